This is an optimization exercise on Yosys and OpenROAD, whose aim is a short achievable clock period and few clock cycles, not a production implementation. RTL that was checked went through simulation tests only; none was proved equivalent to the original. Order is by start time. A run may have started before the one above it ended, and the first run may already hold edits. Not every run is shown, and edits may drop behaviour that the tests do not exercise. No functional check of the RTL was part of run 2.

[flow/design.v]
module MUX(
    input[31:0]a,
    input[31:0]b,
    input switch,
    output reg[31:0]out
);
always@(*) begin
    if(switch)
        out<=b;
    else 
        out<=a;
end
endmodule
module MUX_3src_5bit(
    input[4:0]a,
    input[4:0]b,
    input[4:0]c,
    input b_enable,
    input c_enable,
    output reg[4:0]out
);
always@(*) begin
    if(b_enable)
        out<=b;
    else if(c_enable)
        out<=c;
    else out<=a;
end
endmodule
module MUX3#(parameter WIDTH = 5)
(
    input[WIDTH-1:0]a,
    input[WIDTH-1:0]b,
    input[WIDTH-1:0]c,
    input[1:0]switch,
    output reg[WIDTH-1:0]out
);
always@(*)begin
    case(switch)
    2'b00:out<=a;
    2'b01:out<=b;
    2'b10:out<=c;
    default:out<=a;
    endcase
end
endmodule
module MUX4#(parameter WIDTH = 32)
(
    input[WIDTH-1:0]a,
    input[WIDTH-1:0]b,
    input[WIDTH-1:0]c,
    input[WIDTH-1:0]d,
    input[1:0]switch,
    output reg[WIDTH-1:0]out
);
always@(*)begin
    case(switch)
    2'b00:out=a;
    2'b01:out=b;
    2'b10:out=c;
    default:out=d;
    endcase
end
endmodule
module s_ext(
    input [15:0] in,
    output [31:0] out
);
wire signed [31:0]S={{16{in[15]}},in};
assign out=S;
endmodule
module z_ext(
    input [15:0] in,
    output [31:0] out
);
wire [31:0]Z={16'b0,in};
assign out=Z;
endmodule
module PC(
    input clk,
    input rst,
    input [31:0]input_data,
    output reg[31:0]output_data
);
always@(posedge clk or posedge rst)begin
    if(rst) output_data<=32'h00003000;
    else begin
        output_data<=input_data;
    end
end
endmodule
module regfile(
    input clk,
    input rst,
    input we,    
    input [4:0] raddr1,  
    input [4:0] raddr2,  
    input [4:0] waddr,   
    input [31:0] wdata,  
    output [31:0] rdata1,    
    output [31:0] rdata2     
);
reg [31:0] my_cell [31:0];       
integer i;
always@(posedge clk or posedge rst) begin
    if(rst) begin
        for(i=0;i<32;i=i+1)
        begin
             my_cell[i]<=32'b0;
        end
    end else begin
        if(we&&waddr!=5'b0) my_cell[waddr]<=wdata;
    end
    my_cell[0]<=0; 
end
assign rdata1=my_cell[raddr1];
assign rdata2=my_cell[raddr2];
endmodule
module ALU(
    input [31:0] a,
    input [31:0] b,
    input [4:0] aluc,
    output [31:0] r,
    input [4:0] shamt,   
    output zero,
    output carry,
    output overflow
);
reg[32:0] result;
parameter Addu = 5'b00000;
parameter And = 5'b00011;
parameter Or = 5'b00101;
parameter Xor= 5'b00110;
parameter Nor=5'b00100;
parameter Sll= 5'b00111;
parameter Slt= 5'b00010;
parameter Sltu= 5'b01001;
parameter Srl=5'b01000;
parameter Subu=5'b00001;
parameter Lui=5'b10000;
parameter Sra=5'b01101;
parameter Srav=5'b01110;
parameter Srlv=5'b01111;
parameter Sllv=5'b01100;
parameter Jr=5'b01011;
parameter Jalr=5'b01010;
wire signed [31:0] signed_a=a,signed_b=b;
always@(*) begin
    case(aluc)
        Addu:begin  result=a+b;end
        And:begin  result=a&b;end
        Or:begin  result=a|b;end
        Nor:begin result=~(a|b);end
        Sll:begin  result=b<<shamt;end
        Srl:begin result=b>>shamt;end
        Slt:begin result=signed_a<signed_b?1:0;end
        Sltu:begin result=a<b?1:0;end
        Xor:begin result=a^b;end
        Sra:begin result=signed_b>>>shamt;end
        Srav:begin result=signed_b>>>a;end
        Srlv:begin result=b>>a;end
        Sllv:begin result=b<<a;end
        Subu:begin result=a-b;end
        Lui:begin result = {b[15:0], 16'b0};end
        Jr,Jalr:begin result=a+32'h00003000;end
        default: result=a+b;
    endcase
end
assign r=result[31:0];
assign carry=result[32];
assign zero=(result==32'b0)?1:0;
assign overflow=result[32];
endmodule
module npc(
    input [31:0] cur_pc,     
    input [31:0] rdata1,rdata2, 
    input [31:0] br_offset_words,  
    input [25:0] instruction, 
    input jmp,jr,jalr,jal,
    input Branch,nBranch,BGEZ,BGTZ,BLEZ,BLTZ,
    input [31:0] jf_data,
    input pc_stall_en, 
    output reg[31:0] jr_pc_addr,
    output FlushCondition
);
wire br_ctr;
reg[31:0] br_out;
wire[31:0] br_offset;
wire[31:0] bj_mux_result;
wire[31:0] jmp_pc_addr;
wire bgez,blez,bgtz,bltz;
reg Br_Condition;
wire signed [31:0] signed_a=rdata1,signed_b=rdata2;
wire[3:0]bgbl={BGEZ,BGTZ,BLEZ,BLTZ};
always@(*)begin
    case(bgbl)
    4'd8:Br_Condition=signed_a>=0?1:0;
    4'd4:Br_Condition=signed_a>0?1:0;
    4'd2:Br_Condition=signed_a<=0?1:0;
    4'd1:Br_Condition=signed_a<0?1:0;
    default:Br_Condition=1'b0;
    endcase
end
assign bgez=(BGEZ==1)?Br_Condition:1'b0;
assign bgtz=(BGTZ==1)?Br_Condition:1'b0;
assign blez=(BLEZ==1)?Br_Condition:1'b0;
assign bltz=(BLTZ==1)?Br_Condition:1'b0;
wire zero;
assign zero=(rdata1==rdata2);
assign br_offset=br_offset_words<<2;
assign br_ctr=(((Branch&zero&!nBranch&&!BGEZ&&!BGTZ&&!BLEZ&&!BLTZ)||(nBranch&&!zero)||bgez||bgtz||blez||bltz)&&(!pc_stall_en))?1'b1:1'b0;
always@(*) begin
    if(br_ctr) br_out<=cur_pc+br_offset;
    else br_out<=32'hffff_ffff;
end
assign jmp_pc_addr=(jmp==1)?({cur_pc[31:28],instruction[25:0],2'b00}+32'h00003000):32'b0;
MUX bj_mux(br_out,jmp_pc_addr,jmp,bj_mux_result);
always@(*) begin
    if(jr==1||jalr==1) jr_pc_addr<=jf_data+32'h00003000;
    else jr_pc_addr<=bj_mux_result;
end
assign FlushCondition=(br_ctr||jmp||jalr||jal||jr)&&(!pc_stall_en);
endmodule
module ALUctl(
    input [5:0] func,  
    input R_Type,
    output reg[4:0] aluc,     
    output sftmd,    
    output jr_out,
    output jalr_out
);
wire jr,jalr;
always@(*)begin
    case(func)    
        6'b100001:aluc<=5'b00000; 
        6'b100011:aluc<=5'b00001; 
        6'b101010:aluc<=5'b00010; 
        6'b100100:aluc<=5'b00011; 
        6'b100111:aluc<=5'b00100; 
        6'b100101:aluc<=5'b00101; 
        6'b100110:aluc<=5'b00110; 
        6'b000000:aluc<=5'b00111; 
        6'b000010:aluc<=5'b01000; 
        6'b101011:aluc<=5'b01001; 
        6'b001001:aluc<=5'b01010; 
        6'b001000:aluc<=5'b01011; 
        6'b000100:aluc<=5'b01100; 
        6'b000011:aluc<=5'b01101; 
        6'b000111:aluc<=5'b01110; 
        6'b000110:aluc<=5'b01111; 
        default:aluc<=5'b00000;
    endcase
end
assign sftmd=(!func[5]&&!func[4]&&!func[3]&&!func[2]&&!func[0])
||(!func[5]&&!func[4]&&!func[3]&&!func[2]&&func[1]&&func[0]);    
assign jr=(!func[5]&&!func[4]&&func[3]&&!func[2]&&!func[1]&&!func[0]);
assign jr_out=(R_Type==1)?jr:1'b0;
assign jalr=(!func[5]&&!func[4]&&func[3]&&!func[2]&&!func[1]&&func[0]);
assign jalr_out=(R_Type==1)?jalr:1'b0;
endmodule
module control(
    input [31:26]op,     
    input [20:16]br_div,
    output R_format,     
    output RegDST,   
    output ALUSrc,   
    output MemtoReg, 
    output RegWrite, 
    output MemWrite, 
    output Branch,   
    output nBranch,  
    output BGEZ,BGTZ,BLEZ,BLTZ,
    output lb,lbu,sb,
    output jal,
    output Jmp,      
    output ExtOp,    
    output reg[4:0] ALUop
);
assign Branch=(!op[31]&&!op[30]&&!op[29]&&op[28])||(!op[31]&&!op[30]&&!op[29]&&!op[28]&&!op[27]&&op[26]);
assign nBranch=(!op[31]&&!op[30]&&!op[29]&&op[28]&&!op[27]&&op[26]);
assign lb=(op[31]&&!op[30]&&!op[29]&&!op[28]&&!op[27]&&!op[26]);
assign lbu=(op[31]&&!op[30]&&!op[29]&&op[28]&&!op[27]&&!op[26]);
assign sb=(op[31]&&!op[30]&&op[29]&&!op[28]&&!op[27]&&!op[26]);
assign Jmp=!op[31]&&!op[30]&&!op[29]&&!op[28]&&op[27];
assign R_format=(op==6'b000000)?1'b1:1'b0;
assign RegDST=R_format;
assign ALUSrc=(!op[31]&&!op[30]&&op[29]&&!op[28]&&!op[27]&&op[26])||(op[31]&&!op[30]&&!op[28]&&op[27]&&op[26])
||(!op[31]&&!op[30]&&op[29]&&op[28]&&op[27]&&op[26])||(!op[31]&&!op[30]&&op[29]&&!op[28]&&op[27])
||(op[31]&&!op[30]&&!op[29]&&!op[27]&&!op[26])||(op[31]&&!op[30]&&op[29]&&!op[28]&&!op[27]&&!op[26])
||(!op[31]&&!op[30]&&op[29]&&op[28]&&!op[27])||(!op[31]&&!op[30]&&op[29]&&op[28]&&op[27]&&!op[26]);
assign MemWrite=(op[31]&&!op[30]&&op[29]&&!op[28]&&op[27]&&op[26])
||(op[31]&&!op[30]&&op[29]&&!op[28]&&!op[27]&&!op[26]);
assign MemtoReg= (op[31]&&!op[30]&&!op[29]&&!op[28]&&op[27]&&op[26])
||(op[31]&&!op[30]&&!op[29]&&!op[27]&&!op[26]);
assign RegWrite=(!op[31]&&!op[30]&&!op[29]&&!op[28]&&!op[27]&&!op[26])
||(!op[31]&&!op[30]&&op[29]&&!op[28]&&!op[27]&&op[26])||(op[31]&&!op[30]&&!op[29]&&!op[28]&&op[27]&&op[26])
||(!op[31]&&!op[30]&&op[29]&&op[28]&&op[27]&&op[26])||(!op[31]&&!op[30]&&op[29]&&!op[28]&&op[27])
||(op[31]&&!op[30]&&!op[29]&&!op[27]&&!op[26])||(!op[31]&&!op[30]&&op[29]&&op[28]&&!op[27])
||(!op[31]&&!op[30]&&op[29]&&op[28]&&op[27]&&!op[26])||(!op[31]&&!op[30]&&!op[29]&&!op[28]&&op[27]&&op[26]);
assign ExtOp=(!op[31]&&!op[30]&&op[29]&&!op[28]&&!op[27]&&op[26])
||(!op[31]&&!op[30]&&op[29]&&!op[28]&&op[27])||(op[31]&&!op[30]&&!op[29]&&!op[28]&&!op[27]&&!op[26])
||(op[31]&&!op[30]&&!op[29]&&!op[28]&&op[27]&&op[26])||(op[31]&&!op[30]&&!op[29]&&op[28]&&!op[27]&&!op[26])
||(op[31]&&!op[30]&&op[29]&&!op[28]&&!op[27]&&!op[26])||(op[31]&&!op[30]&&op[29]&&!op[28]&&op[27]&&op[26]);
assign jal=(!op[31]&&!op[30]&&!op[29]&&!op[28]&&op[27]&&op[26]);
always@(*)begin
    case(op)    
        6'b001001:ALUop<=5'b00000; 
        6'b000100:ALUop<=5'b00001; 
        6'b000101:ALUop<=5'b00001; 
        6'b100011:ALUop<=5'b00000; 
        6'b101011:ALUop<=5'b00000; 
        6'b001111:ALUop<=5'b10000; 
        6'b001010:ALUop<=5'b00010; 
        6'b001011:ALUop<=5'b01001; 
        6'b001100:ALUop<=5'b00011; 
        6'b001101:ALUop<=5'b00101; 
        6'b001110:ALUop<=5'b00110; 
        6'b101000:ALUop<=5'b00000; 
        6'b100000:ALUop<=5'b00000; 
        6'b100100:ALUop<=5'b00000; 
        6'b000011:ALUop<=5'b01010; 
        default:ALUop<=5'b00000;
    endcase
end
assign BGEZ=(!op[31]&&!op[30]&&!op[29]&&!op[28]&&!op[27]&&op[26]
&&!br_div[20]&&!br_div[19]&&!br_div[18]&&!br_div[17]&&br_div[16]);
assign BLTZ=(!op[31]&&!op[30]&&!op[29]&&!op[28]&&!op[27]&&op[26]
&&!br_div[20]&&!br_div[19]&&!br_div[18]&&!br_div[17]&&!br_div[16]);
assign BGTZ=!op[31]&&!op[30]&&!op[29]&&op[28]&&op[27]&&op[26];
assign BLEZ=!op[31]&&!op[30]&&!op[29]&&op[28]&&op[27]&&!op[26];
endmodule
module ForwardingUnit(
    input[4:0]IFID_Rs,
    input[4:0]IFID_Rt,
    input[4:0]IDEX_Rw,
    input[4:0]EXMEM_Rw,
    input[4:0]MEMWR_Rw,
    input IDEX_RegWr,
    input EXMEM_RegWr,
    input MEMWR_RegWr,
    output reg[1:0]ForwardS,
    output reg[1:0]ForwardT
);
wire exS,exT,memS,memT,wrS,wrT;
assign exS=IDEX_RegWr&&(IDEX_Rw!=5'b0)&&(IDEX_Rw==IFID_Rs);
assign exT=IDEX_RegWr&&(IDEX_Rw!=5'b0)&&(IDEX_Rw==IFID_Rt);
assign memS=EXMEM_RegWr&&(EXMEM_Rw!=5'b0)&&(EXMEM_Rw==IFID_Rs);
assign memT=EXMEM_RegWr&&(EXMEM_Rw!=5'b0)&&(EXMEM_Rw==IFID_Rt);
assign wrS=MEMWR_RegWr&&(MEMWR_Rw!=5'b0)&&(MEMWR_Rw==IFID_Rs);
assign wrT=MEMWR_RegWr&&(MEMWR_Rw!=5'b0)&&(MEMWR_Rw==IFID_Rt);
always@(*)begin
    if(exS) ForwardS=2'b01;
    else if(memS) ForwardS=2'b10;
    else if(wrS) ForwardS=2'b11;
    else ForwardS=2'b00;
    if(exT) ForwardT=2'b01;
    else if(memT) ForwardT=2'b10;
    else if(wrT) ForwardT=2'b11;
    else ForwardT=2'b00;
end
endmodule
module HazardDetectionUnit(
    input[4:0]IFID_Rs,
    input[4:0]IFID_Rt,
    input[4:0]IDEX_Rt,
    input IDEX_MemtoReg,
    output pc_stall_en,
    output IFID_Wr,
    output IDEX_Clear
);
wire condition;
assign condition=(IDEX_MemtoReg && (IFID_Rs==IDEX_Rt ||IFID_Rt==IDEX_Rt));
assign pc_stall_en=(condition)?1'b1:1'b0;
assign IFID_Wr=(condition)?1'b0:1'b1;
assign IDEX_Clear=(condition)?1'b1:1'b0;
endmodule
module IDEX_SigMux(
    input IDEX_Clear,
    input [31:0] ID_pc,
    input [31:0] ID_pc_plus4,
    input [31:0] ID_npc,
    input [31:0] ID_inst,
    input [31:0] ID_immExt,
    input [31:0] ID_busA,
    input [31:0] ID_busB,
    input ID_RegDST,
    input ID_ALUSrc,
    input ID_MemtoReg,
    input ID_RegWrite,
    input ID_Memwrite,
    input ID_Branch,ID_nBranch,ID_BGEZ,ID_BGTZ,ID_BLEZ,ID_BLTZ,
    input ID_lb,ID_lbu,ID_sb,
    input ID_jal,ID_jmp,ID_jr,ID_jalr,
    input [4:0] ID_ALUctr,
    input [4:0] ID_shamt,
    output reg[31:0] real_ID_pc,
    output reg[31:0] real_ID_pc_plus4,
    output reg[31:0] real_ID_npc,
    output reg[31:0] real_ID_inst,
    output reg[31:0] real_ID_immExt,
    output reg[31:0] real_ID_busA,
    output reg[31:0] real_ID_busB,
    output reg[4:0] real_ID_ALUctr,
    output reg[4:0] real_ID_shamt,
    output reg real_ID_RegDST,
    output reg real_ID_ALUSrc,
    output reg real_ID_MemtoReg,
    output reg real_ID_RegWrite,
    output reg real_ID_Memwrite,
    output reg real_ID_Branch,real_ID_nBranch,real_ID_BGEZ,real_ID_BGTZ,real_ID_BLEZ,real_ID_BLTZ,
    output reg real_ID_lb,real_ID_lbu,real_ID_sb,
    output reg real_ID_jal,real_ID_jmp,real_ID_jr,real_ID_jalr
);
always@(*)begin
    if(IDEX_Clear)begin
        real_ID_pc<=0;
        real_ID_pc_plus4<=0;
        real_ID_npc<=0;
        real_ID_inst<=0;
        real_ID_immExt<=0;
        real_ID_busA<=0;
        real_ID_busB<=0;
        real_ID_RegDST<=0;
        real_ID_ALUSrc<=0;
        real_ID_MemtoReg<=0;
        real_ID_RegWrite<=0;
        real_ID_Memwrite<=0;
        real_ID_Branch<=ID_Branch;real_ID_nBranch<=0;
        real_ID_BGEZ<=0;real_ID_BGTZ<=0;real_ID_BLEZ<=0;real_ID_BLTZ<=0;
        real_ID_lb<=0;real_ID_lbu<=0;real_ID_sb<=0;
        real_ID_jal<=0;real_ID_jmp<=0;real_ID_jr<=0;real_ID_jalr<=0;
        real_ID_ALUctr<=0;
        real_ID_shamt<=0;
    end
    else begin
        real_ID_pc<=ID_pc;
        real_ID_pc_plus4<=ID_pc_plus4;
        real_ID_npc<=ID_npc;
        real_ID_inst<=ID_inst;
        real_ID_immExt<=ID_immExt;
        real_ID_busA<=ID_busA;
        real_ID_busB<=ID_busB;
        real_ID_RegDST<=ID_RegDST;
        real_ID_ALUSrc<=ID_ALUSrc;
        real_ID_MemtoReg<=ID_MemtoReg;
        real_ID_RegWrite<=ID_RegWrite;
        real_ID_Memwrite<=ID_Memwrite;
        real_ID_Branch<=ID_Branch;real_ID_nBranch<=ID_nBranch;
        real_ID_BGEZ<=ID_BGEZ;real_ID_BGTZ<=ID_BGTZ;real_ID_BLEZ<=ID_BLEZ;real_ID_BLTZ<=ID_BLTZ;
        real_ID_lb<=ID_lb;real_ID_lbu<=ID_lbu;real_ID_sb<=ID_sb;
        real_ID_jal<=ID_jal;real_ID_jmp<=ID_jmp;real_ID_jr<=ID_jr;real_ID_jalr<=ID_jalr;
        real_ID_ALUctr<=ID_ALUctr;
        real_ID_shamt<=ID_shamt;
    end
end
endmodule
module IF_ID(
    input clk,
    input rst,
    input [31:0] pc,
    input [31:0] pc_plus4,
    input [31:0] inst,
    input IFID_Wr,
    input Flush,
    output reg[31:0] ID_pc,
    output reg[31:0] ID_pc_plus4,
    output reg[31:0] ID_inst
);
always@(posedge clk or posedge rst)begin
    if(rst)begin
        ID_inst<=0;
        ID_pc<=0;
        ID_pc_plus4<=0;
    end else begin
    if(IFID_Wr&&!Flush)begin     
        ID_inst<=inst;
        ID_pc<=pc;
        ID_pc_plus4<=pc_plus4;
    end
    if(Flush)begin
        ID_inst<=0;
        ID_pc<=0;
        ID_pc_plus4<=0;
    end
    end
end
endmodule
module ID_EX(
    input clk,
    input rst,
    input [31:0] ID_pc,
    input [31:0] ID_pc_plus4,
    input [31:0] ID_inst,
    input [31:0] ID_immExt,
    input [31:0] ID_busA,
    input [31:0] ID_busB,
    input ID_RegDST,
    input ID_ALUSrc,
    input ID_MemtoReg,
    input ID_RegWrite,
    input ID_Memwrite,
    input ID_Branch,ID_nBranch,ID_BGEZ,ID_BGTZ,ID_BLEZ,ID_BLTZ,
    input ID_lb,ID_lbu,ID_sb,
    input ID_jal,ID_jmp,ID_jr,ID_jalr,
    input [4:0] ID_ALUctr,
    input [4:0] ID_shamt,
    output reg[31:0] EX_pc,
    output reg[31:0] EX_pc_plus4,
    output reg[31:0] EX_inst,
    output reg[31:0] EX_immExt,
    output reg[31:0] EX_busA,
    output reg[31:0] EX_busB,
    output reg[4:0] EX_ALUctr,
    output reg[4:0] EX_shamt,
    output reg EX_RegDST,
    output reg EX_ALUSrc,
    output reg EX_MemtoReg,
    output reg EX_RegWrite,
    output reg EX_Memwrite,
    output reg EX_Branch,EX_nBranch,EX_BGEZ,EX_BGTZ,EX_BLEZ,EX_BLTZ,
    output reg EX_lb,EX_lbu,EX_sb,
    output reg EX_jal,EX_jmp,EX_jr,EX_jalr
);
always@(posedge clk or posedge rst)begin
    if(rst)begin
    EX_RegDST<=0;
    EX_ALUSrc<=0;
    EX_MemtoReg<=0;
    EX_RegWrite<=0;
    EX_Memwrite<=0;
    EX_Branch<=0;EX_nBranch<=0;
    EX_BGEZ<=0;EX_BGTZ<=0;EX_BLEZ<=0;EX_BLTZ<=0;
    EX_lb<=0;EX_lbu<=0;EX_sb<=0;EX_jr<=0;EX_jalr<=0;
    EX_jal<=0;EX_jmp<=0;
    EX_immExt<=32'b0;
    EX_inst<=32'b0;
    EX_pc<=32'b0;
    EX_pc_plus4<=32'b0;
    EX_ALUctr<=5'b0;
    EX_busA<=32'b0;
    EX_busB<=32'b0;
    EX_shamt<=5'b0;
    end else begin
    EX_pc<=ID_pc;
    EX_pc_plus4<=ID_pc_plus4;
    EX_inst<=ID_inst;
    EX_immExt<=ID_immExt;
    EX_busA<=ID_busA;
    EX_busB<=ID_busB;
    EX_RegDST<=ID_RegDST;
    EX_ALUSrc<=ID_ALUSrc;
    EX_MemtoReg<=ID_MemtoReg;
    EX_RegWrite<=ID_RegWrite;
    EX_Memwrite<=ID_Memwrite;
    EX_Branch<=ID_Branch;EX_nBranch<=ID_nBranch;
    EX_BGEZ<=ID_BGEZ;EX_BGTZ<=ID_BGTZ;EX_BLEZ<=ID_BLEZ;EX_BLTZ<=ID_BLTZ;
    EX_lb<=ID_lb;EX_lbu<=ID_lbu;EX_sb<=ID_sb;
    EX_jal<=ID_jal;EX_jmp<=ID_jmp;EX_jr<=ID_jr;EX_jalr<=ID_jalr;
    EX_ALUctr<=ID_ALUctr;
    EX_shamt<=ID_shamt;
    end
end
endmodule
module EX_MEM(
    input clk,
    input rst,
    input [31:0] EX_pc,
    input [31:0] EX_pc_plus4,
    input [31:0] EX_inst,
    input [31:0] EX_busB,
    input [4:0] EX_Rw,
    input [31:0] EX_ALUresult,
    input EX_MemtoReg,EX_MemWrite,
    input EX_RegWrite,
    input EX_Branch,EX_nBranch,EX_BGEZ,EX_BGTZ,EX_BLEZ,EX_BLTZ,
    input EX_lb,EX_lbu,EX_sb,
    input EX_jal,EX_jalr,EX_jmp,
    output reg[31:0] MEM_pc,
    output reg[31:0] MEM_pc_plus4,
    output reg[31:0] MEM_inst,
    output reg[31:0] MEM_busB,
    output reg[4:0] MEM_Rw,
    output reg[31:0] MEM_ALUresult,
    output reg MEM_MemtoReg,MEM_MemWrite,
    output reg MEM_RegWrite,
    output reg MEM_Branch,MEM_nBranch,MEM_BGEZ,MEM_BGTZ,MEM_BLEZ,MEM_BLTZ,
    output reg MEM_lb,MEM_lbu,MEM_sb,
    output reg MEM_jal,MEM_jalr,MEM_jmp
);
always@(posedge clk or posedge rst)begin
    if(rst)begin
    MEM_MemtoReg<=0;
    MEM_RegWrite<=0;
    MEM_Branch<=0;MEM_nBranch<=0;
    MEM_BGEZ<=0;MEM_BGTZ<=0;MEM_BLEZ<=0;MEM_BLTZ<=0;
    MEM_lb<=0;MEM_lbu<=0;MEM_sb<=0;
    MEM_jal<=0;MEM_jmp<=0;
    MEM_inst<=32'b0;
    MEM_pc<=32'b0;
    MEM_pc_plus4<=32'b0;
    MEM_busB<=32'b0;
    MEM_ALUresult<=32'b0;
    MEM_Rw<=5'b0;
    MEM_MemWrite<=0;
    MEM_jalr<=0;
    end else begin
    MEM_pc<=EX_pc;
    MEM_pc_plus4<=EX_pc_plus4;
    MEM_inst<=EX_inst;
    MEM_busB<=EX_busB;
    MEM_Rw<=EX_Rw;
    MEM_ALUresult<=EX_ALUresult;
    MEM_MemtoReg<=EX_MemtoReg;
    MEM_MemWrite<=EX_MemWrite;
    MEM_RegWrite<=EX_RegWrite;
    MEM_Branch<=EX_Branch;MEM_nBranch<=EX_nBranch;
    MEM_BGEZ<=EX_BGEZ;MEM_BGTZ<=EX_BGTZ;MEM_BLEZ<=EX_BLEZ;MEM_BLTZ<=EX_BLTZ;
    MEM_lb<=EX_lb;MEM_lbu<=EX_lbu;MEM_sb<=EX_sb;
    MEM_jal<=EX_jal;MEM_jmp<=EX_jmp;
    MEM_jalr<=EX_jalr;
    end
end
endmodule
module MEM_WR(
    input clk,
    input rst,
    input [31:0] MEM_pc,
    input [31:0] MEM_pc_plus4,
    input [31:0] MEM_inst,
    input [31:0] MEM_dout,
    input [31:0] MEM_ALUresult,
    input [4:0] MEM_Rw,
    input MEM_RegWrite,
    input MEM_MemtoReg,
    input MEM_jal,MEM_jalr,
    output reg[31:0] WR_pc,
    output reg[31:0] WR_pc_plus4,
    output reg[31:0] WR_dout,
    output reg[31:0] WR_ALUresult,
    output reg[4:0] WR_Rw,
    output reg WR_RegWrite,
    output reg WR_MemtoReg,
    output reg WR_jal,
    output reg WR_jalr
);
always@(posedge clk or posedge rst)begin
    if(rst)begin
    WR_pc<=32'b0;
    WR_pc_plus4<=32'b0;
    WR_dout<=32'b0;
    WR_ALUresult<=32'b0;
    WR_Rw<=5'b0;
    WR_RegWrite<=0;
    WR_MemtoReg<=0;
    WR_jal<=0;
    WR_jalr<=0;
    end else begin
    WR_pc<=MEM_pc;
    WR_pc_plus4<=MEM_pc_plus4;
    WR_dout<=MEM_dout;
    WR_ALUresult<=MEM_ALUresult;
    WR_Rw<=MEM_Rw;
    WR_RegWrite<=MEM_RegWrite;
    WR_MemtoReg<=MEM_MemtoReg;
    WR_jal<=MEM_jal;
    WR_jalr<=MEM_jalr;
    end
end
endmodule
module IF(
    input[31:0] npc,
    input clk,rst,
    input pc_stall_en,   
    input Flush,
    input[31:0] imem_rdata,  
    output[31:0] inst,
    output[31:0] IF_pc,
    output[31:0] IF_pc_plus4
);
wire[31:0]next_pc;
wire[31:0]next_pc2;
wire[31:0]instruction;
PC pc(
    .clk(clk),.rst(rst),
    .input_data(next_pc2),
    .output_data(IF_pc)
);
assign next_pc2=(pc_stall_en)?IF_pc:next_pc;
assign next_pc=(npc!=32'hffff_ffff)?npc:IF_pc_plus4;
assign IF_pc_plus4=IF_pc+4;
assign instruction=imem_rdata;
assign inst=(Flush)?32'b0:instruction;
endmodule
module ID(
    input clk,rst,
    input [31:0] inst,
    input [4:0] wreg,
    input [4:0] Rs,
    input [4:0] Rt,
    input [31:0] pc,
    input [31:0] pc_plus4,
    input [31:0] wdata,
    input RegWrite,
    input IDEX_Clear,
    input pc_stall_en,
    input [1:0] ForwardS,
    input [1:0] ForwardT,
    input [31:0] C_ex,
    input [31:0] C_mem,
    input [31:0] C_wr,
    output [31:0] real_ID_npc,
    output [31:0] real_ID_inst,
    output [31:0] real_ID_pc,
    output [31:0] real_ID_pc_plus4,
    output [31:0] real_ID_busA,
    output [31:0] real_ID_busB,
    output [31:0] real_ID_immExt,
    output real_ID_RegDST,
    output real_ID_ALUSrc,
    output real_ID_MemtoReg,
    output real_ID_RegWrite,
    output real_ID_MemWrite,
    output real_ID_Branch,real_ID_nBranch,real_ID_BGEZ,real_ID_BGTZ,real_ID_BLEZ,real_ID_BLTZ,
    output real_ID_lb,real_ID_lbu,real_ID_sb,
    output real_ID_jal,real_ID_jmp,real_ID_jr,real_ID_jalr,
    output [4:0] real_ID_ALUctr,
    output [4:0] real_ID_shamt,
    output ID_Flush
);
wire Sftmd;
wire ID_ExtOp;
wire R_format;
wire [4:0] aluc;
wire [4:0] ALUop;
wire [31:0]extend;wire[31:0]zextend;
wire [31:0]ID_npc;
wire [31:0]ID_busA;wire[31:0]ID_busB;wire[31:0]ID_immExt;
wire [4:0]ID_ALUctr;wire[4:0]ID_shamt;
wire ID_ALUSrc,ID_MemtoReg,ID_RegWrite,
ID_MemWrite,ID_Branch,ID_nBranch,ID_BGEZ,ID_BGTZ,ID_BLEZ,ID_BLTZ,
ID_lb,ID_lbu,ID_sb,ID_jmp,ID_jal,ID_jr,ID_jalr;
wire[31:0]bf_rdata1;wire[31:0]bf_rdata2;
wire[31:0]read_Rs;wire[31:0]read_Rt;
regfile rf(
    .clk(clk),.rst(rst),
    .we(RegWrite),
    .raddr1(Rs),.raddr2(Rt),
    .waddr(wreg),
    .wdata(wdata),
    .rdata1(ID_busA),.rdata2(ID_busB)
);
s_ext sext(inst[15:0],extend);
z_ext zext(inst[15:0],zextend);
assign ID_immExt=(ID_ExtOp==1)?extend:zextend;
control ctl(
    .op(inst[31:26]),.br_div(inst[20:16]),
    .R_format(R_format),
    .RegDST(ID_RegDST),.ALUSrc(ID_ALUSrc),.MemtoReg(ID_MemtoReg),
    .RegWrite(ID_RegWrite),.MemWrite(ID_MemWrite),.Branch(ID_Branch),
    .nBranch(ID_nBranch),.BGEZ(ID_BGEZ),.BGTZ(ID_BGTZ),.BLEZ(ID_BLEZ),
    .BLTZ(ID_BLTZ),.lb(ID_lb),.lbu(ID_lbu),.sb(ID_sb),.jal(ID_jal),
    .Jmp(ID_jmp),.ExtOp(ID_ExtOp),.ALUop(ALUop)
);
ALUctl alu_ctl(
    .func(inst[5:0]),
    .R_Type(R_format),
    .aluc(aluc),
    .sftmd(Sftmd),
    .jr_out(ID_jr),.jalr_out(ID_jalr)
);
assign ID_ALUctr=(R_format==1)?aluc:ALUop;
assign ID_shamt=(Sftmd==1)?inst[10:6]:5'b00000;
wire[31:0] real_bf_rdata1,real_bf_rdata2;
wire[31:0] sign_ext_offset;wire[31:0] jf_data;
npc npc(pc,read_Rs,read_Rt,sign_ext_offset,inst[25:0],ID_jmp,ID_jr,ID_jalr,ID_jal,
ID_Branch,ID_nBranch,ID_BGEZ,ID_BGTZ,ID_BLEZ,ID_BLTZ,real_bf_rdata1,pc_stall_en,
ID_npc,ID_Flush);
assign sign_ext_offset=(ID_Branch==1)?extend:32'b0;
MUX4#(32) fwd_rs(ID_busA,C_ex,C_mem,C_wr,ForwardS,read_Rs);
MUX4#(32) fwd_rt(ID_busB,C_ex,C_mem,C_wr,ForwardT,read_Rt);
assign real_bf_rdata1=read_Rs;
IDEX_SigMux IDEX_SigMux(
    .IDEX_Clear(IDEX_Clear),.ID_pc(pc),.ID_pc_plus4(pc_plus4),.ID_npc(ID_npc),.ID_inst(inst),.ID_immExt(ID_immExt),
    .ID_busA(read_Rs),.ID_busB(read_Rt),.ID_RegDST(ID_RegDST),.ID_ALUSrc(ID_ALUSrc),
    .ID_MemtoReg(ID_MemtoReg),.ID_RegWrite(ID_RegWrite),.ID_Memwrite(ID_MemWrite),
    .ID_Branch(ID_Branch),.ID_nBranch(ID_nBranch),.ID_BGEZ(ID_BGEZ),.ID_BGTZ(ID_BGTZ),.ID_BLEZ(ID_BLEZ),.ID_BLTZ(ID_BLTZ),
    .ID_lb(ID_lb),.ID_lbu(ID_lbu),.ID_sb(ID_sb),.ID_jal(ID_jal),.ID_jmp(ID_jmp),.ID_jr(ID_jr),.ID_jalr(ID_jalr),
    .ID_ALUctr(ID_ALUctr),.ID_shamt(ID_shamt),
    .real_ID_pc(real_ID_pc),.real_ID_pc_plus4(real_ID_pc_plus4),.real_ID_npc(real_ID_npc),.real_ID_inst(real_ID_inst),.real_ID_immExt(real_ID_immExt),
    .real_ID_busA(real_ID_busA),.real_ID_busB(real_ID_busB),
    .real_ID_ALUctr(real_ID_ALUctr),.real_ID_shamt(real_ID_shamt),.real_ID_RegDST(real_ID_RegDST),.real_ID_ALUSrc(real_ID_ALUSrc),
    .real_ID_MemtoReg(real_ID_MemtoReg),.real_ID_RegWrite(real_ID_RegWrite),.real_ID_Memwrite(real_ID_MemWrite),
    .real_ID_Branch(real_ID_Branch),.real_ID_nBranch(real_ID_nBranch),.real_ID_BGEZ(real_ID_BGEZ),.real_ID_BGTZ(real_ID_BGTZ),.real_ID_BLEZ(real_ID_BLEZ),.real_ID_BLTZ(real_ID_BLTZ),
    .real_ID_lb(real_ID_lb),.real_ID_lbu(real_ID_lbu),.real_ID_sb(real_ID_sb),.real_ID_jal(real_ID_jal),.real_ID_jmp(real_ID_jmp),.real_ID_jr(real_ID_jr),.real_ID_jalr(real_ID_jalr)
);
endmodule
module EX(
    input[31:0] pc,
    input[31:0] pc_plus4,
    input[31:0] inst,
    input[31:0] immExt,
    input[31:0] busA,
    input[31:0] busB,
    input[4:0] ALUctr,
    input[4:0] shamt,
    input RegDST,
    input ALUSrc,
    input MemtoReg,
    input RegWrite,
    input MemWrite,
    input Branch,nBranch,BGEZ,BGTZ,BLEZ,BLTZ,
    input lb,lbu,sb,
    input jal,jmp,jr,jalr,
    output [31:0] EX_pc,
    output [31:0] EX_pc_plus4,
    output [31:0] EX_inst,
    output EX_MemtoReg,
    output EX_RegWrite,
    output EX_Memwrite,
    output EX_lb,EX_lbu,EX_sb,
    output EX_jal,EX_jalr,
    output [31:0] EX_ALUresult,
    output EX_zero,
    output [4:0] EX_Rw
);
wire carry,overflow;
wire[31:0]ALUbusB;
wire[31:0]real_busA,real_busB;
assign real_busA=busA;
assign real_busB=ALUbusB;
ALU alu(real_busA,real_busB,ALUctr,EX_ALUresult,shamt,EX_zero,carry,overflow);
MUX alusrc_mux(busB,immExt,ALUSrc,ALUbusB);
wire [4:0]reg31=5'b11111;
MUX_3src_5bit wreg_mux(inst[20:16],inst[15:11],reg31[4:0],RegDST,jal,EX_Rw);
assign EX_pc=pc;
assign EX_pc_plus4=pc_plus4;
assign EX_inst=inst;
assign EX_MemtoReg=MemtoReg;
assign EX_RegWrite=RegWrite;
assign EX_Memwrite=MemWrite;
assign EX_lb=lb;
assign EX_lbu=lbu;
assign EX_sb=sb;
assign EX_jal=jal;
assign EX_jalr=jalr;
endmodule
module MEM(
    input clk,
    input [31:0]inst,
    input MemWrite,
    input [11:0]dm_addr,
    input [31:0]busB,
    input sb,lb,lbu,
    input jal,jalr,
    input [31:0]dmem_rdata,   
    output reg[31:0]dm_rdata,
    output dmem_we,
    output reg[3:0]dmem_wstrb,
    output [31:0]dmem_wdata,
    output mem_jal,mem_jalr
);
assign dmem_we=MemWrite;
assign dmem_wdata=sb?{4{busB[7:0]}}:busB;
always@(*)begin
    if(sb) begin
        case(dm_addr[1:0])
        2'b00:dmem_wstrb=4'b0001;
        2'b01:dmem_wstrb=4'b0010;
        2'b10:dmem_wstrb=4'b0100;
        default:dmem_wstrb=4'b1000;
        endcase
    end
    else dmem_wstrb=4'b1111;
end
wire[31:0] r;
assign r=dmem_rdata;
reg[7:0] byte_sel;
always@(*) begin
    case(dm_addr[1:0])
    2'b00:byte_sel=r[7:0];
    2'b01:byte_sel=r[15:8];
    2'b10:byte_sel=r[23:16];
    default:byte_sel=r[31:24];
    endcase
    if(lb) dm_rdata={{24{byte_sel[7]}},byte_sel};
    else if(lbu) dm_rdata={24'b0,byte_sel};
    else dm_rdata=r;
end
assign mem_jal=jal;
assign mem_jalr=jalr;
endmodule
module WR(
    input [31:0]dm_rdata,
    input [31:0]ALUresult,
    input MemtoReg,
    input jal,jalr,
    input [31:0]pc_plus4,
    output [31:0]WR_busW
);
wire[31:0]wdata;
MUX regsrc_mux(ALUresult,dm_rdata,MemtoReg,wdata);
MUX jalr_mux(wdata,pc_plus4,(jalr||jal),WR_busW); 
endmodule
module mips(
    input clk,
    input rst,
    output [9:0] imem_addr,
    input [31:0] imem_rdata,
    output [9:0] dmem_addr,
    input [31:0] dmem_rdata,
    output dmem_we,
    output [3:0] dmem_wstrb,
    output [31:0] dmem_wdata
);
wire[31:0] pc;
wire[31:0] pc_plus4;
wire[31:0]instruction;
wire[31:0] id_pc;
wire[31:0] id_pc_plus4;
wire[31:0] id_inst;
wire[31:0] id_busA;
wire[31:0] id_busB;
wire[31:0] id_immExt;
wire id_RegWr;
wire id_RegDst;
wire id_ALUsrc;
wire id_Branch,id_nBranch,id_BGEZ,id_BGTZ,id_BLTZ,id_BLEZ;
wire id_jmp,id_jal,id_jr,id_jalr;
wire id_lb,id_lbu,id_sb;
wire id_MemWr;
wire id_MemtoReg;
wire[31:0] ID_inst;
wire[31:0] ID_pc;
wire[31:0] ID_pc_plus4;
wire[4:0] id_ALUctr;
wire[4:0] id_shamt;
wire[31:0] ex_inst;
wire[31:0] ex_pc;
wire[31:0] ex_pc_plus4;
wire[31:0] ex_immEXt;
wire[31:0] ex_busA;
wire[31:0] ex_busB;
wire ex_RegWr;
wire ex_RegDst;
wire ex_ALUsrc;
wire ex_Branch,ex_nBranch,ex_BGEZ,ex_BGTZ,ex_BLEZ,ex_BLTZ;
wire ex_Jmp,ex_jal,ex_jr,ex_jalr,ex_lb,ex_lbu,ex_sb;
wire ex_MemWr;
wire ex_MemtoReg;
wire[4:0] ex_ALUctr;
wire[4:0] ex_shamt;
wire[31:0] EX_inst;
wire[31:0] EX_pc;
wire[31:0] EX_pc_plus4;
wire[31:0] EX_alu_result;
wire[4:0] EX_Rw;
wire EX_RegWr;
wire EX_lb,EX_lbu,EX_sb;
wire EX_jal,EX_jalr;
wire EX_MemWr;
wire EX_MemtoReg;
wire EX_zero;
wire[31:0]mem_pc;
wire[31:0]mem_pc_plus4;
wire[31:0]mem_inst;
wire[31:0]mem_busB;
wire[4:0]mem_Rw;
wire[31:0]mem_alu_result;
wire mem_MemtoReg,mem_MemWr;
wire mem_RegWr;
wire mem_Branch,mem_nBranch,mem_BGEZ,mem_BGTZ,mem_BLEZ,mem_BLTZ;
wire mem_lb,mem_lbu,mem_sb;
wire mem_jal,mem_jalr,mem_jmp;
wire[31:0]WR_pc;wire[31:0]WR_pc_plus4;
wire[31:0]WR_rdata;wire[31:0]WR_alu_result;
wire[4:0]WR_Rw;
wire WR_RegWr,WR_MemtoReg;
wire WR_jal,WR_jalr;
wire[31:0]WR_busW;
wire[31:0]MEM_rdata;
wire[31:0]ID_npc;
wire MEM_jal,MEM_jalr;
wire[1:0]ForwardS,ForwardT;
wire pc_stall_en,IFID_Wr,IDEX_Clear;
wire FlushCondition;
ForwardingUnit ForwardingUnit(
    .IFID_Rs(id_inst[25:21]),.IFID_Rt(id_inst[20:16]),
    .IDEX_Rw(EX_Rw),.EXMEM_Rw(mem_Rw),.MEMWR_Rw(WR_Rw),
    .IDEX_RegWr(ex_RegWr),.EXMEM_RegWr(mem_RegWr),.MEMWR_RegWr(WR_RegWr),
    .ForwardS(ForwardS),.ForwardT(ForwardT)
);
HazardDetectionUnit HazardDetectionUnit(
    .IFID_Rs(id_inst[25:21]),.IFID_Rt(id_inst[20:16]),.IDEX_Rt(ex_inst[20:16]),.IDEX_MemtoReg(ex_MemtoReg),
    .pc_stall_en(pc_stall_en),.IFID_Wr(IFID_Wr),.IDEX_Clear(IDEX_Clear)
);
IF IF_(
    .npc(ID_npc),.clk(clk),.rst(rst),.pc_stall_en(pc_stall_en),.Flush(FlushCondition),.imem_rdata(imem_rdata),
    .inst(instruction),.IF_pc_plus4(pc_plus4),.IF_pc(pc)
);
IF_ID reg_IFID(
    .clk(clk),.rst(rst),.pc(pc),.pc_plus4(pc_plus4),.inst(instruction),.IFID_Wr(IFID_Wr),.Flush(FlushCondition),
    .ID_pc(id_pc),.ID_pc_plus4(id_pc_plus4),.ID_inst(id_inst)
);
wire[31:0]id_Cex,id_Cmem;
assign id_Cex=(ex_jal||ex_jalr)?ex_pc_plus4:EX_alu_result;
assign id_Cmem=(mem_MemtoReg)?MEM_rdata:(mem_jal||mem_jalr)?mem_pc_plus4:mem_alu_result;
ID ID_(
    .clk(clk),.rst(rst),.inst(id_inst),.wreg(WR_Rw),.Rs(id_inst[25:21]),.Rt(id_inst[20:16]),
    .pc(id_pc),.pc_plus4(id_pc_plus4),.wdata(WR_busW),.RegWrite(WR_RegWr),.IDEX_Clear(IDEX_Clear),.pc_stall_en(pc_stall_en),
    .ForwardS(ForwardS),.ForwardT(ForwardT),.C_ex(id_Cex),.C_mem(id_Cmem),.C_wr(WR_busW),
    .real_ID_inst(ID_inst),.real_ID_npc(ID_npc),.real_ID_pc(ID_pc),.real_ID_pc_plus4(ID_pc_plus4),
    .real_ID_busA(id_busA),.real_ID_busB(id_busB),.real_ID_immExt(id_immExt),.real_ID_RegDST(id_RegDst),
    .real_ID_ALUSrc(id_ALUsrc),.real_ID_MemtoReg(id_MemtoReg),.real_ID_RegWrite(id_RegWr),
    .real_ID_MemWrite(id_MemWr),.real_ID_Branch(id_Branch),.real_ID_nBranch(id_nBranch),
    .real_ID_BGEZ(id_BGEZ),.real_ID_BGTZ(id_BGTZ),.real_ID_BLEZ(id_BLEZ),.real_ID_BLTZ(id_BLTZ),
    .real_ID_lb(id_lb),.real_ID_lbu(id_lbu),.real_ID_sb(id_sb),.real_ID_jal(id_jal),.real_ID_jmp(id_jmp),
    .real_ID_jr(id_jr),.real_ID_jalr(id_jalr),.real_ID_ALUctr(id_ALUctr),.real_ID_shamt(id_shamt),.ID_Flush(FlushCondition)
);
ID_EX reg_IDEX(
    .clk(clk),.rst(rst),.ID_pc(ID_pc),.ID_pc_plus4(ID_pc_plus4),.ID_inst(ID_inst),.ID_immExt(id_immExt),
    .ID_busA(id_busA),.ID_busB(id_busB),.ID_RegDST(id_RegDst),.ID_ALUSrc(id_ALUsrc),
    .ID_MemtoReg(id_MemtoReg),.ID_RegWrite(id_RegWr),.ID_Memwrite(id_MemWr),
    .ID_Branch(id_Branch),.ID_nBranch(id_nBranch),.ID_BGEZ(id_BGEZ),.ID_BGTZ(id_BGTZ),.ID_BLEZ(id_BLEZ),.ID_BLTZ(id_BLTZ),
    .ID_lb(id_lb),.ID_lbu(id_lbu),.ID_sb(id_sb),.ID_jal(id_jal),.ID_jmp(id_jmp),.ID_jr(id_jr),.ID_jalr(id_jalr),
    .ID_ALUctr(id_ALUctr),.ID_shamt(id_shamt),
    .EX_pc(ex_pc),.EX_pc_plus4(ex_pc_plus4),.EX_inst(ex_inst),.EX_immExt(ex_immEXt),
    .EX_busA(ex_busA),.EX_busB(ex_busB),
    .EX_ALUctr(ex_ALUctr),.EX_shamt(ex_shamt),.EX_RegDST(ex_RegDst),.EX_ALUSrc(ex_ALUsrc),
    .EX_MemtoReg(ex_MemtoReg),.EX_RegWrite(ex_RegWr),.EX_Memwrite(ex_MemWr),
    .EX_Branch(ex_Branch),.EX_nBranch(ex_nBranch),.EX_BGEZ(ex_BGEZ),.EX_BGTZ(ex_BGTZ),.EX_BLEZ(ex_BLEZ),.EX_BLTZ(ex_BLTZ),
    .EX_lb(ex_lb),.EX_lbu(ex_lbu),.EX_sb(ex_sb),.EX_jal(ex_jal),.EX_jmp(ex_Jmp),.EX_jr(ex_jr),.EX_jalr(ex_jalr)
);
EX EX_(
    .pc(ex_pc),.pc_plus4(ex_pc_plus4),.inst(ex_inst),.immExt(ex_immEXt),
    .busA(ex_busA),.busB(ex_busB),.ALUctr(ex_ALUctr),.shamt(ex_shamt),
    .RegDST(ex_RegDst),.ALUSrc(ex_ALUsrc),.MemtoReg(ex_MemtoReg),.RegWrite(ex_RegWr),.MemWrite(ex_MemWr),
    .Branch(ex_Branch),.nBranch(ex_nBranch),.BGEZ(ex_BGEZ),.BGTZ(ex_BGTZ),.BLEZ(ex_BLEZ),.BLTZ(ex_BLTZ),
    .lb(ex_lb),.lbu(ex_lbu),.sb(ex_sb),.jal(ex_jal),.jmp(ex_Jmp),.jr(ex_jr),.jalr(ex_jalr),
    .EX_pc(EX_pc),.EX_pc_plus4(EX_pc_plus4),.EX_inst(EX_inst),
    .EX_MemtoReg(EX_MemtoReg),.EX_RegWrite(EX_RegWr),.EX_Memwrite(EX_MemWr),.EX_lb(EX_lb),.EX_lbu(EX_lbu),.EX_sb(EX_sb),
    .EX_jal(EX_jal),.EX_jalr(EX_jalr),.EX_ALUresult(EX_alu_result),.EX_zero(EX_zero),.EX_Rw(EX_Rw)
);
EX_MEM reg_EXMEM(
    .clk(clk),.rst(rst),.EX_pc(EX_pc),.EX_pc_plus4(EX_pc_plus4),.EX_inst(EX_inst),
    .EX_busB(ex_busB),.EX_Rw(EX_Rw),
    .EX_ALUresult(EX_alu_result),.EX_MemtoReg(EX_MemtoReg),.EX_MemWrite(EX_MemWr),.EX_RegWrite(EX_RegWr),
    .EX_Branch(ex_Branch),.EX_nBranch(ex_nBranch),.EX_BGEZ(ex_BGEZ),.EX_BGTZ(ex_BGTZ),.EX_BLEZ(ex_BLEZ),.EX_BLTZ(ex_BLTZ),
    .EX_lb(ex_lb),.EX_lbu(ex_lbu),.EX_sb(ex_sb),.EX_jal(ex_jal),.EX_jalr(EX_jalr),.EX_jmp(ex_Jmp),
    .MEM_pc(mem_pc),.MEM_pc_plus4(mem_pc_plus4),.MEM_inst(mem_inst),
    .MEM_busB(mem_busB),.MEM_Rw(mem_Rw),.MEM_ALUresult(mem_alu_result),
    .MEM_MemtoReg(mem_MemtoReg),.MEM_MemWrite(mem_MemWr),.MEM_RegWrite(mem_RegWr),
    .MEM_Branch(mem_Branch),.MEM_nBranch(mem_nBranch),.MEM_BGEZ(mem_BGEZ),.MEM_BGTZ(mem_BGTZ),.MEM_BLEZ(mem_BLEZ),.MEM_BLTZ(mem_BLTZ),
    .MEM_lb(mem_lb),.MEM_lbu(mem_lbu),.MEM_sb(mem_sb),.MEM_jal(mem_jal),.MEM_jalr(mem_jalr),.MEM_jmp(mem_jmp)
);
MEM MEM_(
    .clk(clk),
    .inst(mem_inst),
    .MemWrite(mem_MemWr),
    .dm_addr(mem_alu_result[11:0]),
    .busB(mem_busB),
    .sb(mem_sb),.lb(mem_lb),.lbu(mem_lbu),
    .jal(mem_jal),.jalr(mem_jalr),
    .dmem_rdata(dmem_rdata),
    .dm_rdata(MEM_rdata),.dmem_we(dmem_we),.dmem_wstrb(dmem_wstrb),.dmem_wdata(dmem_wdata),
    .mem_jal(MEM_jal),.mem_jalr(MEM_jalr)
);
MEM_WR reg_MEMWR(
    .clk(clk),.rst(rst),
    .MEM_pc(mem_pc),
    .MEM_pc_plus4(mem_pc_plus4),
    .MEM_inst(mem_inst),
    .MEM_dout(MEM_rdata),
    .MEM_ALUresult(mem_alu_result),
    .MEM_Rw(mem_Rw),
    .MEM_RegWrite(mem_RegWr),
    .MEM_MemtoReg(mem_MemtoReg),
    .MEM_jal(MEM_jal),.MEM_jalr(MEM_jalr),
    .WR_pc(WR_pc),
    .WR_pc_plus4(WR_pc_plus4),
    .WR_dout(WR_rdata),
    .WR_ALUresult(WR_alu_result),
    .WR_Rw(WR_Rw),
    .WR_RegWrite(WR_RegWr),
    .WR_MemtoReg(WR_MemtoReg),
    .WR_jal(WR_jal),.WR_jalr(WR_jalr)
);
WR WR_(
    .dm_rdata(WR_rdata),
    .ALUresult(WR_alu_result),
    .MemtoReg(WR_MemtoReg),
    .jal(WR_jal),.jalr(WR_jalr),
    .pc_plus4(WR_pc_plus4),
    .WR_busW(WR_busW)
);
assign imem_addr=pc[11:2];
assign dmem_addr=mem_alu_result[11:2];
endmodule
[flow/run.sh]
#!/bin/bash
# synth_recipe.tcl (not shown) runs the flow's synth.tcl, then flattens the netlist and writes it again
# the make line also repeats each setting of config.mk as NAME=value (left out here)
make -C /OpenROAD-flow-scripts/flow DESIGN_CONFIG=/design/flow/config.mk WORK_HOME=/design/flow/orfs CLKGATE_MAP_FILE= SYNTH_SCRIPT=/design/flow/synth_recipe.tcl finish
[flow/config.mk]
export PLATFORM = sky130hd
export DESIGN_NAME = mips
export DESIGN_NICKNAME = mips
export VERILOG_FILES = /design/flow/design.v
export SDC_FILE = /design/flow/constraint.sdc
export NUM_CORES = 4
export LEC_CHECK = 0
export CAP_MARGIN = 35
export CORE_MARGIN = 2
export CORE_UTILIZATION = 30
export PLACE_DENSITY = 0.5
export SLEW_MARGIN = 30
[flow/constraint.sdc]
create_clock -name core_clock -period 11.5 [get_ports {clk}]
set_input_delay 2.3000 -clock core_clock [delete_from_list [all_inputs] [get_ports {clk}]]
set_output_delay 2.3000 -clock core_clock [all_outputs]
set_load 0.01 [all_outputs]
==> flow_metrics.env, run 1 <==
export IMPL_status="timing/DRC/antenna clean"
export IMPL_fmax_ghz=0.0990
export IMPL_tns_ns=0
export IMPL_synth_top_area_cell="dfrtp_1"
export IMPL_dp_hpwl_um=382000
export IMPL_cp_top_family="simple AND/OR/NAND/NOR gates"
export IMPL_synth_seq_cells=1470
export IMPL_die_width_um=537
export IMPL_num_nets_final=10184
export IMPL_drtAntennaViolNets=0
export IMPL_wirelength_um=551000
export IMPL_gp_congestion=1.04
export IMPL_setup_viol=0
export IMPL_worst_ep_arrival_time_ns=10.80
export IMPL_cpMaxStageDelayCell="a222oi_1"
export IMPL_vias=90627
export IMPL_grt_max_degree=147
export IMPL_synthTopCellsByArea="dfrtp_1, o21ai_0, a22oi_1"
export IMPL_die_area_mm2=0.289
export IMPL_worst_pin_slew_ns=1.19
export IMPL_syn_area_mm2=0.0853
export IMPL_synth_top_flop_cell="dfrtp_1"
export IMPL_clockBufferDepth=4
export IMPL_min_period_ns=10.10
export IMPL_cap_violations=0
export IMPL_syn_avg_cell_area_um2=8.50
export IMPL_yosysMostFrequentCell="nand2_1"
export IMPL_crit_path_end_kind="flop"
export IMPL_rows=195
export IMPL_holdCritPathClass="flop to flop"
export IMPL_multiInputGateArea_mm2=0.0456
export IMPL_area_growth_pct=16.3
export IMPL_async_reset_ff_share_pct=100
export IMPL_synth_distinct_cells=109
export IMPL_cts_resized=0
export IMPL_crit_path_start_kind="flop"
export IMPL_cts_max_level=4
export IMPL_synth_cells=10035
export IMPL_route_detailed_drc=0
export IMPL_hold_violations=0
export IMPL_post_cts_buffers=0
export IMPL_crit_fanout=22
export IMPL_seq_area_mm2=0.0368
export IMPL_cts_made_buffers=168
export IMPL_wl_per_cell_um=39.8
export IMPL_reg2reg_from="reg_IDEX.EX_ALUSrc"
export IMPL_synth_nets=10242
export IMPL_slew_viol_final=0
export IMPL_port_buffers=122
export IMPL_critPathKind="flop to flop"
export IMPL_rsz0062_at_grt="no"
export IMPL_via_per_inst=6.53
export IMPL_synth_edff_count=0
export IMPL_cts_clk_slew_worst_paths_ns=0.07
export IMPL_ys_warn_count=18
export IMPL_critPathBufInv=6
export IMPL_boundaryPins=123
export IMPL_synth_commonest_cells="nand2_1, dfrtp_1, o21ai_0, a22oi_1, clkbuf_1"
export IMPL_grt_pass1_vias=85051
export IMPL_drtIter0Drc=14640
export IMPL_start_util_pct=30.2
export IMPL_clk_latency_ns=0.88
export IMPL_die_y_um=537
export IMPL_drive_gt1_share_pct=10.8
export IMPL_fin_skew_ns=0.0805
export IMPL_grtUsageTotal_pct=37.0
export IMPL_first_pass_iters=9
export IMPL_synth_top_area_share_pct=43.1
export IMPL_slew_headroom_pct=18.9
export IMPL_antenna_found_initial=58
export IMPL_startpoint="reg_IDEX.EX_ALUSrc"
export IMPL_postCtsHoldBufs=0
export IMPL_crit_path_max_incr_delay_ns=0.82
export IMPL_cts_tree="yes"
export IMPL_grt_pass1_wl_um=743000
export IMPL_cts_sinks=1470
export IMPL_ys_seq_area_share_pct=43.1
export IMPL_worstHoldStart="reg_EXMEM.MEM_ALUresult[25]"
export IMPL_grt_ovfl_total=0
export IMPL_coreArea_mm2=0.283
export IMPL_cts_root_buf="clkbuf_16"
export IMPL_nFillCells=29100
export IMPL_fin_crit_sh_pct=87.8
export IMPL_crit_required_ns=12.20
-- layer usage --
layer,GRT usage (%),routed length (um),up-vias
li1,-,-,36769
met1,48.5,216000,45200
met2,53.2,227000,6852
met3,10.2,63500,1782
met4,24.6,44300,24
met5,0,317,-
-- metrics by stage --
| stage | utilization, % | std cells | hold slack (ns) | setup WS (ns) | cell area [um^2] |
|---|---|---|---|---|---|
| 2_1_floorplan | - | 10035 | 0.331 | -11.15 | 85300 |
| 3_3_place_gp | 32.8 | 13490 | 0.339 | 1.77 | 92600 |
| 3_5_place_dp | 33.0 | 13528 | 0.342 | 1.99 | 93300 |
| 4_1_cts | 35.0 | 13818 | 0.339 | 1.89 | 98700 |
| 5_1_grt | 35.1 | 13842 | 0.357 | 1.44 | 99100 |
| 6_report | 35.1 | 13870 | 0.341 | 1.40 | 99200 |
-- registers in the layout, summed over array words and instances, names as in the netlist, 30 cells and up --
| signal | count |
|---|---|
| reg_MEMWR.WR_ALUresult | 32 |
| reg_EXMEM.MEM_pc_plus4 | 32 |
| reg_MEMWR.WR_dout | 32 |
| reg_IDEX.EX_busA | 32 |
| IF_.pc.output_data | 32 |
| reg_EXMEM.MEM_busB | 32 |
| reg_IFID.ID_pc | 30 |
| reg_IFID.ID_pc_plus4 | 32 |
| reg_EXMEM.MEM_ALUresult | 32 |
| reg_IFID.ID_inst | 32 |
| ID_.rf.my_cell | 992 |
| reg_IDEX.EX_pc_plus4 | 32 |
| reg_IDEX.EX_busB | 32 |
| reg_MEMWR.WR_pc_plus4 | 32 |
-- placed cells by master (no fill, tap or decap), types with 138 or more instances in the layout --
cell       Yosys  routed
ha_1         138     138
o21ai_0     1400    1365
nor3_1       171     170
nand2_1     1635    1617
clkbuf_16      0     173
a21oi_1      374     361
buf_4         34     465
inv_1        181     180
dfrtp_1     1468    1464
nor2_1       494     428
a22oi_1      833     833
nand3_1      310     304
-- final cells by class --
cell class / instances / share of cell area [%]
Tap cell: 3743 / 4.72
Multi-Input combinational cell: 7490 / 45.9
Inverter: 190 / 0.723
Timing Repair Buffer: 657 / 5.98
Clock inverter: 49 / 0.531
Antenna cell: 30 / 0.0757
Clock buffer: 241 / 4.96
Sequential cell: 1470 / 37.1
-- logic make-up after synthesis --
logic type               after synthesis  share of synthesized area (%)
flip-flops                          1470                           43.1
AO/OA/AOI/OAI                       3680                           28.0
adder cells (fa/ha/maj)              141                           2.09
buffers and inverters               1075                           4.97
multiplexers                         166                           2.08
XOR/XNOR                             188                           1.93
AND/OR/NAND/NOR                     3315                           17.8
-- final timing paths --
kind / end / slack, ns / cells after the start
max in group asynchronous: reg_IFID.ID_pc_plus4[11] / 7.29 / 5
min in group asynchronous: ID_.rf.my_cell[29][31] / 1.95 / 2
worst max-delay path: IF_.pc.output_data[25] / 1.40 / 26
worst min register to register: reg_MEMWR.WR_ALUresult[25] / 0.34 / 0
worst min-delay path: reg_MEMWR.WR_ALUresult[25] / 0.34 / 0
worst max register to register: IF_.pc.output_data[25] / 1.40 / 26
Testbench counts, summed over its fixed seeds: cycles 22,543.
Power of run 1 is not shown: the default activity estimate is doubtful for this run.
==> inputs of run 2 (changes only) <==
==> flow/design.v (replaced) <==
module mips(
    input clk,
    input rst,
    output [9:0] imem_addr,
    input [31:0] imem_rdata,
    output [9:0] dmem_addr,
    input [31:0] dmem_rdata,
    output dmem_we,
    output [3:0] dmem_wstrb,
    output [31:0] dmem_wdata
);
reg [31:0] pc_f;
reg [31:0] ir, pc_d, pc4_d;
reg        v_d;
reg [31:0] a_q, b_q, sd_q, alt_q;
reg [2:0]  fa_q, fb_q, fs_q;         
reg        e_we;                     
reg [4:0]  e_rd;
reg        e_load, e_lb, e_lbu, e_store, e_sb;
reg        e_add, e_sub, e_slt, e_sltu, e_logic, e_sll, e_srl, e_sra;
reg [3:0]  e_tt;                     
reg [5:0]  e_br;                     
reg        e_pred;                   
reg        e_jr;                     
reg [31:0] m_res;
reg        m_we;
reg [4:0]  m_rd;
reg        m_load, m_lb, m_lbu;
reg        m_dwe;
reg [3:0]  m_strb;
reg [31:0] m_wdata;
reg [31:0] w_val;
reg        w_we;
reg [4:0]  w_rd;
reg [31:0] rf [1:31];
wire [5:0] op = ir[31:26];
wire [4:0] rs = ir[25:21];
wire [4:0] rt = ir[20:16];
wire [4:0] rd = ir[15:11];
wire [4:0] sh = ir[10:6];
wire [5:0] fn = ir[5:0];
wire r_type  = (op == 6'h00);
wire d_jr    = r_type & (fn == 6'h08);
wire d_jalr  = r_type & (fn == 6'h09);
wire d_addu  = r_type & (fn == 6'h21);
wire d_subu  = r_type & (fn == 6'h23);
wire d_sltr  = r_type & (fn == 6'h2A);
wire d_sltur = r_type & (fn == 6'h2B);
wire d_and   = r_type & (fn == 6'h24);
wire d_or    = r_type & (fn == 6'h25);
wire d_xor   = r_type & (fn == 6'h26);
wire d_nor   = r_type & (fn == 6'h27);
wire d_sll   = r_type & (fn == 6'h00);
wire d_srl   = r_type & (fn == 6'h02);
wire d_sra   = r_type & (fn == 6'h03);
wire d_sllv  = r_type & (fn == 6'h04);
wire d_srlv  = r_type & (fn == 6'h06);
wire d_srav  = r_type & (fn == 6'h07);
wire d_shimm = d_sll | d_srl | d_sra;
wire d_addiu = (op == 6'h09);
wire d_slti  = (op == 6'h0A);
wire d_sltiu = (op == 6'h0B);
wire d_andi  = (op == 6'h0C);
wire d_ori   = (op == 6'h0D);
wire d_xori  = (op == 6'h0E);
wire d_lui   = (op == 6'h0F);
wire d_lw    = (op == 6'h23);
wire d_lb    = (op == 6'h20);
wire d_lbu   = (op == 6'h24);
wire d_sw    = (op == 6'h2B);
wire d_sb    = (op == 6'h28);
wire d_beq   = (op == 6'h04);
wire d_bne   = (op == 6'h05);
wire d_rimm  = (op == 6'h01);
wire d_bltz  = d_rimm & ~rt[0];
wire d_bgez  = d_rimm &  rt[0];
wire d_blez  = (op == 6'h06);
wire d_bgtz  = (op == 6'h07);
wire d_j     = (op == 6'h02);
wire d_jal   = (op == 6'h03);
wire d_load   = d_lw | d_lb | d_lbu;
wire d_store  = d_sw | d_sb;
wire d_branch = d_beq | d_bne | d_rimm | d_blez | d_bgtz;
wire d_ialu   = d_addiu | d_slti | d_sltiu | d_andi | d_ori | d_xori | d_lui;
wire [4:0] d_dst = d_jal ? 5'd31 :
                   (r_type & ~d_jr) ? rd :
                   (d_ialu | d_load) ? rt : 5'd0;
wire d_wr = (d_dst != 5'd0);
wire use_rs = ~(d_j | d_jal | d_lui | d_shimm);
wire use_rt = r_type | d_beq | d_bne | d_store;
wire [31:0] rf_rs = (rs == 5'd0) ? 32'd0 : rf[rs];
wire [31:0] rf_rt = (rt == 5'd0) ? 32'd0 : rf[rt];
wire [31:0] rs_val = (w_we && w_rd == rs) ? w_val : rf_rs;
wire [31:0] rt_val = (w_we && w_rd == rt) ? w_val : rf_rt;
wire stall = v_d & e_load & e_we &
             ((use_rs & (e_rd == rs)) | (use_rt & (e_rd == rt)));
wire rs_ex  = use_rs & e_we & (e_rd == rs);
wire rs_mem = use_rs & m_we & (m_rd == rs);
wire rt_ex  = use_rt & e_we & (e_rd == rt);
wire rt_mem = use_rt & m_we & (m_rd == rt);
wire b_imm = d_ialu | d_load | d_store | d_jal | d_jalr;
wire [2:0] fa = rs_ex ? 3'b010 : rs_mem ? 3'b100 : 3'b001;
wire [2:0] ft = rt_ex ? 3'b010 : rt_mem ? 3'b100 : 3'b001;
wire [2:0] fb = b_imm ? 3'b001 : ft;
wire [31:0] simm = {{16{ir[15]}}, ir[15:0]};
wire [31:0] zimm = {16'd0, ir[15:0]};
wire [31:0] a_in = d_shimm ? {27'd0, sh} : rs_val;
wire [31:0] b_in = (d_jal | d_jalr) ? pc4_d :
                   d_lui ? {ir[15:0], 16'd0} :
                   (d_andi | d_ori | d_xori) ? zimm :
                   (d_addiu | d_slti | d_sltiu | d_load | d_store) ? simm :
                   rt_val;
wire [3:0] d_tt = (d_and | d_andi) ? 4'b1000 :
                  (d_or  | d_ori)  ? 4'b1110 :
                  (d_xor | d_xori) ? 4'b0110 :
                  d_nor            ? 4'b0001 :
                                     4'b1010;    
wire d_logic = d_and | d_andi | d_or | d_ori | d_xor | d_xori | d_nor |
               d_lui | d_jal | d_jalr;
wire        pred_t  = d_branch & ir[15];           
wire [31:0] br_tgt  = pc_d + {simm[29:0], 2'b00};
wire [31:0] j_tgt   = {pc_d[31:28], ir[25:0], 2'b00} + 32'h0000_3000;
wire        id_redir = v_d & ~stall & (d_j | d_jal | pred_t);
wire [31:0] id_tgt  = (d_j | d_jal) ? j_tgt : br_tgt;
wire [31:0] m_fwd = m_res;
wire [31:0] opa = ({32{fa_q[0]}} & a_q)  | ({32{fa_q[1]}} & m_fwd) | ({32{fa_q[2]}} & w_val);
wire [31:0] opb = ({32{fb_q[0]}} & b_q)  | ({32{fb_q[1]}} & m_fwd) | ({32{fb_q[2]}} & w_val);
wire [31:0] ops = ({32{fs_q[0]}} & sd_q) | ({32{fs_q[1]}} & m_fwd) | ({32{fs_q[2]}} & w_val);
wire [31:0] sum  = opa + opb;
wire [31:0] diff = opa - opb;
wire lt_s = $signed(opa) < $signed(opb);
wire lt_u = opa < opb;
wire [31:0] lres = ({32{e_tt[0]}} & ~opa & ~opb) | ({32{e_tt[1]}} & ~opa & opb) |
                   ({32{e_tt[2]}} &  opa & ~opb) | ({32{e_tt[3]}} &  opa & opb);
wire        big  = |opa[31:5];
wire [4:0]  amt  = opa[4:0];
wire [31:0] sll_r = big ? 32'd0 : (opb << amt);
wire signed [32:0] sr_in = {e_sra & opb[31], opb};
wire signed [32:0] sr_sh = sr_in >>> amt;
wire [31:0] srl_r = big ? {32{e_sra & opb[31]}} : sr_sh[31:0];
wire [31:0] ex_res = ({32{e_add}} & sum) | ({32{e_sub}} & diff) |
                     {31'd0, (e_slt & lt_s) | (e_sltu & lt_u)} |
                     ({32{e_logic}} & lres) | ({32{e_sll}} & sll_r) |
                     ({32{e_srl | e_sra}} & srl_r);
wire a_eq   = (opa == opb);
wire a_neg  = opa[31];
wire a_zero = (opa == 32'd0);
wire taken  = (e_br[5] & a_eq) | (e_br[4] & ~a_eq) | (e_br[3] & a_neg) |
              (e_br[2] & ~a_neg) | (e_br[1] & (a_neg | a_zero)) |
              (e_br[0] & ~a_neg & ~a_zero);
wire mispred  = (|e_br) & (taken ^ e_pred);
wire ex_redir = mispred | e_jr;
wire [31:0] jr_tgt = opa + 32'h0000_3000;
wire [31:0] ex_tgt = e_jr ? jr_tgt : alt_q;
wire [1:0] ea = sum[1:0];
wire [3:0] st_strb = e_sb ? (4'b0001 << ea) : 4'b1111;
wire [31:0] st_data = e_sb ? {4{ops[7:0]}} : ops;
reg [7:0] ld_byte;
always @(*) begin
    case (m_res[1:0])
    2'b00: ld_byte = dmem_rdata[7:0];
    2'b01: ld_byte = dmem_rdata[15:8];
    2'b10: ld_byte = dmem_rdata[23:16];
    default: ld_byte = dmem_rdata[31:24];
    endcase
end
wire [31:0] ld_val = m_lb  ? {{24{ld_byte[7]}}, ld_byte} :
                     m_lbu ? {24'd0, ld_byte} : dmem_rdata;
wire [31:0] mem_val = m_load ? ld_val : m_res;
assign imem_addr  = pc_f[11:2];
assign dmem_addr  = m_res[11:2];
assign dmem_we    = m_dwe;
assign dmem_wstrb = m_strb;
assign dmem_wdata = m_wdata;
wire [31:0] pc4_f = pc_f + 32'd4;
always @(posedge clk or posedge rst) begin
    if (rst) begin
        pc_f <= 32'h0000_3000;
        v_d  <= 1'b0;
    end else begin
        if (ex_redir)      pc_f <= ex_tgt;
        else if (stall)    pc_f <= pc_f;
        else if (id_redir) pc_f <= id_tgt;
        else               pc_f <= pc4_f;
        if (ex_redir | id_redir) v_d <= 1'b0;
        else if (!stall)         v_d <= 1'b1;
    end
end
always @(posedge clk) begin
    if (ex_redir | ~stall) begin
        ir    <= imem_rdata;
        pc_d  <= pc_f;
        pc4_d <= pc4_f;
    end
end
always @(posedge clk) begin
    a_q   <= a_in;
    b_q   <= b_in;
    sd_q  <= rt_val;
    fa_q  <= fa;
    fb_q  <= fb;
    fs_q  <= ft;
    e_rd  <= d_dst;
    e_lb  <= d_lb;
    e_lbu <= d_lbu;
    e_sb  <= d_sb;
    e_tt  <= d_tt;
    e_add <= d_addu | d_addiu | d_load | d_store;
    e_sub <= d_subu;
    e_slt <= d_sltr | d_slti;
    e_sltu <= d_sltur | d_sltiu;
    e_logic <= d_logic;
    e_sll <= d_sll | d_sllv;
    e_srl <= d_srl | d_srlv;
    e_sra <= d_sra | d_srav;
    e_pred <= pred_t;
    alt_q <= pred_t ? pc4_d : br_tgt;
end
wire id_go = v_d & ~stall & ~ex_redir;
always @(posedge clk or posedge rst) begin
    if (rst) begin
        e_we <= 1'b0; e_load <= 1'b0; e_store <= 1'b0; e_br <= 6'd0; e_jr <= 1'b0;
    end else begin
        e_we    <= id_go & d_wr;
        e_load  <= id_go & d_load;
        e_store <= id_go & d_store;
        e_br    <= {6{id_go}} & {d_beq, d_bne, d_bltz, d_bgez, d_blez, d_bgtz};
        e_jr    <= id_go & (d_jr | d_jalr);
    end
end
always @(posedge clk) begin
    m_res   <= ex_res;
    m_rd    <= e_rd;
    m_lb    <= e_lb;
    m_lbu   <= e_lbu;
    m_strb  <= st_strb;
    m_wdata <= st_data;
end
always @(posedge clk or posedge rst) begin
    if (rst) begin
        m_we <= 1'b0; m_load <= 1'b0; m_dwe <= 1'b0;
    end else begin
        m_we   <= e_we;
        m_load <= e_load;
        m_dwe  <= e_store;
    end
end
always @(posedge clk) begin
    w_val <= mem_val;
    w_rd  <= m_rd;
end
always @(posedge clk or posedge rst) begin
    if (rst) w_we <= 1'b0;
    else     w_we <= m_we;
end
integer i;
always @(posedge clk or posedge rst) begin
    if (rst) begin
        for (i = 1; i < 32; i = i + 1) rf[i] <= 32'd0;
    end else begin
        for (i = 1; i < 32; i = i + 1)
            if (w_we && w_rd == i) rf[i] <= w_val;
    end
end
endmodule
==> run 2 against run 1 <==
Compared with the run above: utilization is 0.14 points lower; non-clock buffer count is 183 lower; sequential cell count is 67 lower; area after synthesis is 12% lower; final cell count is 23% lower; global-route usage is 6.5 points lower; routed wire length is 26% lower; register-to-register slack better by 3.6 ns; critical path depth is 11 lower; clock skew is 0.031 ns lower.
==> flow_metrics.env, run 2 <==
export IMPL_synth_top_flop_cell="dfrtp_1"
export IMPL_syn_avg_cell_area_um2=10.3
export IMPL_antenna_found_initial=23
export IMPL_first_pass_iters=11
export IMPL_hold_ws_ns=0.326
export IMPL_cts_made_buffers=152
export IMPL_cts_max_level=4
export IMPL_cts_resized=0
export IMPL_min_period_ns=6.47
export IMPL_slew_headroom_pct=21.9
export IMPL_postCtsHoldBufs=0
export IMPL_layout_commonest_cell="mux2_2"
export IMPL_holdCritPathClass="flop to flop"
export IMPL_cp_cell_sequence="buf_4, a222oi_1, clkdlybuf4s15_2, inv_1, ha_1, nor4_1, nand4_1, o31ai_1, nand4b_1, mux2i_1, mux2i_4, buf_4, nor2_4, nand2_4, buf_4"
export IMPL_dp_hpwl_um=260000
export IMPL_cts_clk_slew_worst_paths_ns=0.06
export IMPL_coreArea_mm2=0.251
export IMPL_gp_congestion=0.967
export IMPL_synthTopCellsByArea="dfrtp_1, mux2_2, dfxtp_1"
export IMPL_crit_required_ns=11.93
export IMPL_r2r_cells=15
export IMPL_num_nets_final=7373
export IMPL_post_cts_buffers=0
export IMPL_route_detailed_drc=0
export IMPL_reg2reg_setup_slack_ns=5.03
export IMPL_area_growth_pct=16.2
export IMPL_clk_latency_ns=0.84
export IMPL_largest_reg_flops=992
export IMPL_drtAntennaViolNets=0
export IMPL_place_inst=10389
export IMPL_async_reset_ff_share_pct=74.1
export IMPL_via_per_inst=6.54
export IMPL_reg2reg_from="fa_q[2]"
export IMPL_cts_sinks=1403
export IMPL_wirelength_um=406000
export IMPL_synth_top_area_share_pct=34.4
export IMPL_die_width_um=506
export IMPL_die_y_um=506
export IMPL_worstHoldStart="e_lbu"
export IMPL_synth_commonest_cells="mux2_2, dfrtp_1, nand2_1, clkbuf_1, a22oi_1"
export IMPL_place_area_mm2=0.0820
export IMPL_fmax_ghz=0.155
export IMPL_crit_path_end_kind="flop"
export IMPL_grt_pass1_wl_um=555000
export IMPL_critPathKind="flop to flop"
export IMPL_worst_pin_slew_ns=1.17
export IMPL_synth_top_area_cell="dfrtp_1"
export IMPL_grt_pass1_vias=66760
export IMPL_clockBufferDepth=3
export IMPL_syn_area_mm2=0.0755
export IMPL_fin_cells=10691
export IMPL_synth_distinct_cells=89
export IMPL_cpMaxStageDelayCell="buf_4"
export IMPL_setup_viol=0
export IMPL_largest_register="rf"
export IMPL_yosysMostFrequentCell="mux2_2"
export IMPL_grtUsageTotal_pct=30.6
export IMPL_ys_seq_area_share_pct=45.4
export IMPL_cts_tree="yes"
export IMPL_cp_top_family="buffers and inverters"
export IMPL_vias=69952
export IMPL_port_buffers=122
export IMPL_worst_ep_arrival_time_ns=6.90
export IMPL_min_to="m_lbu"
export IMPL_grt_ovfl_total=0
export IMPL_synth_cells=7304
export IMPL_critPathBufInv=5
export IMPL_r2r_end="pc4_d[4]"
export IMPL_crit_path_start_kind="flop"
export IMPL_rows=184
export IMPL_cts_root_buf="clkbuf_16"
export IMPL_drive_gt1_share_pct=24.8
export IMPL_wl_per_cell_um=38.0
export IMPL_ys_warn_count=34
export IMPL_hold_depth=0
export IMPL_die_area_mm2=0.256
export IMPL_fin_crit_sh_pct=56.3
export IMPL_crit_fanout=63
export IMPL_synth_nets=7470
export IMPL_boundaryPins=123
export IMPL_start_util_pct=30.1
export IMPL_drtIter0Drc=12404
export IMPL_crit_path_max_incr_delay_ns=0.73
export IMPL_final_area_mm2=0.0877
export IMPL_synth_edff_count=94
export IMPL_cap_violations=0
export IMPL_layout_common_cells="mux2_2, dfrtp_1, nand2_1"
export IMPL_hold_violations=0
export IMPL_synth_seq_cells=1403
export IMPL_status="timing/DRC/antenna clean"
export IMPL_slew_viol_final=0
export IMPL_fin_skew_ns=0.0497
export IMPL_rsz0062_at_grt="no"
export IMPL_grt_max_degree=183
export IMPL_crit_top_cell="buf_4"
run 2: cell types whose count changed after synthesis, moves of 136 or more:
| cell | change |
|---|---|
| nand3_1 | -207 |
| a221oi_1 | +149 |
| mux2_2 | +1021 |
| dfrtp_1 | -431 |
| o21ai_0 | -1176 |
| dfxtp_1 | +270 |
| nor2_1 | -136 |
| nand2_1 | -1057 |
| a22oi_1 | -349 |
run 2: area by class of cell:
| type | count | area (um^2) |
|---|---|---|
| repair buffers | 474 | 4600 |
| flip-flops and latches | 1403 | 34200 |
| clock buffers | 212 | 4520 |
| diodes | 10 | 25.0 |
| clock inverters | 68 | 920 |
| fillers | 25186 | 163000 |
| multi-input cells | 5016 | 38600 |
| inverters | 160 | 604 |
| well taps | 3348 | 4190 |
run 2: cells by family after synthesis:
logic type | share of synthesized area, %
AO/OA/AOI/OAI | 20.2
XOR/XNOR | 1.47
adder cells (fa/ha/maj) | 1.69
buffers and inverters | 4.56
flip-flops | 45.4
multiplexers | 17.6
AND/OR/NAND/NOR | 9.11
run 2: worst max-delay path by stage:
stage	from	to	depth (start not counted)
after floorplan	rst	e_br[0]	1
after global placement	fa_q[2]	ir[9]	14
after detailed placement	fa_q[2]	ir[5]	15
after CTS	fa_q[2]	pc_d[4]	15
after global routing	w_val[23]	pc4_d[4]	15
final	fa_q[2]	pc4_d[4]	15
run 2: stage by stage:
stage	util, %	setup WS [ns]	TNS (ns)
3_3_place_gp	32.4	4.86	0
3_5_place_dp	32.7	5.09	0
6_report	35.0	5.03	0
4_1_cts	34.9	5.09	0
5_1_grt	35.0	4.56	0
2_1_floorplan	-	-5.12	-5313.66
run 2: per-layer routing:
metal | track usage, % | routed length [um]
met5 | 0.0938 | 409
met1 | 39.2 | 155000
met3 | 9.73 | 49900
met4 | 19.4 | 31500
met2 | 44.2 | 169000
Power of run 2 is not shown: the default activity estimate is doubtful for this run.
==> inputs of run 3 (changes only) <==
--- a/flow/design.v
+++ b/flow/design.v
@@ -128,7 +128,7 @@
 wire [31:0] ops = ({32{fs_q[0]}} & sd_q) | ({32{fs_q[1]}} & m_fwd) | ({32{fs_q[2]}} & w_val);
 wire [31:0] sum  = opa + opb;
 wire [31:0] diff = opa - opb;
-wire lt_s = $signed(opa) < $signed(opb);
+wire lt_s = (opa[31] ^ opb[31]) ? opa[31] : diff[31];
 wire lt_u = opa < opb;
 wire [31:0] lres = ({32{e_tt[0]}} & ~opa & ~opb) | ({32{e_tt[1]}} & ~opa & opb) |
                    ({32{e_tt[2]}} &  opa & ~opb) | ({32{e_tt[3]}} &  opa & opb);
@@ -187,7 +187,7 @@
     end
 end
 always @(posedge clk) begin
-    if (ex_redir | ~stall) begin
+    if (~stall) begin
         ir    <= imem_rdata;
         pc_d  <= pc_f;
         pc4_d <= pc4_f;
==> flow/flow/run.sh (new file) <==
#!/bin/bash
# Standard layout, with the timing repair steps asked to leave more setup slack than the
# clock needs (the constraint file is the standard flow's, unchanged).
set -euo pipefail
bash standard.sh SETUP_SLACK_MARGIN=8 TNS_END_PERCENT=100 finish > standard_flow.log 2>&1
==> flow/standard.sh (new file) <==
#!/bin/bash
# synth_recipe.tcl (not shown) runs the flow's synth.tcl, then flattens the netlist and writes it again
# the make line also repeats each setting of config.mk as NAME=value (left out here)
make -C /OpenROAD-flow-scripts/flow DESIGN_CONFIG=/design/flow/config.mk WORK_HOME=/design/flow/orfs CLKGATE_MAP_FILE= SYNTH_SCRIPT=/design/flow/synth_recipe.tcl "${@:-finish}"
--- a/flow/config.mk
+++ b/flow/config.mk
@@ -10,3 +10,4 @@
 export CORE_UTILIZATION = 30
 export PLACE_DENSITY = 0.5
 export SLEW_MARGIN = 30
+export TNS_END_PERCENT = 100
removed: flow/run.sh
==> run 3 against run 2 <==
Compared with the run above: critical path type unchanged; via count rose by 2.9%; still clean; clock-buffer cell count up 20; critical path depth rose by 1; worst setup slack improved by 1.6 ns.
==> flow_metrics.env, run 3 <==
export IMPL_port_buffers=122
export IMPL_grt_pass1_wl_um=568000
export IMPL_cts_tree="yes"
export IMPL_multiInputGateArea_mm2=0.0411
export IMPL_synth_top_area_share_pct=34.4
export IMPL_drive_gt1_share_pct=33.6
export IMPL_rsz0062_at_grt="yes"
export IMPL_grtUsageTotal_pct=31.4
export IMPL_setup_viol=0
export IMPL_fin_skew_ns=0.0479
export IMPL_synth_top_flop_cell="dfrtp_1"
export IMPL_synth_edff_count=94
export IMPL_fin_crit_sh_pct=42.0
export IMPL_hold_depth=0
export IMPL_area_growth_pct=24.3
export IMPL_boundaryPins=123
export IMPL_reg2reg_from="fa_q[0]"
export IMPL_gp_congestion=0.961
export IMPL_ys_warn_count=34
export IMPL_critPathKind="flop to flop"
export IMPL_slew_headroom_pct=25.2
export IMPL_synth_commonest_cells="mux2_2, dfrtp_1, clkbuf_1, nand2_1, a22oi_1"
export IMPL_synth_seq_cells=1403
export IMPL_cts_sinks=1403
export IMPL_crit_path_end_kind="flop"
export IMPL_coreArea_mm2=0.251
export IMPL_wl_per_cell_um=38.0
export IMPL_grt_ovfl_total=0
export IMPL_clk_latency_ns=0.84
export IMPL_layout_commonest_cell="mux2_2"
export IMPL_syn_avg_cell_area_um2=10.3
export IMPL_syn_area_mm2=0.0754
export IMPL_dp_hpwl_um=250000
export IMPL_r2r_end="e_br[1]"
export IMPL_r2r_cells=16
export IMPL_crit_path_start_kind="flop"
export IMPL_slew_viol_final=0
export IMPL_num_nets_final=7672
export IMPL_postCtsHoldBufs=0
export IMPL_grt_pass1_vias=68396
export IMPL_crit_fanout=16
export IMPL_cts_made_buffers=154
export IMPL_hold_violations=0
export IMPL_start_util_pct=30.1
export IMPL_die_width_um=505
export IMPL_fin_cells=10993
export IMPL_synth_distinct_cells=84
export IMPL_synth_top_area_cell="dfrtp_1"
export IMPL_status="timing/DRC/antenna clean"
export IMPL_seq_area_mm2=0.0344
export IMPL_vias=71986
export IMPL_drtIter0Drc=12701
export IMPL_crit_required_ns=12.24
export IMPL_largest_reg_flops=992
export IMPL_nFillCells=24633
export IMPL_cts_clk_slew_worst_paths_ns=0.06
export IMPL_async_reset_ff_share_pct=74.1
export IMPL_cap_violations=0
export IMPL_hold_ws_ns=0.340
export IMPL_worst_ep_arrival_time_ns=5.56
export IMPL_min_to="m_lbu"
export IMPL_antenna_found_initial=24
export IMPL_via_per_inst=6.55
export IMPL_tns_ns=0
export IMPL_place_inst=10355
export IMPL_die_y_um=505
export IMPL_largest_register="rf"
export IMPL_synth_nets=7459
export IMPL_rows=184
export IMPL_ys_seq_area_share_pct=45.4
export IMPL_reg2reg_setup_slack_ns=6.67
export IMPL_worst_pin_slew_ns=1.12
export IMPL_crit_top_cell="nor4_4"
export IMPL_grt_max_degree=143
export IMPL_layout_common_cells="mux2_2, dfrtp_1, a22oi_1"
export IMPL_first_pass_iters=10
export IMPL_min_period_ns=4.83
export IMPL_crit_path_max_incr_delay_ns=0.48
export IMPL_wirelength_um=418000
export IMPL_clockBufferDepth=3
export IMPL_synth_cells=7292
export IMPL_cts_root_buf="clkbuf_16"
export IMPL_drtAntennaViolNets=0
export IMPL_fmax_ghz=0.207
export IMPL_synthTopCellsByArea="dfrtp_1, mux2_2, dfxtp_1"
export IMPL_holdCritPathClass="flop to flop"
export IMPL_route_detailed_drc=0
export IMPL_worstHoldStart="e_lbu"
export IMPL_cp_cell_sequence="bufbuf_16, a222oi_1, buf_4, inv_1, ha_1, inv_1, nor4_4, nand3_2, nor4_4, mux2_4, nor4_4, mux2i_4, buf_12, or3_4, or4_4, nor2_1"
export IMPL_cts_max_level=4
export IMPL_cpMaxStageDelayCell="or4_4"
export IMPL_die_area_mm2=0.255
export IMPL_yosysMostFrequentCell="mux2_2"
==> run 3: layout make-up <==
| type | count | share of cell area [%] |
|---|---|---|
| Antenna cell | 19 | 0.0507 |
| Clock buffer | 232 | 4.88 |
| Clock inverter | 45 | 0.644 |
| Inverter | 153 | 0.683 |
| Multi-Input combinational cell | 5012 | 43.8 |
| Sequential cell | 1403 | 36.7 |
| Tap cell | 3348 | 4.47 |
| Timing Repair Buffer | 781 | 8.83 |
==> run 3: how the worst max path moves through the flow <==
stage	cells past startpoint	start	slack (ns)	endpoint
2_1_floorplan	1	rst	-5.12	e_br[0]
3_3_place_gp	19	w_val[2]	5.00	m_res[0]
3_5_place_dp	14	w_val[22]	5.09	e_store
4_1_cts	16	fa_q[0]	6.61	e_br[5]
5_1_grt	19	fa_q[2]	6.54	m_res[31]
6_report	16	fa_q[0]	6.67	e_br[1]
==> run 3: cells by family (layout without fill, tap and decap cells) <==
kind of cell               count (synthesis)  after routing  synth area share, %
AOI/OAI and AO/OA                       2076           2076                 19.9
and+or+nand+nor                         1480           1481                 9.03
DFF                                     1403           1403                 45.4
muxes                                   1222           1222                 18.0
buffers and inverters                    878           1211                 4.51
xor gates and xnor gates                 132            132                 1.53
adders and majority gates                101            101                 1.72
other                                      0             19                    0
==> run 3: critical path: cells and delay by family (launching register included) <==
family          cells  cell delay (ns)
simple gates        7             2.25
mux                 2             0.48
fa+ha+maj           1             0.35
flops               1             0.36
compound gates      1             0.42
buf+inv             5             0.88
==> run 3: what timing repair did <==
item	CTS	global route
setup buffers	221	84
endpoints found under the setup margin	677	506
gates cloned	27	4
gates resized for setup	884	263
pin swaps	158	99
==> run 3: per-stage QoR <==
stage | util, % | worst slack [ns] | area [um^2]
finish | 37.4 | 6.67 | 93800
global route | 37.4 | 6.54 | 93700
CTS | 36.6 | 6.61 | 91700
detailed placement | 32.5 | 5.09 | 81600
global placement | 32.4 | 5.00 | 81100
floorplan | - | -5.12 | 75600
==> run 3: layer usage <==
metal / share of wire [%] / vias to the layer above / global-route usage [%] / routed length [um]
met2: 41 / 5806 / 44.6 / 171000
met4: 7.7 / 14 / 19.0 / 32000
met1: 38 / 36538 / 39.9 / 159000
met3: 13 / 1582 / 12.1 / 55700
met5: 0.033 / - / 0.188 / 138
li1: - / 28046 / - / -
Testbench counts for the RTL of run 3, summed over its fixed seeds: cycles 24,865.
Power of run 3 is not shown: the default activity estimate is doubtful for this run.
==> inputs of run 4 (changes only) <==
--- a/flow/design.v
+++ b/flow/design.v
@@ -13,15 +13,14 @@
 reg [31:0] ir, pc_d, pc4_d;
 reg        v_d;
 reg [31:0] a_q, b_q, sd_q, alt_q;
-reg [2:0]  fa_q, fb_q, fs_q;         
 reg        e_we;                     
 reg [4:0]  e_rd;
 reg        e_load, e_lb, e_lbu, e_store, e_sb;
 reg        e_add, e_sub, e_slt, e_sltu, e_logic, e_sll, e_srl, e_sra;
 reg [3:0]  e_tt;                     
-reg [5:0]  e_br;                     
-reg        e_pred;                   
+reg [5:0]  e_mc;                     
 reg        e_jr;                     
+reg        e_kill;                   
 reg [31:0] m_res;
 reg        m_we;
 reg [4:0]  m_rd;
@@ -33,6 +32,18 @@
 reg        w_we;
 reg [4:0]  w_rd;
 reg [31:0] rf [1:31];
+reg [7:0] ld_byte;
+always @(*) begin
+    case (m_res[1:0])
+    2'b00: ld_byte = dmem_rdata[7:0];
+    2'b01: ld_byte = dmem_rdata[15:8];
+    2'b10: ld_byte = dmem_rdata[23:16];
+    default: ld_byte = dmem_rdata[31:24];
+    endcase
+end
+wire [31:0] ld_val = m_lb  ? {{24{ld_byte[7]}}, ld_byte} :
+                     m_lbu ? {24'd0, ld_byte} : dmem_rdata;
+wire [31:0] mem_val = m_load ? ld_val : m_res;
 wire [5:0] op = ir[31:26];
 wire [4:0] rs = ir[25:21];
 wire [4:0] rt = ir[20:16];
@@ -92,24 +103,23 @@
 wire [31:0] rf_rt = (rt == 5'd0) ? 32'd0 : rf[rt];
 wire [31:0] rs_val = (w_we && w_rd == rs) ? w_val : rf_rs;
 wire [31:0] rt_val = (w_we && w_rd == rt) ? w_val : rf_rt;
-wire stall = v_d & e_load & e_we &
+wire e_wv = e_we & ~e_kill;
+wire stall = v_d & e_load & e_wv &
              ((use_rs & (e_rd == rs)) | (use_rt & (e_rd == rt)));
-wire rs_ex  = use_rs & e_we & (e_rd == rs);
+wire rs_ex  = use_rs & e_wv & (e_rd == rs);
 wire rs_mem = use_rs & m_we & (m_rd == rs);
-wire rt_ex  = use_rt & e_we & (e_rd == rt);
+wire rt_ex  = use_rt & e_wv & (e_rd == rt);
 wire rt_mem = use_rt & m_we & (m_rd == rt);
 wire b_imm = d_ialu | d_load | d_store | d_jal | d_jalr;
-wire [2:0] fa = rs_ex ? 3'b010 : rs_mem ? 3'b100 : 3'b001;
-wire [2:0] ft = rt_ex ? 3'b010 : rt_mem ? 3'b100 : 3'b001;
-wire [2:0] fb = b_imm ? 3'b001 : ft;
 wire [31:0] simm = {{16{ir[15]}}, ir[15:0]};
 wire [31:0] zimm = {16'd0, ir[15:0]};
-wire [31:0] a_in = d_shimm ? {27'd0, sh} : rs_val;
-wire [31:0] b_in = (d_jal | d_jalr) ? pc4_d :
+wire [31:0] a_early = d_shimm ? {27'd0, sh} : rs_mem ? mem_val : rs_val;
+wire [31:0] rt_early = rt_mem ? mem_val : rt_val;
+wire [31:0] b_early = (d_jal | d_jalr) ? pc4_d :
                    d_lui ? {ir[15:0], 16'd0} :
                    (d_andi | d_ori | d_xori) ? zimm :
                    (d_addiu | d_slti | d_sltiu | d_load | d_store) ? simm :
-                   rt_val;
+                   rt_early;
 wire [3:0] d_tt = (d_and | d_andi) ? 4'b1000 :
                   (d_or  | d_ori)  ? 4'b1110 :
                   (d_xor | d_xori) ? 4'b0110 :
@@ -121,15 +131,55 @@
 wire [31:0] br_tgt  = pc_d + {simm[29:0], 2'b00};
 wire [31:0] j_tgt   = {pc_d[31:28], ir[25:0], 2'b00} + 32'h0000_3000;
 wire        id_redir = v_d & ~stall & (d_j | d_jal | pred_t);
+wire [5:0] d_mc = {(d_beq & ~pred_t) | (d_bne & pred_t),
+                   (d_bne & ~pred_t) | (d_beq & pred_t),
+                   (d_bltz & ~pred_t) | (d_bgez & pred_t),
+                   (d_bgez & ~pred_t) | (d_bltz & pred_t),
+                   (d_blez & ~pred_t) | (d_bgtz & pred_t),
+                   (d_bgtz & ~pred_t) | (d_blez & pred_t)};
 wire [31:0] id_tgt  = (d_j | d_jal) ? j_tgt : br_tgt;
-wire [31:0] m_fwd = m_res;
-wire [31:0] opa = ({32{fa_q[0]}} & a_q)  | ({32{fa_q[1]}} & m_fwd) | ({32{fa_q[2]}} & w_val);
-wire [31:0] opb = ({32{fb_q[0]}} & b_q)  | ({32{fb_q[1]}} & m_fwd) | ({32{fb_q[2]}} & w_val);
-wire [31:0] ops = ({32{fs_q[0]}} & sd_q) | ({32{fs_q[1]}} & m_fwd) | ({32{fs_q[2]}} & w_val);
-wire [31:0] sum  = opa + opb;
-wire [31:0] diff = opa - opb;
+function [32:0] ks_add;
+    input [31:0] a, b;
+    input cin;
+    reg [31:0] p, g, pp, gg, pn, gn;
+    integer i, d;
+    begin
+        p = a ^ b;
+        g = a & b;
+        gg = g;
+        gg[0] = g[0] | (p[0] & cin);
+        pp = p;
+        for (d = 1; d < 32; d = d * 2) begin
+            for (i = 0; i < 32; i = i + 1) begin
+                if (i >= d) begin
+                    gn[i] = gg[i] | (pp[i] & gg[i-d]);
+                    pn[i] = pp[i] & pp[i-d];
+                end else begin
+                    gn[i] = gg[i];
+                    pn[i] = pp[i];
+                end
+            end
+            gg = gn;
+            pp = pn;
+        end
+        ks_add = {gg[31], p ^ {gg[30:0], cin}};
+    end
+endfunction
+wire [31:0] opa = a_q;
+wire [31:0] opb = b_q;
+wire [31:0] ops = sd_q;
+wire [16:0] sl   = {1'b0, opa[15:0]} + {1'b0, opb[15:0]};
+wire [16:0] sh0  = {1'b0, opa[31:16]} + {1'b0, opb[31:16]};
+wire [16:0] sh1  = {1'b0, opa[31:16]} + {1'b0, opb[31:16]} + 17'd1;
+wire [32:0] sum_c = sl[16] ? {sh1, sl[15:0]} : {sh0, sl[15:0]};
+wire [16:0] dl   = {1'b0, opa[15:0]} + {1'b0, ~opb[15:0]} + 17'd1;
+wire [16:0] dh0  = {1'b0, opa[31:16]} + {1'b0, ~opb[31:16]};
+wire [16:0] dh1  = {1'b0, opa[31:16]} + {1'b0, ~opb[31:16]} + 17'd1;
+wire [32:0] diff_c = dl[16] ? {dh1, dl[15:0]} : {dh0, dl[15:0]};
+wire [31:0] sum  = sum_c[31:0];
+wire [31:0] diff = diff_c[31:0];
 wire lt_s = (opa[31] ^ opb[31]) ? opa[31] : diff[31];
-wire lt_u = opa < opb;
+wire lt_u = ~diff_c[32];
 wire [31:0] lres = ({32{e_tt[0]}} & ~opa & ~opb) | ({32{e_tt[1]}} & ~opa & opb) |
                    ({32{e_tt[2]}} &  opa & ~opb) | ({32{e_tt[3]}} &  opa & opb);
 wire        big  = |opa[31:5];
@@ -143,47 +193,31 @@
                      ({32{e_logic}} & lres) | ({32{e_sll}} & sll_r) |
                      ({32{e_srl | e_sra}} & srl_r);
 wire a_eq   = (opa == opb);
+wire a_zero = (opa == 32'd0);
 wire a_neg  = opa[31];
-wire a_zero = (opa == 32'd0);
-wire taken  = (e_br[5] & a_eq) | (e_br[4] & ~a_eq) | (e_br[3] & a_neg) |
-              (e_br[2] & ~a_neg) | (e_br[1] & (a_neg | a_zero)) |
-              (e_br[0] & ~a_neg & ~a_zero);
-wire mispred  = (|e_br) & (taken ^ e_pred);
-wire ex_redir = mispred | e_jr;
+wire a_le   = a_neg | a_zero;
+wire mispred = (e_mc[5] & a_eq) | (e_mc[4] & ~a_eq) | (e_mc[3] & a_neg) |
+               (e_mc[2] & ~a_neg) | (e_mc[1] & a_le) | (e_mc[0] & ~a_le);
+wire ex_redir = (mispred | e_jr) & ~e_kill;
 wire [31:0] jr_tgt = opa + 32'h0000_3000;
 wire [31:0] ex_tgt = e_jr ? jr_tgt : alt_q;
 wire [1:0] ea = sum[1:0];
 wire [3:0] st_strb = e_sb ? (4'b0001 << ea) : 4'b1111;
 wire [31:0] st_data = e_sb ? {4{ops[7:0]}} : ops;
-reg [7:0] ld_byte;
-always @(*) begin
-    case (m_res[1:0])
-    2'b00: ld_byte = dmem_rdata[7:0];
-    2'b01: ld_byte = dmem_rdata[15:8];
-    2'b10: ld_byte = dmem_rdata[23:16];
-    default: ld_byte = dmem_rdata[31:24];
-    endcase
-end
-wire [31:0] ld_val = m_lb  ? {{24{ld_byte[7]}}, ld_byte} :
-                     m_lbu ? {24'd0, ld_byte} : dmem_rdata;
-wire [31:0] mem_val = m_load ? ld_val : m_res;
 assign imem_addr  = pc_f[11:2];
 assign dmem_addr  = m_res[11:2];
 assign dmem_we    = m_dwe;
 assign dmem_wstrb = m_strb;
 assign dmem_wdata = m_wdata;
 wire [31:0] pc4_f = pc_f + 32'd4;
+wire [31:0] pc_seq = stall ? pc_f : id_redir ? id_tgt : pc4_f;
 always @(posedge clk or posedge rst) begin
     if (rst) begin
         pc_f <= 32'h0000_3000;
         v_d  <= 1'b0;
     end else begin
-        if (ex_redir)      pc_f <= ex_tgt;
-        else if (stall)    pc_f <= pc_f;
-        else if (id_redir) pc_f <= id_tgt;
-        else               pc_f <= pc4_f;
-        if (ex_redir | id_redir) v_d <= 1'b0;
-        else if (!stall)         v_d <= 1'b1;
+        pc_f <= ex_redir ? ex_tgt : pc_seq;
+        v_d  <= ex_redir ? 1'b0 : stall ? v_d : ~id_redir;
     end
 end
 always @(posedge clk) begin
@@ -194,12 +228,9 @@
     end
 end
 always @(posedge clk) begin
-    a_q   <= a_in;
-    b_q   <= b_in;
-    sd_q  <= rt_val;
-    fa_q  <= fa;
-    fb_q  <= fb;
-    fs_q  <= ft;
+    a_q   <= rs_ex ? ex_res : a_early;
+    b_q   <= (rt_ex & ~b_imm) ? ex_res : b_early;
+    sd_q  <= rt_ex ? ex_res : rt_early;
     e_rd  <= d_dst;
     e_lb  <= d_lb;
     e_lbu <= d_lbu;
@@ -213,19 +244,20 @@
     e_sll <= d_sll | d_sllv;
     e_srl <= d_srl | d_srlv;
     e_sra <= d_sra | d_srav;
-    e_pred <= pred_t;
     alt_q <= pred_t ? pc4_d : br_tgt;
 end
-wire id_go = v_d & ~stall & ~ex_redir;
-always @(posedge clk or posedge rst) begin
-    if (rst) begin
-        e_we <= 1'b0; e_load <= 1'b0; e_store <= 1'b0; e_br <= 6'd0; e_jr <= 1'b0;
+wire id_go = v_d & ~stall;
+always @(posedge clk or posedge rst) begin
+    if (rst) begin
+        e_we <= 1'b0; e_load <= 1'b0; e_store <= 1'b0; e_mc <= 6'd0; e_jr <= 1'b0;
+        e_kill <= 1'b0;
     end else begin
         e_we    <= id_go & d_wr;
         e_load  <= id_go & d_load;
         e_store <= id_go & d_store;
-        e_br    <= {6{id_go}} & {d_beq, d_bne, d_bltz, d_bgez, d_blez, d_bgtz};
+        e_mc    <= {6{id_go}} & d_mc;
         e_jr    <= id_go & (d_jr | d_jalr);
+        e_kill  <= ex_redir;
     end
 end
 always @(posedge clk) begin
@@ -240,9 +272,9 @@
     if (rst) begin
         m_we <= 1'b0; m_load <= 1'b0; m_dwe <= 1'b0;
     end else begin
-        m_we   <= e_we;
+        m_we   <= e_we & ~e_kill;
         m_load <= e_load;
-        m_dwe  <= e_store;
+        m_dwe  <= e_store & ~e_kill;
     end
 end
 always @(posedge clk) begin
==> run 4 against run 3 <==
Compared with the run above: still clean on timing, DRC and antenna; final cell count increased by 1.3%; clock-buffer cell count decreased by 19; fmax increased by 24%; largest cell class unchanged.
==> flow_metrics.env, run 4 <==
export IMPL_status="timing/DRC/antenna clean"
export IMPL_cp_top_family="compound AO/OA/AOI/OAI gates"
export IMPL_via_per_inst=6.55
export IMPL_critPathBufInv=6
export IMPL_drtIter0Drc=12127
export IMPL_die_area_mm2=0.260
export IMPL_cts_root_buf="clkbuf_16"
export IMPL_wl_per_cell_um=38.7
export IMPL_layout_commonest_cell="mux2_2"
export IMPL_hold_ws_ns=0.372
export IMPL_rsz0062_at_grt="yes"
export IMPL_synth_edff_count=94
export IMPL_die_width_um=510
export IMPL_gp_congestion=0.971
export IMPL_clk_latency_ns=0.84
export IMPL_synth_top_family_by_area="multiplexers"
export IMPL_cts_clk_slew_worst_paths_ns=0.06
export IMPL_coreArea_mm2=0.254
export IMPL_synth_xor_area_share_pct=1.90
export IMPL_worst_pin_slew_ns=1.05
export IMPL_grtUsageTotal_pct=31.5
export IMPL_area_growth_pct=24.8
export IMPL_syn_avg_cell_area_um2=10.4
export IMPL_ys_warn_count=34
export IMPL_synthTopCellsByArea="dfrtp_1, mux2_2, a22oi_1"
export IMPL_ys_seq_area_share_pct=44.3
export IMPL_synth_compound_area_share_pct=18.4
export IMPL_grt_pass1_vias=69057
export IMPL_rows=185
export IMPL_largest_register="rf"
export IMPL_boundaryPins=123
export IMPL_synth_cells=7354
export IMPL_critPathKind="flop to flop"
export IMPL_postCtsHoldBufs=0
export IMPL_syn_area_mm2=0.0768
export IMPL_cts_sinks=1394
export IMPL_antenna_found_initial=35
export IMPL_worst_ep_arrival_time_ns=4.60
export IMPL_setup_viol=0
export IMPL_cts_max_level=4
export IMPL_yosys_area_share_simple_pct=10.4
export IMPL_seq_area_mm2=0.0342
export IMPL_synthAdderAreaFrac_pct=1.73
export IMPL_cts_made_buffers=152
export IMPL_min_period_ns=3.89
export IMPL_start_util_pct=30.2
export IMPL_cp_cell_sequence="buf_6, inv_4, ha_4, fa_2, a211o_4, a2111oi_4, a311oi_4, a2111oi_4, buf_4, buf_6, o2111ai_4, or3_4, nor2_4, xnor2_2, a211oi_4, buf_4, inv_2"
export IMPL_fmax_ghz=0.257
export IMPL_die_y_um=510
export IMPL_grt_pass1_wl_um=576000
export IMPL_synth_commonest_cells="mux2_2, dfrtp_1, a22oi_1, clkbuf_1, nand2_1"
export IMPL_crit_path_start_kind="flop"
export IMPL_synth_top_area_cell="dfrtp_1"
export IMPL_nFillCells=24712
export IMPL_yosysMostFrequentCell="mux2_2"
export IMPL_grt_ovfl_total=0
export IMPL_route_detailed_drc=0
export IMPL_synth_top_flop_cell="dfrtp_1"
export IMPL_vias=72999
export IMPL_port_buffers=122
export IMPL_async_reset_ff_share_pct=74.6
export IMPL_dp_hpwl_um=266000
export IMPL_fin_crit_sh_pct=33.8
export IMPL_drtAntennaViolNets=0
export IMPL_crit_path_end_kind="flop"
export IMPL_synth_nets=7523
export IMPL_clockBufferDepth=3
export IMPL_holdCritPathClass="flop to flop"
export IMPL_slew_headroom_pct=29.7
export IMPL_hold_violations=0
export IMPL_multiInputGateArea_mm2=0.0430
export IMPL_synth_seq_cells=1394
export IMPL_crit_required_ns=12.21
export IMPL_crit_path_max_incr_delay_ns=0.40
export IMPL_slew_viol_final=0
export IMPL_cts_tree="yes"
export IMPL_cap_violations=0
export IMPL_synth_distinct_cells=104
export IMPL_synth_top_area_share_pct=33.8
export IMPL_largest_reg_flops=992
export IMPL_wirelength_um=431000
export IMPL_crit_fanout=5
export IMPL_num_nets_final=7815
export IMPL_cpMaxStageDelayCell="or3_4"
export IMPL_first_pass_iters=10
export IMPL_muxShareOfSynthArea_pct=18.9
export IMPL_fin_skew_ns=0.0480
export IMPL_grt_max_degree=112
export IMPL_layout_common_cells="mux2_2, dfrtp_1, a22oi_1"
export IMPL_drive_gt1_share_pct=35.6
-- run 4: cell types whose count changed after synthesis, sizes merged, moves of 92 or more --
cell	previous run	this run
a221oi	230	80
a22oi	484	762
mux2i	175	62
mux4	1	93
a21oi	434	279
a22o	207	54
-- run 4: final cells by class --
type | count | share of cell area [%]
multi-input cells | 5116 | 44.9
clock buffers | 213 | 4.59
flip-flops and latches | 1394 | 35.7
repair buffers | 831 | 8.95
inverters | 151 | 0.641
diodes | 12 | 0.0313
clock inverters | 56 | 0.831
well taps | 3366 | 4.39
-- run 4: worst paths after layout --
check                              from  cells past startpoint  slack (ns)          to
max in group asynchronous           rst                      5        8.35   rf[31][4]
worst min-delay path            m_rd[1]                      0        0.37     w_rd[1]
min in group asynchronous           rst                      3        1.94  rf[16][15]
worst max-delay path            b_q[16]                     17        7.61    m_res[0]
worst max register to register  b_q[16]                     17        7.61    m_res[0]
worst min register to register  m_rd[1]                      0        0.37     w_rd[1]
-- run 4: cell families after synthesis --
logic type | count (synthesis)
compound gates | 1984
simple gates | 1654
flops | 1394
mux | 1205
buf+inv | 848
xor+xnor | 166
fa+ha+maj | 103
-- run 4: metrics by stage --
| step | cell area (um^2) | worst slack, ns | util (%) | instances | setup TNS, ns |
|---|---|---|---|---|---|
| finish | 95900 | 7.61 | 37.7 | 11139 | 0 |
| detailed placement | 82900 | 6.28 | 32.6 | 10440 | 0 |
| floorplan | 77000 | -5.14 | - | 7354 | -5333.32 |
| global placement | 82500 | 6.46 | 32.4 | 10419 | 0 |
| CTS | 92100 | 7.61 | 36.2 | 10907 | 0 |
| global route | 95900 | 7.56 | 37.7 | 11133 | 0 |
-- run 4: metal layers --
metal	GRT usage [%]	up-vias	part of all wire (%)
met5	0	-	0.052
met4	23.7	26	9.7
met3	12.1	2091	13
met2	46.0	5992	41
met1	37.3	36459	36
li1	-	28431	-
-- run 4: timing repair --
action / CTS / global route
setup endpoints to repair: 1130 / 610
resized for setup: 851 / 383
buffers inserted: 182 / 198
cloned: 16 / 16
pin swaps: 121 / 177
Testbench counts for the RTL of run 4, summed over its fixed seeds: cycles 24,865.
Power of run 4 is not shown: the default activity estimate is doubtful for this run.
==> inputs of run 5 (changes only) <==
--- a/flow/design.v
+++ b/flow/design.v
@@ -12,6 +12,9 @@
 reg [31:0] pc_f;
 reg [31:0] ir, pc_d, pc4_d;
 reg        v_d;
+reg        u_rs, u_rt;               
+reg        fx_rs, fm_rs, fw_rs, fx_rt, fm_rt, fw_rt;
+reg [31:0] ras_tgt, ras_link;
 reg [31:0] a_q, b_q, sd_q, alt_q;
 reg        e_we;                     
 reg [4:0]  e_rd;
@@ -19,6 +22,8 @@
 reg        e_add, e_sub, e_slt, e_sltu, e_logic, e_sll, e_srl, e_sra;
 reg [3:0]  e_tt;                     
 reg [5:0]  e_mc;                     
+reg        e_addx;                   
+reg        e_jrp;                    
 reg        e_jr;                     
 reg        e_kill;                   
 reg [31:0] m_res;
@@ -97,25 +102,25 @@
                    (r_type & ~d_jr) ? rd :
                    (d_ialu | d_load) ? rt : 5'd0;
 wire d_wr = (d_dst != 5'd0);
-wire use_rs = ~(d_j | d_jal | d_lui | d_shimm);
-wire use_rt = r_type | d_beq | d_bne | d_store;
+wire use_rs = u_rs;
+wire use_rt = u_rt;
 wire [31:0] rf_rs = (rs == 5'd0) ? 32'd0 : rf[rs];
 wire [31:0] rf_rt = (rt == 5'd0) ? 32'd0 : rf[rt];
-wire [31:0] rs_val = (w_we && w_rd == rs) ? w_val : rf_rs;
-wire [31:0] rt_val = (w_we && w_rd == rt) ? w_val : rf_rt;
+wire [31:0] rs_val = fw_rs ? w_val : rf_rs;
+wire [31:0] rt_val = fw_rt ? w_val : rf_rt;
 wire e_wv = e_we & ~e_kill;
-wire stall = v_d & e_load & e_wv &
-             ((use_rs & (e_rd == rs)) | (use_rt & (e_rd == rt)));
-wire rs_ex  = use_rs & e_wv & (e_rd == rs);
-wire rs_mem = use_rs & m_we & (m_rd == rs);
-wire rt_ex  = use_rt & e_wv & (e_rd == rt);
-wire rt_mem = use_rt & m_we & (m_rd == rt);
-wire b_imm = d_ialu | d_load | d_store | d_jal | d_jalr;
+wire stall = v_d & e_load & ((use_rs & fx_rs) | (use_rt & fx_rt));
+wire rs_ex  = use_rs & fx_rs;
+wire rs_mem = use_rs & fm_rs;
+wire rt_ex  = use_rt & fx_rt;
+wire rt_mem = use_rt & fm_rt;
+wire b_imm = d_ialu | d_load | d_store | d_jal | d_jalr | d_jr;
 wire [31:0] simm = {{16{ir[15]}}, ir[15:0]};
 wire [31:0] zimm = {16'd0, ir[15:0]};
 wire [31:0] a_early = d_shimm ? {27'd0, sh} : rs_mem ? mem_val : rs_val;
 wire [31:0] rt_early = rt_mem ? mem_val : rt_val;
 wire [31:0] b_early = (d_jal | d_jalr) ? pc4_d :
+                   d_jr ? ras_link :
                    d_lui ? {ir[15:0], 16'd0} :
                    (d_andi | d_ori | d_xori) ? zimm :
                    (d_addiu | d_slti | d_sltiu | d_load | d_store) ? simm :
@@ -130,14 +135,18 @@
 wire        pred_t  = d_branch & ir[15];           
 wire [31:0] br_tgt  = pc_d + {simm[29:0], 2'b00};
 wire [31:0] j_tgt   = {pc_d[31:28], ir[25:0], 2'b00} + 32'h0000_3000;
-wire        id_redir = v_d & ~stall & (d_j | d_jal | pred_t);
+wire ex_zero = ((a_q ^ b_q) == {a_q[30:0] | b_q[30:0], 1'b0});
+wire fz = (d_beq | d_bne) & (rt == 5'd0) & rs_ex & e_addx;
+wire fz_taken = d_beq ? ex_zero : ~ex_zero;
+wire br_ids = d_branch & (fz ? fz_taken : pred_t);
+wire        id_redir = v_d & ~stall & (d_j | d_jal | d_jr | br_ids);
 wire [5:0] d_mc = {(d_beq & ~pred_t) | (d_bne & pred_t),
                    (d_bne & ~pred_t) | (d_beq & pred_t),
                    (d_bltz & ~pred_t) | (d_bgez & pred_t),
                    (d_bgez & ~pred_t) | (d_bltz & pred_t),
                    (d_blez & ~pred_t) | (d_bgtz & pred_t),
                    (d_bgtz & ~pred_t) | (d_blez & pred_t)};
-wire [31:0] id_tgt  = (d_j | d_jal) ? j_tgt : br_tgt;
+wire [31:0] id_tgt  = (d_j | d_jal) ? j_tgt : d_jr ? ras_tgt : br_tgt;
 function [32:0] ks_add;
     input [31:0] a, b;
     input cin;
@@ -198,9 +207,9 @@
 wire a_le   = a_neg | a_zero;
 wire mispred = (e_mc[5] & a_eq) | (e_mc[4] & ~a_eq) | (e_mc[3] & a_neg) |
                (e_mc[2] & ~a_neg) | (e_mc[1] & a_le) | (e_mc[0] & ~a_le);
-wire ex_redir = (mispred | e_jr) & ~e_kill;
+wire ex_redir = (mispred | e_jr | (e_jrp & ~a_eq)) & ~e_kill;
 wire [31:0] jr_tgt = opa + 32'h0000_3000;
-wire [31:0] ex_tgt = e_jr ? jr_tgt : alt_q;
+wire [31:0] ex_tgt = (e_jr | e_jrp) ? jr_tgt : alt_q;
 wire [1:0] ea = sum[1:0];
 wire [3:0] st_strb = e_sb ? (4'b0001 << ea) : 4'b1111;
 wire [31:0] st_data = e_sb ? {4{ops[7:0]}} : ops;
@@ -210,6 +219,13 @@
 assign dmem_wstrb = m_strb;
 assign dmem_wdata = m_wdata;
 wire [31:0] pc4_f = pc_f + 32'd4;
+wire [4:0] n_rs = imem_rdata[25:21];
+wire [4:0] n_rt = imem_rdata[20:16];
+wire [5:0] n_op = imem_rdata[31:26];
+wire [5:0] n_fn = imem_rdata[5:0];
+wire n_use_rs = ~((n_op == 6'h02) | (n_op == 6'h03) | (n_op == 6'h0F) |
+                  ((n_op == 6'h00) & ((n_fn == 6'h00) | (n_fn == 6'h02) | (n_fn == 6'h03))));
+wire n_use_rt = (n_op == 6'h00) | (n_op == 6'h04) | (n_op == 6'h05) | (n_op == 6'h2B) | (n_op == 6'h28);
 wire [31:0] pc_seq = stall ? pc_f : id_redir ? id_tgt : pc4_f;
 always @(posedge clk or posedge rst) begin
     if (rst) begin
@@ -223,11 +239,39 @@
 always @(posedge clk) begin
     if (~stall) begin
         ir    <= imem_rdata;
+        u_rs  <= n_use_rs;
+        u_rt  <= n_use_rt;
         pc_d  <= pc_f;
         pc4_d <= pc4_f;
     end
 end
 always @(posedge clk) begin
+    if (~stall) begin
+        fx_rs <= v_d & d_wr & (d_dst == n_rs);
+        fm_rs <= e_wv & (e_rd == n_rs);
+        fw_rs <= m_we & (m_rd == n_rs);
+        fx_rt <= v_d & d_wr & (d_dst == n_rt);
+        fm_rt <= e_wv & (e_rd == n_rt);
+        fw_rt <= m_we & (m_rd == n_rt);
+    end else begin
+        fx_rs <= 1'b0;
+        fm_rs <= fx_rs;
+        fw_rs <= fm_rs;
+        fx_rt <= 1'b0;
+        fm_rt <= fx_rt;
+        fw_rt <= fm_rt;
+    end
+end
+always @(posedge clk or posedge rst) begin
+    if (rst) begin
+        ras_tgt  <= 32'h0000_3000;
+        ras_link <= 32'd0;
+    end else if (v_d & ~stall & (d_jal | d_jalr)) begin
+        ras_tgt  <= pc4_d + 32'h0000_3000;
+        ras_link <= pc4_d;
+    end
+end
+always @(posedge clk) begin
     a_q   <= rs_ex ? ex_res : a_early;
     b_q   <= (rt_ex & ~b_imm) ? ex_res : b_early;
     sd_q  <= rt_ex ? ex_res : rt_early;
@@ -238,6 +282,7 @@
     e_tt  <= d_tt;
     e_add <= d_addu | d_addiu | d_load | d_store;
     e_sub <= d_subu;
+    e_addx <= d_addu | d_addiu;
     e_slt <= d_sltr | d_slti;
     e_sltu <= d_sltur | d_sltiu;
     e_logic <= d_logic;
@@ -250,13 +295,15 @@
 always @(posedge clk or posedge rst) begin
     if (rst) begin
         e_we <= 1'b0; e_load <= 1'b0; e_store <= 1'b0; e_mc <= 6'd0; e_jr <= 1'b0;
+        e_jrp <= 1'b0;
         e_kill <= 1'b0;
     end else begin
         e_we    <= id_go & d_wr;
         e_load  <= id_go & d_load;
         e_store <= id_go & d_store;
-        e_mc    <= {6{id_go}} & d_mc;
-        e_jr    <= id_go & (d_jr | d_jalr);
+        e_mc    <= {6{id_go & ~fz}} & d_mc;
+        e_jr    <= id_go & d_jalr;
+        e_jrp   <= id_go & d_jr;
         e_kill  <= ex_redir;
     end
 end
--- a/flow/config.mk
+++ b/flow/config.mk
@@ -7,7 +7,9 @@
 export LEC_CHECK = 0
 export CAP_MARGIN = 35
 export CORE_MARGIN = 2
-export CORE_UTILIZATION = 30
-export PLACE_DENSITY = 0.5
+export CORE_UTILIZATION = 50
+export CTS_CLUSTER_DIAMETER = 60
+export CTS_CLUSTER_SIZE = 30
+export PLACE_DENSITY = 0.65
 export SLEW_MARGIN = 30
 export TNS_END_PERCENT = 100
==> run 5 against run 4 <==
Compared with the run above: area after synthesis is 4.1% higher; sequential share of layout area is 2.1 points higher; synthesized cell count is 5.1% higher; largest cell class unchanged; non-clock buffer count is 186 lower; sequential cell count is 62 higher; worst setup slack better by 0.049 ns; critical path type unchanged; critical endpoint is now b_q[22].
==> flow_metrics.env, run 5 <==
export IMPL_syn_area_mm2=0.0799
export IMPL_cts_sinks=1456
export IMPL_yosysMostFrequentCell="dfrtp_1"
export IMPL_fin_crit_sh_pct=33.4
export IMPL_drive_gt1_share_pct=32.7
export IMPL_wl_per_cell_um=40.5
export IMPL_r2r_end="b_q[22]"
export IMPL_synth_seq_cells=1456
export IMPL_crit_required_ns=12.17
export IMPL_ys_warn_count=34
export IMPL_reg2reg_from="ir[20]"
export IMPL_drtAntennaViolNets=0
export IMPL_layout_commonest_cell="dfrtp_1"
export IMPL_grt_max_degree=128
export IMPL_largest_reg_flops=992
export IMPL_cts_max_level=3
export IMPL_min_period_ns=3.84
export IMPL_port_buffers=122
export IMPL_gp_congestion=1.09
export IMPL_cts_made_buffers=117
export IMPL_slew_headroom_pct=24.3
export IMPL_layout_common_cells="dfrtp_1, mux2_2, a22oi_1"
export IMPL_endpoint="b_q[22]"
export IMPL_cts_root_buf="clkbuf_16"
export IMPL_fin_cells=9978
export IMPL_wirelength_um=404000
export IMPL_holdCritPathClass="flop to flop"
export IMPL_cts_clk_slew_worst_paths_ns=0.09
export IMPL_vias=75791
export IMPL_clockBufferDepth=3
export IMPL_slew_viol_final=0
export IMPL_worst_ep_arrival_time_ns=4.51
export IMPL_die_width_um=404
export IMPL_synth_distinct_cells=88
export IMPL_tns_ns=0
export IMPL_synth_commonest_cells="dfrtp_1, mux2_2, a22oi_1, clkbuf_1, nand2_1"
export IMPL_status="timing/DRC/antenna clean"
export IMPL_dp_hpwl_um=249000
export IMPL_utilization_pct=59.8
export IMPL_num_nets_final=7986
export IMPL_r2r_cells=13
export IMPL_place_inst=9473
export IMPL_critPathKind="flop to flop"
export IMPL_start_util_pct=50.4
export IMPL_clk_latency_ns=0.82
export IMPL_route_detailed_drc=0
export IMPL_rsz0062_at_grt="yes"
export IMPL_die_y_um=404
export IMPL_hold_violations=0
export IMPL_synth_top_area_share_pct=34.1
export IMPL_reg2reg_setup_slack_ns=7.66
export IMPL_grt_pass1_vias=71142
export IMPL_die_area_mm2=0.163
export IMPL_syn_avg_cell_area_um2=10.3
export IMPL_first_pass_iters=14
export IMPL_cts_tree="yes"
export IMPL_worst_pin_slew_ns=1.14
export IMPL_fin_skew_ns=0.0795
export IMPL_largest_register="rf"
export IMPL_crit_path_start_kind="flop"
export IMPL_antenna_found_initial=30
export IMPL_setup_viol=0
export IMPL_grtUsageTotal_pct=47.9
export IMPL_fmax_ghz=0.261
export IMPL_ys_seq_area_share_pct=44.5
export IMPL_multiInputGateArea_mm2=0.0442
export IMPL_nFillCells=13191
export IMPL_async_reset_ff_share_pct=75.1
export IMPL_boundaryPins=123
export IMPL_synth_cells=7731
export IMPL_startpoint="ir[20]"
export IMPL_synth_nets=7932
export IMPL_synth_top_flop_cell="dfrtp_1"
export IMPL_synth_edff_count=96
export IMPL_drtIter0Drc=14146
export IMPL_crit_path_end_kind="flop"
export IMPL_synthTopCellsByArea="dfrtp_1, mux2_2, a22oi_1"
export IMPL_grt_pass1_wl_um=553000
export IMPL_synth_top_area_cell="dfrtp_1"
export IMPL_postCtsHoldBufs=0
export IMPL_grt_ovfl_total=0
export IMPL_rows=146
export IMPL_cap_violations=0
export IMPL_area_growth_pct=18.7
export IMPL_seq_area_mm2=0.0358
export IMPL_crit_fanout=26
export IMPL_via_per_inst=7.60
export IMPL_coreArea_mm2=0.159
run 5: changes by cell type after synthesis, moves of 47 or more:
| cell | delta |
|---|---|
| o21ai_0 | +120 |
| nand2_1 | +71 |
| xnor2_1 | +64 |
| a22oi_1 | +54 |
| dfrtp_1 | +51 |
| inv_1 | +47 |
run 5: layout make-up:
class / count / area share, %
inverter: 197 / 0.818
clock inverter: 98 / 1.49
antenna: 16 / 0.0422
tap: 2072 / 2.73
clock buffer: 126 / 3.27
sequential: 1456 / 37.8
multi-input combinational: 5368 / 46.6
timing repair buffer: 645 / 7.21
run 5: repair_timing:
item / in CTS / in global routing
endpoints found under the setup margin: 834 / 497
resized for setup: 939 / 316
cloned: 8 / 8
buffers inserted: 157 / 84
pin swaps: 89 / 103
run 5: metrics by stage:
stage          instance area [um^2]  hold slack (ns)  setup slack [ns]
6_report                      94800            0.329              7.66
5_1_grt                       94800            0.342              7.69
4_1_cts                       92300            0.331              7.74
3_5_place_dp                  83900            0.315              5.49
3_3_place_gp                  83300            0.314              5.50
2_1_floorplan                 79900            0.310             -5.88
run 5: how the worst min path moves through the flow:
stage | slack (ns) | endpoint | startpoint | depth (start not counted)
floorplan | 0.31 | m_lb | e_lb | 0
CTS | 0.33 | m_lbu | e_lbu | 0
finish | 0.33 | m_lbu | e_lbu | 0
detailed placement | 0.32 | m_lbu | e_lbu | 0
global placement | 0.31 | m_lbu | e_lbu | 0
global route | 0.34 | m_lbu | e_lbu | 0
run 5: per-layer routing:
metal  part of all wire [%]  up-vias  GRT usage [%]
li1                       -    29057              -
met1                     34    37182           58.2
met2                     40     7192           66.5
met3                     15     2326           19.2
met4                     11       34           38.7
met5                   0.19        -           2.59
run 5: worst max-delay path, stage by stage, from the launching register on:
cell and delay [ns]:
edfxtp_1 0.35, buf_6 0.31, nand3b_1 0.17, buf_4 0.20
nor2_4 0.35, buf_6 0.51, a222oi_1 0.24, nand3_1 0.12
nor3_1 0.07, a21oi_2 0.41, a211oi_1 0.11, a21o_1 0.23
a21oi_1 0.15, a2bb2oi_1 0.35
run 5: logic make-up after synthesis:
family | count (synthesis) | share of synthesized area (%)
XOR/XNOR | 241 | 2.64
AND/OR/NAND/NOR | 1716 | 10.3
AO/OA/AOI/OAI | 2093 | 18.0
flip-flops | 1456 | 44.5
buffers and inverters | 907 | 4.38
multiplexers | 1183 | 18.0
adder cells (fa/ha/maj) | 135 | 2.16
Testbench counts for the RTL of run 5, summed over its fixed seeds: cycles 23,535.
Power of run 5 is not shown: the default activity estimate is doubtful for this run.
==> inputs of run 6 (changes only) <==
--- a/flow/design.v
+++ b/flow/design.v
@@ -10,10 +10,14 @@
     output [31:0] dmem_wdata
 );
 reg [31:0] pc_f;
+reg [9:0]  pc_o;                     
 reg [31:0] ir, pc_d, pc4_d;
 reg        v_d;
 reg        u_rs, u_rt;               
 reg        fx_rs, fm_rs, fw_rs, fx_rt, fm_rt, fw_rt;
+reg [31:0] rq_s, rq_t, w2_val;
+reg        f2_rs, f2_rt;
+reg        sm_s, sw_s, s2_s, sq_s, sm_t, sw_t, s2_t, sq_t;
 reg [31:0] ras_tgt, ras_link;
 reg [31:0] a_q, b_q, sd_q, alt_q;
 reg        e_we;                     
@@ -27,6 +31,7 @@
 reg        e_jr;                     
 reg        e_kill;                   
 reg [31:0] m_res;
+reg [9:0]  m_addr;                   
 reg        m_we;
 reg [4:0]  m_rd;
 reg        m_load, m_lb, m_lbu;
@@ -104,27 +109,24 @@
 wire d_wr = (d_dst != 5'd0);
 wire use_rs = u_rs;
 wire use_rt = u_rt;
-wire [31:0] rf_rs = (rs == 5'd0) ? 32'd0 : rf[rs];
-wire [31:0] rf_rt = (rt == 5'd0) ? 32'd0 : rf[rt];
-wire [31:0] rs_val = fw_rs ? w_val : rf_rs;
-wire [31:0] rt_val = fw_rt ? w_val : rf_rt;
+wire [31:0] rs_val = fw_rs ? w_val : f2_rs ? w2_val : rq_s;
+wire [31:0] rt_val = fw_rt ? w_val : f2_rt ? w2_val : rq_t;
 wire e_wv = e_we & ~e_kill;
-wire stall = v_d & e_load & ((use_rs & fx_rs) | (use_rt & fx_rt));
-wire rs_ex  = use_rs & fx_rs;
-wire rs_mem = use_rs & fm_rs;
-wire rt_ex  = use_rt & fx_rt;
-wire rt_mem = use_rt & fm_rt;
+wire stall = v_d & e_load & (fx_rs | fx_rt);
+wire rs_ex  = fx_rs;
+wire rs_mem = fm_rs;
+wire rt_ex  = fx_rt;
+wire rt_mem = fm_rt;
 wire b_imm = d_ialu | d_load | d_store | d_jal | d_jalr | d_jr;
 wire [31:0] simm = {{16{ir[15]}}, ir[15:0]};
 wire [31:0] zimm = {16'd0, ir[15:0]};
-wire [31:0] a_early = d_shimm ? {27'd0, sh} : rs_mem ? mem_val : rs_val;
-wire [31:0] rt_early = rt_mem ? mem_val : rt_val;
+wire [31:0] a_early = d_shimm ? {27'd0, sh} : rs_val;
 wire [31:0] b_early = (d_jal | d_jalr) ? pc4_d :
                    d_jr ? ras_link :
                    d_lui ? {ir[15:0], 16'd0} :
                    (d_andi | d_ori | d_xori) ? zimm :
                    (d_addiu | d_slti | d_sltiu | d_load | d_store) ? simm :
-                   rt_early;
+                   rt_val;
 wire [3:0] d_tt = (d_and | d_andi) ? 4'b1000 :
                   (d_or  | d_ori)  ? 4'b1110 :
                   (d_xor | d_xori) ? 4'b0110 :
@@ -134,19 +136,44 @@
                d_lui | d_jal | d_jalr;
 wire        pred_t  = d_branch & ir[15];           
 wire [31:0] br_tgt  = pc_d + {simm[29:0], 2'b00};
-wire [31:0] j_tgt   = {pc_d[31:28], ir[25:0], 2'b00} + 32'h0000_3000;
 wire ex_zero = ((a_q ^ b_q) == {a_q[30:0] | b_q[30:0], 1'b0});
 wire fz = (d_beq | d_bne) & (rt == 5'd0) & rs_ex & e_addx;
 wire fz_taken = d_beq ? ex_zero : ~ex_zero;
-wire br_ids = d_branch & (fz ? fz_taken : pred_t);
-wire        id_redir = v_d & ~stall & (d_j | d_jal | d_jr | br_ids);
+wire [31:0] rs_id = ({32{sm_s}} & m_res) | ({32{sw_s}} & w_val) | ({32{s2_s}} & w2_val) | ({32{sq_s}} & rq_s);
+wire [31:0] rt_id = ({32{sm_t}} & m_res) | ({32{sw_t}} & w_val) | ({32{s2_t}} & w2_val) | ({32{sq_t}} & rq_t);
+wire rs_ok = ~rs_ex & ~(rs_mem & m_load);
+wire rt_ok = ~rt_ex & ~(rt_mem & m_load);
+wire br_ready = (rs_ok & (~use_rt | rt_ok)) | fz;
+wire e_mw = (m_res == w_val),  e_m2 = (m_res == w2_val), e_mt = (m_res == rq_t);
+wire e_w2 = (w_val == w2_val), e_wt = (w_val == rq_t),   e_2t = (w2_val == rq_t);
+wire e_sm = (rq_s == m_res),   e_sw = (rq_s == w_val),   e_s2 = (rq_s == w2_val);
+wire e_st = (rq_s == rq_t);
+wire id_eq = (sm_s & sm_t) | (sm_s & sw_t & e_mw) | (sm_s & s2_t & e_m2) | (sm_s & sq_t & e_mt) |
+             (sw_s & sm_t & e_mw) | (sw_s & sw_t) | (sw_s & s2_t & e_w2) | (sw_s & sq_t & e_wt) |
+             (s2_s & sm_t & e_m2) | (s2_s & sw_t & e_w2) | (s2_s & s2_t) | (s2_s & sq_t & e_2t) |
+             (sq_s & sm_t & e_sm) | (sq_s & sw_t & e_sw) | (sq_s & s2_t & e_s2) | (sq_s & sq_t & e_st);
+wire id_neg  = rs_id[31];
+wire id_zero = (sm_s & (m_res == 32'd0)) | (sw_s & (w_val == 32'd0)) |
+               (s2_s & (w2_val == 32'd0)) | (sq_s & (rq_s == 32'd0));
+wire id_le   = id_neg | id_zero;
+wire id_ok = v_d & ~stall;
+wire gr = id_ok & br_ready;
+wire gz = gr & fz;
+wire gn = gr & ~fz;
+wire take_id = (gz & d_beq & ex_zero) | (gz & d_bne & ~ex_zero) |
+               (gn & d_beq & id_eq) | (gn & d_bne & ~id_eq) |
+               (gr & d_bltz & id_neg) | (gr & d_bgez & ~id_neg) |
+               (gr & d_blez & id_le) | (gr & d_bgtz & ~id_le);
+wire d_jrx = d_jr | d_jalr;
+wire early_redir = id_ok & d_branch & ~br_ready & pred_t;
+wire id_redir = early_redir | take_id;
 wire [5:0] d_mc = {(d_beq & ~pred_t) | (d_bne & pred_t),
                    (d_bne & ~pred_t) | (d_beq & pred_t),
                    (d_bltz & ~pred_t) | (d_bgez & pred_t),
                    (d_bgez & ~pred_t) | (d_bltz & pred_t),
                    (d_blez & ~pred_t) | (d_bgtz & pred_t),
                    (d_bgtz & ~pred_t) | (d_blez & pred_t)};
-wire [31:0] id_tgt  = (d_j | d_jal) ? j_tgt : d_jr ? ras_tgt : br_tgt;
+wire [31:0] id_tgt  = br_tgt;
 function [32:0] ks_add;
     input [31:0] a, b;
     input cin;
@@ -187,8 +214,8 @@
 wire [32:0] diff_c = dl[16] ? {dh1, dl[15:0]} : {dh0, dl[15:0]};
 wire [31:0] sum  = sum_c[31:0];
 wire [31:0] diff = diff_c[31:0];
-wire lt_s = (opa[31] ^ opb[31]) ? opa[31] : diff[31];
-wire lt_u = ~diff_c[32];
+wire lt_s = {~opa[31], opa[30:0]} < {~opb[31], opb[30:0]};
+wire lt_u = opa < opb;
 wire [31:0] lres = ({32{e_tt[0]}} & ~opa & ~opb) | ({32{e_tt[1]}} & ~opa & opb) |
                    ({32{e_tt[2]}} &  opa & ~opb) | ({32{e_tt[3]}} &  opa & opb);
 wire        big  = |opa[31:5];
@@ -213,8 +240,8 @@
 wire [1:0] ea = sum[1:0];
 wire [3:0] st_strb = e_sb ? (4'b0001 << ea) : 4'b1111;
 wire [31:0] st_data = e_sb ? {4{ops[7:0]}} : ops;
-assign imem_addr  = pc_f[11:2];
-assign dmem_addr  = m_res[11:2];
+assign imem_addr  = pc_o;
+assign dmem_addr  = m_addr;
 assign dmem_we    = m_dwe;
 assign dmem_wstrb = m_strb;
 assign dmem_wdata = m_wdata;
@@ -226,13 +253,23 @@
 wire n_use_rs = ~((n_op == 6'h02) | (n_op == 6'h03) | (n_op == 6'h0F) |
                   ((n_op == 6'h00) & ((n_fn == 6'h00) | (n_fn == 6'h02) | (n_fn == 6'h03))));
 wire n_use_rt = (n_op == 6'h00) | (n_op == 6'h04) | (n_op == 6'h05) | (n_op == 6'h2B) | (n_op == 6'h28);
-wire [31:0] pc_seq = stall ? pc_f : id_redir ? id_tgt : pc4_f;
+wire [31:0] pc_seq = stall ? pc_f : early_redir ? id_tgt : pc4_f;
+wire n_jmp = (n_op == 6'h02) | (n_op == 6'h03);
+wire n_jr  = (n_op == 6'h00) & (n_fn == 6'h08);
+wire ras_we = v_d & ~stall & (d_jal | d_jalr);
+wire [31:0] ras_now = ras_we ? pc4_d + 32'h0000_3000 : ras_tgt;
+wire [31:0] if_tgt = n_jr ? ras_now : {pc_f[31:28], imem_rdata[25:0], 2'b00} + 32'h0000_3000;
+wire if_redir = (n_jmp | n_jr) & ~stall & ~early_redir;
+wire [31:0] pc_next = ex_redir ? ex_tgt : take_id ? br_tgt : if_redir ? if_tgt : pc_seq;
+always @(posedge clk) begin
+    pc_o <= rst ? 10'd0 : pc_next[11:2];
+end
 always @(posedge clk or posedge rst) begin
     if (rst) begin
         pc_f <= 32'h0000_3000;
         v_d  <= 1'b0;
     end else begin
-        pc_f <= ex_redir ? ex_tgt : pc_seq;
+        pc_f <= pc_next;
         v_d  <= ex_redir ? 1'b0 : stall ? v_d : ~id_redir;
     end
 end
@@ -245,15 +282,34 @@
         pc4_d <= pc4_f;
     end
 end
+wire nfm_s = stall ? fx_rs : n_use_rs & e_wv & (e_rd == n_rs);
+wire nfw_s = stall ? fm_rs : m_we & (m_rd == n_rs);
+wire nf2_s = stall ? fw_rs : w_we & (w_rd == n_rs);
+wire nfm_t = stall ? fx_rt : n_use_rt & e_wv & (e_rd == n_rt);
+wire nfw_t = stall ? fm_rt : m_we & (m_rd == n_rt);
+wire nf2_t = stall ? fw_rt : w_we & (w_rd == n_rt);
 always @(posedge clk) begin
+    w2_val <= w_val;
+    sm_s <= nfm_s;
+    sw_s <= ~nfm_s & nfw_s;
+    s2_s <= ~nfm_s & ~nfw_s & nf2_s;
+    sq_s <= ~nfm_s & ~nfw_s & ~nf2_s;
+    sm_t <= nfm_t;
+    sw_t <= ~nfm_t & nfw_t;
+    s2_t <= ~nfm_t & ~nfw_t & nf2_t;
+    sq_t <= ~nfm_t & ~nfw_t & ~nf2_t;
     if (~stall) begin
-        fx_rs <= v_d & d_wr & (d_dst == n_rs);
-        fm_rs <= e_wv & (e_rd == n_rs);
+        f2_rs <= w_we & (w_rd == n_rs);
+        f2_rt <= w_we & (w_rd == n_rt);
+        fx_rs <= n_use_rs & v_d & d_wr & (d_dst == n_rs);
+        fm_rs <= n_use_rs & e_wv & (e_rd == n_rs);
         fw_rs <= m_we & (m_rd == n_rs);
-        fx_rt <= v_d & d_wr & (d_dst == n_rt);
-        fm_rt <= e_wv & (e_rd == n_rt);
+        fx_rt <= n_use_rt & v_d & d_wr & (d_dst == n_rt);
+        fm_rt <= n_use_rt & e_wv & (e_rd == n_rt);
         fw_rt <= m_we & (m_rd == n_rt);
     end else begin
+        f2_rs <= fw_rs;
+        f2_rt <= fw_rt;
         fx_rs <= 1'b0;
         fm_rs <= fx_rs;
         fw_rs <= fm_rs;
@@ -262,19 +318,25 @@
         fw_rt <= fm_rt;
     end
 end
+wire [4:0] rfa_s = stall ? rs : n_rs;
+wire [4:0] rfa_t = stall ? rt : n_rt;
+always @(posedge clk) begin
+    rq_s <= (rfa_s == 5'd0) ? 32'd0 : rf[rfa_s];
+    rq_t <= (rfa_t == 5'd0) ? 32'd0 : rf[rfa_t];
+end
 always @(posedge clk or posedge rst) begin
     if (rst) begin
         ras_tgt  <= 32'h0000_3000;
         ras_link <= 32'd0;
-    end else if (v_d & ~stall & (d_jal | d_jalr)) begin
+    end else if (ras_we) begin
         ras_tgt  <= pc4_d + 32'h0000_3000;
         ras_link <= pc4_d;
     end
 end
 always @(posedge clk) begin
-    a_q   <= rs_ex ? ex_res : a_early;
-    b_q   <= (rt_ex & ~b_imm) ? ex_res : b_early;
-    sd_q  <= rt_ex ? ex_res : rt_early;
+    a_q   <= rs_ex ? ex_res : rs_mem ? mem_val : a_early;
+    b_q   <= (rt_ex & ~b_imm) ? ex_res : (rt_mem & ~b_imm) ? mem_val : b_early;
+    sd_q  <= rt_ex ? ex_res : rt_mem ? mem_val : rt_val;
     e_rd  <= d_dst;
     e_lb  <= d_lb;
     e_lbu <= d_lbu;
@@ -301,7 +363,7 @@
         e_we    <= id_go & d_wr;
         e_load  <= id_go & d_load;
         e_store <= id_go & d_store;
-        e_mc    <= {6{id_go & ~fz}} & d_mc;
+        e_mc    <= {6{id_go & ~br_ready}} & d_mc;
         e_jr    <= id_go & d_jalr;
         e_jrp   <= id_go & d_jr;
         e_kill  <= ex_redir;
@@ -309,6 +371,7 @@
 end
 always @(posedge clk) begin
     m_res   <= ex_res;
+    m_addr  <= sum[11:2];
     m_rd    <= e_rd;
     m_lb    <= e_lb;
     m_lbu   <= e_lbu;
--- a/flow/config.mk
+++ b/flow/config.mk
@@ -7,9 +7,7 @@
 export LEC_CHECK = 0
 export CAP_MARGIN = 35
 export CORE_MARGIN = 2
-export CORE_UTILIZATION = 50
-export CTS_CLUSTER_DIAMETER = 60
-export CTS_CLUSTER_SIZE = 30
-export PLACE_DENSITY = 0.65
+export CORE_UTILIZATION = 30
+export PLACE_DENSITY = 0.5
 export SLEW_MARGIN = 30
 export TNS_END_PERCENT = 100
==> run 6 against run 5 <==
Compared with the run above: non-clock buffer count is 365 higher; utilization shrank 20 points; clock-buffer cell count rose by 146; sequential cell count grew 135; via count is 17% higher; die area rose by 84%; synthesized cell count is 12% higher; critical path type unchanged.
==> flow_metrics.env, run 6 <==
export IMPL_crit_fanout=4
export IMPL_crit_path_start_kind="flop"
export IMPL_drive_gt1_share_pct=37.1
export IMPL_cts_sinks=1591
export IMPL_route_detailed_drc=0
export IMPL_dp_hpwl_um=300000
export IMPL_critPathKind="flop to flop"
export IMPL_syn_area_mm2=0.0888
export IMPL_num_nets_final=9213
export IMPL_die_area_mm2=0.300
export IMPL_clockBufferDepth=4
export IMPL_boundaryPins=123
export IMPL_grt_max_degree=89
export IMPL_synth_top_area_cell="dfrtp_1"
export IMPL_rows=199
export IMPL_holdCritPathClass="flop to flop"
export IMPL_first_pass_iters=14
export IMPL_coreArea_mm2=0.294
export IMPL_crit_path_end_kind="flop"
export IMPL_synthTopCellsByArea="dfrtp_1, mux2_2, dfxtp_1"
export IMPL_grt_ovfl_total=0
export IMPL_cap_violations=0
export IMPL_synth_commonest_cells="dfrtp_1, mux2_2, clkbuf_1, nand2_1, nor2_1"
export IMPL_synth_seq_cells=1591
export IMPL_worst_ep_arrival_time_ns=4.74
export IMPL_fin_ws_ns=7.49
export IMPL_synth_top_flop_cell="dfrtp_1"
export IMPL_setup_viol=0
export IMPL_fin_crit_sh_pct=34.9
export IMPL_min_period_ns=4.01
export IMPL_wl_per_cell_um=40.9
export IMPL_clk_latency_ns=0.95
export IMPL_start_util_pct=30.2
export IMPL_largest_register="rf"
export IMPL_postCtsHoldBufs=0
export IMPL_grt_pass1_wl_um=705000
export IMPL_layout_common_cells="dfrtp_1, mux2_2, nand2_1"
export IMPL_syn_avg_cell_area_um2=10.2
export IMPL_hold_ws_ns=0.340
export IMPL_slew_headroom_pct=25.9
export IMPL_pre_cts_slack_ns=4.50
export IMPL_area_growth_pct=31.1
export IMPL_reg2reg_setup_slack_ns=7.49
export IMPL_cts_tree="yes"
export IMPL_grtUsageTotal_pct=33.6
export IMPL_drtAntennaViolNets=0
export IMPL_layout_commonest_cell="dfrtp_1"
export IMPL_fmax_ghz=0.249
export IMPL_largest_reg_flops=992
export IMPL_status="timing/DRC/antenna clean"
export IMPL_yosysMostFrequentCell="dfrtp_1"
export IMPL_cts_made_buffers=188
export IMPL_die_width_um=548
export IMPL_worst_pin_slew_ns=1.11
export IMPL_cts_root_buf="clkbuf_16"
export IMPL_grt_pass1_vias=81789
export IMPL_antenna_found_initial=52
export IMPL_gp_congestion=1.01
export IMPL_vias=88736
export IMPL_drtIter0Drc=14655
export IMPL_port_buffers=122
export IMPL_synth_top_area_share_pct=31.0
export IMPL_crit_required_ns=12.23
export IMPL_slew_viol_final=0
export IMPL_rsz0062_at_grt="yes"
export IMPL_synth_edff_count=95
export IMPL_synth_distinct_cells=97
export IMPL_cts_clk_slew_worst_paths_ns=0.06
export IMPL_synth_nets=8867
export IMPL_via_per_inst=6.75
export IMPL_die_y_um=548
export IMPL_cts_max_level=4
export IMPL_ys_warn_count=34
export IMPL_synth_cells=8665
export IMPL_fin_skew_ns=0.141
export IMPL_ys_seq_area_share_pct=43.2
export IMPL_wirelength_um=538000
export IMPL_async_reset_ff_share_pct=69.5
export IMPL_hold_violations=0
==> run 6: changes by cell type in the layout (fill, tap and decap cells not counted), sizes merged, moves of 104 or more <==
cell | previous run | this run
a21oi | 293 | 429
a221oi | 55 | 339
a22o | 21 | 260
a22oi | 816 | 320
buf | 568 | 902
clkbuf | 134 | 315
dfxtp | 267 | 391
xnor2 | 156 | 260
xor2 | 85 | 309
==> run 6: through the flow <==
step	setup TNS [ns]	std cells	instance area, um^2	utilization, %
2_1_floorplan	-6722.07	8665	88900	-
3_3_place_gp	0	12079	94100	32.0
5_1_grt	0	13098	116000	39.5
3_5_place_dp	0	12113	94900	32.3
4_1_cts	0	12879	112000	37.9
6_report	0	13144	116000	39.6
==> run 6: logic make-up (layout without fill, tap and decap cells) <==
kind of cell	after synthesis	after routing	share of synthesized area, %
fa+ha+maj	136	136	1.96
other cells	0	65	0
flops	1591	1591	43.2
compound gates	2205	2206	18.0
simple gates	1862	1869	9.91
xor+xnor	569	569	5.61
buf+inv	1060	1547	4.76
mux	1242	1242	16.6
==> run 6: layout make-up <==
type                       instances  area [um^2]
inverter                         197          813
tap                             3919         4900
multi-input combinational       6022        52200
timing repair inverter             1         8.76
fill                           28094       178000
antenna                           65          163
clock inverter                    67          662
clock buffer                     272         5530
timing repair buffer            1010        13500
sequential                      1591        38600
==> run 6: path summary, 6_finish.rpt <==
path,end,start,depth (start not counted)
worst max-delay path,sd_q[29],a_q[0],15
worst min-delay path,m_lb,e_lb,0
worst max register to register,sd_q[29],a_q[0],15
worst min register to register,m_lb,e_lb,0
max in group asynchronous,rf[26][11],rst,5
min in group asynchronous,pc_f[4],rst,3
==> run 6: timing repair <==
item                       4_1_cts  5_1_grt
setup endpoints to repair     1317      565
buffers inserted               353      171
cloned                          74       25
pin swaps                      256      307
resized for setup             1562      512
hold endpoints to repair         0        0
==> run 6: worst max-delay path, stage by stage (launching register included) <==
cell	delay, ns
dfxtp_4	0.41
ha_4	0.20
fa_2	0.41
a21oi_4	0.19
nor4_4	0.07
o31a_1	0.29
o31a_4	0.31
a41o_4	0.24
a2111oi_4	0.41
buf_12	0.18
buf_12	0.12
nor3_4	0.06
nor4b_4	0.16
xor2_2	0.23
o221ai_4	0.21
mux2_4	0.37
==> run 6: layer usage <==
metal | track usage [%] | part of all wire (%)
met4 | 27.0 | 11
met2 | 47.5 | 40
met1 | 38.9 | 35
met5 | 2.03 | 0.26
met3 | 15.0 | 14
Testbench counts for the RTL of run 6, summed over its fixed seeds: cycles 21,688.
Power of run 6 is not shown: the default activity estimate is doubtful for this run.
==> inputs of run 7 (changes only) <==
--- a/flow/design.v
+++ b/flow/design.v
@@ -204,14 +204,8 @@
 wire [31:0] opa = a_q;
 wire [31:0] opb = b_q;
 wire [31:0] ops = sd_q;
-wire [16:0] sl   = {1'b0, opa[15:0]} + {1'b0, opb[15:0]};
-wire [16:0] sh0  = {1'b0, opa[31:16]} + {1'b0, opb[31:16]};
-wire [16:0] sh1  = {1'b0, opa[31:16]} + {1'b0, opb[31:16]} + 17'd1;
-wire [32:0] sum_c = sl[16] ? {sh1, sl[15:0]} : {sh0, sl[15:0]};
-wire [16:0] dl   = {1'b0, opa[15:0]} + {1'b0, ~opb[15:0]} + 17'd1;
-wire [16:0] dh0  = {1'b0, opa[31:16]} + {1'b0, ~opb[31:16]};
-wire [16:0] dh1  = {1'b0, opa[31:16]} + {1'b0, ~opb[31:16]} + 17'd1;
-wire [32:0] diff_c = dl[16] ? {dh1, dl[15:0]} : {dh0, dl[15:0]};
+wire [32:0] sum_c  = ks_add(opa, opb, 1'b0);
+wire [32:0] diff_c = ks_add(opa, ~opb, 1'b1);
 wire [31:0] sum  = sum_c[31:0];
 wire [31:0] diff = diff_c[31:0];
 wire lt_s = {~opa[31], opa[30:0]} < {~opb[31], opb[30:0]};
==> run 7 against run 6 <==
Compared with the run above: still clean on timing, DRC and antenna; non-clock buffer count down 88; via count fell by 1.3%; sequential share of layout area up 0.75 points; routed wire length shrank 2.2%; synthesized cell count increased by 0.24%; worst setup slack gained 0.062 ns; cell area fell by 2.2%; clock skew down 0.038 ns; global-route usage is 1.4 points lower.
==> flow_metrics.env, run 7 <==
export IMPL_num_nets_final=9119
export IMPL_vias=87585
export IMPL_synth_cells=8686
export IMPL_largest_register="rf"
export IMPL_synth_top_flop_cell="dfrtp_1"
export IMPL_ys_warn_count=34
export IMPL_die_area_mm2=0.299
export IMPL_fin_crit_sh_pct=34.4
export IMPL_drtIter0Drc=16859
export IMPL_synth_compound_area_share_pct=17.5
export IMPL_cts_max_level=4
export IMPL_area_growth_pct=28.6
export IMPL_r2r_end="pc_o[8]"
export IMPL_hold_depth=0
export IMPL_layout_commonest_cell="dfrtp_1"
export IMPL_yosysMostFrequentCell="dfrtp_1"
export IMPL_muxShareOfSynthArea_pct=16.7
export IMPL_min_to="m_lbu"
export IMPL_synth_top_family_by_area="compound AO/OA/AOI/OAI gates"
export IMPL_cp_cell_sequence="xor2_1, nor4_1, nand4_1, nor4_2, or4_1, or4_1, mux2i_2, a21oi_4, buf_8, buf_12, and2_1, o311a_1"
export IMPL_largest_reg_flops=992
export IMPL_coreArea_mm2=0.294
export IMPL_crit_fanout=6
export IMPL_status="timing/DRC/antenna clean"
export IMPL_crit_path_max_incr_delay_ns=0.84
export IMPL_rows=199
export IMPL_wirelength_um=526000
export IMPL_synth_seq_cells=1591
export IMPL_first_pass_iters=30
export IMPL_syn_avg_cell_area_um2=10.2
export IMPL_worstHoldStart="e_lbu"
export IMPL_synthTopCellsByArea="dfrtp_1, mux2_2, dfxtp_1"
export IMPL_place_area_mm2=0.0940
export IMPL_crit_path_end_kind="flop"
export IMPL_reg2reg_setup_slack_ns=7.55
export IMPL_worst_ep_arrival_time_ns=4.68
export IMPL_cts_root_buf="clkbuf_16"
export IMPL_die_width_um=547
export IMPL_final_area_mm2=0.114
export IMPL_reg2reg_from="rq_t[19]"
export IMPL_slew_headroom_pct=27.6
export IMPL_critPathKind="flop to flop"
export IMPL_wl_per_cell_um=40.3
export IMPL_async_reset_ff_share_pct=69.5
export IMPL_cts_made_buffers=183
export IMPL_cts_clk_slew_worst_paths_ns=0.06
export IMPL_port_buffers=122
export IMPL_grtUsageTotal_pct=32.1
export IMPL_critPathBufInv=2
export IMPL_boundaryPins=123
export IMPL_cap_violations=0
export IMPL_synth_commonest_cells="dfrtp_1, mux2_2, clkbuf_1, nor2_1, nand2_1"
export IMPL_postCtsHoldBufs=0
export IMPL_grt_pass1_wl_um=677000
export IMPL_synth_xor_area_share_pct=5.21
export IMPL_crit_top_cell="or4_1"
export IMPL_drive_gt1_share_pct=35.4
export IMPL_synthAdderAreaFrac_pct=1.89
export IMPL_synth_nets=8884
export IMPL_clk_latency_ns=0.93
export IMPL_dp_hpwl_um=285000
export IMPL_worst_pin_slew_ns=1.09
export IMPL_route_detailed_drc=0
export IMPL_setup_viol=0
export IMPL_clockBufferDepth=4
export IMPL_yosys_area_share_simple_pct=10.4
export IMPL_antenna_found_initial=47
export IMPL_cts_sinks=1591
export IMPL_hold_violations=0
export IMPL_drtAntennaViolNets=0
export IMPL_synth_distinct_cells=102
export IMPL_crit_required_ns=12.23
export IMPL_layout_common_cells="dfrtp_1, mux2_2, nand2_1"
export IMPL_fmax_ghz=0.253
export IMPL_grt_ovfl_total=0
export IMPL_cpMaxStageDelayCell="dfxtp_1"
export IMPL_cts_tree="yes"
export IMPL_synth_top_area_share_pct=31.1
export IMPL_utilization_pct=38.7
export IMPL_cp_top_family="simple AND/OR/NAND/NOR gates"
export IMPL_via_per_inst=6.71
export IMPL_synth_top_area_cell="dfrtp_1"
export IMPL_grt_pass1_vias=79539
export IMPL_syn_area_mm2=0.0885
export IMPL_min_period_ns=3.95
export IMPL_ys_seq_area_share_pct=43.3
export IMPL_hold_ws_ns=0.314
export IMPL_gp_congestion=0.977
export IMPL_grt_max_degree=156
export IMPL_die_y_um=547
export IMPL_start_util_pct=30.1
export IMPL_rsz0062_at_grt="yes"
export IMPL_fin_skew_ns=0.103
export IMPL_synth_edff_count=95
export IMPL_holdCritPathClass="flop to flop"
export IMPL_r2r_cells=12
export IMPL_slew_viol_final=0
export IMPL_crit_path_start_kind="flop"
-- run 7: cell count changes in the layout (fill, tap and decap cells not counted), moves of 35 or more --
cell	before	now
a221oi_2	185	110
a22o_1	260	181
a22oi_1	301	409
nand3_1	126	164
o21ai_0	298	263
xor2_1	304	232
-- run 7: through the flow --
step,setup WS (ns),std cells,setup TNS [ns]
2_1_floorplan,-7.76,8686,-7026.66
3_3_place_gp,5.12,12069,0
3_5_place_dp,5.10,12089,0
4_1_cts,7.77,12710,0
5_1_grt,7.62,12996,0
6_report,7.55,13054,0
-- run 7: cell families after synthesis --
logic type,Yosys count
and+or+nand+nor,1927
muxes,1242
AOI/OAI and AO/OA,2183
xor gates and xnor gates,527
buffers and inverters,1084
adders and majority gates,132
DFF,1591
-- run 7: area by class of cell --
cell class                 count  area (um^2)
timing repair inverter         2         13.8
fill                       28333       180000
tap                         3919         4900
inverter                     202          842
antenna                       69          173
multi-input combinational   6019        51100
sequential                  1591        38600
clock inverter                68          802
timing repair buffer         922        12000
clock buffer                 262         5320
-- run 7: worst max-delay path by stage --
stage / cells past startpoint / start / endpoint / slack [ns]
after floorplan: 3 / rst / pc_o[4] / -7.76
after global placement: 12 / imem_rdata[21] / rq_s[17] / 5.12
after detailed placement: 12 / imem_rdata[21] / rq_s[17] / 5.10
after CTS: 13 / b_q[10] / pc_o[2] / 7.77
after global routing: 14 / b_q[26] / pc_o[8] / 7.62
final: 12 / rq_t[19] / pc_o[8] / 7.55
-- run 7: timing repair --
item	4_1_cts	5_1_grt
endpoints found under the setup margin	1358	535
pin swaps	191	341
gates cloned	64	30
gates resized for setup	1402	519
setup buffers	227	241
-- run 7: metal layers --
metal / vias to the layer above / wire length [um] / GRT usage, %
met5: - / 1220 / 0.981
li1: 32950 / - / -
met1: 43738 / 189000 / 39.7
met4: 51 / 50600 / 22.3
met3: 2702 / 75200 / 12.9
met2: 8144 / 209000 / 45.3
Testbench counts for the RTL of run 7, summed over its fixed seeds: cycles 21,688.
Power of run 7 is not shown: the default activity estimate is doubtful for this run.

## re-timing with driven ports
How much do the figures lean on ideal ports? The routed layouts below were timed once more, with nothing changed but the port constraints. Step 1 assumes that a clkbuf_16 drives the clock port and a buf_2 every other input. Step 2 moves the port delays by t, midway between the first and last clock arrival at a register: inputs arrive t later, outputs are due t later. That takes back most of the time a late clock gives input paths. Slacks: ideal ports / drivers / drivers and shift; pairs: ideal ports / drivers.
| run | t (ns) | setup slack, ns | clock arrival spread, ns | worst register clock-pin slew, ns | worst slew at a driven data input, ns |
|---|---|---|---|---|---|
| run 1 | 0.926 | 1.399 / 1.399 / 1.399 | 0.081 / 0.081 | 0.07 / 0.07 | 0.11 |
| run 2 | 0.899 | 5.028 / 5.028 / 5.028 | 0.051 / 0.051 | 0.07 / 0.07 | 0.07 |
| run 3 | 0.912 | 6.672 / 6.672 / 6.672 | 0.048 / 0.048 | 0.07 / 0.07 | 0.08 |
| run 4 | 0.916 | 7.612 / 7.612 / 7.017 | 0.051 / 0.051 | 0.07 / 0.07 | 0.10 |
| run 5 | 0.878 | 7.662 / 7.662 / 6.843 | 0.085 / 0.084 | 0.11 / 0.11 | 0.05 |
| run 6 | 0.975 | 7.486 / 7.486 / 6.594 | 0.142 / 0.142 | 0.07 / 0.07 | 0.17 |
| run 7 | 0.972 | 7.548 / 7.548 / 6.768 | 0.114 / 0.115 | 0.08 / 0.08 | 0.11 |
After both steps every run listed still meets setup and hold. For run 6, which loses most, drivers alone change the setup slack by 0.000 ns; drivers and shift together by -0.892 ns.
